Source: an optimization exercise on an open RTL-to-GDS flow (aim: small area). Production flows keep margins and buffers that such runs may drop.
RTL that was checked went through simulation tests only; none was proved equivalent to the original.
Order is by start time. A run may have started before the one above it ended, and the first run may already hold edits.
Some runs may be left out. An edit can pass the tests and still lose a function that they never use.
Function not checked in runs 1, 6, 8, 9 and 12: the RTL went through the layout flow alone.
No driver is modelled on the clock port, so clocking that relies on it looks cheaper here than on a real chip.
Power and IR drop assume default switching activity.

File: flow/config.mk
export PLATFORM = sky130hd
export DESIGN_NAME = codec_fsm
export DESIGN_NICKNAME = codec_fsm
export VERILOG_FILES = /design/flow/design.v
export SDC_FILE = /design/flow/constraint.sdc
export NUM_CORES = 4
export LEC_CHECK = 0
export CAP_MARGIN = 20
export CORE_MARGIN = 2
export CORE_UTILIZATION = 40
export SLEW_MARGIN = 20
File: flow/design.v
module codec_fsm #(
	parameter OVERSAMPLE 	= 250,
	parameter DATA_WIDTH 	= 32,
	parameter CHANNELS		= 2
)(
	input	wire 						xclk_i,
	input	wire						reset_n,
	input	wire	signed	[ 31:0 ] 	right_i,
	input	wire	signed	[ 31:0 ] 	left_i,
	output	wire	signed	[ 31:0 ]	right_o,
	output	wire	signed	[ 31:0 ]	left_o,
	output	wire						ready_o,
	output 	wire						bclk_o,
	output 	wire						daclrck_o,
	output	wire						dacdat_o,
	output	wire						adclrck_o,
	input	wire						adcdat_i
);
	reg			half;
	reg [ 6:0 ]	cnt;
	reg			adc_d;				 
	reg [ 31:0 ]	sh_left, sh_right;		 
	reg [ 31:0 ]	adc_left_reg, adc_right_reg;
	wire rst		= ~reset_n;
	wire end_half	= ( cnt == 7'd124 );
	wire in_reset	= ( cnt == 7'd127 );
	wire start		= ( half & end_half ) | in_reset;	 
	wire first64	= ~cnt[6];
	wire shift_l	= ~half & first64 & cnt[0];
	wire shift_r	= half & ~cnt[0] & ( first64 | ( cnt == 7'd64 ) );
	always @( posedge xclk_i ) begin
		adc_d <= adcdat_i;
		if( rst ) begin
			half	<= 1'b0;
			cnt		<= 7'd127;
		end
		else if( end_half ) begin
			half	<= ~half;
			cnt		<= 7'd0;
		end
		else begin
			cnt		<= cnt + 1'b1;
		end
	end
	always @( posedge xclk_i ) begin
		if( rst ) begin
			sh_left		<= 32'd0;
			sh_right	<= 32'd0;
		end
		else if( start ) begin
			sh_left		<= left_i;
			sh_right	<= right_i;
		end
		else begin
			if( shift_l ) sh_left	<= { sh_left[30:0], adc_d };
			if( shift_r ) sh_right	<= { sh_right[30:0], adc_d };
		end
	end
	always @( posedge xclk_i ) begin
		if( ~rst & start ) begin
			adc_left_reg	<= sh_left;
			adc_right_reg	<= sh_right;
		end
	end
	assign bclk_o		= cnt[0] ^ half;
	assign daclrck_o	= ~half;
	assign adclrck_o	= ~half;
	assign ready_o		= ~half & ( cnt == 7'd0 );
	assign dacdat_o		= half ? ( sh_right[31] & ( cnt < 7'd63 ) ) : ( sh_left[31] & first64 );
	assign left_o		= adc_left_reg;
	assign right_o		= adc_right_reg;
endmodule
File: flow/run.sh
#!/bin/bash
# synth_recipe.tcl (not shown) runs the flow's synth.tcl, then flattens the netlist and writes it again
# the make line also repeats each setting of config.mk as NAME=value (left out here)
make -C /OpenROAD-flow-scripts/flow DESIGN_CONFIG=/design/flow/config.mk WORK_HOME=/design/flow/orfs CLKGATE_MAP_FILE= SYNTH_SCRIPT=/design/flow/synth_recipe.tcl finish
File: flow/constraint.sdc
create_clock -name core_clock -period 5.0 [get_ports {xclk_i}]
set_input_delay 1.0000 -clock core_clock [delete_from_list [all_inputs] [get_ports {xclk_i}]]
set_output_delay 1.0000 -clock core_clock [all_outputs]
set_load 0.01 [all_outputs]
==> results of run 1 <==
-- power breakdown --
part / total [W] / switching [W] / internal (W)
Combinational: 0.000946 / 0.000469 / 0.000477
Sequential: 0.00164 / 0.000163 / 0.00147
Clock: 0.00120 / 0.000446 / 0.000752
-- layer usage --
metal  up-vias  GRT usage [%]
met2       110           22.1
met3        13           5.76
met4         0           5.82
met1      1616           20.3
met5         -              0
li1       1779              -
-- worst paths after layout --
kind	from	cells past startpoint	endpoint	slack, ns
worst max-delay path	cnt[0]	6	ready_o	1.78
worst min-delay path	sh_left[16]	0	adc_left_reg[16]	0.45
worst max register to register	cnt[0]	5	adc_right_reg[9]	2.29
worst min register to register	sh_left[16]	0	adc_left_reg[16]	0.45
-- cell usage in the layout, fill, tap and decap left out, types with 2 or more instances in the layout --
cell type,netlist,final
buf_4,9,2
nor3b_2,1,2
dfxtp_1,73,73
clkinvlp_4,0,6
a22oi_2,29,29
o21ai_1,6,6
o211a_1,31,31
inv_1,3,3
a21oi_1,2,2
xor2_1,2,2
nand3b_1,2,2
a22oi_1,5,5
bufinv_16,0,2
mux2i_1,30,30
xnor2_1,3,3
nor3_1,2,2
nand2_1,32,32
clkbuf_8,0,2
clkdlybuf4s50_1,0,134
a21boi_1,5,5
ha_1,3,3
a21boi_2,29,29
edfxtp_1,64,64
nand3_1,37,37
clkinv_1,0,2
clkinv_2,0,3
clkbuf_16,0,17
-- per-stage QoR --
stage | cells | total power, W | hold slack, ns | worst slack [ns] | util [%]
after floorplan | 408 | 0.00235 | 0.429 | 1.52 | -
after global placement | 690 | 0.00258 | 0.444 | 2.08 | 50.5
after detailed placement | 690 | 0.00260 | 0.441 | 2.07 | 50.5
final | 724 | 0.00378 | 0.454 | 1.78 | 54.9
after global routing | 723 | 0.00398 | 0.458 | 1.64 | 54.9
after CTS | 722 | 0.00381 | 0.455 | 1.75 | 54.7
-- kinds of logic after synthesis --
kind of cell,Yosys count
AO/OA/AOI/OAI,110
multiplexers,30
flip-flops,137
AND/OR/NAND/NOR,84
adder cells (fa/ha/maj),3
buffers and inverters,39
XOR/XNOR,5
-- worst max-delay path: stages (launching register included) --
cell	delay, ns
dfxtp_1	0.34
inv_1	0.12
ha_1	0.21
nor3b_2	0.33
nand2_1	0.10
nor3_1	0.16
clkdlybuf4s50_1	0.56
-- cell type report --
| type | count | area [µm²] | area share (%) |
|---|---|---|---|
| inverter | 4 | 15.0 | 0.199 |
| clock inverter | 13 | 128 | 1.69 |
| tap | 180 | 225 | 2.98 |
| antenna | 1 | 2.50 | 0.0331 |
| clock buffer | 19 | 453 | 5.99 |
| timing repair buffer | 138 | 1390 | 18.4 |
| sequential | 137 | 3380 | 44.7 |
| multi-input combinational | 232 | 1970 | 26.0 |
==> reports/metrics.cfg, run 1 <==
[worst_setup_path]
crit_path_end_kind=output pin
worst_ep_required_time_ns=4.00
path_max_fanout=6
arrival_ns=2.22
crit_path_start_kind=register
path_class=reg -> out

[logic_synthesis]
synth_seq_area_share_pct=60.4
syn_area_per_cell_um2=13.7
synth_area_mm2=0.00560
syn_inst=408
synth.distinct_cells=37
synth_fa_ha_area_share_pct=0.670
async_flop_share_pct=0
synth_mux_area_share_pct=5.36
yosysTopAreaCellShare_pct=34.3
synthXorXnorAreaFrac_pct=0.782
synth_compound_area_share_pct=20.4
ys.flop_type=dfxtp_1
yosys.area.top_type=edfxtp_1
synth_common_cells=dfxtp_1, edfxtp_1, nand3_1
synthSimpleGateAreaFrac_pct=7.46
synth_top_family_by_area=compound AO/OA/AOI/OAI gates
yosys-top-cells-area=edfxtp_1, dfxtp_1, a22oi_2
synth-seq-cells=137
synth_edf_count=64
syn_nets=478
synth.most_common_cell=dfxtp_1
synth_warnings=1

[die]
io_pins=136
die_h_um=122
fp-row-count=43
core_area_mm2=0.0138
die_w_um=122
initial_core_util_pct=40.7
die-area_mm2=0.0150

[status]
status=complete, no violations

[route]
vias_per_cell=4.86
routed_wl_um=11200
wl_met2_um=4920
vias=3518
antenna_left=0
drtIter0Drc=177
drt-met1-wl_um=5180
wl_met3_um=933
topRoutingLayerUsed=met4
dr.pass1.iters=4
drcViolationCount=0
wl_per_cell_um=15.5

[clock_tree]
clockBufferDepth=2
cts_sinks=137
cts-root-buf=clkbuf_16
hold_buffers=0
post_cts_buffers=0
path_clk_slew_ns=0.06
cts_buffers=17
cts_resized=0
htree_levels=4
clock_latency_ns=0.40
cts_tree=yes

[placed_design]
place_congestion=0.756
placed_area_mm2=0.00695
detailed_place_hpwl_um=6980
port_buffers=135

[global_route]
antenna_found_initial=0
grt_util_all_layers_pct=15.1
grt_pass1_vias=3334
grt_start_max_net_pins=95
grt.overflow.total=0
grt_pass1_wl_um=17100

[hold_path]
hp-class=reg -> reg

[sta]
report.final.slew_viol_count=0
rsz0062_at_grt=no
setup_viol=0
worst_slew_pin_slew_ns=0.990
hold_violations=0
relSlewSlack_pct=34.0
post-route-period-util_pct=64.5
skew_ns=0.00522
period_minus_slack_ns=3.22
finalSetupTns_ns=0
max_freq_mhz=310

[power_and_ir_drop]
power_density_mw_per_mm2=500
ir_drop_v=0.000185
p_leak_nw=2.83

[layout]
fin_area_mm2=0.00756
layout-drive-gt1-share_pct=18.6
nFillCells=1193
fin_nets=600
area_delta_synth_final_pct=35.0

[flow_run]
drv_cap=0

==> inputs of run 2 (changes only) <==
--- a/flow/design.v
+++ b/flow/design.v
@@ -42,22 +42,17 @@
 			cnt		<= cnt + 1'b1;
 		end
 	end
+	wire load		= reset_n & start;
+	wire sl			= reset_n & shift_l;
+	wire sr			= reset_n & shift_r;
 	always @( posedge xclk_i ) begin
-		if( rst ) begin
-			sh_left		<= 32'd0;
-			sh_right	<= 32'd0;
-		end
-		else if( start ) begin
-			sh_left		<= left_i;
-			sh_right	<= right_i;
-		end
-		else begin
-			if( shift_l ) sh_left	<= { sh_left[30:0], adc_d };
-			if( shift_r ) sh_right	<= { sh_right[30:0], adc_d };
-		end
+		if( rst | load | sl )
+			sh_left		<= ( {32{load}} & left_i ) | ( {32{sl}} & { sh_left[30:0], adc_d } );
+		if( rst | load | sr )
+			sh_right	<= ( {32{load}} & right_i ) | ( {32{sr}} & { sh_right[30:0], adc_d } );
 	end
 	always @( posedge xclk_i ) begin
-		if( ~rst & start ) begin
+		if( load ) begin
 			adc_left_reg	<= sh_left;
 			adc_right_reg	<= sh_right;
 		end
==> run 2 against run 1 <==
Non-clock buffer count increased by 2. Global-route usage about the same. Setup slack improved by 0.084 ns. Wire length decreased by 8.8%. Critical endpoint unchanged. Highest routed layer unchanged. Synthesized cell count decreased by 34%. Clock power increased by 19%. Still clean. Design area decreased by 4.7%.
==> reports/metrics.cfg, run 2 <==
[status]
status=complete, no violations

[die]
fp-row-count=41  ; -4.7%
die_w_um=116  ; -4.9%
io_pins=136  ; unchanged
die_h_um=116  ; -4.9%
die-area_mm2=0.0135  ; -9.6%
core_area_mm2=0.0125  ; -9.5%
initial_core_util_pct=40.5  ; -0.17 points

[logic_synthesis]
synth_area_mm2=0.00505  ; -9.9%
synth-seq-cells=137  ; unchanged
synth.most_common_cell=edfxtp_1
syn_inst=269  ; -34%
syn_area_per_cell_um2=18.8  ; +37%
synth_warnings=1  ; unchanged
yosys.area.top_type=edfxtp_1
synth.distinct_cells=30  ; -19%
yosysTopAreaCellShare_pct=76.2  ; +42 points
ys.flop_type=edfxtp_1
synth_common_cells=edfxtp_1, a22o_1, buf_6, dfxtp_1
synth_edf_count=128  ; +100%
yosys-top-cells-area=edfxtp_1, a22o_1, dfxtp_1
syn_nets=339  ; -29%
async_flop_share_pct=0  ; unchanged
synth_seq_area_share_pct=79.7  ; +19 points

[sta]
relSlewSlack_pct=55.6  ; +22 points
hold_violations=0  ; unchanged
skew_ns=0.0151  ; +0.00990 ns
finalSetupTns_ns=0  ; unchanged
period_minus_slack_ns=3.14  ; -0.0837 ns
worst_slew_pin_slew_ns=0.666  ; -0.324 ns
post-route-period-util_pct=62.8  ; -1.7 points
report.final.slew_viol_count=0  ; unchanged
max_freq_mhz=319  ; +2.7%
setup_viol=0  ; unchanged
rsz0062_at_grt=no

[hold_path]
hold_path_end=adc_left_reg[9]
hp-start=sh_left[9]
hold_depth=0  ; unchanged
hp-class=reg -> reg

[worst_setup_path]
crit_path_start_kind=register
rrSetupSlack_ns=2.68  ; +0.39 ns
reg2reg_depth=5  ; unchanged
path_class=reg -> out
worst_ep_required_time_ns=4.00  ; about the same
crit_chain=inv_1, ha_1, nor3b_1, and3_1, clkdlybuf4s50_1
cp_top_family=buffers and inverters
r2r_start=cnt[0]
crit_buf_inv=2  ; unchanged
path_max_fanout=6  ; unchanged
cp_slowest_cell=clkdlybuf4s50_1
arrival_ns=2.14  ; -0.08 ns
crit_path_end_kind=output pin
r2r_end=sh_left[26]
crit_path_max_incr_delay_ns=0.54  ; -0.02 ns

[clock_tree]
cts_sinks=137  ; unchanged
clockBufferDepth=2  ; unchanged
hold_buffers=0  ; unchanged
post_cts_buffers=0  ; unchanged
htree_levels=4  ; unchanged
clock_latency_ns=0.41  ; about the same
cts_resized=0  ; unchanged
path_clk_slew_ns=0.06  ; about the same
cts-root-buf=clkbuf_16
cts_tree=yes
cts_buffers=17  ; unchanged

[power_and_ir_drop]
totalPowerFinal_w=0.00361  ; -4.7%
seqPwrFrac_pct=46.7  ; +3.4 points
clock_power_share_pct=39.7  ; +8.0 points
combPwrFrac_pct=13.6  ; -11 points
p_sw_w=0.000811  ; -25%
power_density_mw_per_mm2=501  ; about the same
p_int_w=0.00279  ; +3.4%
p_leak_nw=2.59  ; -8.5%
ir_drop_v=0.000224  ; +21%
sw_frac_of_total_pct=22.5  ; -6.0 points

[route]
drcViolationCount=0  ; unchanged
wl_per_cell_um=17.2  ; +11%
vias=2987  ; -15%
drtIter0Drc=299  ; +69%
antenna_left=0  ; unchanged
dr.pass1.iters=4  ; unchanged
vias_per_cell=5.02  ; +3.3%
routed_wl_um=10200  ; -8.8%

[flow_run]
drv_cap=0  ; unchanged

[global_route]
antenna_found_initial=0  ; unchanged
grt_pass1_wl_um=14900  ; -13%
grt_start_max_net_pins=73  ; -23%
grt_util_all_layers_pct=15.2  ; +0.029 points
grt_pass1_vias=2819  ; -15%
grt.overflow.total=0  ; unchanged

[placed_design]
port_buffers=135  ; unchanged
detailed_place_hpwl_um=6600  ; -5.4%
place_congestion=0.761  ; +0.75%

[layout]
antenna_cells=0  ; -1
fin_nets=480  ; -20%
layout-drive-gt1-share_pct=8.75  ; -9.9 points
final_cell_mix=clkdlybuf4s50_1, edfxtp_1, a22o_1
area_delta_synth_final_pct=42.7
layout_commonest_cell=clkdlybuf4s50_1

run 2: how the worst max path moves through the flow:
stage | start | to | slack (ns) | cells past startpoint
5_1_grt | cnt[0] | ready_o | 1.71 | 5
6_report | cnt[0] | ready_o | 1.86 | 5
2_1_floorplan | cnt[0] | sh_right[0] | 2.03 | 5
3_5_place_dp | reset_n | adc_right_reg[5] | 1.66 | 3
3_3_place_gp | reset_n | adc_right_reg[2] | 1.69 | 3
4_1_cts | cnt[0] | ready_o | 1.84 | 5
run 2: cell families after synthesis:
group,count (synthesis),share of synthesized area [%]
flops,137,79.7
compound gates,79,13.0
fa+ha+maj,3,0.744
buf+inv,24,3.27
mux,1,0.198
xor+xnor,3,0.521
simple gates,22,2.58
run 2: power groups by stage:
stage	Clock, W	Combinational [W]	Sequential, W
2_1_floorplan	0	0.000235	0.00170
3_3_place_gp	0	0.000486	0.00170
3_5_place_dp	0	0.000496	0.00170
4_1_cts	0.00145	0.000497	0.00168
5_1_grt	0.00149	0.000530	0.00171
6_report	0.00143	0.000490	0.00168
run 2: cell type report:
type,instances,area [µm²]
inverters,6,22.5
repair buffers,140,1400
fillers,970,5260
flip-flops and latches,137,4020
well taps,172,215
multi-input cells,108,858
clock inverters,13,249
clock buffers,19,433
run 2: stage by stage:
step	instances	util [%]	setup slack [ns]	hold slack, ns	area, µm²
floorplan	269	-	2.03	0.427	5050
global placement	563	52.3	1.69	0.431	6520
detailed placement	563	52.3	1.66	0.436	6520
CTS	595	57.8	1.84	0.448	7200
global route	595	57.8	1.71	0.456	7200
finish	595	57.8	1.86	0.447	7200
run 2: per-layer routing:
layer,track usage (%),vias up,wire length (µm)
li1,-,1388,-
met1,19.2,1498,4390
met2,24.3,95,5270
met3,3.63,6,450
met4,8.17,0,97
met5,0,-,0
==> inputs of run 3 (changes only) <==
==> flow/flow/run.sh (new file) <==
#!/bin/bash
# Standard ORFS layout with small port buffers and a clock tree built from
# small clock buffers without dummy balancing loads.
set -euo pipefail
export BUFFER_PORTS_ARGS="-buffer_cell sky130_fd_sc_hd__buf_1"
export CTS_ARGS="-sink_clustering_enable -repair_clock_nets -buf_list {sky130_fd_sc_hd__clkbuf_4 sky130_fd_sc_hd__clkbuf_8} -dont_use_dummy_load"
bash standard.sh > standard.log 2>&1
==> flow/standard.sh (new file) <==
#!/bin/bash
# synth_recipe.tcl (not shown) runs the flow's synth.tcl, then flattens the netlist and writes it again
# the make line also repeats each setting of config.mk as NAME=value (left out here)
make -C /OpenROAD-flow-scripts/flow DESIGN_CONFIG=/design/flow/config.mk WORK_HOME=/design/flow/orfs CLKGATE_MAP_FILE= SYNTH_SCRIPT=/design/flow/synth_recipe.tcl "${@:-finish}"
removed: flow/run.sh
==> run 3 against run 2 <==
Still clean on timing, DRC and antenna. Clock power down 55%. Register-to-register slack improved by 0.10 ns. Wire length is 5.9% lower. Hold slack worse by 0.0099 ns. First-iteration DRC count fell by 37%. Sequential power hardly changed. Clock-buffer cell count is 2 lower. Maximum frequency up 14%. Total power is 25% lower. Flip-flop and latch count unchanged. Largest power group unchanged.
==> reports/metrics.cfg, run 3 <==
[worst_setup_path]
cp_top_family=simple AND/OR/NAND/NOR gates
crit_path_start=cnt[0]
crit_path_start_kind=register
r2r_end=adc_right_reg[6]
arrival_ns=1.75  ; -0.39 ns
reg2reg_depth=4  ; -1
rrSetupSlack_ns=2.78  ; +0.10 ns
worst_ep_required_time_ns=4.00  ; about the same
cp_slowest_cell=dfxtp_1
path_class=reg -> out
crit_path_end_kind=output pin
path_max_fanout=6  ; unchanged
crit_buf_inv=2  ; unchanged
crit_path_max_incr_delay_ns=0.35  ; -0.19 ns
crit_chain=inv_1, ha_1, nor3b_1, and3_1, buf_1
r2r_start=cnt[0]

[logic_synthesis]
syn_area_per_cell_um2=18.8  ; unchanged
syn_nets=339  ; unchanged
synth.most_common_cell=edfxtp_1
synth_warnings=1  ; unchanged
synth-seq-cells=137  ; unchanged
async_flop_share_pct=0  ; unchanged
synth.distinct_cells=30  ; unchanged
synth_area_mm2=0.00505  ; unchanged
yosys.area.top_type=edfxtp_1
yosys-top-cells-area=edfxtp_1, a22o_1, dfxtp_1
synth_edf_count=128  ; unchanged
synth_common_cells=edfxtp_1, a22o_1, buf_6, dfxtp_1
ys.flop_type=edfxtp_1
yosysTopAreaCellShare_pct=76.2  ; unchanged
syn_inst=269  ; unchanged
synth_seq_area_share_pct=79.7  ; unchanged

[clock_tree]
path_clk_slew_ns=0.08  ; +0.02 ns
htree_levels=4  ; unchanged
cts_sinks=137  ; unchanged
post_cts_buffers=0  ; unchanged
cts_buffers=17  ; unchanged
cts_tree=yes
cts-root-buf=clkbuf_8
clockBufferDepth=2  ; unchanged
hold_buffers=0  ; unchanged
cts_resized=0  ; unchanged
clock_latency_ns=0.42  ; about the same

[sta]
skew_ns=0.0221  ; +0.00699 ns
setup_viol=0  ; unchanged
period_minus_slack_ns=2.75  ; -0.390 ns
max_freq_mhz=364  ; +14%
hold_violations=0  ; unchanged
rsz0062_at_grt=no
report.final.slew_viol_count=0  ; unchanged
relSlewSlack_pct=59.6  ; +4.0 points
post-route-period-util_pct=55.0  ; -7.8 points
finalSetupTns_ns=0  ; unchanged
worst_slew_pin_slew_ns=0.606  ; -0.0604 ns

[power_and_ir_drop]
p_int_w=0.00200  ; -29%
power_density_mw_per_mm2=456  ; -8.9%
combPwrFrac_pct=13.9  ; +0.3 points
p_sw_w=0.000699  ; -14%
sw_frac_of_total_pct=25.9  ; +3.4 points
totalPowerFinal_w=0.00270  ; -25%
p_leak_nw=2.02  ; -22%
seqPwrFrac_pct=62.5  ; +16 points
ir_drop_v=0.000120  ; -46%
clock_power_share_pct=23.7  ; -16 points

[flow_run]
drv_cap=0  ; unchanged

[global_route]
grt_pass1_wl_um=14000  ; -5.9%
grt_util_all_layers_pct=13.9  ; -1.2 points
top_usage_layer=met2
use_met2_pct=21.9  ; -2.4 points
grt_util_met3_pct=4.41  ; +0.78 points
grt.overflow.total=0  ; unchanged
use_met1_pct=17.8  ; -1.3 points
antenna_found_initial=0  ; unchanged
grt_start_max_net_pins=87  ; +19%
grt_pass1_vias=2714  ; -3.7%

[route]
routed_wl_um=9610  ; -5.9%
drcViolationCount=0  ; unchanged
wl_per_cell_um=16.6  ; -3.4%
vias=2892  ; -3.2%
vias_per_cell=4.99  ; -0.68%
drtIter0Drc=187  ; -37%
dr.pass1.iters=4  ; unchanged
antenna_left=0  ; unchanged

[die]
initial_core_util_pct=40.5  ; unchanged
io_pins=136  ; unchanged
die-area_mm2=0.0135  ; unchanged
core_area_mm2=0.0125  ; unchanged
fp-row-count=41  ; unchanged
die_w_um=116  ; unchanged
die_h_um=116  ; unchanged

[layout]
area_delta_synth_final_pct=17.1
layout-drive-gt1-share_pct=5.88  ; -2.9 points
instances_no_fill=580  ; -2.5%
seq_area_mm2=0.00402  ; unchanged
fin_nets=480  ; unchanged
multi_input_area_um2=858  ; unchanged
layout_commonest_cell=buf_1
nFillCells=1112  ; +15%
final_cell_mix=buf_1, edfxtp_1, a22o_1
antenna_cells=0  ; unchanged

[hold_path]
hold_path_end=adc_left_reg[4]
hp-start=sh_left[4]
hp-class=reg -> reg
hold_depth=0  ; unchanged

[placed_design]
port_buffers=135  ; unchanged
detailed_place_hpwl_um=6160  ; -6.7%
dp.cells=563  ; unchanged
place_congestion=0.776  ; +2.0%

[status]
status=complete, no violations

-- run 3: cell counts after synthesis --
Identical to the previous run, type by type.
-- run 3: kinds of logic after synthesis --
logic type | after synthesis | share of synthesized area, %
and+or+nand+nor | 22 | 2.58
muxes | 1 | 0.198
buffers and inverters | 24 | 3.27
xor gates and xnor gates | 3 | 0.521
AOI/OAI and AO/OA | 79 | 13.0
DFF | 137 | 79.7
adders and majority gates | 3 | 0.744
-- run 3: stage by stage --
stage | utilization [%] | instance area, µm² | hold slack (ns) | worst slack [ns]
2_1_floorplan | - | 5050 | 0.427 | 2.03
3_3_place_gp | 45.5 | 5680 | 0.430 | 2.06
3_5_place_dp | 45.5 | 5680 | 0.435 | 2.01
4_1_cts | 47.4 | 5910 | 0.435 | 2.22
5_1_grt | 47.4 | 5910 | 0.448 | 2.09
6_report | 47.4 | 5910 | 0.437 | 2.25
-- run 3: final cells by class --
cell class                 count  share of cell area [%]
tap                          172                    3.64
sequential                   137                    68.1
inverter                       6                   0.381
timing repair buffer         140                    9.42
multi-input combinational    108                    14.5
clock buffer                  17                    3.96
-- run 3: power groups by stage --
stage                     clock network, W  registers (W)  logic, W
final                             0.000638        0.00168  0.000374
after global routing              0.000702        0.00171  0.000417
after CTS                         0.000663        0.00168  0.000382
after detailed placement                 0        0.00170  0.000379
after global placement                   0        0.00170  0.000372
after floorplan                          0        0.00170  0.000235
-- run 3: worst reg2reg max path, stage by stage, from the launching register on --
cell     delay (ns)
dfxtp_1        0.40
ha_1           0.29
a21o_1         0.13
and4_4         0.59
buf_12         0.42
-- run 3: worst max path at each step --
stage / slack (ns) / to / cells after the start
after floorplan: 2.03 / sh_right[0] / 5
after global placement: 2.06 / sh_left[27] / 5
after detailed placement: 2.01 / sh_left[28] / 5
after CTS: 2.22 / ready_o / 5
after global routing: 2.09 / ready_o / 5
final: 2.25 / ready_o / 5
-- run 3: per-layer routing --
layer	vias up	routed length, µm
li1	1367	-
met1	1425	4260
met2	88	4740
met3	12	459
met4	0	148
met5	-	0
==> inputs of run 4 (changes only) <==
==> flow/flow/run.sh (replaced) <==
#!/bin/bash
# Standard ORFS layout with small port buffers and a clock tree built from
# small clock buffers without dummy balancing loads.
set -euo pipefail
export BUFFER_PORTS_ARGS="-buffer_cell sky130_fd_sc_hd__buf_1"
export CTS_ARGS="-sink_clustering_enable -repair_clock_nets -buf_list {sky130_fd_sc_hd__clkbuf_8} -sink_clustering_size 30 -dont_use_dummy_load"
bash standard.sh > standard.log 2>&1
==> run 4 against run 3 <==
Final cell count stayed put. Clock skew stayed put. Combinational power hardly changed. Flip-flop and latch count stayed put. Critical path depth stayed put. Hold slack stayed put. Critical path type unchanged. Largest cell class unchanged.
==> reports/metrics.cfg, run 4 <==
[power_and_ir_drop]
clock_power_share_pct=23.7  ; about the same
p_leak_nw=2.02  ; unchanged
p_sw_w=0.000699  ; unchanged
seqPwrFrac_pct=62.5  ; about the same
p_int_w=0.00200  ; unchanged
power_density_mw_per_mm2=456  ; unchanged
ir_drop_v=0.000120  ; unchanged
sw_frac_of_total_pct=25.9  ; unchanged
combPwrFrac_pct=13.9  ; about the same
totalPowerFinal_w=0.00270  ; unchanged

[clock_tree]
cts_resized=0  ; unchanged
cts_sinks=137  ; unchanged
path_clk_slew_ns=0.08  ; about the same
hold_buffers=0  ; unchanged
cts-root-buf=clkbuf_8
htree_levels=4  ; unchanged
cts_buffers=17  ; unchanged
clockBufferDepth=2  ; unchanged
post_cts_buffers=0  ; unchanged
clock_latency_ns=0.42  ; about the same
cts_tree=yes

[placed_design]
port_buffers=135  ; unchanged
place_congestion=0.776  ; unchanged
detailed_place_hpwl_um=6160  ; unchanged

[status]
status=complete, no violations

[logic_synthesis]
synth.most_common_cell=edfxtp_1
syn_inst=269  ; unchanged
async_flop_share_pct=0  ; unchanged
synth_warnings=1  ; unchanged
synth_edf_count=128  ; unchanged
ys.flop_type=edfxtp_1
yosys.area.top_type=edfxtp_1
synth_seq_area_share_pct=79.7  ; unchanged
synth_area_mm2=0.00505  ; unchanged
syn_nets=339  ; unchanged
syn_area_per_cell_um2=18.8  ; unchanged
yosysTopAreaCellShare_pct=76.2  ; unchanged
synth-seq-cells=137  ; unchanged
synth_common_cells=edfxtp_1, a22o_1, buf_6, dfxtp_1
yosys-top-cells-area=edfxtp_1, a22o_1, dfxtp_1
synth.distinct_cells=30  ; unchanged

[sta]
max_freq_mhz=364  ; unchanged
hold_violations=0  ; unchanged
worst_slew_pin_slew_ns=0.606  ; unchanged
period_minus_slack_ns=2.75  ; unchanged
finalSetupTns_ns=0  ; unchanged
report.final.slew_viol_count=0  ; unchanged
hold_slack_ns=0.437  ; unchanged
skew_ns=0.0221  ; unchanged
relSlewSlack_pct=59.6  ; unchanged
setup_viol=0  ; unchanged
post-route-period-util_pct=55.0  ; unchanged
rsz0062_at_grt=no

[layout]
layout-drive-gt1-share_pct=5.88  ; unchanged
area_delta_synth_final_pct=17.1  ; unchanged
layout_commonest_cell=buf_1
fin_nets=480  ; unchanged
antenna_cells=0  ; unchanged
final_cell_mix=buf_1, edfxtp_1, a22o_1

[route]
antenna_left=0  ; unchanged
dr.pass1.iters=4  ; unchanged
wl_per_cell_um=16.6  ; unchanged
vias_per_cell=4.99  ; unchanged
vias=2892  ; unchanged
drcViolationCount=0  ; unchanged
routed_wl_um=9610  ; unchanged
drtIter0Drc=187  ; unchanged

[global_route]
grt_util_all_layers_pct=13.9  ; unchanged
grt_pass1_wl_um=14000  ; unchanged
grt_start_max_net_pins=87  ; unchanged
grt_pass1_vias=2714  ; unchanged
antenna_found_initial=0  ; unchanged
grt.overflow.total=0  ; unchanged

[die]
initial_core_util_pct=40.5  ; unchanged
io_pins=136  ; unchanged
core_area_mm2=0.0125  ; unchanged
die_w_um=116  ; unchanged
die_h_um=116  ; unchanged
die-area_mm2=0.0135  ; unchanged
fp-row-count=41  ; unchanged

[worst_setup_path]
rrSetupSlack_ns=2.78  ; about the same
arrival_ns=1.75  ; about the same
crit_path_start=cnt[0]
crit_path_start_kind=register
path_class=reg -> out
path_max_fanout=6  ; unchanged
reg2reg_depth=4  ; unchanged
worst_ep_required_time_ns=4.00  ; about the same
r2r_start=cnt[0]
setup.worst_path.end=ready_o
r2r_end=adc_right_reg[6]
crit_path_end_kind=output pin

[hold_path]
hp-class=reg -> reg

[flow_run]
drv_cap=0  ; unchanged

[run 4: cell counts after synthesis]
Identical to the previous run, type by type.
[run 4: worst min-delay path by stage]
stage                       from           endpoint  depth (start not counted)
floorplan           sh_right[31]  adc_right_reg[31]                          0
global placement     sh_right[4]   adc_right_reg[4]                          0
detailed placement  sh_right[19]  adc_right_reg[19]                          0
CTS                 sh_right[26]  adc_right_reg[26]                          0
global route          sh_left[4]    adc_left_reg[4]                          0
finish                sh_left[4]    adc_left_reg[4]                          0
[run 4: final cells by class]
type	instances	area, µm²
fillers	1112	6560
well taps	172	215
flip-flops and latches	137	4020
clock buffers	17	234
repair buffers	140	557
multi-input cells	108	858
inverters	6	22.5
[run 4: cells by family after synthesis]
| kind of cell | count (synthesis) | share of synthesized area [%] |
|---|---|---|
| flip-flops | 137 | 79.7 |
| AO/OA/AOI/OAI | 79 | 13.0 |
| buffers and inverters | 24 | 3.27 |
| AND/OR/NAND/NOR | 22 | 2.58 |
| XOR/XNOR | 3 | 0.521 |
| adder cells (fa/ha/maj) | 3 | 0.744 |
| multiplexers | 1 | 0.198 |
[run 4: per-layer routing]
| metal | global-route usage, % | vias to the layer above | wire [µm] |
|---|---|---|---|
| met5 | 0 | - | 0 |
| met4 | 6.27 | 0 | 148 |
| met3 | 4.41 | 12 | 459 |
| met2 | 21.9 | 88 | 4740 |
| met1 | 17.8 | 1425 | 4260 |
| li1 | - | 1367 | - |
[run 4: per-stage QoR]
step                setup WS (ns)  instance area [µm²]  utilization, %  instances
detailed placement           2.01                 5680            45.5        563
global placement             2.06                 5680            45.5        563
finish                       2.25                 5910            47.4        580
CTS                          2.22                 5910            47.4        580
global route                 2.09                 5910            47.4        580
floorplan                    2.03                 5050               -        269
[run 4: power groups by stage]
| stage | Clock [W] | Combinational, W | Sequential (W) |
|---|---|---|---|
| final | 0.000638 | 0.000374 | 0.00168 |
| after global routing | 0.000702 | 0.000417 | 0.00171 |
| after CTS | 0.000663 | 0.000382 | 0.00168 |
| after detailed placement | 0 | 0.000379 | 0.00170 |
| after global placement | 0 | 0.000372 | 0.00170 |
| after floorplan | 0 | 0.000235 | 0.00170 |
[run 4: critical path, stage by stage (launching register included)]
cell     delay (ns)
dfxtp_1        0.35
inv_1          0.09
ha_1           0.21
nor3b_1        0.32
and3_1         0.23
buf_1          0.15
==> inputs of run 5 (changes only) <==
==> flow/flow/run.sh (replaced) <==
#!/bin/bash
# Standard ORFS layout with small port buffers and a clock tree built from
# small clock buffers without dummy balancing loads.
set -euo pipefail
export BUFFER_PORTS_ARGS="-buffer_cell sky130_fd_sc_hd__buf_1"
export CTS_ARGS="-sink_clustering_enable -repair_clock_nets -buf_list {sky130_fd_sc_hd__clkbuf_2 sky130_fd_sc_hd__clkbuf_4} -dont_use_dummy_load"
bash standard.sh > standard.log 2>&1
==> run 5 against run 4 <==
Still clean. Maximum frequency decreased by 2.5%. Die area unchanged. Non-clock buffer count unchanged. Via count increased by 0.80%. Largest power group unchanged.
==> reports/metrics.cfg, run 5 <==
[status]
status=complete, no violations

[placed_design]
dp.cells=563  ; unchanged
port_buffers=135  ; unchanged
placed_area_mm2=0.00568  ; unchanged
detailed_place_hpwl_um=6160  ; unchanged
place_congestion=0.776  ; unchanged

[global_route]
grt_util_met3_pct=5.03  ; +0.62 points
antenna_found_initial=0  ; unchanged
use_met2_pct=21.8  ; -0.078 points
top_usage_layer=met2
grt_start_max_net_pins=87  ; unchanged
grt.overflow.total=0  ; unchanged
grt_pass1_vias=2715  ; +0.037%
use_met1_pct=17.8  ; -0.028 points
grt_pass1_wl_um=14000  ; -0.15%
grt_util_all_layers_pct=14.0  ; +0.035 points

[layout]
area_delta_synth_final_pct=15.0
final_cell_mix=buf_1, edfxtp_1, a22o_1
seq_area_mm2=0.00402  ; unchanged
instances_no_fill=581  ; +0.17%
fin_nets=480  ; unchanged
fin_area_mm2=0.00581  ; -1.8%
layout-drive-gt1-share_pct=5.88  ; unchanged
multi_input_area_um2=858  ; unchanged
nFillCells=1128  ; +1.4%
layout_commonest_cell=buf_1

[sta]
period_minus_slack_ns=2.82  ; +0.0711 ns
rsz0062_at_grt=no
max_freq_mhz=355  ; -2.5%
hold_violations=0  ; unchanged
finalSetupTns_ns=0  ; unchanged
setup_viol=0  ; unchanged
post-route-period-util_pct=56.4  ; +1.4 points
skew_ns=0.0356  ; +0.0135 ns
relSlewSlack_pct=59.7  ; +0.085 points
report.final.slew_viol_count=0  ; unchanged
worst_slew_pin_slew_ns=0.604  ; -0.00128 ns

[worst_setup_path]
reg2reg_depth=4  ; unchanged
crit_path_end_kind=output pin
path_class=reg -> out
crit_path_start_kind=register
worst_ep_required_time_ns=4.00  ; about the same
crit_path_start=cnt[0]
r2r_start=cnt[0]
rrSetupSlack_ns=2.77  ; about the same
path_max_fanout=6  ; unchanged
r2r_end=adc_right_reg[29]
arrival_ns=1.82  ; +0.07 ns

[clock_tree]
cts-root-buf=clkbuf_4
hold_buffers=0  ; unchanged
clock_latency_ns=0.50  ; +0.08 ns
cts_tree=yes
clockBufferDepth=2  ; unchanged
path_clk_slew_ns=0.12  ; +0.04 ns
post_cts_buffers=0  ; unchanged
cts_sinks=137  ; unchanged
cts_buffers=17  ; unchanged
cts_resized=0  ; unchanged
htree_levels=4  ; unchanged

[die]
die-area_mm2=0.0135  ; unchanged
die_h_um=116  ; unchanged
core_area_mm2=0.0125  ; unchanged
fp-row-count=41  ; unchanged
initial_core_util_pct=40.5  ; unchanged
die_w_um=116  ; unchanged
io_pins=136  ; unchanged

[route]
routed_wl_um=9560  ; -0.56%
vias=2915  ; +0.80%
vias_per_cell=5.02  ; +0.62%
dr.pass1.iters=4  ; unchanged
wl_per_cell_um=16.4  ; -0.73%
antenna_left=0  ; unchanged
drcViolationCount=0  ; unchanged
drtIter0Drc=206  ; +10%

[hold_path]
hold_path_end=adc_right_reg[26]
hold_depth=0  ; unchanged
hp-start=sh_right[26]
hp-class=reg -> reg

[logic_synthesis]
synth_common_cells=edfxtp_1, a22o_1, buf_6, dfxtp_1
synth_seq_area_share_pct=79.7  ; unchanged
synth_warnings=1  ; unchanged
syn_area_per_cell_um2=18.8  ; unchanged
synth.most_common_cell=edfxtp_1
syn_inst=269  ; unchanged
yosysTopAreaCellShare_pct=76.2  ; unchanged
synth_edf_count=128  ; unchanged
yosys.area.top_type=edfxtp_1
synth-seq-cells=137  ; unchanged
async_flop_share_pct=0  ; unchanged
synth_area_mm2=0.00505  ; unchanged
syn_nets=339  ; unchanged
synth.distinct_cells=30  ; unchanged
ys.flop_type=edfxtp_1
yosys-top-cells-area=edfxtp_1, a22o_1, dfxtp_1

[power_and_ir_drop]
totalPowerFinal_w=0.00253  ; -6.2%
p_leak_nw=1.98  ; -2.2%
power_density_mw_per_mm2=435  ; -4.6%
ir_drop_v=0.000120  ; -0.51%

[flow_run]
drv_cap=0  ; unchanged

==> run 5: kinds of logic after synthesis <==
logic type | after synthesis | synth area share [%]
adders and majority gates | 3 | 0.744
and+or+nand+nor | 22 | 2.58
DFF | 137 | 79.7
buffers and inverters | 24 | 3.27
xor gates and xnor gates | 3 | 0.521
muxes | 1 | 0.198
AOI/OAI and AO/OA | 79 | 13.0
==> run 5: how the worst max path moves through the flow <==
stage / endpoint / cells after the start
after CTS: ready_o / 5
final: ready_o / 5
after detailed placement: sh_left[28] / 5
after global placement: sh_left[27] / 5
after floorplan: sh_right[0] / 5
after global routing: ready_o / 5
==> run 5: metrics by stage <==
step | util (%) | hold slack, ns | setup slack [ns]
final | 46.6 | 0.428 | 2.18
after CTS | 46.6 | 0.428 | 2.12
after floorplan | - | 0.427 | 2.03
after detailed placement | 45.5 | 0.435 | 2.01
after global routing | 46.6 | 0.436 | 1.97
after global placement | 45.5 | 0.430 | 2.06
==> run 5: metal layers <==
metal | vias up | part of all wire [%]
met4 | 0 | 1.4
met2 | 97 | 49
met3 | 10 | 5.7
met1 | 1438 | 44
met5 | - | 0
li1 | 1370 | -
==> run 5: worst max-delay path: stages, from the launching register on <==
cell	delay [ns]
dfxtp_1	0.36
inv_1	0.09
ha_1	0.21
nor3b_1	0.32
and3_1	0.23
buf_1	0.15
==> run 5: cell type report <==
cell class,instances,area share [%]
tap,172,3.71
antenna,1,0.0431
timing repair buffer,140,9.59
sequential,137,69.3
inverter,6,0.388
multi-input combinational,108,14.8
clock buffer,17,2.20
==> run 5: where the power goes <==
part           internal [W]  total, W  switching [W]
sequential          0.00156   0.00168       0.000116
combinational      0.000131  0.000373       0.000242
clock              0.000156  0.000475       0.000319
==> inputs of run 6 (changes only) <==
==> flow/design.v (replaced) <==
module codec_fsm #(
	parameter OVERSAMPLE 	= 250,
	parameter DATA_WIDTH 	= 32,
	parameter CHANNELS		= 2
)(
	input	wire 						xclk_i,
	input	wire						reset_n,
	input	wire	signed	[ 31:0 ] 	right_i,
	input	wire	signed	[ 31:0 ] 	left_i,
	output	wire	signed	[ 31:0 ]	right_o,
	output	wire	signed	[ 31:0 ]	left_o,
	output	wire						ready_o,
	output 	wire						bclk_o,
	output 	wire						daclrck_o,
	output	wire						dacdat_o,
	output	wire						adclrck_o,
	input	wire						adcdat_i
);
	reg			seg;
	reg [ 6:0 ]	cnt;
	reg			in_rst;
	reg			adc_d;					 
	reg [ 31:0 ]	sh_left, sh_right;		 
	reg [ 31:0 ]	adc_left_reg, adc_right_reg;
	wire rst		= ~reset_n;
	wire seg_end	= &cnt;
	wire window		= cnt[6];
	wire start		= ~seg & ( cnt == 7'd63 );		 
	wire shift		= window & cnt[0];
	wire load		= reset_n & start;
	wire sl			= reset_n & ~seg & shift;
	wire sr			= reset_n & seg & shift;
	always @( posedge xclk_i ) begin
		adc_d	<= adcdat_i;
		in_rst	<= rst;
		if( rst ) begin
			seg		<= 1'b0;
			cnt		<= 7'd63;
		end
		else if( seg_end ) begin
			seg		<= ~seg;
			cnt		<= 7'd3;
		end
		else begin
			cnt		<= cnt + 1'b1;
		end
	end
	always @( posedge xclk_i ) begin
		if( rst | load | sl )
			sh_left		<= ( {32{load}} & left_i ) | ( {32{sl}} & { sh_left[30:0], adc_d } );
		if( rst | load | sr )
			sh_right	<= ( {32{load}} & right_i ) | ( {32{sr}} & { sh_right[30:0], adcdat_i } );
	end
	always @( posedge xclk_i ) begin
		if( load ) begin
			adc_left_reg	<= sh_left;
			adc_right_reg	<= sh_right;
		end
	end
	wire lrck = ( seg ^ cnt[6] ) | in_rst;
	assign bclk_o		= cnt[0] ^ seg;
	assign daclrck_o	= lrck;
	assign adclrck_o	= lrck;
	assign ready_o		= ~seg & ( cnt == 7'd64 );
	assign dacdat_o		= window & ( seg ? ( ~seg_end & ( cnt[0] ? sh_right[30] : sh_right[31] ) ) : sh_left[31] );
	assign left_o		= adc_left_reg;
	assign right_o		= adc_right_reg;
endmodule
==> run 6 against run 5 <==
Total power increased by 16%. Largest cell class unchanged. Maximum frequency about the same. Final cell count decreased by 0.34%. Synthesized area decreased by 0.15%. Combinational power increased by 47%. Design area increased by 0.24%. Via count decreased by 1.2%. Critical endpoint is now dacdat_o. Utilization increased by 0.11 points. Clock power increased by 1%. Critical path type unchanged. Wire length increased by 3.5%.
==> reports/metrics.cfg, run 6 <==
[status]
status=complete, no violations

[sta]
finalSetupTns_ns=0  ; unchanged
rsz0062_at_grt=no
setup_viol=0  ; unchanged
post-route-period-util_pct=56.4  ; about the same
report.final.slew_viol_count=0  ; unchanged
period_minus_slack_ns=2.82  ; +0.000810 ns
max_freq_mhz=355  ; about the same
hold_violations=0  ; unchanged
relSlewSlack_pct=53.1  ; -6.6 points
worst_slew_pin_slew_ns=0.703  ; +0.0987 ns
skew_ns=0.0277  ; -0.00791 ns

[placed_design]
detailed_place_hpwl_um=6410  ; +4.1%
placed_area_mm2=0.00569  ; +0.29%
place_congestion=0.805  ; +3.7%
port_buffers=135  ; unchanged

[global_route]
antenna_found_initial=0  ; unchanged
grt.overflow.total=0  ; unchanged
grt_pass1_wl_um=14900  ; +6.2%
grt_start_max_net_pins=59  ; -32%
grt_pass1_vias=2804  ; +3.3%
grt_util_all_layers_pct=15.0  ; +1.1 points

[logic_synthesis]
synth.most_common_cell=edfxtp_1
synth.distinct_cells=32  ; +6.7%
synth_area_mm2=0.00504  ; -0.15%
yosys.area.top_type=edfxtp_1
synth_warnings=1  ; unchanged
synth-seq-cells=138  ; +0.73%
yosys-top-cells-area=edfxtp_1, a22o_1, dfxtp_1
synth_edf_count=128  ; unchanged
syn_nets=336  ; -0.88%
syn_area_per_cell_um2=18.9  ; +0.98%
yosysTopAreaCellShare_pct=76.3  ; +0.11 points
synth_seq_area_share_pct=80.2  ; +0.52 points
ys.flop_type=edfxtp_1
synth_common_cells=edfxtp_1, a22o_1, dfxtp_1
syn_inst=266  ; -1.1%
async_flop_share_pct=0  ; unchanged

[die]
fp-row-count=41  ; unchanged
die-area_mm2=0.0135  ; -0.15%
initial_core_util_pct=40.4  ; -0.060 points
die_h_um=116  ; about the same
io_pins=136  ; unchanged
die_w_um=116  ; about the same
core_area_mm2=0.0125  ; unchanged

[worst_setup_path]
crit_path_max_incr_delay_ns=0.55  ; +0.19 ns
r2r_end=adc_right_reg[12]
path_class=reg -> out
reg2reg_depth=3  ; -1
r2r_start=cnt[0]
crit_chain=ha_1, a211oi_1, a21o_1, buf_1
crit_path_start=cnt[0]
crit_buf_inv=1  ; -1
crit_path_start_kind=register
cp_top_family=flip-flops
worst_ep_required_time_ns=4.00  ; about the same
cp_slowest_cell=dfxtp_1
arrival_ns=1.82  ; about the same
crit_path_end_kind=output pin
path_max_fanout=9  ; +3
rrSetupSlack_ns=2.46  ; -0.31 ns

[layout]
fin_area_mm2=0.00582  ; +0.24%
antenna_cells=0  ; -1
layout-drive-gt1-share_pct=6.88  ; +1.0 points
final_cell_mix=buf_1, edfxtp_1, a22o_1
fin_nets=479  ; -0.21%
layout_commonest_cell=buf_1
area_delta_synth_final_pct=15.5

[clock_tree]
hold_buffers=0  ; unchanged
cts_buffers=17  ; unchanged
clock_latency_ns=0.52  ; +0.02 ns
post_cts_buffers=0  ; unchanged
cts_resized=0  ; unchanged
clockBufferDepth=2  ; unchanged
cts_sinks=138  ; +0.73%
cts-root-buf=clkbuf_4
path_clk_slew_ns=0.11  ; about the same
htree_levels=4  ; unchanged
cts_tree=yes

[route]
wl_per_cell_um=17.1  ; +3.8%
antenna_left=0  ; unchanged
vias_per_cell=4.98  ; -0.82%
vias=2881  ; -1.2%
dr.pass1.iters=6  ; +2
drtIter0Drc=299  ; +45%
routed_wl_um=9890  ; +3.5%
drcViolationCount=0  ; unchanged

[power_and_ir_drop]
ir_drop_v=0.000201  ; +68%
p_leak_nw=1.99  ; +0.52%
power_density_mw_per_mm2=505  ; +16%

[hold_path]
hold_depth=0  ; unchanged
hp-class=reg -> reg
hp-start=sh_right[11]
hold_path_end=adc_right_reg[11]

[flow_run]
drv_cap=0  ; unchanged

==> run 6: changes by cell type after synthesis, moves of 2 or more <==
| cell | previous run | this run |
|---|---|---|
| nor2b_1 | 0 | 3 |
| a21oi_1 | 3 | 1 |
| buf_2 | 3 | 7 |
| o21ai_0 | 6 | 3 |
| clkbuf_1 | 5 | 3 |
| or3_1 | 0 | 2 |
| inv_1 | 6 | 3 |
| buf_6 | 9 | 6 |
==> run 6: cells by family after synthesis <==
| family | count (synthesis) | synth area share, % |
|---|---|---|
| AOI/OAI and AO/OA | 73 | 12.3 |
| xor gates and xnor gates | 4 | 0.695 |
| adders and majority gates | 3 | 0.745 |
| buffers and inverters | 20 | 2.63 |
| DFF | 138 | 80.2 |
| muxes | 2 | 0.397 |
| and+or+nand+nor | 26 | 3.00 |
==> run 6: layer usage <==
| metal | vias up | wire length, µm | track usage, % |
|---|---|---|---|
| met5 | - | 0 | 0 |
| met4 | 0 | 181 | 6.90 |
| met3 | 18 | 1220 | 8.77 |
| met2 | 139 | 4130 | 19.9 |
| met1 | 1369 | 4360 | 19.8 |
| li1 | 1355 | - | - |
==> run 6: how the worst max path moves through the flow <==
stage | to | slack [ns] | cells after the start
finish | dacdat_o | 2.18 | 4
global route | dacdat_o | 1.99 | 4
CTS | dacdat_o | 2.11 | 4
detailed placement | adc_right_reg[11] | 1.96 | 3
global placement | adc_right_reg[24] | 2.02 | 3
floorplan | sh_left[0] | 2.21 | 5
==> run 6: per-stage QoR <==
stage,setup WS [ns],utilization (%),power [W],hold WS [ns],cells
2_1_floorplan,2.21,-,0.00227,0.426,266
3_3_place_gp,2.02,45.7,0.00248,0.432,562
3_5_place_dp,1.96,45.7,0.00249,0.434,562
4_1_cts,2.11,46.7,0.00298,0.426,579
5_1_grt,1.99,46.7,0.00312,0.429,579
6_report,2.18,46.7,0.00294,0.425,579
==> run 6: power breakdown <==
group          internal (W)  leakage [nW]  switching (W)  total [W]
Sequential          0.00174          1.35       0.000176    0.00191
Combinational      0.000191         0.557       0.000356   0.000547
Clock              0.000155        0.0782       0.000325   0.000480
==> run 6: cell type report <==
type / instances / area (µm²)
inverter: 3 / 11.3
sequential: 138 / 4040
fill: 1135 / 6650
timing repair buffer: 141 / 552
multi-input combinational: 108 / 871
tap: 172 / 215
clock buffer: 17 / 128
==> run 6: worst reg2reg max path, stage by stage (launching register included) <==
cell and delay [ns]:
dfxtp_1 0.55, ha_1 0.35, and4_4 0.73, buf_4 0.53
==> inputs of run 7 (changes only) <==
==> flow/design.v (replaced) <==
module codec_fsm #(
	parameter OVERSAMPLE 	= 250,
	parameter DATA_WIDTH 	= 32,
	parameter CHANNELS		= 2
)(
	input	wire 						xclk_i,
	input	wire						reset_n,
	input	wire	signed	[ 31:0 ] 	right_i,
	input	wire	signed	[ 31:0 ] 	left_i,
	output	wire	signed	[ 31:0 ]	right_o,
	output	wire	signed	[ 31:0 ]	left_o,
	output	wire						ready_o,
	output 	wire						bclk_o,
	output 	wire						daclrck_o,
	output	wire						dacdat_o,
	output	wire						adclrck_o,
	input	wire						adcdat_i
);
	reg			half;
	reg [ 6:0 ]	cnt;
	reg			adc_d;				 
	reg [ 31:0 ]	sh_left, sh_right;		 
	reg [ 31:0 ]	adc_left_reg, adc_right_reg;
	wire rst		= ~reset_n;
	wire end_half	= ( cnt == 7'd124 );
	wire in_reset	= ( cnt == 7'd127 );
	wire start		= ( half & end_half ) | in_reset;	 
	wire first64	= ~cnt[6];
	wire shift_l	= ~half & first64 & cnt[0];
	wire shift_r	= half & ~cnt[0] & ( first64 | ( cnt == 7'd64 ) );
	always @( posedge xclk_i ) begin
		adc_d <= adcdat_i;
		if( rst ) begin
			half	<= 1'b0;
			cnt		<= 7'd127;
		end
		else if( end_half ) begin
			half	<= ~half;
			cnt		<= 7'd0;
		end
		else begin
			cnt		<= cnt + 1'b1;
		end
	end
	wire load		= reset_n & start;
	wire sl			= reset_n & shift_l;
	wire sr			= reset_n & shift_r;
	always @( posedge xclk_i ) begin
		if( rst | load | sl )
			sh_left		<= ( {32{load}} & left_i ) | ( {32{sl}} & { sh_left[30:0], adc_d } );
		if( rst | load | sr )
			sh_right	<= ( {32{load}} & right_i ) | ( {32{sr}} & { sh_right[30:0], adc_d } );
	end
	always @( posedge xclk_i ) begin
		if( load ) begin
			adc_left_reg	<= sh_left;
			adc_right_reg	<= sh_right;
		end
	end
	assign bclk_o		= cnt[0] ^ half;
	assign daclrck_o	= ~half;
	assign adclrck_o	= ~half;
	assign ready_o		= ~half & ( cnt == 7'd0 );
	assign dacdat_o		= half ? ( sh_right[31] & ( cnt < 7'd63 ) ) : ( sh_left[31] & first64 );
	assign left_o		= adc_left_reg;
	assign right_o		= adc_right_reg;
endmodule
--- a/flow/config.mk
+++ b/flow/config.mk
@@ -5,7 +5,7 @@
 export SDC_FILE = /design/flow/constraint.sdc
 export NUM_CORES = 4
 export LEC_CHECK = 0
-export CAP_MARGIN = 20
+export CAP_MARGIN = 0
 export CORE_MARGIN = 2
 export CORE_UTILIZATION = 40
-export SLEW_MARGIN = 20
+export SLEW_MARGIN = 0
==> run 7 against run 6 <==
Largest power group unchanged. Register-to-register slack better by 0.31 ns. Hold slack better by 0.0028 ns. Sequential share of layout area shrank 0.18 points. Final cell count increased by 0.35%. Clock skew up 0.0079 ns.
==> reports/metrics.cfg, run 7 <==
[status]
status=complete, no violations

[placed_design]
place_congestion=0.776  ; -3.6%
port_buffers=135  ; unchanged
pre_cts_slack_ns=2.01  ; +0.0570 ns
dp.cells=563  ; +0.18%
detailed_place_hpwl_um=6160  ; -3.9%

[global_route]
grt_util_all_layers_pct=14.0  ; -1.1 points
grt_pass1_vias=2715  ; -3.2%
antenna_found_initial=0  ; unchanged
grt.overflow.total=0  ; unchanged
grt_pass1_wl_um=14000  ; -5.8%
grt_start_max_net_pins=87  ; +47%

[power_and_ir_drop]
power_density_mw_per_mm2=435  ; -14%
p_leak_nw=1.98  ; -0.52%
totalPowerFinal_w=0.00253  ; -14%
ir_drop_v=0.000120  ; -40%

[worst_setup_path]
crit_path_start_kind=register
crit_path_max_incr_delay_ns=0.36  ; -0.19 ns
crit_chain=inv_1, ha_1, nor3b_1, and3_1, buf_1
r2r_start=cnt[0]
worst_ep_required_time_ns=4.00  ; about the same
path_class=reg -> out
rrSetupSlack_ns=2.77  ; +0.31 ns
cp_slowest_cell=dfxtp_1
reg2reg_depth=4  ; +1
path_max_fanout=6  ; -3
arrival_ns=1.82  ; about the same
r2r_end=adc_right_reg[29]
crit_path_start=cnt[0]
crit_path_end_kind=output pin
setup.worst_path.end=ready_o

[layout]
area_delta_synth_final_pct=15.0
final_cell_mix=buf_1, edfxtp_1, a22o_1
nFillCells=1128  ; -0.62%
utilization_pct=46.6  ; -0.11 points
layout-drive-gt1-share_pct=5.88  ; -1.0 points
layout_commonest_cell=buf_1
multi_input_area_um2=858  ; -1.4%
fin_nets=480  ; +0.21%
seq_area_mm2=0.00402  ; -0.50%
instances_no_fill=581  ; +0.35%

[sta]
rsz0062_at_grt=no
max_freq_mhz=355  ; about the same
finalWorstSetupSlack_ns=2.18  ; +0.000810 ns
setup_viol=0  ; unchanged
finalSetupTns_ns=0  ; unchanged
hold_violations=0  ; unchanged
worst_slew_pin_slew_ns=0.604  ; -0.0987 ns
skew_ns=0.0356  ; +0.00791 ns
period_minus_slack_ns=2.82  ; -0.000810 ns
post-route-period-util_pct=56.4  ; about the same
relSlewSlack_pct=59.7  ; +6.6 points
report.final.slew_viol_count=0  ; unchanged

[route]
wl_per_cell_um=16.4  ; -3.7%
dr.pass1.iters=4  ; -2
drtIter0Drc=206  ; -31%
vias=2915  ; +1.2%
antenna_left=0  ; unchanged
vias_per_cell=5.02  ; +0.83%
drcViolationCount=0  ; unchanged
routed_wl_um=9560  ; -3.3%

[die]
fp-row-count=41  ; unchanged
initial_core_util_pct=40.5  ; +0.060 points
die-area_mm2=0.0135  ; +0.15%
die_w_um=116  ; about the same
core_area_mm2=0.0125  ; unchanged
io_pins=136  ; unchanged
die_h_um=116  ; about the same

[clock_tree]
clockBufferDepth=2  ; unchanged
hold_buffers=0  ; unchanged
path_clk_slew_ns=0.12  ; about the same
post_cts_buffers=0  ; unchanged
htree_levels=4  ; unchanged
cts_resized=0  ; unchanged
clock_latency_ns=0.50  ; -0.02 ns
cts-root-buf=clkbuf_4
cts_sinks=137  ; -0.72%
cts_buffers=17  ; unchanged
cts_tree=yes

[logic_synthesis]
syn_area_per_cell_um2=18.8  ; -0.97%
yosys.area.top_type=edfxtp_1
synth_seq_area_share_pct=79.7  ; -0.52 points
syn_inst=269  ; +1.1%
synth_warnings=1  ; unchanged
synth_area_mm2=0.00505  ; +0.15%
yosysTopAreaCellShare_pct=76.2  ; -0.11 points
synth.distinct_cells=30  ; -6.3%
yosys-top-cells-area=edfxtp_1, a22o_1, dfxtp_1
synth-seq-cells=137  ; -0.72%
async_flop_share_pct=0  ; unchanged
syn_nets=339  ; +0.89%
synth.most_common_cell=edfxtp_1
synth_edf_count=128  ; unchanged
synth_common_cells=edfxtp_1, a22o_1, buf_6, dfxtp_1
ys.flop_type=edfxtp_1

[flow_run]
drv_cap=0  ; unchanged

[hold_path]
hp-class=reg -> reg

## run 7: worst min-delay path by stage
stage / end / start / depth (start not counted) / slack (ns)
2_1_floorplan: adc_right_reg[31] / sh_right[31] / 0 / 0.43
3_3_place_gp: adc_right_reg[4] / sh_right[4] / 0 / 0.43
3_5_place_dp: adc_right_reg[19] / sh_right[19] / 0 / 0.43
4_1_cts: adc_right_reg[26] / sh_right[26] / 0 / 0.43
5_1_grt: adc_left_reg[4] / sh_left[4] / 0 / 0.44
6_report: adc_right_reg[26] / sh_right[26] / 0 / 0.43
## run 7: where the power goes
part / switching (W) / internal, W / total (W) / leakage [nW]
clock: 0.000319 / 0.000156 / 0.000475 / 0.0782
combinational: 0.000242 / 0.000131 / 0.000373 / 0.555
sequential: 0.000116 / 0.00156 / 0.00168 / 1.34
total: 0.000677 / 0.00185 / 0.00253 / 1.98
## run 7: cell families after synthesis
kind of cell	count (synthesis)	share of synthesized area (%)
flops	137	79.7
compound gates	79	13.0
buf+inv	24	3.27
simple gates	22	2.58
xor+xnor	3	0.521
fa+ha+maj	3	0.744
mux	1	0.198
## run 7: worst max-delay path: cells and delay by family (launching register included)
family                     cells  cell delay, ns
DFF                            1            0.36
and+or+nand+nor                2            0.55
buffers and inverters          2            0.24
adders and majority gates      1            0.21
## run 7: area by class of cell
class	instances	area share (%)
tap	172	3.71
antenna	1	0.0431
multi-input combinational	108	14.8
sequential	137	69.3
inverter	6	0.388
timing repair buffer	140	9.59
clock buffer	17	2.20
## run 7: through the flow
step	cell area, µm²	hold slack (ns)
after floorplan	5050	0.427
after CTS	5800	0.428
final	5810	0.428
after detailed placement	5680	0.435
after global placement	5680	0.430
after global routing	5800	0.436
## run 7: layer usage
| metal | share of wire (%) | global-route usage (%) |
|---|---|---|
| met1 | 44 | 17.8 |
| met4 | 1.4 | 5.79 |
| met2 | 49 | 21.8 |
| met3 | 5.7 | 5.03 |
| met5 | 0 | 0 |
==> inputs of run 8 (changes only) <==
--- a/flow/design.v
+++ b/flow/design.v
@@ -27,7 +27,7 @@
 	wire start		= ( half & end_half ) | in_reset;	 
 	wire first64	= ~cnt[6];
 	wire shift_l	= ~half & first64 & cnt[0];
-	wire shift_r	= half & ~cnt[0] & ( first64 | ( cnt == 7'd64 ) );
+	wire shift_r	= half & first64 & cnt[0];
 	always @( posedge xclk_i ) begin
 		adc_d <= adcdat_i;
 		if( rst ) begin
@@ -49,7 +49,7 @@
 		if( rst | load | sl )
 			sh_left		<= ( {32{load}} & left_i ) | ( {32{sl}} & { sh_left[30:0], adc_d } );
 		if( rst | load | sr )
-			sh_right	<= ( {32{load}} & right_i ) | ( {32{sr}} & { sh_right[30:0], adc_d } );
+			sh_right	<= ( {32{load}} & right_i ) | ( {32{sr}} & { sh_right[30:0], adcdat_i } );
 	end
 	always @( posedge xclk_i ) begin
 		if( load ) begin
@@ -61,7 +61,7 @@
 	assign daclrck_o	= ~half;
 	assign adclrck_o	= ~half;
 	assign ready_o		= ~half & ( cnt == 7'd0 );
-	assign dacdat_o		= half ? ( sh_right[31] & ( cnt < 7'd63 ) ) : ( sh_left[31] & first64 );
+	assign dacdat_o		= half ? ( ( cnt[0] ? sh_right[30] : sh_right[31] ) & ( cnt < 7'd63 ) ) : ( sh_left[31] & first64 );
 	assign left_o		= adc_left_reg;
 	assign right_o		= adc_right_reg;
 endmodule
--- a/flow/config.mk
+++ b/flow/config.mk
@@ -5,7 +5,7 @@
 export SDC_FILE = /design/flow/constraint.sdc
 export NUM_CORES = 4
 export LEC_CHECK = 0
-export CAP_MARGIN = 0
+export CAP_MARGIN = 20
 export CORE_MARGIN = 2
 export CORE_UTILIZATION = 40
-export SLEW_MARGIN = 0
+export SLEW_MARGIN = 20
==> run 8 against run 7 <==
Critical path depth decreased by 1. Clock power about the same. Clock skew decreased by 0.0056 ns. Combinational power increased by about 20%. Still clean. Largest power group unchanged. Non-clock buffer count increased by 1. Setup slack got worse by 0.12 ns. Global-route usage increased by 1.3 points. Maximum frequency decreased by 4.2%. Synthesized area decreased by 0.50%.
==> reports/metrics.cfg, run 8 <==
[worst_setup_path]
path_class=reg -> out
worst_ep_required_time_ns=4.00  ; about the same
crit_path_max_incr_delay_ns=0.48  ; +0.12 ns
arrival_ns=1.94  ; +0.12 ns
crit_buf_inv=1  ; -1
cp_slowest_cell=dfxtp_1
cp_top_family=compound AO/OA/AOI/OAI gates
crit_path_start_kind=register
crit_path_end_kind=output pin
path_max_fanout=7  ; +1
crit_chain=nand4_2, o311ai_0, a21oi_1, buf_1

[route]
antenna_left=0  ; unchanged
drcViolationCount=0  ; unchanged
dr.pass1.iters=4  ; unchanged
wl_per_cell_um=17.2  ; +4.5%
routed_wl_um=9930  ; +3.9%
vias_per_cell=5.08  ; +1.3%
vias=2939  ; +0.82%
drtIter0Drc=236  ; +15%

[logic_synthesis]
yosys.area.top_type=edfxtp_1
synth.most_common_cell=edfxtp_1
synthXorXnorAreaFrac_pct=0.698  ; +0.18 points
yosysTopAreaCellShare_pct=76.5  ; +0.38 points
synth_compound_area_share_pct=12.9  ; -0.035 points
yosys-top-cells-area=edfxtp_1, a22o_1, dfxtp_1
synth_area_mm2=0.00502  ; -0.50%
synth_edf_count=128  ; unchanged
synth_top_family_by_area=compound AO/OA/AOI/OAI gates
async_flop_share_pct=0  ; unchanged
ys.flop_type=edfxtp_1
syn_inst=268  ; -0.37%
synth_warnings=1  ; unchanged
synth_mux_area_share_pct=0.424  ; +0.23 points
synth_seq_area_share_pct=80.1  ; +0.40 points
synth-seq-cells=137  ; unchanged
synthSimpleGateAreaFrac_pct=2.82  ; +0.24 points
syn_area_per_cell_um2=18.7  ; -0.12%
synth_fa_ha_area_share_pct=0.498  ; -0.25 points
syn_nets=337  ; -0.59%
synth.distinct_cells=32  ; +6.7%
synth_common_cells=edfxtp_1, a22o_1, dfxtp_1

[power_and_ir_drop]
power_density_mw_per_mm2=454  ; +4.3%
totalPowerFinal_w=0.00266  ; +5.3%
ir_drop_v=0.000210  ; +75%
p_leak_nw=1.97  ; -0.37%

[die]
core_area_mm2=0.0121  ; -2.8%
die-area_mm2=0.0135  ; -0.48%
die_h_um=116  ; -0.24%
die_w_um=116  ; -0.24%
initial_core_util_pct=41.5  ; +0.98 points
io_pins=136  ; unchanged
fp-row-count=40  ; -2.4%

[layout]
area_delta_synth_final_pct=16.7
utilization_pct=48.4  ; +1.8 points
fin_nets=481  ; +0.21%
final_cell_mix=buf_1, edfxtp_1, a22o_1
layout_commonest_cell=buf_1
layout-drive-gt1-share_pct=7.07  ; +1.2 points
antenna_cells=0  ; -1

[clock_tree]
path_clk_slew_ns=0.11  ; about the same
cts_tree=yes
cts-root-buf=clkbuf_4
cts_sinks=137  ; unchanged
cts_resized=0  ; unchanged
cts_buffers=17  ; unchanged
clock_latency_ns=0.52  ; +0.02 ns
post_cts_buffers=0  ; unchanged
hold_buffers=0  ; unchanged
htree_levels=4  ; unchanged
clockBufferDepth=2  ; unchanged

[flow_run]
drv_cap=0  ; unchanged

[global_route]
grt.overflow.total=0  ; unchanged
antenna_found_initial=0  ; unchanged
grt_pass1_vias=2894  ; +6.6%
grt_start_max_net_pins=79  ; -9.2%
grt_util_all_layers_pct=15.2  ; +1.3 points
grt_pass1_wl_um=14900  ; +6.3%

[placed_design]
port_buffers=135  ; unchanged
detailed_place_hpwl_um=6300  ; +2.3%
place_congestion=0.803  ; +3.4%

[sta]
period_minus_slack_ns=2.94  ; +0.124 ns
max_freq_mhz=340  ; -4.2%
relSlewSlack_pct=41.9  ; -18 points
rsz0062_at_grt=no
report.final.slew_viol_count=0  ; unchanged
setup_viol=0  ; unchanged
hold_violations=0  ; unchanged
skew_ns=0.0300  ; -0.00557 ns
finalSetupTns_ns=0  ; unchanged
worst_slew_pin_slew_ns=0.872  ; +0.267 ns
post-route-period-util_pct=58.9  ; +2.5 points
hold_slack_ns=0.431  ; +0.00293 ns

[status]
status=complete, no violations

[hold_path]
hp-class=reg -> reg

[run 8: cell types whose count changed in the layout (fill, tap and decap cells not counted), moves of 2 or more]
cell / delta
and4_1: +2
and4_4: -2
o211ai_1: -2
and3_1: -2
[run 8: path summary, 6_finish.rpt]
path | slack [ns] | startpoint | to | cells past startpoint
worst max-delay path | 2.06 | cnt[2] | dacdat_o | 4
worst min register to register | 0.43 | sh_right[2] | adc_right_reg[2] | 0
worst min-delay path | 0.43 | sh_right[2] | adc_right_reg[2] | 0
worst max register to register | 2.63 | cnt[0] | sh_right[15] | 5
[run 8: routing by layer]
| layer | up-vias | GRT usage [%] | routed length (µm) |
|---|---|---|---|
| met5 | - | 0 | 0 |
| li1 | 1367 | - | - |
| met4 | 0 | 6.27 | 107 |
| met3 | 11 | 8.32 | 1030 |
| met1 | 1430 | 19.7 | 4540 |
| met2 | 131 | 21.4 | 4250 |
[run 8: kinds of logic (layout without fill, tap and decap cells)]
logic type      count (synthesis)  after routing
mux                             2              2
flops                         137            137
buf+inv                        21            163
compound gates                 78             78
fa+ha+maj                       2              2
simple gates                   24             24
xor+xnor                        4              4
[run 8: worst register-to-register path: stages (launching register included)]
cell and delay (ns):
dfxtp_1 0.51, ha_1 0.35, a21oi_1 0.15, nor4_4 0.20, buf_4 0.72, a22o_1 0.30
[run 8: through the flow]
step / instances / cell area (µm²) / worst slack [ns]
after detailed placement: 560 / 5700 / 1.86
after global placement: 560 / 5700 / 1.96
final: 578 / 5860 / 2.06
after floorplan: 268 / 5020 / 2.09
after CTS: 577 / 5830 / 2.00
after global routing: 578 / 5860 / 1.90
[run 8: power by group]
group	leakage, nW	switching (W)	internal, W	total, W
clock network	0.0782	0.000320	0.000155	0.000475
logic	0.545	0.000291	0.000155	0.000446
registers	1.35	0.000133	0.00161	0.00174
[run 8: layout make-up]
cell class | instances | area [µm²]
multi-input cells | 110 | 907
repair buffers | 141 | 572
clock buffers | 17 | 128
fillers | 1088 | 6250
inverters | 5 | 18.8
flip-flops and latches | 137 | 4020
well taps | 168 | 210
==> inputs of run 9 (changes only) <==
--- a/flow/design.v
+++ b/flow/design.v
@@ -27,7 +27,7 @@
 	wire start		= ( half & end_half ) | in_reset;	 
 	wire first64	= ~cnt[6];
 	wire shift_l	= ~half & first64 & cnt[0];
-	wire shift_r	= half & first64 & cnt[0];
+	wire shift_r	= half & ~cnt[0] & ( first64 | ( cnt == 7'd64 ) );
 	always @( posedge xclk_i ) begin
 		adc_d <= adcdat_i;
 		if( rst ) begin
@@ -49,10 +49,10 @@
 		if( rst | load | sl )
 			sh_left		<= ( {32{load}} & left_i ) | ( {32{sl}} & { sh_left[30:0], adc_d } );
 		if( rst | load | sr )
-			sh_right	<= ( {32{load}} & right_i ) | ( {32{sr}} & { sh_right[30:0], adcdat_i } );
+			sh_right	<= ( {32{load}} & right_i ) | ( {32{sr}} & { sh_right[30:0], adc_d } );
 	end
 	always @( posedge xclk_i ) begin
-		if( load ) begin
+		if( start ) begin
 			adc_left_reg	<= sh_left;
 			adc_right_reg	<= sh_right;
 		end
@@ -61,7 +61,7 @@
 	assign daclrck_o	= ~half;
 	assign adclrck_o	= ~half;
 	assign ready_o		= ~half & ( cnt == 7'd0 );
-	assign dacdat_o		= half ? ( ( cnt[0] ? sh_right[30] : sh_right[31] ) & ( cnt < 7'd63 ) ) : ( sh_left[31] & first64 );
+	assign dacdat_o		= half ? ( sh_right[31] & ( cnt < 7'd63 ) ) : ( sh_left[31] & first64 );
 	assign left_o		= adc_left_reg;
 	assign right_o		= adc_right_reg;
 endmodule
==> run 9 against run 8 <==
Final cell count increased by 0.35%. Sequential power grew 2%. First-iteration DRC count fell by 33%. Design area is 0.23% lower. Total power is 4.0% higher. Via count down 2.1%. Setup slack gained 0.25 ns. Die area is 0.87% higher. Flip-flop and latch count stayed put. Maximum frequency rose by 9.3%. Sequential share of layout area rose by 0.16 points.
==> reports/metrics.cfg, run 9 <==
[power_and_ir_drop]
p_int_w=0.00197  ; +2.7%
combPwrFrac_pct=18.4  ; +1.6 points
clock_power_share_pct=17.3  ; -0.6 points
ir_drop_v=0.000229  ; +9.1%
power_density_mw_per_mm2=473  ; +4.3%
p_sw_w=0.000799  ; +7.3%
seqPwrFrac_pct=64.3  ; -1.1 points
p_leak_nw=2.00  ; +1.4%
sw_frac_of_total_pct=28.9  ; +0.89 points

[route]
vias=2876  ; -2.1%
wl_per_cell_um=16.7  ; -2.9%
antenna_left=0  ; unchanged
dr.pass1.iters=4  ; unchanged
routed_wl_um=9680  ; -2.6%
drcViolationCount=0  ; unchanged
drtIter0Drc=158  ; -33%
vias_per_cell=4.96  ; -2.5%

[worst_setup_path]
arrival_ns=1.69  ; -0.25 ns
worst_ep_required_time_ns=4.00  ; about the same
crit_path_end_kind=output pin
path_class=reg -> out
path_max_fanout=7  ; unchanged
crit_path_start_kind=register
reg2reg_depth=4  ; -1

[clock_tree]
cts_sinks=137  ; unchanged
path_clk_slew_ns=0.09  ; -0.02 ns
post_cts_buffers=0  ; unchanged
cts-root-buf=clkbuf_4
cts_resized=0  ; unchanged
htree_levels=4  ; unchanged
hold_buffers=0  ; unchanged
cts_buffers=17  ; unchanged
clockBufferDepth=2  ; unchanged
cts_tree=yes
clock_latency_ns=0.53  ; about the same

[global_route]
grt_pass1_wl_um=14200  ; -4.5%
grt_util_all_layers_pct=14.3  ; -0.92 points
grt.overflow.total=0  ; unchanged
antenna_found_initial=0  ; unchanged
grt_pass1_vias=2728  ; -5.7%
grt_start_max_net_pins=50  ; -37%

[sta]
report.final.slew_viol_count=0  ; unchanged
finalSetupTns_ns=0  ; unchanged
max_freq_mhz=371  ; +9.3%
rsz0062_at_grt=no
setup_viol=0  ; unchanged
hold_violations=0  ; unchanged
worst_slew_pin_slew_ns=1.08  ; +0.206 ns
period_minus_slack_ns=2.69  ; -0.251 ns
hold_slack_ns=0.452  ; +0.0212 ns
relSlewSlack_pct=28.0  ; -14 points
skew_ns=0.0290  ; -0.00102 ns
post-route-period-util_pct=53.8  ; -5.0 points

[logic_synthesis]
synth-seq-cells=137  ; unchanged
synth_edf_count=128  ; unchanged
ys.flop_type=edfxtp_1
yosys-top-cells-area=edfxtp_1, a22o_1, dfxtp_1
synth_seq_area_share_pct=79.4  ; -0.71 points
syn_area_per_cell_um2=18.8  ; +0.52%
synth.most_common_cell=edfxtp_1
yosys.area.top_type=edfxtp_1
syn_inst=269  ; +0.37%
async_flop_share_pct=0  ; unchanged
synth.distinct_cells=33  ; +3.1%
syn_nets=339  ; +0.59%
yosysTopAreaCellShare_pct=75.9  ; -0.68 points
synth_warnings=1  ; unchanged
synth_common_cells=edfxtp_1, a22o_1, buf_6
synth_area_mm2=0.00507  ; +0.90%

[placed_design]
dp.cells=561  ; +0.18%
port_buffers=135  ; unchanged
placed_area_mm2=0.00569  ; -0.31%
detailed_place_hpwl_um=6340  ; +0.57%
place_congestion=0.801  ; -0.22%

[die]
die_w_um=117  ; +0.44%
io_pins=136  ; unchanged
die-area_mm2=0.0136  ; +0.87%
die_h_um=117  ; +0.44%
initial_core_util_pct=40.5  ; -0.98 points
fp-row-count=41  ; +2.5%
core_area_mm2=0.0125  ; +3.3%

[layout]
layout-drive-gt1-share_pct=6.88  ; -0.19 points
nFillCells=1156  ; +6.3%
instances_no_fill=580  ; +0.35%
final_cell_mix=buf_1, edfxtp_1, a22o_1
fin_area_mm2=0.00585  ; -0.23%
utilization_pct=46.7  ; -1.7 points
fin_nets=479  ; -0.42%
area_delta_synth_final_pct=15.4
layout_commonest_cell=buf_1

[flow_run]
drv_cap=0  ; unchanged

[hold_path]
hp-class=reg -> reg
hold_depth=0  ; unchanged

[status]
status=complete, no violations

==> run 9: logic make-up (layout without fill, tap and decap cells) <==
| family | count (synthesis) | in the layout | share of synthesized area [%] |
|---|---|---|---|
| fa+ha+maj | 3 | 3 | 0.741 |
| buf+inv | 23 | 161 | 3.36 |
| other cells | 0 | 1 | 0 |
| mux | 1 | 1 | 0.198 |
| xor+xnor | 3 | 3 | 0.519 |
| compound gates | 81 | 81 | 13.4 |
| simple gates | 21 | 21 | 2.40 |
| flops | 137 | 137 | 79.4 |
==> run 9: path summary, 6_finish.rpt <==
| kind | from | to | slack [ns] |
|---|---|---|---|
| max | cnt[3] | ready_o | 2.31 |
| min | sh_right[28] | adc_right_reg[28] | 0.45 |
| max reg2reg | cnt[3] | adc_left_reg[30] | 2.32 |
| min reg2reg | sh_right[28] | adc_right_reg[28] | 0.45 |
==> run 9: per-layer routing <==
layer,up-vias,part of all wire (%),global-route usage (%)
met5,-,0,0
met4,0,1.9,7.84
met3,14,5.1,4.15
met2,87,49,22.2
met1,1401,44,18.2
li1,1374,-,-
==> run 9: power groups by stage <==
stage | logic (W) | clock network (W) | registers, W
6_report | 0.000509 | 0.000479 | 0.00178
5_1_grt | 0.000564 | 0.000538 | 0.00181
4_1_cts | 0.000512 | 0.000495 | 0.00178
3_5_place_dp | 0.000511 | 0 | 0.00181
3_3_place_gp | 0.000499 | 0 | 0.00180
2_1_floorplan | 0.000265 | 0 | 0.00185
==> run 9: final cells by class <==
class                      count  area, µm²  area share [%]
antenna                        1       2.50          0.0428
clock buffer                  17        128            2.18
inverter                       5       18.8           0.321
multi-input combinational    109        901            15.4
sequential                   137       4020            68.8
tap                          172        215            3.68
timing repair buffer         139        557            9.52
==> run 9: worst max-delay path: stages (launching register included) <==
cell	delay, ns
dfxtp_1	0.39
nor4_1	0.40
and3_1	0.22
buf_1	0.17
==> run 9: per-stage QoR <==
stage | power, W | setup WS, ns
2_1_floorplan | 0.00211 | 1.08
3_3_place_gp | 0.00230 | 1.84
3_5_place_dp | 0.00232 | 1.77
4_1_cts | 0.00279 | 2.25
5_1_grt | 0.00291 | 2.17
6_report | 0.00277 | 2.31
==> inputs of run 10 (changes only) <==
--- a/flow/design.v
+++ b/flow/design.v
@@ -52,7 +52,7 @@
 			sh_right	<= ( {32{load}} & right_i ) | ( {32{sr}} & { sh_right[30:0], adc_d } );
 	end
 	always @( posedge xclk_i ) begin
-		if( start ) begin
+		if( load ) begin
 			adc_left_reg	<= sh_left;
 			adc_right_reg	<= sh_right;
 		end
--- a/flow/flow/run.sh
+++ b/flow/flow/run.sh
@@ -4,4 +4,5 @@
 set -euo pipefail
 export BUFFER_PORTS_ARGS="-buffer_cell sky130_fd_sc_hd__buf_1"
 export CTS_ARGS="-sink_clustering_enable -repair_clock_nets -buf_list {sky130_fd_sc_hd__clkbuf_2 sky130_fd_sc_hd__clkbuf_4} -dont_use_dummy_load"
+export RECOVER_POWER=100
 bash standard.sh > standard.log 2>&1
==> run 10 against run 9 <==
Sequential share of layout area rose by 0.61 points. Combinational power fell by 28%. Critical path type is now in -> reg. Die area fell by 0.39%. Highest routed layer unchanged. Largest power group unchanged. Clock-buffer cell count did not move. Sequential power fell by 6%. Hold slack got worse by 0.025 ns. The layout now fails its checks (max-capacitance violations, max-slew violations). Synthesized cell count did not move. Global-route usage fell by 0.33 points. Critical endpoint is now sh_left[25]. Largest cell class unchanged.
==> reports/metrics.cfg, run 10 <==
[status]
status=failed layout checks
failed_checks=max-capacitance violations, max-slew violations

[logic_synthesis]
synthSimpleGateAreaFrac_pct=2.58  ; +0.18 points
synth_edf_count=128  ; unchanged
synth.distinct_cells=30  ; -9.1%
synth_area_mm2=0.00505  ; -0.40%
syn_area_per_cell_um2=18.8  ; -0.40%
synth_mux_area_share_pct=0.198  ; +0.00078 points
async_flop_share_pct=0  ; unchanged
synth_compound_area_share_pct=13.0  ; -0.42 points
syn_nets=339  ; unchanged
synthXorXnorAreaFrac_pct=0.521  ; +0.0021 points
ys.flop_type=edfxtp_1
synth_common_cells=edfxtp_1, a22o_1, buf_6, dfxtp_1
synth_top_family_by_area=compound AO/OA/AOI/OAI gates
synth.most_common_cell=edfxtp_1
synth_fa_ha_area_share_pct=0.744  ; +0.0029 points
synth-seq-cells=137  ; unchanged
synth_seq_area_share_pct=79.7  ; +0.31 points
synth_warnings=1  ; unchanged
syn_inst=269  ; unchanged
yosys-top-cells-area=edfxtp_1, a22o_1, dfxtp_1
yosysTopAreaCellShare_pct=76.2  ; +0.30 points
yosys.area.top_type=edfxtp_1

[global_route]
grt_pass1_vias=2715  ; -0.48%
grt_util_all_layers_pct=14.0  ; -0.33 points
grt.overflow.total=0  ; unchanged
grt_start_max_net_pins=87  ; +74%
antenna_found_initial=0  ; unchanged
grt_pass1_wl_um=14000  ; -1.5%

[placed_design]
pre_cts_slack_ns=2.01  ; +0.248 ns
place_congestion=0.776  ; -3.1%
detailed_place_hpwl_um=6160  ; -2.9%
port_buffers=135  ; unchanged
dp.cells=563  ; +0.36%

[worst_setup_path]
arrival_ns=3.53  ; +1.84 ns
crit_chain=clkbuf_1, and3_1, buf_4, nand3b_1, clkbuf_1
cp_slowest_cell=clkbuf_1
path_class=in -> reg
crit_path_start_kind=primary input
cp_common_cell=clkbuf_1
rrSetupSlack_ns=1.97  ; -0.35 ns
worst_ep_required_time_ns=5.08  ; +1.08 ns
crit_path_max_incr_delay_ns=1.29  ; +0.89 ns
crit_path_end_kind=register
reg2reg_depth=4  ; unchanged
path_max_fanout=33  ; +26

[power_and_ir_drop]
seqPwrFrac_pct=66.7  ; +2.4 points
p_sw_w=0.000679  ; -15%
combPwrFrac_pct=14.4  ; -4.0 points
power_density_mw_per_mm2=436  ; -7.9%
clock_power_share_pct=18.9  ; +1.6 points
p_leak_nw=1.97  ; -1.5%
ir_drop_v=0.000118  ; -48%
p_int_w=0.00185  ; -6.1%
sw_frac_of_total_pct=26.9  ; -2.0 points

[route]
drtIter0Drc=190  ; +20%
wl_per_cell_um=16.5  ; -1.0%
vias=2940  ; +2.2%
drcViolationCount=0  ; unchanged
vias_per_cell=5.06  ; +2.0%
dr.pass1.iters=4  ; unchanged
antenna_left=0  ; unchanged
routed_wl_um=9590  ; -0.87%

[sta]
max_freq_mhz=290  ; -22%
skew_ns=0.0346  ; +0.00561 ns
finalSetupTns_ns=0  ; unchanged
rsz0062_at_grt=no
post-route-period-util_pct=69.1  ; +15 points
worst_slew_pin_slew_ns=1.81  ; +0.733 ns
period_minus_slack_ns=3.45  ; +0.761 ns
report.final.slew_viol_count=109  ; +109
relSlewSlack_pct=-20.7  ; -49 points
hold_violations=0  ; unchanged
finalWorstSetupSlack_ns=1.55  ; -0.761 ns
setup_viol=0  ; unchanged

[layout]
layout-drive-gt1-share_pct=4.90  ; -2.0 points
utilization_pct=46.5  ; -0.22 points
final_cell_mix=buf_1, edfxtp_1, a22o_1
instances_no_fill=581  ; +0.17%
area_delta_synth_final_pct=14.8
layout_commonest_cell=buf_1
fin_nets=480  ; +0.21%

[die]
die_h_um=116  ; -0.19%
die-area_mm2=0.0135  ; -0.39%
fp-row-count=41  ; unchanged
io_pins=136  ; unchanged
core_area_mm2=0.0125  ; -0.41%
initial_core_util_pct=40.5  ; about the same
die_w_um=116  ; -0.19%

[clock_tree]
clockBufferDepth=2  ; unchanged
hold_buffers=0  ; unchanged
cts-root-buf=clkbuf_4
post_cts_buffers=0  ; unchanged
htree_levels=4  ; unchanged
cts_tree=yes
clock_latency_ns=0.50  ; -0.03 ns
cts_buffers=17  ; unchanged
cts_sinks=137  ; unchanged
path_clk_slew_ns=0.12  ; +0.03 ns
cts_resized=0  ; unchanged

[flow_run]
drv_cap=3  ; +3

[hold_path]
hold_depth=0  ; unchanged
hp-class=reg -> reg

==> run 10: final cells by class <==
cell class	count	area, µm²
timing repair buffer	140	549
antenna	1	2.50
fill	1130	6670
tap	172	215
inverter	6	22.5
multi-input combinational	108	853
sequential	137	4020
clock buffer	17	128
==> run 10: kinds of logic (layout without fill, tap and decap cells) <==
group	count (synthesis)	count (layout)
adder cells (fa/ha/maj)	3	3
multiplexers	1	1
AO/OA/AOI/OAI	79	79
buffers and inverters	24	163
AND/OR/NAND/NOR	22	22
XOR/XNOR	3	3
flip-flops	137	137
other	0	1
==> run 10: path summary, 6_finish.rpt <==
| check | startpoint | endpoint |
|---|---|---|
| min | sh_left[4] | adc_left_reg[4] |
| max reg2reg | cnt[0] | adc_right_reg[5] |
| min reg2reg | sh_left[4] | adc_left_reg[4] |
| max | reset_n | sh_left[25] |
==> run 10: stage by stage <==
stage	total power, W	hold slack, ns	instance area, µm²
after floorplan	0.00194	0.427	5050
after global placement	0.00207	0.430	5680
after CTS	0.00256	0.428	5800
final	0.00253	0.428	5790
after detailed placement	0.00208	0.435	5680
after global routing	0.00266	0.436	5790
==> run 10: power groups by stage <==
stage | clock network [W] | logic [W] | registers, W
floorplan | 0 | 0.000235 | 0.00170
global placement | 0 | 0.000372 | 0.00170
detailed placement | 0 | 0.000379 | 0.00170
CTS | 0.000497 | 0.000382 | 0.00168
global route | 0.000540 | 0.000407 | 0.00171
finish | 0.000478 | 0.000365 | 0.00168
==> run 10: critical path: cells and delay by family <==
kind / cells / cell delay, ns
buffers and inverters: 3 / 2.08
AND/OR/NAND/NOR: 2 / 0.41
==> run 10: routing by layer <==
layer | part of all wire (%) | global-route usage [%]
met1 | 44 | 17.8
met2 | 49 | 21.8
met3 | 5.3 | 5.03
met4 | 1.5 | 5.79
met5 | 0 | 0
==> inputs of run 11 (changes only) <==
==> flow/design.v (replaced) <==
module codec_fsm #(
	parameter OVERSAMPLE 	= 250,
	parameter DATA_WIDTH 	= 32,
	parameter CHANNELS		= 2
)(
	input	wire 						xclk_i,
	input	wire						reset_n,
	input	wire	signed	[ 31:0 ] 	right_i,
	input	wire	signed	[ 31:0 ] 	left_i,
	output	wire	signed	[ 31:0 ]	right_o,
	output	wire	signed	[ 31:0 ]	left_o,
	output	wire						ready_o,
	output 	wire						bclk_o,
	output 	wire						daclrck_o,
	output	wire						dacdat_o,
	output	wire						adclrck_o,
	input	wire						adcdat_i
);
	reg			half;
	reg [ 6:0 ]	cnt;
	reg			adc_d;				 
	reg [ 31:0 ]	sh_left, sh_right;		 
	reg [ 31:0 ]	adc_left_reg, adc_right_reg;
	reg			load_q, sl_q, sr_q, hl_q, hr_q;
	wire rst		= ~reset_n;
	wire		end_half	= ( cnt == 7'd124 );
	wire		half_n		= ~rst & ( half ^ end_half );
	wire [ 6:0 ]	cnt_n		= rst ? 7'd127 : end_half ? 7'd0 : cnt + 1'b1;
	wire start_n	= ( half_n & ( cnt_n == 7'd124 ) ) | ( cnt_n == 7'd127 );
	wire sl_n		= ~half_n & ~cnt_n[6] & cnt_n[0];
	wire sr_n		= half_n & ~cnt_n[0] & ( ~cnt_n[6] | ( cnt_n == 7'd64 ) );
	always @( posedge xclk_i ) begin
		adc_d	<= adcdat_i;
		half	<= half_n;
		cnt		<= cnt_n;
		load_q	<= start_n;
		sl_q	<= sl_n;
		sr_q	<= sr_n;
		hl_q	<= ~start_n & ~sl_n;
		hr_q	<= ~start_n & ~sr_n;
	end
	always @( posedge xclk_i ) begin
		sh_left		<= {32{reset_n}} & ( ( {32{load_q}} & left_i ) | ( {32{sl_q}} & { sh_left[30:0], adc_d } ) | ( {32{hl_q}} & sh_left ) );
		sh_right	<= {32{reset_n}} & ( ( {32{load_q}} & right_i ) | ( {32{sr_q}} & { sh_right[30:0], adc_d } ) | ( {32{hr_q}} & sh_right ) );
	end
	always @( posedge xclk_i ) begin
		if( reset_n & load_q ) begin
			adc_left_reg	<= sh_left;
			adc_right_reg	<= sh_right;
		end
	end
	assign bclk_o		= cnt[0] ^ half;
	assign daclrck_o	= ~half;
	assign adclrck_o	= ~half;
	assign ready_o		= ~half & ( cnt == 7'd0 );
	assign dacdat_o		= half ? ( sh_right[31] & ( cnt < 7'd63 ) ) : ( sh_left[31] & ~cnt[6] );
	assign left_o		= adc_left_reg;
	assign right_o		= adc_right_reg;
endmodule
--- a/flow/flow/run.sh
+++ b/flow/flow/run.sh
@@ -4,5 +4,4 @@
 set -euo pipefail
 export BUFFER_PORTS_ARGS="-buffer_cell sky130_fd_sc_hd__buf_1"
 export CTS_ARGS="-sink_clustering_enable -repair_clock_nets -buf_list {sky130_fd_sc_hd__clkbuf_2 sky130_fd_sc_hd__clkbuf_4} -dont_use_dummy_load"
-export RECOVER_POWER=100
 bash standard.sh > standard.log 2>&1
==> run 11 against run 10 <==
Now clean on timing, DRC and antenna. Maximum frequency grew 18%. Setup slack better by 0.53 ns. Combinational power up 39%. Sequential power is 2% lower. Die area shrank 2.8%. Global-route usage rose by 2.2 points. Via count grew 18%. Flip-flop and latch count increased by 5. Utilization rose by 0.43 points. Largest power group unchanged.
==> reports/metrics.cfg, run 11 <==
[sta]
max_freq_mhz=342  ; +18%
rsz0062_at_grt=no
report.final.slew_viol_count=0  ; -100%
setup_viol=0  ; unchanged
post-route-period-util_pct=58.5  ; -11 points
hold_violations=0  ; unchanged
worst_slew_pin_slew_ns=1.08  ; -0.732 ns
hold_slack_ns=0.453  ; +0.0251 ns
period_minus_slack_ns=2.92  ; -0.529 ns
skew_ns=0.0216  ; -0.0130 ns
finalSetupTns_ns=0  ; unchanged
relSlewSlack_pct=28.0  ; +49 points

[logic_synthesis]
yosys-top-cells-area=edfxtp_1, dfxtp_1, a222oi_1
synth.distinct_cells=35  ; +17%
synth_area_mm2=0.00490  ; -2.9%
ys.flop_type=dfxtp_1
synth-seq-cells=142  ; +3.6%
synth_common_cells=dfxtp_1, nor2_1, a222oi_1, edfxtp_1, clkbuf_1
yosys.area.top_type=edfxtp_1
synth_seq_area_share_pct=71.1  ; -8.6 points
synth_edf_count=64  ; -50%
yosysTopAreaCellShare_pct=39.2  ; -37 points
async_flop_share_pct=0  ; unchanged
syn_area_per_cell_um2=13.8  ; -26%
synth_warnings=1  ; unchanged
synth.most_common_cell=dfxtp_1
syn_nets=424  ; +25%
syn_inst=355  ; +32%

[layout]
area_delta_synth_final_pct=14.5
layout_commonest_cell=buf_1
antenna_cells=0  ; -1
seq_area_mm2=0.00349  ; -13%
fin_nets=549  ; +14%
final_cell_mix=buf_1, dfxtp_1, nor2_1
multi_input_area_mm2=0.00127  ; +48%
nFillCells=1094  ; -3.2%
layout-drive-gt1-share_pct=7.53  ; +2.6 points

[clock_tree]
cts_sinks=142  ; +3.6%
hold_buffers=0  ; unchanged
path_clk_slew_ns=0.11  ; about the same
cts_buffers=17  ; unchanged
clockBufferDepth=2  ; unchanged
htree_levels=4  ; unchanged
cts_tree=yes
post_cts_buffers=0  ; unchanged
cts-root-buf=clkbuf_4
clock_latency_ns=0.49  ; about the same
cts_resized=0  ; unchanged

[worst_setup_path]
crit_path_max_incr_delay_ns=0.88  ; -0.41 ns
path_class=in -> reg
path_max_fanout=67  ; +100%
cp_common_cell=nor2_1
crit_path_end_kind=register
crit_path_start_kind=primary input
crit_buf_inv=2  ; -1
cp_slowest_cell=clkinv_2
crit_chain=buf_1, clkinv_2, nor2_1, nand4_1, a311oi_2, nor2_1
worst_ep_required_time_ns=5.36  ; +0.28 ns
cp_top_family=buffers and inverters
arrival_ns=3.28  ; -0.25 ns

[die]
fp-row-count=40  ; -2.4%
core_area_mm2=0.0120  ; -4.0%
die_h_um=115  ; -1.4%
die-area_mm2=0.0132  ; -2.8%
io_pins=136  ; unchanged
die_w_um=115  ; -1.4%
initial_core_util_pct=41.0  ; +0.48 points

[route]
wl_per_cell_um=17.0  ; +3.1%
drtIter0Drc=402  ; +110%
dr.pass1.iters=9  ; +5
drcViolationCount=0  ; unchanged
antenna_left=0  ; unchanged
vias_per_cell=5.56  ; +9.9%
routed_wl_um=10600  ; +11%
vias=3477  ; +18%

[global_route]
grt.overflow.total=0  ; unchanged
grt_pass1_wl_um=16300  ; +16%
antenna_found_initial=0  ; unchanged
grt_start_max_net_pins=68  ; -22%
grt_pass1_vias=3261  ; +20%
grt_util_all_layers_pct=16.2  ; +2.2 points

[flow_run]
drv_cap=0  ; -3

[placed_design]
place_congestion=0.820  ; +5.6%
port_buffers=135  ; unchanged
detailed_place_hpwl_um=7030  ; +14%

[power_and_ir_drop]
ir_drop_v=0.000218  ; +85%
p_leak_nw=1.90  ; -3.5%
power_density_mw_per_mm2=467  ; +7.2%
totalPowerFinal_w=0.00262  ; +3.8%

[status]
status=complete, no violations

[hold_path]
hp-class=reg -> reg

## run 11: changes by cell type in the layout (fill, tap and decap cells not counted), sizes merged, moves of 2 or more
cell / previous run / this run
clkbuf: 20 / 17
o311ai: 0 / 2
nor2: 3 / 71
a22o: 64 / 0
edfxtp: 128 / 64
dfxtp: 9 / 78
mux2: 0 / 2
a222oi: 0 / 64
## run 11: layout make-up
type                       count  area share (%)
tap                          147            3.28
timing repair buffer         137            9.30
sequential                   142            62.2
inverter                       6           0.424
multi-input combinational    176            22.6
clock buffer                  17            2.27
## run 11: path summary, 6_finish.rpt
path,start,end,slack (ns),cells after the start
max,reset_n,hr_q,2.08,6
min,sh_left[5],adc_left_reg[5],0.45,0
max reg2reg,load_q,adc_right_reg[27],2.54,3
min reg2reg,sh_left[5],adc_left_reg[5],0.45,0
## run 11: cell families (layout without fill, tap and decap cells)
kind of cell / Yosys count / in the layout / share of synthesized area (%)
fa+ha+maj: 2 / 2 / 0.511
flops: 142 / 142 / 71.1
xor+xnor: 5 / 5 / 0.894
simple gates: 87 / 87 / 7.84
compound gates: 80 / 80 / 16.1
buf+inv: 37 / 160 / 3.11
mux: 2 / 2 / 0.460
## run 11: power by group
group	internal (W)	total, W	switching [W]	leakage, nW
registers	0.00145	0.00164	0.000192	1.25
clock network	0.000156	0.000474	0.000318	0.0782
logic	0.000213	0.000508	0.000295	0.565
total	0.00182	0.00262	0.000806	1.90
## run 11: worst reg2reg max path, stage by stage, from the launching register on
cell,delay [ns]
dfxtp_2,0.32
buf_4,0.53
and2_2,0.66
buf_4,0.56
## run 11: layer usage
metal | vias up | global-route usage [%] | wire (µm)
li1 | 1658 | - | -
met5 | - | 0 | 0
met3 | 10 | 5.13 | 656
met4 | 0 | 5.46 | 127
met1 | 1670 | 20.9 | 4570
met2 | 139 | 25.8 | 5280
## run 11: metrics by stage
stage	utilization [%]	instance area, µm²	setup WS (ns)	instances
after floorplan	-	4900	1.89	355
after global placement	45.8	5480	2.04	608
after detailed placement	45.8	5480	1.97	608
after CTS	46.9	5610	2.24	625
after global routing	46.9	5610	1.91	625
final	46.9	5610	2.08	625
==> inputs of run 12 (changes only) <==
--- a/flow/design.v
+++ b/flow/design.v
@@ -21,7 +21,7 @@
 	reg			adc_d;				 
 	reg [ 31:0 ]	sh_left, sh_right;		 
 	reg [ 31:0 ]	adc_left_reg, adc_right_reg;
-	reg			load_q, sl_q, sr_q, hl_q, hr_q;
+	reg			load_q, hold_q, sl_q, sr_q, hl_q, hr_q;
 	wire rst		= ~reset_n;
 	wire		end_half	= ( cnt == 7'd124 );
 	wire		half_n		= ~rst & ( half ^ end_half );
@@ -34,6 +34,7 @@
 		half	<= half_n;
 		cnt		<= cnt_n;
 		load_q	<= start_n;
+		hold_q	<= ~start_n;
 		sl_q	<= sl_n;
 		sr_q	<= sr_n;
 		hl_q	<= ~start_n & ~sl_n;
@@ -43,11 +44,11 @@
 		sh_left		<= {32{reset_n}} & ( ( {32{load_q}} & left_i ) | ( {32{sl_q}} & { sh_left[30:0], adc_d } ) | ( {32{hl_q}} & sh_left ) );
 		sh_right	<= {32{reset_n}} & ( ( {32{load_q}} & right_i ) | ( {32{sr_q}} & { sh_right[30:0], adc_d } ) | ( {32{hr_q}} & sh_right ) );
 	end
+	wire out_load	= reset_n & load_q;
+	wire out_hold	= rst | hold_q;
 	always @( posedge xclk_i ) begin
-		if( reset_n & load_q ) begin
-			adc_left_reg	<= sh_left;
-			adc_right_reg	<= sh_right;
-		end
+		adc_left_reg	<= ( {32{out_load}} & sh_left ) | ( {32{out_hold}} & adc_left_reg );
+		adc_right_reg	<= ( {32{out_load}} & sh_right ) | ( {32{out_hold}} & adc_right_reg );
 	end
 	assign bclk_o		= cnt[0] ^ half;
 	assign daclrck_o	= ~half;
==> run 12 against run 11 <==
Sequential share of layout area is 11 points lower. Critical endpoint is now ready_o. Still clean on timing, DRC and antenna. Synthesized area hardly changed. Die area hardly changed. Utilization is 0.42 points lower. Global-route usage is 2.3 points higher.
==> reports/metrics.cfg, run 12 <==
[worst_setup_path]
worst_ep_required_time_ns=4.00  ; -1.36 ns
crit_path_end_kind=output pin
path_max_fanout=10  ; -85%
path_class=reg -> out
arrival_ns=1.71  ; -1.57 ns
crit_path_start_kind=register

[logic_synthesis]
synth_area_mm2=0.00490  ; about the same
ys.flop_type=dfxtp_1
async_flop_share_pct=0  ; unchanged
synth_common_cells=dfxtp_1, nor2_1, a222oi_1, a22o_1, clkbuf_1
yosys-top-cells-area=dfxtp_1, a222oi_1, a22o_1
synth_edf_count=0  ; -100%
synth.distinct_cells=42  ; +20%
synth_seq_area_share_pct=58.4  ; -13 points
synth.most_common_cell=dfxtp_1
syn_inst=435  ; +23%
yosysTopAreaCellShare_pct=58.4  ; +19 points
syn_nets=504  ; +19%
syn_area_per_cell_um2=11.3  ; -18%
yosys.area.top_type=dfxtp_1
synth-seq-cells=143  ; +0.70%
synth_warnings=1  ; unchanged

[clock_tree]
cts_resized=0  ; unchanged
cts_tree=yes
hold_buffers=0  ; unchanged
htree_levels=4  ; unchanged
cts_buffers=17  ; unchanged
post_cts_buffers=0  ; unchanged
cts-root-buf=clkbuf_4
clockBufferDepth=2  ; unchanged
clock_latency_ns=0.53  ; +0.04 ns
cts_sinks=143  ; +0.70%
path_clk_slew_ns=0.09  ; -0.02 ns

[sta]
setup_viol=0  ; unchanged
relSlewSlack_pct=53.4  ; +25 points
skew_ns=0.0413  ; +0.0197 ns
finalSetupTns_ns=0  ; unchanged
hold_violations=0  ; unchanged
worst_slew_pin_slew_ns=0.699  ; -0.381 ns
rsz0062_at_grt=no
period_minus_slack_ns=2.71  ; -0.213 ns
post-route-period-util_pct=54.2  ; -4.3 points
max_freq_mhz=369  ; +7.9%
report.final.slew_viol_count=0  ; unchanged

[layout]
area_delta_synth_final_pct=13.5
final_cell_mix=dfxtp_1, buf_1, nor2_1
antenna_cells=0  ; unchanged
layout-drive-gt1-share_pct=7.14  ; -0.39 points
layout_commonest_cell=dfxtp_1
instances_no_fill=693  ; +11%
fin_nets=617  ; +12%

[flow_run]
drv_cap=0  ; unchanged

[status]
status=complete, no violations

[global_route]
grt_pass1_vias=3699  ; +13%
use_met2_pct=29.6  ; +3.8 points
grt_pass1_wl_um=18800  ; +16%
use_met1_pct=23.1  ; +2.2 points
top_usage_layer=met2
grt.overflow.total=0  ; unchanged
antenna_found_initial=0  ; unchanged
grt_util_all_layers_pct=18.5  ; +2.3 points
grt_util_met3_pct=5.88  ; +0.74 points
grt_start_max_net_pins=65  ; -4.4%

[placed_design]
detailed_place_hpwl_um=7670  ; +9.2%
place_congestion=0.859  ; +4.7%
port_buffers=135  ; unchanged
dp.cells=676  ; +11%

[route]
drtIter0Drc=435  ; +8.2%
wl_per_cell_um=17.4  ; +2.5%
routed_wl_um=12100  ; +14%
drcViolationCount=0  ; unchanged
dr.pass1.iters=8  ; -1
vias_per_cell=5.82  ; +4.7%
antenna_left=0  ; unchanged
vias=4036  ; +16%

[die]
initial_core_util_pct=41.0  ; about the same
die_h_um=115  ; about the same
core_area_mm2=0.0120  ; unchanged
io_pins=136  ; unchanged
fp-row-count=40  ; unchanged
die-area_mm2=0.0132  ; about the same
die_w_um=115  ; about the same

[power_and_ir_drop]
totalPowerFinal_w=0.00302  ; +15%
power_density_mw_per_mm2=544  ; +16%
ir_drop_v=0.000259  ; +19%
p_leak_nw=2.07  ; +9.0%

[hold_path]
hp-class=reg -> reg

[run 12: cell types whose count changed after synthesis, moves of 2 or more]
cell,before,now
dfxtp_1,78,143
a22o_1,0,64
edfxtp_1,64,0
clkbuf_1,23,34
buf_2,2,7
buf_1,3,1
buf_4,3,1
buf_6,0,2
[run 12: kinds of logic after synthesis]
kind of cell | Yosys count | share of synthesized area [%]
adders and majority gates | 2 | 0.511
muxes | 2 | 0.460
AOI/OAI and AO/OA | 144 | 27.1
DFF | 143 | 58.4
buffers and inverters | 51 | 4.47
xor gates and xnor gates | 5 | 0.894
and+or+nand+nor | 88 | 8.12
[run 12: power breakdown]
part	leakage, nW	total, W	internal [W]	switching, W
clock network	0.0782	0.000493	0.000155	0.000338
logic	0.813	0.000809	0.000371	0.000437
registers	1.18	0.00172	0.00144	0.000277
total	2.07	0.00302	0.00197	0.00105
[run 12: area by class of cell]
class / count / area [µm²]
well taps: 147 / 184
repair buffers: 139 / 537
clock buffers: 17 / 128
multi-input cells: 241 / 1820
flip-flops and latches: 143 / 2870
fillers: 1153 / 6400
inverters: 6 / 22.5
[run 12: final timing paths]
check             cells past startpoint          endpoint  slack [ns]              from
setup / recovery                      4           ready_o        2.29            cnt[0]
hold / removal                        1  adc_right_reg[6]        0.48  adc_right_reg[6]
setup reg to reg                      6              hr_q        2.81            cnt[0]
hold reg to reg                       1  adc_right_reg[6]        0.48  adc_right_reg[6]
[run 12: critical path, cell delays in order, from the launching register on]
cell and delay, ns:
dfxtp_1 0.56, inv_1 0.11, ha_1 0.24, and4_1 0.16, buf_1 0.12
[run 12: metrics by stage]
stage                     setup WS [ns]  instance area (µm²)  util (%)  hold WS (ns)
after detailed placement           2.21                 5430      45.4         0.464
final                              2.29                 5560      46.5         0.478
after CTS                          2.24                 5560      46.5         0.482
after global routing               2.14                 5560      46.5         0.495
after global placement             2.28                 5430      45.4         0.462
after floorplan                    2.84                 4900         -         0.462
[run 12: layer usage]
layer | part of all wire [%] | wire, µm | up-vias
met5 | 0 | 0 | -
met3 | 7.2 | 866 | 18
met1 | 44 | 5320 | 1936
met4 | 1.8 | 217 | 0
met2 | 47 | 5680 | 140
li1 | - | - | 1942
==> inputs of run 13 (changes only) <==
--- a/flow/design.v
+++ b/flow/design.v
@@ -26,19 +26,21 @@
 	wire		end_half	= ( cnt == 7'd124 );
 	wire		half_n		= ~rst & ( half ^ end_half );
 	wire [ 6:0 ]	cnt_n		= rst ? 7'd127 : end_half ? 7'd0 : cnt + 1'b1;
-	wire start_n	= ( half_n & ( cnt_n == 7'd124 ) ) | ( cnt_n == 7'd127 );
-	wire sl_n		= ~half_n & ~cnt_n[6] & cnt_n[0];
-	wire sr_n		= half_n & ~cnt_n[0] & ( ~cnt_n[6] | ( cnt_n == 7'd64 ) );
 	always @( posedge xclk_i ) begin
 		adc_d	<= adcdat_i;
 		half	<= half_n;
 		cnt		<= cnt_n;
-		load_q	<= start_n;
-		hold_q	<= ~start_n;
+	end
+	wire load_n		= rst | ( half & ( cnt == 7'd123 ) );
+	wire sl_n		= reset_n & ~half & ~cnt[6] & ~cnt[0];
+	wire sr_n		= reset_n & ( half ? ( ~cnt[6] & cnt[0] ) : end_half );
+	always @( posedge xclk_i ) begin
+		load_q	<= load_n;
+		hold_q	<= ~load_n;
 		sl_q	<= sl_n;
 		sr_q	<= sr_n;
-		hl_q	<= ~start_n & ~sl_n;
-		hr_q	<= ~start_n & ~sr_n;
+		hl_q	<= ~load_n & ~sl_n;
+		hr_q	<= ~load_n & ~sr_n;
 	end
 	always @( posedge xclk_i ) begin
 		sh_left		<= {32{reset_n}} & ( ( {32{load_q}} & left_i ) | ( {32{sl_q}} & { sh_left[30:0], adc_d } ) | ( {32{hl_q}} & sh_left ) );
==> run 13 against run 12 <==
Total power is 30% lower. Final cell count shrank 1.0%. Synthesized area is 1.6% lower. Clock power is 1% lower. Utilization shrank 0.51 points. Clock-buffer cell count stayed put. Still clean on timing, DRC and antenna. Via count decreased by 0.45%. Clock skew fell by 0.012 ns. First-iteration DRC count rose by 24%.
==> reports/metrics.cfg, run 13 <==
[logic_synthesis]
yosysTopAreaCellShare_pct=59.4  ; +0.94 points
synth_compound_area_share_pct=27.2  ; +0.073 points
synth_top_family_by_area=compound AO/OA/AOI/OAI gates
synth_common_cells=dfxtp_1, nor2_1, a222oi_1, a22o_1, clkbuf_1
synth_area_mm2=0.00482  ; -1.6%
synthSimpleGateAreaFrac_pct=7.65  ; -0.47 points
synth_fa_ha_area_share_pct=0.519  ; +0.0082 points
synth.most_common_cell=dfxtp_1
synthXorXnorAreaFrac_pct=0.727  ; -0.17 points
synth_mux_area_share_pct=0  ; -0.46 points
synth-seq-cells=143  ; unchanged
syn_nets=498  ; -1.2%
async_flop_share_pct=0  ; unchanged
syn_area_per_cell_um2=11.2  ; -0.21%
synth_warnings=1  ; unchanged
synth.distinct_cells=32  ; -24%
ys.flop_type=dfxtp_1
syn_inst=429  ; -1.4%
synth_seq_area_share_pct=59.4  ; +0.94 points
synth_edf_count=0  ; unchanged
yosys-top-cells-area=dfxtp_1, a222oi_1, a22o_1
yosys.area.top_type=dfxtp_1

[global_route]
grt_pass1_wl_um=18400  ; -2.4%
grt_start_max_net_pins=67  ; +3.1%
grt.overflow.total=0  ; unchanged
grt_pass1_vias=3705  ; +0.16%
antenna_found_initial=0  ; unchanged
grt_util_all_layers_pct=18.0  ; -0.46 points

[sta]
post-route-period-util_pct=55.0  ; +0.81 points
hold_slack_ns=0.484  ; +0.00523 ns
report.final.slew_viol_count=0  ; unchanged
relSlewSlack_pct=35.7  ; -18 points
setup_viol=0  ; unchanged
worst_slew_pin_slew_ns=0.963  ; +0.265 ns
hold_violations=0  ; unchanged
finalWorstSetupSlack_ns=2.25  ; -0.0405 ns
rsz0062_at_grt=no
period_minus_slack_ns=2.75  ; +0.0405 ns
max_freq_mhz=363  ; -1.5%
skew_ns=0.0297  ; -0.0116 ns
finalSetupTns_ns=0  ; unchanged

[hold_path]
hold_depth=1  ; unchanged
hp-start=adc_right_reg[12]
hold_path_end=adc_right_reg[12]
hp-class=reg -> reg

[placed_design]
detailed_place_hpwl_um=7470  ; -2.6%
place_congestion=0.807  ; -6.1%
port_buffers=135  ; unchanged
pre_cts_slack_ns=2.10  ; -0.112 ns
placed_area_mm2=0.00534  ; -1.6%
dp.cells=669  ; -1.0%

[route]
wl_per_cell_um=17.2  ; -1.6%
antenna_left=0  ; unchanged
dr.pass1.iters=10  ; +2
vias=4018  ; -0.45%
drcViolationCount=0  ; unchanged
routed_wl_um=11800  ; -2.6%
vias_per_cell=5.86  ; +0.57%
drtIter0Drc=540  ; +24%

[worst_setup_path]
rrSetupSlack_ns=3.29  ; +0.48 ns
crit_path_end_kind=output pin
cp_slowest_cell=dfxtp_1
worst_ep_required_time_ns=4.00  ; about the same
reg2reg_depth=4  ; -2
crit_path_start_kind=register
path_class=reg -> out
path_max_fanout=7  ; -3
crit_path_max_incr_delay_ns=0.57  ; about the same
r2r_end=hr_q
arrival_ns=1.75  ; +0.04 ns
crit_chain=nand4_1, o211ai_1, a21oi_1, buf_1
r2r_start=cnt[0]

[power_and_ir_drop]
clock_power_share_pct=22.9  ; +6.6 points
power_density_mw_per_mm2=389  ; -28%
sw_frac_of_total_pct=28.2  ; -6.6 points
ir_drop_v=0.000174  ; -33%
p_leak_nw=2.10  ; +1.5%
combPwrFrac_pct=13.6  ; -13 points
p_sw_w=0.000601  ; -43%
seqPwrFrac_pct=63.5  ; +6.6 points
p_int_w=0.00153  ; -22%

[clock_tree]
hold_buffers=0  ; unchanged
clock_latency_ns=0.55  ; +0.02 ns
path_clk_slew_ns=0.11  ; +0.02 ns
post_cts_buffers=0  ; unchanged
cts_buffers=17  ; unchanged
cts-root-buf=clkbuf_4
htree_levels=4  ; unchanged
clockBufferDepth=2  ; unchanged
cts_tree=yes
cts_sinks=143  ; unchanged
cts_resized=0  ; unchanged

[flow_run]
drv_cap=0  ; unchanged

[status]
status=complete, no violations

[die]
fp-row-count=40  ; unchanged
core_area_mm2=0.0119  ; -0.42%
die_h_um=114  ; -0.77%
io_pins=136  ; unchanged
die-area_mm2=0.0129  ; -1.5%
initial_core_util_pct=40.5  ; -0.48 points
die_w_um=114  ; -0.77%

[layout]
fin_nets=610  ; -1.1%
layout_commonest_cell=dfxtp_1
antenna_cells=0  ; unchanged
fin_area_mm2=0.00548  ; -1.5%
nFillCells=1171  ; +1.6%
instances_no_fill=686  ; -1.0%
layout-drive-gt1-share_pct=5.94  ; -1.2 points
final_cell_mix=dfxtp_1, buf_1, nor2_1
area_delta_synth_final_pct=13.6  ; about the same

[run 13: cell families (layout without fill, tap and decap cells)]
logic type               count (synthesis)  after routing
buffers and inverters                   51            161
adder cells (fa/ha/maj)                  2              2
XOR/XNOR                                 4              4
AND/OR/NAND/NOR                         86             86
flip-flops                             143            143
AO/OA/AOI/OAI                          143            143
[run 13: critical path: cells and delay by family, from the launching register on]
family          cells  cell delay (ns)
simple gates        1             0.19
compound gates      2             0.30
buf+inv             1             0.15
flops               1             0.57
[run 13: how the worst max path moves through the flow]
stage / start / end / slack, ns / cells past startpoint
after global routing: cnt[2] / dacdat_o / 2.10 / 4
after detailed placement: reset_n / adc_left_reg[24] / 2.10 / 4
final: cnt[2] / dacdat_o / 2.25 / 4
after global placement: reset_n / adc_right_reg[15] / 2.21 / 4
after floorplan: cnt[0] / ready_o / 3.08 / 4
after CTS: cnt[2] / dacdat_o / 2.21 / 4
[run 13: power by group through the flow]
| stage | registers, W | clock network, W | logic [W] |
|---|---|---|---|
| finish | 0.00135 | 0.000488 | 0.000289 |
| global route | 0.00137 | 0.000554 | 0.000324 |
| CTS | 0.00135 | 0.000510 | 0.000291 |
| detailed placement | 0.00137 | 0 | 0.000291 |
| global placement | 0.00137 | 0 | 0.000281 |
| floorplan | 0.00135 | 0 | 0.000205 |
[run 13: final cells by class]
class	count	area, µm²	share of cell area (%)
flip-flops and latches	143	2870	52.4
clock buffers	17	128	2.33
well taps	147	184	3.36
repair buffers	138	529	9.66
inverters	6	23.8	0.434
multi-input cells	235	1740	31.8
[run 13: routing by layer]
metal	up-vias	share of wire, %	track usage [%]
met5	-	0	0
met4	0	1.5	6.67
met3	15	10	7.60
met2	196	45	27.5
met1	1905	44	22.9
li1	1902	-	-
[run 13: through the flow]
step,utilization [%],total power [W]
floorplan,-,0.00156
global placement,44.9,0.00165
detailed placement,44.9,0.00167
CTS,45.9,0.00215
global route,46.0,0.00224
finish,46.0,0.00213
==> inputs of run 14 (changes only) <==
==> flow/design.v (replaced) <==
module codec_fsm #(
	parameter OVERSAMPLE 	= 250,
	parameter DATA_WIDTH 	= 32,
	parameter CHANNELS		= 2
)(
	input	wire 						xclk_i,
	input	wire						reset_n,
	input	wire	signed	[ 31:0 ] 	right_i,
	input	wire	signed	[ 31:0 ] 	left_i,
	output	wire	signed	[ 31:0 ]	right_o,
	output	wire	signed	[ 31:0 ]	left_o,
	output	wire						ready_o,
	output 	wire						bclk_o,
	output 	wire						daclrck_o,
	output	wire						dacdat_o,
	output	wire						adclrck_o,
	input	wire						adcdat_i
);
	reg			half;
	reg [ 6:0 ]	cnt;
	reg			adc_d;				 
	reg [ 63:0 ]	sh;					 
	reg [ 31:0 ]	adc_left_reg, adc_right_reg;
	reg			load_q, hold_q, sh_q, hd_q;
	reg			in_rst;				 
	wire rst		= ~reset_n;
	wire		end_half	= ( cnt == 7'd124 );
	wire		half_n		= ~rst & ( half ^ end_half );
	wire [ 6:0 ]	cnt_n		= rst ? 7'd127 : end_half ? 7'd0 : cnt + 1'b1;
	always @( posedge xclk_i ) begin
		adc_d	<= adcdat_i;
		half	<= half_n;
		cnt		<= cnt_n;
	end
	wire load_n		= rst | ( half & ( cnt == 7'd123 ) );
	wire sh_n		= reset_n & ~cnt[6] & ~cnt[0];
	always @( posedge xclk_i ) begin
		in_rst	<= rst;
		load_q	<= load_n;
		hold_q	<= ~load_n;
		sh_q	<= sh_n;
		hd_q	<= ~load_n & ~sh_n;
	end
	wire adc_in = half ? adcdat_i : adc_d;
	always @( posedge xclk_i ) begin
		sh <= ( {64{load_q}} & { left_i, right_i } ) | ( {64{sh_q}} & { sh[62:0], adc_in } ) | ( {64{hd_q}} & sh );
	end
	wire out_load	= reset_n & load_q & ~in_rst;
	wire out_hold	= rst | hold_q;
	always @( posedge xclk_i ) begin
		adc_left_reg	<= ( {32{out_load}} & sh[63:32] ) | ( {32{out_hold}} & adc_left_reg );
		adc_right_reg	<= ( {32{out_load}} & sh[31:0] ) | ( {32{out_hold}} & adc_right_reg );
	end
	assign dacdat_o		= ~cnt[6] & ( ( half & cnt[0] ) ? ( sh[62] & ~( cnt == 7'd63 ) ) : sh[63] );
	assign bclk_o		= cnt[0] ^ half;
	assign daclrck_o	= ~half;
	assign adclrck_o	= ~half;
	assign ready_o		= ~half & ( cnt == 7'd0 );
	assign left_o		= adc_left_reg;
	assign right_o		= adc_right_reg;
endmodule
==> run 14 against run 13 <==
Wire length fell by 5.6%. Clock power fell by 1%. Clock skew barely moved. Utilization rose by 1.4 points. Critical path depth rose by 1. Non-clock buffer count rose by 2. First-iteration DRC count fell by 11%. Sequential share of layout area fell by 0.26 points. Sequential power rose by 7%. Clock-buffer cell count did not move. Largest cell class unchanged.
==> reports/metrics.cfg, run 14 <==
[power_and_ir_drop]
p_sw_w=0.000665  ; +11%
sw_frac_of_total_pct=28.9  ; +0.73 points
clock_power_share_pct=21.0  ; -1.9 points
p_leak_nw=2.38  ; +13%
combPwrFrac_pct=16.1  ; +2.5 points
seqPwrFrac_pct=62.9  ; -0.6 points
ir_drop_v=0.000160  ; -8.2%
power_density_mw_per_mm2=421  ; +8.2%
p_int_w=0.00163  ; +6.8%

[sta]
period_minus_slack_ns=2.97  ; +0.220 ns
rsz0062_at_grt=no
report.final.slew_viol_count=0  ; unchanged
finalSetupTns_ns=0  ; unchanged
skew_ns=0.0294  ; -0.000329 ns
post-route-period-util_pct=59.4  ; +4.4 points
max_freq_mhz=337  ; -7.4%
setup_viol=0  ; unchanged
worst_slew_pin_slew_ns=1.02  ; +0.0543 ns
hold_violations=0  ; unchanged
relSlewSlack_pct=32.0  ; -3.7 points

[hold_path]
hold_depth=1  ; unchanged
hp-class=reg -> reg
hold_path_end=adc_right_reg[7]
hp-start=sh[7]

[worst_setup_path]
rrSetupSlack_ns=3.12  ; -0.17 ns
worst_ep_required_time_ns=4.00  ; about the same
arrival_ns=1.97  ; +0.22 ns
path_max_fanout=7  ; unchanged
r2r_end=adc_right_reg[21]
reg2reg_depth=4  ; unchanged
crit_path_start_kind=register
r2r_start=load_q
path_class=reg -> out
crit_path_end_kind=output pin

[logic_synthesis]
synth_edf_count=0  ; unchanged
syn_area_per_cell_um2=11.4  ; +1.4%
yosys-top-cells-area=dfxtp_1, a222oi_1, a22o_1
synth_warnings=1  ; unchanged
syn_inst=419  ; -2.3%
syn_nets=489  ; -1.8%
synth_seq_area_share_pct=59.5  ; +0.14 points
synth-seq-cells=142  ; -0.70%
yosys.area.top_type=dfxtp_1
synth.distinct_cells=30  ; -6.3%
async_flop_share_pct=0  ; unchanged
synth_common_cells=dfxtp_1, inv_1, a222oi_1, a22o_1, buf_2
yosysTopAreaCellShare_pct=59.5  ; +0.14 points
synth_area_mm2=0.00478  ; -0.93%
synth.most_common_cell=dfxtp_1
ys.flop_type=dfxtp_1

[global_route]
grt_pass1_vias=3532  ; -4.7%
grt_start_max_net_pins=65  ; -3.0%
grt_util_all_layers_pct=17.6  ; -0.47 points
antenna_found_initial=1  ; +1
grt.overflow.total=0  ; unchanged
grt_pass1_wl_um=17700  ; -3.7%

[route]
antenna_left=0  ; unchanged
drcViolationCount=0  ; unchanged
vias_per_cell=5.62  ; -4.0%
routed_wl_um=11100  ; -5.6%
vias=3834  ; -4.6%
drtIter0Drc=479  ; -11%
wl_per_cell_um=16.3  ; -5.0%
dr.pass1.iters=13  ; +3

[die]
die_w_um=113  ; -0.45%
fp-row-count=39  ; -2.5%
die_h_um=113  ; -0.45%
die-area_mm2=0.0128  ; -0.90%
io_pins=136  ; unchanged
core_area_mm2=0.0115  ; -3.3%
initial_core_util_pct=41.5  ; +1.0 points

[placed_design]
detailed_place_hpwl_um=7140  ; -4.5%
port_buffers=135  ; unchanged
place_congestion=0.811  ; +0.51%

[clock_tree]
cts-root-buf=clkbuf_4
post_cts_buffers=0  ; unchanged
hold_buffers=0  ; unchanged
cts_resized=0  ; unchanged
htree_levels=4  ; unchanged
clockBufferDepth=2  ; unchanged
cts_sinks=142  ; -0.70%
cts_buffers=17  ; unchanged
cts_tree=yes
clock_latency_ns=0.52  ; -0.03 ns
path_clk_slew_ns=0.10  ; about the same

[layout]
area_delta_synth_final_pct=14.3
fin_nets=610  ; unchanged
final_cell_mix=dfxtp_1, buf_1, inv_1
layout_commonest_cell=dfxtp_1
utilization_pct=47.4  ; +1.4 points
largest_register_ff_count=64
layout-drive-gt1-share_pct=5.76  ; -0.17 points

[status]
status=complete, no violations

[flow_run]
drv_cap=0  ; unchanged

run 14: worst max path at each step:
stage / from / to / cells after the start
final: cnt[0] / ready_o / 5
after global routing: cnt[0] / ready_o / 5
after CTS: cnt[0] / ready_o / 5
after detailed placement: reset_n / adc_right_reg[21] / 5
after global placement: reset_n / adc_right_reg[22] / 5
after floorplan: cnt[0] / ready_o / 4
run 14: critical path, cell delays in order, from the launching register on:
cell and delay [ns]:
dfxtp_1 0.39, inv_1 0.09, ha_1 0.19, or4b_1 0.45
nor4_2 0.16, buf_1 0.18
run 14: power groups by stage:
| stage | Clock (W) | Sequential (W) | Combinational, W |
|---|---|---|---|
| final | 0.000482 | 0.00145 | 0.000371 |
| after global routing | 0.000557 | 0.00147 | 0.000416 |
| after CTS | 0.000510 | 0.00144 | 0.000375 |
| after detailed placement | 0 | 0.00147 | 0.000374 |
| after global placement | 0 | 0.00146 | 0.000364 |
| after floorplan | 0 | 0.00145 | 0.000252 |
run 14: area by class of cell:
| class | count | area (µm²) |
|---|---|---|
| inverters | 70 | 263 |
| flip-flops and latches | 142 | 2850 |
| clock buffers | 17 | 128 |
| diodes | 1 | 2.50 |
| multi-input cells | 169 | 1500 |
| fillers | 1118 | 6050 |
| repair buffers | 140 | 544 |
| well taps | 143 | 179 |
run 14: metrics by stage:
step | instance area [µm²] | hold WS (ns) | worst slack (ns) | total power, W | std cells
global route | 5460 | 0.500 | 1.84 | 0.00244 | 682
finish | 5460 | 0.472 | 2.03 | 0.00230 | 682
floorplan | 4780 | 0.462 | 2.75 | 0.00170 | 419
CTS | 5460 | 0.473 | 1.93 | 0.00233 | 681
global placement | 5330 | 0.460 | 1.89 | 0.00183 | 664
detailed placement | 5330 | 0.463 | 1.81 | 0.00184 | 664
run 14: logic make-up (layout without fill, tap and decap cells):
family / Yosys count / in the layout / share of synthesized area (%)
multiplexers: 3 / 3 / 0.655
AO/OA/AOI/OAI: 139 / 139 / 26.7
flip-flops: 142 / 142 / 59.5
AND/OR/NAND/NOR: 21 / 21 / 2.62
XOR/XNOR: 3 / 3 / 0.550
other: 0 / 1 / 0
buffers and inverters: 108 / 227 / 9.17
adder cells (fa/ha/maj): 3 / 3 / 0.786
run 14: per-layer routing:
| metal | wire length [µm] | track usage [%] | vias to the layer above |
|---|---|---|---|
| met5 | 0 | 0 | - |
| met4 | 244 | 8.54 | 0 |
| met3 | 766 | 5.30 | 16 |
| met2 | 5020 | 25.4 | 152 |
| met1 | 5090 | 23.9 | 1839 |
| li1 | - | - | 1827 |
==> inputs of run 15 (changes only) <==
--- a/flow/design.v
+++ b/flow/design.v
@@ -22,7 +22,6 @@
 	reg [ 63:0 ]	sh;					 
 	reg [ 31:0 ]	adc_left_reg, adc_right_reg;
 	reg			load_q, hold_q, sh_q, hd_q;
-	reg			in_rst;				 
 	wire rst		= ~reset_n;
 	wire		end_half	= ( cnt == 7'd124 );
 	wire		half_n		= ~rst & ( half ^ end_half );
@@ -35,7 +34,6 @@
 	wire load_n		= rst | ( half & ( cnt == 7'd123 ) );
 	wire sh_n		= reset_n & ~cnt[6] & ~cnt[0];
 	always @( posedge xclk_i ) begin
-		in_rst	<= rst;
 		load_q	<= load_n;
 		hold_q	<= ~load_n;
 		sh_q	<= sh_n;
@@ -45,7 +43,7 @@
 	always @( posedge xclk_i ) begin
 		sh <= ( {64{load_q}} & { left_i, right_i } ) | ( {64{sh_q}} & { sh[62:0], adc_in } ) | ( {64{hd_q}} & sh );
 	end
-	wire out_load	= reset_n & load_q & ~in_rst;
+	wire out_load	= reset_n & load_q & half;
 	wire out_hold	= rst | hold_q;
 	always @( posedge xclk_i ) begin
 		adc_left_reg	<= ( {32{out_load}} & sh[63:32] ) | ( {32{out_hold}} & adc_left_reg );
==> run 15 against run 14 <==
Critical endpoint unchanged. Clock-buffer cell count did not move. Total power is 8.4% lower. Still clean on timing, DRC and antenna. Die area shrank 0.53%. Non-clock buffer count stayed put. Combinational power down 28%. Hold slack improved by 0.012 ns. Design area is 0.53% lower. Critical path type unchanged. Maximum frequency rose by 1.1%.
==> reports/metrics.cfg, run 15 <==
[layout]
fin_nets=607  ; -0.49%
instances_no_fill=679  ; -0.44%
nFillCells=1123  ; +0.45%
layout_commonest_cell=dfxtp_1
area_delta_synth_final_pct=14.4  ; about the same
final_cell_mix=dfxtp_1, buf_1, inv_1
layout-drive-gt1-share_pct=5.79  ; +0.032 points
largest_register_ff_count=64  ; unchanged
seq_area_mm2=0.00283  ; -0.70%
multi_input_area_mm2=0.00149  ; -0.33%

[sta]
finalSetupTns_ns=0  ; unchanged
post-route-period-util_pct=58.8  ; -0.64 points
hold_slack_ns=0.484  ; +0.0121 ns
setup_viol=0  ; unchanged
rsz0062_at_grt=no
worst_slew_pin_slew_ns=1.07  ; +0.0511 ns
period_minus_slack_ns=2.94  ; -0.0322 ns
skew_ns=0.0383  ; +0.00896 ns
relSlewSlack_pct=28.7  ; -3.2 points
hold_violations=0  ; unchanged
max_freq_mhz=340  ; +1.1%
report.final.slew_viol_count=0  ; unchanged

[global_route]
grt.overflow.total=0  ; unchanged
grt_util_all_layers_pct=17.8  ; +0.30 points
antenna_found_initial=1  ; unchanged
grt_start_max_net_pins=65  ; unchanged
grt_pass1_vias=3637  ; +3.0%
grt_pass1_wl_um=18200  ; +3.2%

[worst_setup_path]
crit_path_end_kind=output pin
rrSetupSlack_ns=3.06  ; -0.06 ns
worst_ep_required_time_ns=4.00  ; about the same
reg2reg_depth=3  ; -1
r2r_start=half
path_max_fanout=6  ; -1
arrival_ns=1.94  ; -0.03 ns
path_class=reg -> out
crit_path_start_kind=register
r2r_end=adc_right_reg[24]
crit_chain=inv_1, ha_1, or4b_4, nor4_2, buf_1
cp_slowest_cell=or4b_4
crit_path_max_incr_delay_ns=0.47  ; +0.02 ns

[clock_tree]
hold_buffers=0  ; unchanged
clock_latency_ns=0.51  ; about the same
post_cts_buffers=0  ; unchanged
cts_sinks=141  ; -0.70%
path_clk_slew_ns=0.11  ; about the same
htree_levels=4  ; unchanged
cts-root-buf=clkbuf_4
cts_tree=yes
cts_resized=0  ; unchanged
clockBufferDepth=2  ; unchanged
cts_buffers=17  ; unchanged

[route]
antenna_left=0  ; unchanged
dr.pass1.iters=23  ; +10
drtIter0Drc=623  ; +30%
vias_per_cell=5.63  ; +0.21%
routed_wl_um=11100  ; about the same
vias=3825  ; -0.23%
wl_per_cell_um=16.4  ; +0.36%
drcViolationCount=0  ; unchanged

[logic_synthesis]
synth-seq-cells=141  ; -0.70%
synth.distinct_cells=29  ; -3.3%
synth_edf_count=0  ; unchanged
synth_area_mm2=0.00475  ; -0.55%
ys.flop_type=dfxtp_1
yosys.area.top_type=dfxtp_1
synth_seq_area_share_pct=59.4  ; -0.092 points
synth_common_cells=dfxtp_1, inv_1, a222oi_1, a22o_1, buf_2
synth_warnings=1  ; unchanged
async_flop_share_pct=0  ; unchanged
syn_nets=487  ; -0.41%
syn_inst=417  ; -0.48%
synth.most_common_cell=dfxtp_1
yosysTopAreaCellShare_pct=59.4  ; -0.092 points
yosys-top-cells-area=dfxtp_1, a222oi_1, a22o_1
syn_area_per_cell_um2=11.4  ; about the same

[die]
die_h_um=113  ; -0.26%
die_w_um=113  ; -0.26%
io_pins=136  ; unchanged
initial_core_util_pct=41.3  ; -0.23 points
fp-row-count=39  ; unchanged
die-area_mm2=0.0128  ; -0.53%
core_area_mm2=0.0115  ; unchanged

[power_and_ir_drop]
p_leak_nw=2.33  ; -2.3%
power_density_mw_per_mm2=387  ; -7.9%
ir_drop_v=0.000135  ; -16%

[hold_path]
hold_depth=1  ; unchanged
hp-start=adc_right_reg[0]
hp-class=reg -> reg
hold_path_end=adc_right_reg[0]

[status]
status=complete, no violations

[placed_design]
dp.cells=661  ; -0.45%
place_congestion=0.746  ; -8.1%
port_buffers=135  ; unchanged
detailed_place_hpwl_um=7250  ; +1.5%

[flow_run]
drv_cap=0  ; unchanged

[run 15: report_power, final]
| part | switching (W) | internal (W) | total [W] |
|---|---|---|---|
| Combinational | 0.000144 | 0.000124 | 0.000268 |
| Clock | 0.000321 | 0.000156 | 0.000476 |
| Sequential | 0.000114 | 0.00125 | 0.00136 |
| Total | 0.000579 | 0.00153 | 0.00211 |
[run 15: routing by layer]
layer / routed length [µm] / GRT usage, %
met1: 5040 / 23.0
met3: 816 / 5.95
met5: 0 / 0
met2: 5070 / 27.9
met4: 180 / 6.75
[run 15: area by class of cell]
cell class / instances / share of cell area [%]
diodes: 1 / 0.0461
clock buffers: 17 / 2.35
inverters: 69 / 4.77
multi-input cells: 168 / 27.5
flip-flops and latches: 141 / 52.0
well taps: 143 / 3.29
repair buffers: 140 / 10.0
[run 15: cell families after synthesis]
| kind of cell | Yosys count | share of synthesized area, % |
|---|---|---|
| AOI/OAI and AO/OA | 139 | 26.9 |
| xor gates and xnor gates | 3 | 0.553 |
| adders and majority gates | 3 | 0.790 |
| buffers and inverters | 108 | 9.22 |
| DFF | 141 | 59.4 |
| muxes | 3 | 0.658 |
| and+or+nand+nor | 20 | 2.50 |
[run 15: stage by stage]
stage	setup slack (ns)	instance area (µm²)	util, %	power (W)
2_1_floorplan	2.75	4750	-	0.00156
3_3_place_gp	2.02	5300	46.0	0.00164
3_5_place_dp	1.95	5300	46.0	0.00165
4_1_cts	1.97	5430	47.2	0.00213
5_1_grt	1.87	5430	47.2	0.00223
6_report	2.06	5430	47.2	0.00211
[run 15: worst max path at each step]
stage             from                end  slack [ns]  cells past startpoint
2_1_floorplan   cnt[0]            ready_o        2.75                      4
3_3_place_gp   reset_n  adc_right_reg[25]        2.02                      4
3_5_place_dp   reset_n  adc_right_reg[16]        1.95                      4
4_1_cts         cnt[0]            ready_o        1.97                      5
5_1_grt         cnt[0]            ready_o        1.87                      5
6_report        cnt[0]            ready_o        2.06                      5
[run 15: worst max-delay path, delay by kind of cell, from the launching register on]
kind	cells	cell delay (ns)
fa+ha+maj	1	0.18
buf+inv	2	0.26
flops	1	0.38
simple gates	2	0.62
==> inputs of run 16 (changes only) <==
==> flow/design.v (replaced) <==
module codec_fsm #(
	parameter OVERSAMPLE 	= 250,
	parameter DATA_WIDTH 	= 32,
	parameter CHANNELS		= 2
)(
	input	wire 						xclk_i,
	input	wire						reset_n,
	input	wire	signed	[ 31:0 ] 	right_i,
	input	wire	signed	[ 31:0 ] 	left_i,
	output	wire	signed	[ 31:0 ]	right_o,
	output	wire	signed	[ 31:0 ]	left_o,
	output	wire						ready_o,
	output 	wire						bclk_o,
	output 	wire						daclrck_o,
	output	wire						dacdat_o,
	output	wire						adclrck_o,
	input	wire						adcdat_i
);
	reg			half;
	reg [ 6:0 ]	cnt;
	reg			adc_d;				 
	reg [ 63:0 ]	ring;
	reg [ 31:0 ]	adc_left_reg, adc_right_reg;
	reg			load_q, move_q;
	wire rst		= ~reset_n;
	wire		end_half	= ( cnt == 7'd124 );
	wire		half_n		= ~rst & ( half ^ end_half );
	wire [ 6:0 ]	cnt_n		= rst ? 7'd127 : end_half ? 7'd0 : cnt + 1'b1;
	always @( posedge xclk_i ) begin
		adc_d	<= adcdat_i;
		half	<= half_n;
		cnt		<= cnt_n;
	end
	wire load_n		= rst | ( half & ( cnt == 7'd123 ) );
	always @( posedge xclk_i ) begin
		load_q	<= load_n;
		move_q	<= ~load_n;
	end
	wire [ 63:0 ] load_word;
	genvar gb;
	generate for( gb = 0; gb < 32; gb = gb + 1 ) begin : g_load
		assign load_word[ 2*gb+1 ]						= left_i[ gb ];
		assign load_word[ ( 2 - 2*( 31 - gb ) + 64 ) % 64 ]	= right_i[ gb ];
	end endgenerate
	wire ins		= ~load_q & ~cnt[6] & cnt[0];
	wire adc_in		= half ? ~adcdat_i : adc_d;
	always @( posedge xclk_i ) begin
		ring[ 0 ]		<= ~( ( load_q & load_word[ 0 ] ) | ( move_q & ring[ 63 ] ) );
		ring[ 1 ]		<= ~( ( load_q & load_word[ 1 ] ) | ( ~load_q & ( ins ? adc_in : ring[ 0 ] ) ) );
		ring[ 63:2 ]	<= ~( ( {62{load_q}} & load_word[ 63:2 ] ) | ( {62{move_q}} & ring[ 62:1 ] ) );
	end
	wire [ 31:0 ] ring_left, ring_right;
	generate for( gb = 0; gb < 32; gb = gb + 1 ) begin : g_adc
		assign ring_left[ gb ]	= ring[ ( 56 - 2*( 31 - gb ) + 64 ) % 64 ];
		assign ring_right[ gb ]	= ring[ ( 123 - 2*( 31 - gb ) + 64 ) % 64 ];
	end endgenerate
	wire out_load	= reset_n & load_q & half;
	wire out_hold	= rst | move_q;
	always @( posedge xclk_i ) begin
		adc_left_reg	<= ( {32{out_load}} & ring_left ) | ( {32{out_hold}} & adc_left_reg );
		adc_right_reg	<= ( {32{out_load}} & ring_right ) | ( {32{out_hold}} & adc_right_reg );
	end
	wire dac_l		= cnt[0] ? ring[ 0 ] : ~ring[ 63 ];
	wire dac_r		= cnt[0] ? ( ~ring[ 62 ] & ~( cnt == 7'd63 ) ) : ring[ 63 ];
	assign dacdat_o		= ~cnt[6] & ( half ? dac_r : dac_l );
	assign bclk_o		= cnt[0] ^ half;
	assign daclrck_o	= ~half;
	assign adclrck_o	= ~half;
	assign ready_o		= ~half & ( cnt == 7'd0 );
	assign left_o		= adc_left_reg;
	assign right_o		= adc_right_reg;
endmodule
==> run 16 against run 15 <==
Synthesized cell count down 17%. Final cell count down 10%. Clock power grew 0.8%. Register-to-register slack worse by 0.10 ns. Critical endpoint unchanged. Via count shrank 17%. Setup slack worse by 0.098 ns. Flip-flop and latch count is 2 lower. Critical path depth did not move.
==> reports/metrics.cfg, run 16 <==
[status]
status=complete, no violations

[logic_synthesis]
synth_top_family_by_area=compound AO/OA/AOI/OAI gates
yosys-top-cells-area=dfxtp_1, a22o_1, a22oi_1
synth.distinct_cells=34  ; +17%
synth_mux_area_share_pct=0  ; -0.66 points
yosys.area.top_type=dfxtp_1
synth.most_common_cell=dfxtp_1
synthSimpleGateAreaFrac_pct=2.58  ; +0.081 points
syn_nets=416  ; -15%
async_flop_share_pct=0  ; unchanged
synth_edf_count=0  ; unchanged
syn_area_per_cell_um2=12.6  ; +10%
syn_inst=347  ; -17%
synth_seq_area_share_pct=63.8  ; +4.4 points
synth_area_mm2=0.00436  ; -8.2%
synth_fa_ha_area_share_pct=0.574  ; -0.22 points
synth_common_cells=dfxtp_1, a22o_1, a22oi_1
synthXorXnorAreaFrac_pct=0.804  ; +0.25 points
ys.flop_type=dfxtp_1
synth_warnings=1  ; unchanged
synth-seq-cells=139  ; -1.4%
yosysTopAreaCellShare_pct=63.8  ; +4.4 points
synth_compound_area_share_pct=26.7  ; -0.14 points

[worst_setup_path]
path_max_fanout=8  ; +2
cp_top_family=simple AND/OR/NAND/NOR gates
worst_ep_required_time_ns=4.00  ; about the same
crit_buf_inv=2  ; unchanged
crit_path_end_kind=output pin
rrSetupSlack_ns=2.96  ; -0.10 ns
crit_path_start_kind=register
cp_slowest_cell=or4b_1
crit_chain=inv_1, ha_1, or4b_1, nor4_2, buf_1
crit_path_max_incr_delay_ns=0.45  ; -0.02 ns
path_class=reg -> out
arrival_ns=2.04  ; +0.10 ns

[clock_tree]
htree_levels=4  ; unchanged
hold_buffers=0  ; unchanged
cts_tree=yes
clock_latency_ns=0.52  ; about the same
cts_resized=0  ; unchanged
cts-root-buf=clkbuf_4
clockBufferDepth=2  ; unchanged
cts_sinks=139  ; -1.4%
post_cts_buffers=0  ; unchanged
cts_buffers=17  ; unchanged
path_clk_slew_ns=0.12  ; about the same

[route]
antenna_left=0  ; unchanged
vias=3182  ; -17%
vias_per_cell=5.22  ; -7.4%
dr.pass1.iters=4  ; -83%
wl_per_cell_um=15.9  ; -2.7%
drcViolationCount=0  ; unchanged
drtIter0Drc=159  ; -74%
routed_wl_um=9710  ; -13%

[power_and_ir_drop]
power_density_mw_per_mm2=395  ; +1.9%
ir_drop_v=0.000184  ; +37%
p_leak_nw=1.91  ; -18%

[die]
die-area_mm2=0.0117  ; -8.0%
io_pins=136  ; unchanged
initial_core_util_pct=40.6  ; -0.69 points
die_h_um=108  ; -4.1%
core_area_mm2=0.0107  ; -6.7%
fp-row-count=38  ; -2.6%
die_w_um=108  ; -4.1%

[sta]
setup_viol=0  ; unchanged
hold_violations=0  ; unchanged
skew_ns=0.0371  ; -0.00118 ns
max_freq_mhz=329  ; -3.2%
rsz0062_at_grt=no
worst_slew_pin_slew_ns=0.725  ; -0.343 ns
relSlewSlack_pct=51.6  ; +23 points
report.final.slew_viol_count=0  ; unchanged
hold_slack_ns=0.432  ; -0.0528 ns
post-route-period-util_pct=60.7  ; +2.0 points
finalSetupTns_ns=0  ; unchanged
period_minus_slack_ns=3.04  ; +0.0977 ns

[hold_path]
hp-class=reg -> reg

[global_route]
grt_util_all_layers_pct=17.1  ; -0.70 points
grt.overflow.total=0  ; unchanged
grt_pass1_wl_um=15100  ; -17%
grt_start_max_net_pins=66  ; +1.5%
antenna_found_initial=0  ; -1
grt_pass1_vias=3037  ; -16%

[layout]
layout-drive-gt1-share_pct=5.96  ; +0.16 points
nFillCells=1065  ; -5.2%
largest_register_ff_count=64  ; unchanged
layout_commonest_cell=dfxtp_1
instances_no_fill=610  ; -10%
fin_nets=541  ; -11%
final_cell_mix=dfxtp_1, buf_1, a22o_1
utilization_pct=46.4  ; -0.82 points
antenna_cells=0  ; -1
area_delta_synth_final_pct=14.3  ; about the same

[placed_design]
detailed_place_hpwl_um=6050  ; -16%
dp.cells=593  ; -10%
port_buffers=135  ; unchanged
place_congestion=0.803  ; +7.7%

[flow_run]
drv_cap=0  ; unchanged

-- run 16: cell types whose count changed after synthesis, moves of 8 or more --
cell | previous run | this run
inv_1 | 69 | 4
a222oi_1 | 64 | 0
a22oi_1 | 0 | 63
buf_2 | 17 | 4
clkbuf_1 | 14 | 5
buf_6 | 1 | 9
-- run 16: routing by layer --
| layer | GRT usage [%] | up-vias | part of all wire (%) |
|---|---|---|---|
| met4 | 6.04 | 0 | 0.66 |
| met5 | 0 | - | 0 |
| met1 | 20.4 | 1514 | 45 |
| met3 | 8.02 | 6 | 7.3 |
| li1 | - | 1562 | - |
| met2 | 27.2 | 100 | 47 |
-- run 16: layout make-up --
cell class                 instances  area, µm²  area share (%)
sequential                       139       2790            55.9
timing repair buffer             139        537            10.8
multi-input combinational        171       1340            26.9
inverter                           4       15.0           0.301
clock buffer                      17        128            2.56
tap                              140        175            3.52
-- run 16: final timing paths --
check / end / cells past startpoint / from
worst min register to register: ring[36] / 1 / ring[35]
worst max register to register: adc_right_reg[13] / 4 / move_q
worst max-delay path: ready_o / 5 / cnt[0]
worst min-delay path: ring[36] / 1 / ring[35]
-- run 16: through the flow --
stage          total power, W  setup WS [ns]  area (µm²)
6_report              0.00197           1.96        4980
3_3_place_gp          0.00151           2.29        4850
2_1_floorplan         0.00144           2.61        4360
3_5_place_dp          0.00151           2.24        4850
5_1_grt               0.00208           1.72        4980
4_1_cts               0.00200           1.90        4980
-- run 16: cells by family (layout without fill, tap and decap cells) --
group | count (synthesis) | in the layout
compound gates | 146 | 146
xor+xnor | 4 | 4
fa+ha+maj | 2 | 2
buf+inv | 37 | 160
flops | 139 | 139
simple gates | 19 | 19
-- run 16: worst register-to-register path, cell delays in order, from the launching register on --
cell	delay [ns]
dfxtp_2	0.32
buf_4	0.55
nand2b_2	0.24
buf_4	0.58
a22o_1	0.29
-- run 16: power by group --
| group | internal [W] | total (W) | switching [W] | leakage [nW] |
|---|---|---|---|---|
| registers | 0.00121 | 0.00128 | 0.0000730 | 1.15 |
| logic | 0.0000960 | 0.000209 | 0.000113 | 0.682 |
| clock network | 0.000155 | 0.000480 | 0.000324 | 0.0782 |
| total | 0.00146 | 0.00197 | 0.000510 | 1.91 |
==> inputs of run 17 (changes only) <==
--- a/flow/design.v
+++ b/flow/design.v
@@ -45,9 +45,9 @@
 	wire ins		= ~load_q & ~cnt[6] & cnt[0];
 	wire adc_in		= half ? ~adcdat_i : adc_d;
 	always @( posedge xclk_i ) begin
-		ring[ 0 ]		<= ~( ( load_q & load_word[ 0 ] ) | ( move_q & ring[ 63 ] ) );
+		ring[ 0 ]		<= ~( ( move_q | load_word[ 0 ] ) & ( load_q | ring[ 63 ] ) );
 		ring[ 1 ]		<= ~( ( load_q & load_word[ 1 ] ) | ( ~load_q & ( ins ? adc_in : ring[ 0 ] ) ) );
-		ring[ 63:2 ]	<= ~( ( {62{load_q}} & load_word[ 63:2 ] ) | ( {62{move_q}} & ring[ 62:1 ] ) );
+		ring[ 63:2 ]	<= ~( ( {62{move_q}} | load_word[ 63:2 ] ) & ( {62{load_q}} | ring[ 62:1 ] ) );
 	end
 	wire [ 31:0 ] ring_left, ring_right;
 	generate for( gb = 0; gb < 32; gb = gb + 1 ) begin : g_adc
==> run 17 against run 16 <==
Still clean. Clock skew is 0.016 ns higher. Critical path depth stayed put. First-iteration DRC count shrank 33%. Setup slack better by 0.073 ns. Total power is 1.2% lower. Synthesized cell count unchanged. Die area is 1.7% lower. Critical path type unchanged. Highest routed layer unchanged.
==> reports/metrics.cfg, run 17 <==
[die]
die-area_mm2=0.0115  ; -1.7%
fp-row-count=37  ; -2.6%
initial_core_util_pct=41.3  ; +0.71 points
core_area_mm2=0.0104  ; -3.5%
io_pins=136  ; unchanged
die_w_um=107  ; -0.88%
die_h_um=107  ; -0.88%

[layout]
nFillCells=1039  ; -2.4%
area_delta_synth_final_pct=14.4
largest_register_ff_count=64  ; unchanged
fin_area_mm2=0.00490  ; -1.7%
layout_commonest_cell=dfxtp_1
final_cell_mix=dfxtp_1, buf_1, a22o_1
fin_nets=541  ; unchanged
antenna_cells=0  ; unchanged
layout-drive-gt1-share_pct=5.96  ; unchanged

[sta]
relSlewSlack_pct=53.0  ; +1.4 points
worst_slew_pin_slew_ns=0.704  ; -0.0210 ns
report.final.slew_viol_count=0  ; unchanged
finalSetupTns_ns=0  ; unchanged
max_freq_mhz=337  ; +2.5%
hold_violations=0  ; unchanged
skew_ns=0.0536  ; +0.0164 ns
setup_viol=0  ; unchanged
post-route-period-util_pct=59.3  ; -1.5 points
period_minus_slack_ns=2.96  ; -0.0728 ns
rsz0062_at_grt=no

[placed_design]
detailed_place_hpwl_um=6120  ; +1.0%
port_buffers=135  ; unchanged
placed_area_mm2=0.00477  ; -1.7%
place_congestion=0.773  ; -3.7%

[clock_tree]
cts_tree=yes
cts-root-buf=clkbuf_4
hold_buffers=0  ; unchanged
clock_latency_ns=0.49  ; -0.03 ns
cts_buffers=17  ; unchanged
clockBufferDepth=2  ; unchanged
cts_resized=0  ; unchanged
post_cts_buffers=0  ; unchanged
cts_sinks=139  ; unchanged
htree_levels=4  ; unchanged
path_clk_slew_ns=0.10  ; -0.02 ns

[worst_setup_path]
path_max_fanout=8  ; unchanged
arrival_ns=1.96  ; -0.08 ns
crit_chain=inv_1, ha_1, or4b_1, nor4_2, buf_1
worst_ep_required_time_ns=4.00  ; about the same
rrSetupSlack_ns=3.06  ; +0.10 ns
path_class=reg -> out
cp_slowest_cell=or4b_1
crit_path_start_kind=register
crit_path_end_kind=output pin
crit_path_max_incr_delay_ns=0.46  ; about the same

[power_and_ir_drop]
p_int_w=0.00145  ; -0.63%
sw_frac_of_total_pct=25.5  ; -0.42 points
combPwrFrac_pct=10.3  ; -0.3 points
clock_power_share_pct=24.3  ; about the same
ir_drop_v=0.000193  ; +4.7%
p_leak_nw=1.82  ; -4.4%
p_sw_w=0.000496  ; -2.8%
power_density_mw_per_mm2=397  ; +0.50%
seqPwrFrac_pct=65.4  ; +0.4 points

[logic_synthesis]
synth_warnings=1  ; unchanged
async_flop_share_pct=0  ; unchanged
yosys-top-cells-area=dfxtp_1, a22o_1, o22ai_1
yosys.area.top_type=dfxtp_1
synth.most_common_cell=dfxtp_1
synth_area_mm2=0.00428  ; -1.8%
synth_seq_area_share_pct=65.0  ; +1.2 points
ys.flop_type=dfxtp_1
yosysTopAreaCellShare_pct=65.0  ; +1.2 points
synth_common_cells=dfxtp_1, a22o_1, o22ai_1
syn_inst=347  ; unchanged
synth_edf_count=0  ; unchanged
syn_nets=416  ; unchanged
syn_area_per_cell_um2=12.3  ; -1.8%
synth.distinct_cells=34  ; unchanged
synth-seq-cells=139  ; unchanged

[global_route]
grt_util_all_layers_pct=16.6  ; -0.51 points
antenna_found_initial=0  ; unchanged
grt_pass1_wl_um=14800  ; -1.5%
grt_pass1_vias=3048  ; +0.36%
grt_start_max_net_pins=66  ; unchanged
grt.overflow.total=0  ; unchanged

[flow_run]
drv_cap=0  ; unchanged

[route]
vias_per_cell=5.19  ; -0.45%
antenna_left=0  ; unchanged
routed_wl_um=9340  ; -3.8%
wl_per_cell_um=15.4  ; -3.2%
vias=3147  ; -1.1%
drcViolationCount=0  ; unchanged
drtIter0Drc=107  ; -33%
dr.pass1.iters=7  ; +3

[status]
status=complete, no violations

[hold_path]
hp-class=reg -> reg

run 17: worst paths after layout:
| path | depth (start not counted) | from | endpoint |
|---|---|---|---|
| worst min register to register | 1 | ring[57] | adc_right_reg[30] |
| worst min-delay path | 1 | ring[57] | adc_right_reg[30] |
| worst max register to register | 3 | half | adc_right_reg[1] |
| worst max-delay path | 5 | cnt[0] | ready_o |
run 17: area by class of cell:
type,instances,area [µm²],area share [%]
sequential,139,2790,56.9
multi-input combinational,171,1260,25.8
timing repair buffer,139,537,11.0
tap,136,170,3.47
clock buffer,17,128,2.61
inverter,4,15.0,0.307
run 17: worst max-delay path, delay by kind of cell (launching register included):
kind / cells / cell delay, ns
buffers and inverters: 2 / 0.33
adder cells (fa/ha/maj): 1 / 0.19
AND/OR/NAND/NOR: 2 / 0.60
flip-flops: 1 / 0.39
run 17: power groups by stage:
stage	Combinational (W)	Clock [W]	Sequential, W
2_1_floorplan	0.000142	0	0.00129
3_3_place_gp	0.000196	0	0.00129
3_5_place_dp	0.000202	0	0.00130
4_1_cts	0.000202	0.000497	0.00127
5_1_grt	0.000226	0.000543	0.00129
6_report	0.000199	0.000473	0.00127
run 17: kinds of logic after synthesis:
kind of cell    synth area share [%]
compound gates                  25.4
flops                           65.0
buf+inv                         5.58
simple gates                    2.63
xor+xnor                       0.819
fa+ha+maj                      0.585
run 17: metrics by stage:
step                      worst slack, ns  power (W)  utilization (%)  hold slack, ns  instances
final                                2.04    0.00194             47.2           0.424        606
after global routing                 1.84    0.00206             47.2           0.449        606
after CTS                            1.98    0.00197             47.2           0.430        606
after detailed placement             2.31    0.00150             46.0           0.446        589
after global placement               2.33    0.00149             46.0           0.441        589
after floorplan                      2.61    0.00143                -           0.412        347
run 17: metal layers:
metal  wire [µm]  GRT usage [%]
met1        4410           21.8
met2        4190           25.0
met3         647           6.23
met4          96           6.04
met5           0              0
==> inputs of run 18 (changes only) <==
==> flow/flow/run.sh (replaced) <==
#!/bin/bash
# Standard ORFS layout with small port buffers and a clock tree built from
# small clock buffers without dummy balancing loads; clock buffers that
# drive a slow clock slew are up-sized after CTS (flow/fixclk.tcl).
set -euo pipefail
export BUFFER_PORTS_ARGS="-buffer_cell sky130_fd_sc_hd__buf_1"
export CTS_ARGS="-sink_clustering_enable -repair_clock_nets -buf_list {sky130_fd_sc_hd__clkbuf_2 sky130_fd_sc_hd__clkbuf_4} -dont_use_dummy_load"
export POST_CTS_TCL="$(pwd)/flow/fixclk.tcl"
bash standard.sh > standard.log 2>&1
==> flow/flow/fixclk.tcl (new file) <==
# POST_CTS hook: up-size to clkbuf_8 the clock buffers whose flip-flop clock
# pins see a slew over 115 ps (placement estimate), then legalise again.
set_propagated_clock [all_clocks]
estimate_parasitics -placement
set fixclk_n 0
foreach inst [get_cells *] {
  if {[get_property $inst ref_name] != "sky130_fd_sc_hd__clkbuf_4"} { continue }
  set out [get_pins -of_objects $inst -filter "direction == output"]
  set worst 0
  foreach p [get_pins -of_objects [get_nets -of_objects $out] -filter "direction == input"] {
    set s [get_property $p slew_max]
    if {$s > $worst} { set worst $s }
  }
  if {$worst > 0.115} {
    replace_cell $inst [get_lib_cells */sky130_fd_sc_hd__clkbuf_8]
    incr fixclk_n
  }
}
puts "fixclk: up-sized $fixclk_n clock buffers"
detailed_placement
check_placement -verbose
estimate_parasitics -placement
==> run 18 against run 17 <==
Non-clock buffer count did not move. Synthesized area stayed put. Total power grew 1.4%. Via count is 0.22% higher. Largest cell class unchanged. Synthesized cell count did not move. Final cell count unchanged. Clock-buffer cell count stayed put. Still clean. Maximum frequency is 2.9% higher. Critical path depth unchanged. Clock skew fell by 0.021 ns. Combinational power is essentially flat. Largest power group unchanged. Flip-flop and latch count stayed put.
==> reports/metrics.cfg, run 18 <==
[status]
status=complete, no violations

[logic_synthesis]
synth_area_mm2=0.00428  ; unchanged
synth_warnings=1  ; unchanged
syn_nets=416  ; unchanged
yosysTopAreaCellShare_pct=65.0  ; unchanged
yosys.area.top_type=dfxtp_1
ys.flop_type=dfxtp_1
synth-seq-cells=139  ; unchanged
syn_inst=347  ; unchanged
yosys-top-cells-area=dfxtp_1, a22o_1, o22ai_1
synth_fa_ha_area_share_pct=0.585  ; unchanged
synth_mux_area_share_pct=0  ; unchanged
synth.most_common_cell=dfxtp_1
synth_compound_area_share_pct=25.4  ; unchanged
synthSimpleGateAreaFrac_pct=2.63  ; unchanged
syn_area_per_cell_um2=12.3  ; unchanged
synth_seq_area_share_pct=65.0  ; unchanged
synthXorXnorAreaFrac_pct=0.818  ; unchanged
synth_top_family_by_area=compound AO/OA/AOI/OAI gates
synth_common_cells=dfxtp_1, a22o_1, o22ai_1
synth.distinct_cells=34  ; unchanged
async_flop_share_pct=0  ; unchanged
synth_edf_count=0  ; unchanged

[layout]
layout_commonest_cell=dfxtp_1
layout-drive-gt1-share_pct=5.96  ; unchanged
fin_nets=541  ; unchanged
antenna_cells=0  ; unchanged
area_delta_synth_final_pct=14.8
seq_area_mm2=0.00279  ; unchanged
largest_register_ff_count=64  ; unchanged
multi_input_area_mm2=0.00126  ; unchanged
final_cell_mix=dfxtp_1, buf_1, a22o_1
nFillCells=1036  ; -0.29%

[clock_tree]
clock_latency_ns=0.39  ; -0.10 ns
cts_tree=yes
path_clk_slew_ns=0.10  ; about the same
cts_sinks=139  ; unchanged

[worst_setup_path]
cp_top_family=simple AND/OR/NAND/NOR gates
crit_path_max_incr_delay_ns=0.46  ; about the same
crit_chain=inv_1, ha_1, or4b_1, nor4_2, buf_1
cp_slowest_cell=or4b_1
rrSetupSlack_ns=3.06  ; about the same
path_max_fanout=8  ; unchanged
path_class=reg -> out
cp.depth=5  ; unchanged
crit_path_start_kind=register
crit_buf_inv=2  ; unchanged
arrival_ns=1.88  ; -0.08 ns
worst_ep_required_time_ns=4.00  ; about the same
reg2reg_depth=3  ; unchanged
crit_path_end_kind=output pin

[power_and_ir_drop]
p_sw_w=0.000496  ; -0.13%
ir_drop_v=0.000193  ; about the same
seqPwrFrac_pct=64.5  ; -0.9 points
combPwrFrac_pct=10.1  ; -0.2 points
p_int_w=0.00148  ; +1.9%
p_leak_nw=1.83  ; +0.43%
power_density_mw_per_mm2=401  ; +1.0%
sw_frac_of_total_pct=25.1  ; -0.39 points
clock_power_share_pct=25.4  ; +1.1 points

[sta]
report.final.slew_viol_count=0  ; unchanged
max_freq_mhz=347  ; +2.9%
finalSetupTns_ns=0  ; unchanged
worst_slew_pin_slew_ns=0.708  ; +0.00420 ns
skew_ns=0.0325  ; -0.0211 ns
post-route-period-util_pct=57.6  ; -1.6 points
rsz0062_at_grt=no
relSlewSlack_pct=52.8  ; -0.28 points
hold_violations=0  ; unchanged
setup_viol=0  ; unchanged
hold_slack_ns=0.429  ; +0.00479 ns
period_minus_slack_ns=2.88  ; -0.0825 ns

[global_route]
grt_start_max_net_pins=66  ; unchanged
antenna_found_initial=0  ; unchanged
grt.overflow.total=0  ; unchanged
grt_pass1_wl_um=14900  ; about the same
grt_pass1_vias=3052  ; +0.13%
grt_util_all_layers_pct=16.6  ; unchanged

[route]
antenna_left=0  ; unchanged
wl_per_cell_um=15.3  ; -0.43%
routed_wl_um=9300  ; -0.43%
vias_per_cell=5.20  ; +0.22%
drcViolationCount=0  ; unchanged
vias=3154  ; +0.22%
dr.pass1.iters=5  ; -2
drtIter0Drc=114  ; +6.5%

[placed_design]
detailed_place_hpwl_um=6120  ; unchanged
port_buffers=135  ; unchanged
place_congestion=0.773  ; unchanged

[hold_path]
hold_depth=1  ; unchanged
hp-class=reg -> reg

[die]
initial_core_util_pct=41.3  ; unchanged
core_area_mm2=0.0104  ; unchanged
die_h_um=107  ; unchanged
die-area_mm2=0.0115  ; unchanged
die_w_um=107  ; unchanged
fp-row-count=37  ; unchanged
io_pins=136  ; unchanged

[flow_run]
drv_cap=0  ; unchanged

[run 18: metrics by stage]
step	worst slack, ns	power, W	area [µm²]	instances	utilization (%)
final	2.12	0.00197	4920	606	47.4
after global routing	1.95	0.00209	4920	606	47.4
after detailed placement	2.31	0.00150	4770	589	46.0
after global placement	2.33	0.00149	4770	589	46.0
after floorplan	2.61	0.00143	4280	347	-
[run 18: worst register-to-register path, stage by stage, from the launching register on]
cell and delay [ns]:
dfxtp_1 0.58, and3_2 0.61, buf_4 0.49, a22o_1 0.19
[run 18: final timing paths]
kind	endpoint	from
hold / removal	adc_right_reg[30]	ring[57]
setup / recovery	ready_o	cnt[0]
hold reg to reg	adc_right_reg[30]	ring[57]
setup reg to reg	adc_right_reg[1]	half
[run 18: routing by layer]
metal	GRT usage [%]	wire, µm	up-vias
met5	0	0	-
met4	6.59	94	0
met3	5.87	686	9
met2	25.0	4180	106
met1	21.8	4340	1475
li1	-	-	1564
[run 18: power by group through the flow]
stage | Clock [W] | Sequential (W) | Combinational [W]
floorplan | 0 | 0.00129 | 0.000142
global placement | 0 | 0.00129 | 0.000196
detailed placement | 0 | 0.00130 | 0.000202
global route | 0.000575 | 0.00129 | 0.000226
finish | 0.000500 | 0.00127 | 0.000199
[run 18: kinds of logic after synthesis]
| logic type | after synthesis |
|---|---|
| flip-flops | 139 |
| AND/OR/NAND/NOR | 19 |
| adder cells (fa/ha/maj) | 2 |
| XOR/XNOR | 4 |
| buffers and inverters | 37 |
| AO/OA/AOI/OAI | 146 |
[run 18: final cells by class]
| cell class | instances | share of cell area (%) |
|---|---|---|
| inverter | 4 | 0.305 |
| clock buffer | 17 | 2.98 |
| timing repair buffer | 139 | 10.9 |
| multi-input combinational | 171 | 25.7 |
| sequential | 139 | 56.7 |
| tap | 136 | 3.46 |
==> inputs of run 19 (changes only) <==
--- a/flow/config.mk
+++ b/flow/config.mk
@@ -7,5 +7,5 @@
 export LEC_CHECK = 0
 export CAP_MARGIN = 20
 export CORE_MARGIN = 2
-export CORE_UTILIZATION = 40
+export CORE_UTILIZATION = 60
 export SLEW_MARGIN = 20
==> run 19 against run 18 <==
Non-clock buffer count decreased by 1. Wire length is 4.2% lower. Final cell count decreased by 6.8%. Utilization is 24 points higher. Sequential share of layout area rose by 0.39 points. Still clean. Synthesized cell count unchanged. Synthesized area unchanged. Maximum frequency shrank 1.8%. Clock skew fell by 0.0031 ns. Largest cell class unchanged. Flip-flop and latch count unchanged. Hold slack gained 0.0050 ns.
==> reports/metrics.cfg, run 19 <==
[clock_tree]
cts_tree=yes
cts_sinks=139  ; unchanged
clock_latency_ns=0.40  ; about the same
path_clk_slew_ns=0.11  ; about the same

[logic_synthesis]
synth_area_mm2=0.00428  ; unchanged
syn_area_per_cell_um2=12.3  ; unchanged
async_flop_share_pct=0  ; unchanged
yosys-top-cells-area=dfxtp_1, a22o_1, o22ai_1
synth_warnings=1  ; unchanged
ys.flop_type=dfxtp_1
synth.distinct_cells=34  ; unchanged
synth_edf_count=0  ; unchanged
synth_common_cells=dfxtp_1, a22o_1, o22ai_1
syn_nets=416  ; unchanged
synth.most_common_cell=dfxtp_1
yosys.area.top_type=dfxtp_1
synth_seq_area_share_pct=65.0  ; unchanged
syn_inst=347  ; unchanged
yosysTopAreaCellShare_pct=65.0  ; unchanged
synth-seq-cells=139  ; unchanged

[global_route]
grt_util_all_layers_pct=22.8  ; +6.2 points
grt_pass1_vias=2934  ; -3.9%
antenna_found_initial=0  ; unchanged
grt_util_met3_pct=8.21  ; +2.3 points
use_met2_pct=34.7  ; +9.6 points
grt_start_max_net_pins=66  ; unchanged
use_met1_pct=29.7  ; +7.8 points
top_usage_layer=met2
grt.overflow.total=0  ; unchanged
grt_pass1_wl_um=13600  ; -8.5%

[power_and_ir_drop]
p_leak_nw=1.83  ; about the same
power_density_mw_per_mm2=404  ; +0.85%
ir_drop_v=0.000191  ; -0.85%

[route]
drcViolationCount=0  ; unchanged
dr.pass1.iters=4  ; -1
vias_per_cell=5.65  ; +8.6%
wl_per_cell_um=15.8  ; +2.8%
vias=3194  ; +1.3%
drtIter0Drc=166  ; +46%
antenna_left=0  ; unchanged
routed_wl_um=8910  ; -4.2%

[status]
status=complete, no violations

[worst_setup_path]
crit_path_end_kind=output pin
worst_ep_required_time_ns=4.00  ; about the same
path_max_fanout=8  ; unchanged
crit_path_start_kind=register
arrival_ns=1.93  ; +0.05 ns
path_class=reg -> out

[layout]
final_cell_mix=dfxtp_1, buf_1, a22o_1
layout-drive-gt1-share_pct=5.76  ; -0.20 points
fin_nets=540  ; -0.18%
layout_commonest_cell=dfxtp_1
fin_area_mm2=0.00488  ; -0.69%
largest_register_ff_count=64  ; unchanged
antenna_cells=0  ; unchanged
area_delta_synth_final_pct=14.1

[sta]
worst_slew_pin_slew_ns=0.723  ; +0.0148 ns
setup_viol=0  ; unchanged
rsz0062_at_grt=no
relSlewSlack_pct=51.8  ; -0.99 points
finalWorstSetupSlack_ns=2.07  ; -0.0525 ns
max_freq_mhz=341  ; -1.8%
hold_violations=0  ; unchanged
report.final.slew_viol_count=0  ; unchanged
period_minus_slack_ns=2.93  ; +0.0525 ns
finalSetupTns_ns=0  ; unchanged
post-route-period-util_pct=58.7  ; +1.0 points
skew_ns=0.0294  ; -0.00306 ns

[die]
die-area_mm2=0.00783  ; -32%
initial_core_util_pct=62.7  ; +21 points
fp-row-count=30  ; -19%
io_pins=136  ; unchanged
core_area_mm2=0.00683  ; -34%
die_w_um=88.5  ; -18%
die_h_um=88.5  ; -18%

[flow_run]
drv_cap=0  ; unchanged

[placed_design]
port_buffers=135  ; unchanged
place_congestion=0.837  ; +8.3%
placed_area_mm2=0.00473  ; -0.79%
detailed_place_hpwl_um=5690  ; -7.0%
pre_cts_slack_ns=2.28  ; -0.0361 ns

[hold_path]
hp-class=reg -> reg

-- run 19: cell counts after synthesis --
No cell type changed its count.
-- run 19: metrics by stage --
stage                     power (W)  instances  hold WS, ns  utilization, %
after global placement      0.00148        547        0.433            68.9
after floorplan             0.00143        347        0.412               -
final                       0.00197        565        0.434            71.5
after global routing        0.00207        565        0.448            71.5
after detailed placement    0.00150        548        0.444            69.3
-- run 19: power by group --
part / internal [W] / total, W / switching (W)
Clock: 0.000184 / 0.000502 / 0.000318
Sequential: 0.00120 / 0.00128 / 0.0000742
Combinational: 0.0000921 / 0.000197 / 0.000104
Total: 0.00148 / 0.00197 / 0.000497
-- run 19: metal layers --
layer / vias to the layer above / share of wire (%)
met5: - / 0
met2: 103 / 46
li1: 1558 / -
met4: 0 / 1.6
met1: 1520 / 45
met3: 13 / 7.1
-- run 19: path summary, 6_finish.rpt --
kind	startpoint	endpoint	slack, ns	depth (start not counted)
max	cnt[0]	ready_o	2.07	5
min	ring[5]	ring[6]	0.43	1
max reg2reg	move_q	adc_right_reg[22]	3.08	3
min reg2reg	ring[5]	ring[6]	0.43	1
-- run 19: critical path, cell delays in order (launching register included) --
cell	delay, ns
dfxtp_1	0.40
inv_1	0.15
ha_1	0.20
or4b_1	0.47
nor4_2	0.14
buf_1	0.18
-- run 19: final cells by class --
type / instances / area (µm²)
inverter: 4 / 15.0
tap: 96 / 120
clock buffer: 17 / 146
sequential: 139 / 2790
fill: 595 / 1950
multi-input combinational: 171 / 1270
timing repair buffer: 138 / 549
-- run 19: logic make-up (layout without fill, tap and decap cells) --
logic type                 count (synthesis)  count (layout)  synth area share (%)
adders and majority gates                  2               2                 0.585
and+or+nand+nor                           19              19                  2.63
AOI/OAI and AO/OA                        146             146                  25.4
xor gates and xnor gates                   4               4                 0.819
DFF                                      139             139                  65.0
buffers and inverters                     37             159                  5.58
==> inputs of run 20 (changes only) <==
==> flow/flow/run.sh (replaced) <==
#!/bin/bash
# Standard ORFS layout with small port buffers and a clock tree built from
# small clock buffers without dummy balancing loads; after CTS the clock
# sinks are spread more evenly over the leaf buffers (flow/fixclk.tcl).
set -euo pipefail
export BUFFER_PORTS_ARGS="-buffer_cell sky130_fd_sc_hd__buf_1"
export CTS_ARGS="-sink_clustering_enable -repair_clock_nets -buf_list {sky130_fd_sc_hd__clkbuf_2 sky130_fd_sc_hd__clkbuf_4} -dont_use_dummy_load"
export POST_CTS_TCL="$(pwd)/flow/fixclk.tcl"
bash standard.sh > standard.log 2>&1
--- a/flow/flow/fixclk.tcl
+++ b/flow/flow/fixclk.tcl
@@ -1,5 +1,64 @@
-# POST_CTS hook: up-size to clkbuf_8 the clock buffers whose flip-flop clock
-# pins see a slew over 115 ps (placement estimate), then legalise again.
+# POST_CTS hook.  The H-tree leaves of the clock tree drive 5 to 13 flip-flops
+# each.  Move clock sinks from leaves that drive more than 10 to the nearest
+# leaf that drives fewer, farthest sink first; then up-size to clkbuf_8 any
+# clock buffer whose flip-flop clock pins still see a slew over 115 ps
+# (placement estimate), and legalise the placement again.
+proc fixclk_xy {inst} {
+  set bb [$inst getBBox]
+  return [list [expr {([$bb xMin]+[$bb xMax])/2.0}] [expr {([$bb yMin]+[$bb yMax])/2.0}]]
+}
+set fixclk_max 10
+set block [ord::get_db_block]
+set leaves {}
+foreach inst [$block getInsts] {
+  if {![string match "sky130_fd_sc_hd__clkbuf_*" [[$inst getMaster] getName]]} { continue }
+  set onet [[$inst findITerm X] getNet]
+  set sinks {}
+  foreach it [$onet getITerms] {
+    if {[$it isOutputSignal]} { continue }
+    if {[string match "*clkbuf*" [[[$it getInst] getMaster] getName]]} { set sinks {}; break }
+    lappend sinks $it
+  }
+  if {[llength $sinks] > 0} { lappend leaves [list $inst $onet $sinks] }
+}
+set moves 0
+set changed 1
+while {$changed} {
+  set changed 0
+  set cnt {}
+  foreach l $leaves { lappend cnt [llength [lindex $l 2]] }
+  for {set i 0} {$i < [llength $leaves]} {incr i} {
+    if {[lindex $cnt $i] <= $fixclk_max} { continue }
+    lassign [lindex $leaves $i] inst onet sinks
+    lassign [fixclk_xy $inst] bx by
+    set far ""; set fard -1
+    foreach it $sinks {
+      lassign [fixclk_xy [$it getInst]] x y
+      set d [expr {abs($x-$bx)+abs($y-$by)}]
+      if {$d > $fard} { set fard $d; set far $it }
+    }
+    lassign [fixclk_xy [$far getInst]] sx sy
+    set bj -1; set bd 1e18
+    for {set j 0} {$j < [llength $leaves]} {incr j} {
+      if {$j == $i || [lindex $cnt $j] >= $fixclk_max} { continue }
+      lassign [fixclk_xy [lindex [lindex $leaves $j] 0]] x y
+      set d [expr {abs($x-$sx)+abs($y-$sy)}]
+      if {$d < $bd} { set bd $d; set bj $j }
+    }
+    if {$bj < 0} { continue }
+    $far disconnect
+    $far connect [lindex [lindex $leaves $bj] 1]
+    set k [lsearch -exact $sinks $far]
+    lset leaves $i 2 [lreplace $sinks $k $k]
+    set lj [lindex $leaves $bj]
+    lset leaves $bj 2 [concat [lindex $lj 2] [list $far]]
+    incr moves
+    set changed 1
+    break
+  }
+}
+puts "fixclk: moved $moves clock sinks"
+
 set_propagated_clock [all_clocks]
 estimate_parasitics -placement
 set fixclk_n 0
--- a/flow/config.mk
+++ b/flow/config.mk
@@ -7,5 +7,5 @@
 export LEC_CHECK = 0
 export CAP_MARGIN = 20
 export CORE_MARGIN = 2
-export CORE_UTILIZATION = 60
+export CORE_UTILIZATION = 40
 export SLEW_MARGIN = 20
==> run 20 against run 19 <==
Die area is 48% higher. Synthesized area stayed put. Wire length is 5.9% higher. Sequential power hardly changed. Critical path depth stayed put. Utilization is 24 points lower. Setup slack better by 0.062 ns. Critical endpoint unchanged. Still clean. Non-clock buffer count is 1 higher. Register-to-register slack hardly changed. Clock skew is 0.0074 ns higher.
==> reports/metrics.cfg, run 20 <==
[status]
status=complete, no violations

[sta]
max_freq_mhz=348  ; +2.1%
skew_ns=0.0368  ; +0.00741 ns
finalSetupTns_ns=0  ; unchanged
finalWorstSetupSlack_ns=2.13  ; +0.0616 ns
post-route-period-util_pct=57.5  ; -1.2 points
period_minus_slack_ns=2.87  ; -0.0616 ns
setup_viol=0  ; unchanged
relSlewSlack_pct=52.2  ; +0.39 points
hold_violations=0  ; unchanged
report.final.slew_viol_count=0  ; unchanged
worst_slew_pin_slew_ns=0.717  ; -0.00592 ns
rsz0062_at_grt=no

[worst_setup_path]
r2r_end=adc_left_reg[3]
cp.depth=5  ; unchanged
crit_chain=inv_1, ha_1, or4b_1, nor4_2, buf_1
worst_ep_required_time_ns=4.00  ; about the same
reg2reg_depth=3  ; unchanged
setup.worst_path.end=ready_o
crit_buf_inv=2  ; unchanged
r2r_start=half
path_max_fanout=8  ; unchanged
crit_path_start_kind=register
arrival_ns=1.87  ; -0.06 ns
crit_path_end_kind=output pin
crit_path_start=cnt[0]
cp_top_family=simple AND/OR/NAND/NOR gates
rrSetupSlack_ns=3.07  ; about the same
path_class=reg -> out
cp_slowest_cell=or4b_1
crit_path_max_incr_delay_ns=0.46  ; about the same

[logic_synthesis]
synth.distinct_cells=34  ; unchanged
syn_nets=416  ; unchanged
synth_warnings=1  ; unchanged
yosysTopAreaCellShare_pct=65.0  ; unchanged
yosys.area.top_type=dfxtp_1
syn_area_per_cell_um2=12.3  ; unchanged
synth_seq_area_share_pct=65.0  ; unchanged
synth_area_mm2=0.00428  ; unchanged
async_flop_share_pct=0  ; unchanged
syn_inst=347  ; unchanged
synth_common_cells=dfxtp_1, a22o_1, o22ai_1
synth-seq-cells=139  ; unchanged
yosys-top-cells-area=dfxtp_1, a22o_1, o22ai_1
synth_edf_count=0  ; unchanged
synth.most_common_cell=dfxtp_1
ys.flop_type=dfxtp_1

[die]
die-area_mm2=0.0115  ; +48%
initial_core_util_pct=41.3  ; -21 points
io_pins=136  ; unchanged
die_w_um=107  ; +21%
die_h_um=107  ; +21%
core_area_mm2=0.0104  ; +52%
fp-row-count=37  ; +23%

[global_route]
grt_pass1_wl_um=15000  ; +10%
grt.overflow.total=0  ; unchanged
antenna_found_initial=0  ; unchanged
grt_util_all_layers_pct=16.9  ; -5.9 points
grt_start_max_net_pins=66  ; unchanged
grt_pass1_vias=3067  ; +4.5%

[route]
routed_wl_um=9440  ; +5.9%
vias=3150  ; -1.4%
antenna_left=0  ; unchanged
drtIter0Drc=108  ; -35%
drcViolationCount=0  ; unchanged
dr.pass1.iters=4  ; unchanged
wl_per_cell_um=15.6  ; -1.3%
vias_per_cell=5.20  ; -8.1%

[layout]
nFillCells=1038  ; +74%
antenna_cells=0  ; unchanged
final_cell_mix=dfxtp_1, buf_1, a22o_1
largest_register_ff_count=64  ; unchanged
instances_no_fill=606  ; +7.3%
fin_nets=541  ; +0.19%
area_delta_synth_final_pct=14.6
layout-drive-gt1-share_pct=5.96  ; +0.20 points
layout_commonest_cell=dfxtp_1

[power_and_ir_drop]
combPwrFrac_pct=10.1  ; about the same
totalPowerFinal_w=0.00197  ; -0.40%
power_density_mw_per_mm2=401  ; -0.83%
sw_frac_of_total_pct=25.8  ; +0.63 points
p_sw_w=0.000507  ; +2.1%
seqPwrFrac_pct=64.7  ; about the same
clock_power_share_pct=25.2  ; -0.2 points
ir_drop_v=0.000192  ; +0.83%
p_int_w=0.00146  ; -1.2%
p_leak_nw=1.83  ; -0.33%

[clock_tree]
clock_latency_ns=0.39  ; about the same
cts_tree=yes
path_clk_slew_ns=0.10  ; about the same
cts_sinks=139  ; unchanged

[placed_design]
pre_cts_slack_ns=2.31  ; +0.0361 ns
dp.cells=589  ; +7.5%
place_congestion=0.773  ; -7.7%
detailed_place_hpwl_um=6120  ; +7.5%
port_buffers=135  ; unchanged

[hold_path]
hold_depth=1  ; unchanged
hp-class=reg -> reg

[flow_run]
drv_cap=0  ; unchanged

==> run 20: worst min-delay path by stage <==
stage	start	endpoint
6_report	ring[57]	adc_right_reg[30]
5_1_grt	ring[59]	ring[60]
3_5_place_dp	ring[51]	ring[52]
3_3_place_gp	ring[56]	ring[57]
2_1_floorplan	ring[61]	ring[62]
==> run 20: kinds of logic (layout without fill, tap and decap cells) <==
group / count (synthesis) / in the layout / share of synthesized area [%]
xor gates and xnor gates: 4 / 4 / 0.819
buffers and inverters: 37 / 160 / 5.58
adders and majority gates: 2 / 2 / 0.585
DFF: 139 / 139 / 65.0
and+or+nand+nor: 19 / 19 / 2.63
AOI/OAI and AO/OA: 146 / 146 / 25.4
==> run 20: power groups by stage <==
stage / logic (W) / clock network, W / registers (W)
after floorplan: 0.000142 / 0 / 0.00129
after global placement: 0.000196 / 0 / 0.00129
after detailed placement: 0.000202 / 0 / 0.00130
after global routing: 0.000226 / 0.000567 / 0.00129
final: 0.000199 / 0.000495 / 0.00127
==> run 20: cell type report <==
cell class | instances | area (µm²) | area share, %
Clock buffer | 17 | 134 | 2.73
Inverter | 4 | 15.0 | 0.306
Multi-Input combinational cell | 171 | 1260 | 25.7
Sequential cell | 139 | 2790 | 56.8
Tap cell | 136 | 170 | 3.47
Timing Repair Buffer | 139 | 537 | 10.9
==> run 20: metal layers <==
metal  GRT usage, %  part of all wire [%]  vias up
met5              0                     0        -
met4           6.59                   1.0        0
met3           5.69                   7.0       10
met2           25.9                    45      103
met1           22.0                    47     1472
li1               -                     -     1565
==> run 20: metrics by stage <==
stage	instance area (µm²)	util [%]	hold WS, ns
after floorplan	4280	-	0.412
after global placement	4770	46.0	0.441
after detailed placement	4770	46.0	0.446
after global routing	4900	47.3	0.447
final	4900	47.3	0.429
==> inputs of run 21 (changes only) <==
--- a/flow/config.mk
+++ b/flow/config.mk
@@ -8,4 +8,5 @@
 export CAP_MARGIN = 20
 export CORE_MARGIN = 2
 export CORE_UTILIZATION = 40
+export PLACE_DENSITY = 0.7
 export SLEW_MARGIN = 20
==> run 21 against run 20 <==
Total power up 1.3%. Critical endpoint unchanged. Design area up 0.28%. Clock power up 5.5%. Utilization increased by 0.13 points. Non-clock buffer count decreased by 1. Synthesized cell count stayed put. Final cell count shrank 0.17%.
==> reports/metrics.cfg, run 21 <==
[layout]
fin_nets=540  ; -0.18%
nFillCells=1010  ; -2.7%
layout-drive-gt1-share_pct=5.76  ; -0.20 points
fin_area_mm2=0.00492  ; +0.28%
largest_register_ff_count=64  ; unchanged
final_cell_mix=dfxtp_1, buf_1, a22o_1
area_delta_synth_final_pct=14.9
antenna_cells=0  ; unchanged
layout_commonest_cell=dfxtp_1

[die]
die_h_um=107  ; unchanged
core_area_mm2=0.0104  ; unchanged
initial_core_util_pct=41.3  ; unchanged
io_pins=136  ; unchanged
die_w_um=107  ; unchanged
fp-row-count=37  ; unchanged
die-area_mm2=0.0115  ; unchanged

[sta]
post-route-period-util_pct=58.8  ; +1.3 points
hold_violations=0  ; unchanged
finalSetupTns_ns=0  ; unchanged
relSlewSlack_pct=53.4  ; +1.2 points
report.final.slew_viol_count=0  ; unchanged
max_freq_mhz=340  ; -2.3%
rsz0062_at_grt=no
setup_viol=0  ; unchanged
skew_ns=0.0321  ; -0.00474 ns
period_minus_slack_ns=2.94  ; +0.0667 ns
worst_slew_pin_slew_ns=0.699  ; -0.0180 ns

[placed_design]
port_buffers=135  ; unchanged
place_congestion=0.765  ; -1.0%
detailed_place_hpwl_um=6110  ; -0.17%
placed_area_mm2=0.00476  ; -0.10%

[route]
antenna_left=0  ; unchanged
drcViolationCount=0  ; unchanged
vias=3200  ; +1.6%
drtIter0Drc=128  ; +19%
dr.pass1.iters=4  ; unchanged
wl_per_cell_um=15.4  ; -1.3%
vias_per_cell=5.29  ; +1.8%
routed_wl_um=9300  ; -1.4%

[hold_path]
hp-class=reg -> reg

[logic_synthesis]
synth_edf_count=0  ; unchanged
yosys.area.top_type=dfxtp_1
syn_nets=416  ; unchanged
yosys-top-cells-area=dfxtp_1, a22o_1, o22ai_1
yosysTopAreaCellShare_pct=65.0  ; unchanged
synth.distinct_cells=34  ; unchanged
syn_inst=347  ; unchanged
synth_warnings=1  ; unchanged
synth_common_cells=dfxtp_1, a22o_1, o22ai_1
synth-seq-cells=139  ; unchanged
syn_area_per_cell_um2=12.3  ; unchanged
synth_seq_area_share_pct=65.0  ; unchanged
synth.most_common_cell=dfxtp_1
async_flop_share_pct=0  ; unchanged
ys.flop_type=dfxtp_1
synth_area_mm2=0.00428  ; unchanged

[global_route]
use_met1_pct=20.0  ; -2.0 points
antenna_found_initial=0  ; unchanged
grt_pass1_vias=3165  ; +3.2%
grt_start_max_net_pins=67  ; +1.5%
top_usage_layer=met2
use_met2_pct=26.8  ; +0.95 points
grt_util_met3_pct=4.96  ; -0.73 points
grt_pass1_wl_um=14900  ; -0.92%
grt_util_all_layers_pct=16.4  ; -0.51 points
grt.overflow.total=0  ; unchanged

[clock_tree]
cts_sinks=139  ; unchanged
path_clk_slew_ns=0.10  ; about the same
clock_latency_ns=0.39  ; about the same
cts_tree=yes

[power_and_ir_drop]
power_density_mw_per_mm2=405  ; +1.1%
totalPowerFinal_w=0.00199  ; +1.3%
ir_drop_v=0.000154  ; -20%
p_leak_nw=1.83  ; +0.18%

[worst_setup_path]
path_max_fanout=8  ; unchanged
crit_path_start_kind=register
arrival_ns=1.94  ; +0.07 ns
path_class=reg -> out
worst_ep_required_time_ns=4.00  ; about the same
crit_path_end_kind=output pin

[flow_run]
drv_cap=0  ; unchanged

[status]
status=complete, no violations

==> run 21: cell counts after synthesis <==
Identical to the previous run, type by type.
==> run 21: report_power, final <==
part	internal [W]	switching, W
Sequential	0.00120	0.0000791
Combinational	0.0000898	0.000101
Clock	0.000193	0.000330
==> run 21: logic make-up after synthesis <==
kind of cell | count (synthesis) | synth area share, %
compound gates | 146 | 25.4
flops | 139 | 65.0
buf+inv | 37 | 5.58
simple gates | 19 | 2.63
xor+xnor | 4 | 0.819
fa+ha+maj | 2 | 0.585
==> run 21: worst paths after layout <==
kind                                from         endpoint  slack (ns)  cells past startpoint
worst max-delay path              cnt[0]          ready_o        2.06                      5
worst min-delay path            ring[60]         ring[61]        0.43                      1
worst max register to register    load_q  adc_left_reg[2]        2.68                      4
worst min register to register  ring[60]         ring[61]        0.43                      1
==> run 21: through the flow <==
| stage | worst slack (ns) | hold slack (ns) | cells | utilization (%) |
|---|---|---|---|---|
| 2_1_floorplan | 2.61 | 0.412 | 347 | - |
| 3_3_place_gp | 2.35 | 0.439 | 588 | 45.9 |
| 3_5_place_dp | 2.33 | 0.442 | 588 | 45.9 |
| 5_1_grt | 1.90 | 0.446 | 605 | 47.4 |
| 6_report | 2.06 | 0.429 | 605 | 47.4 |
==> run 21: critical path, cell delays in order (launching register included) <==
cell and delay, ns:
dfxtp_1 0.39, inv_1 0.14, ha_1 0.19, or4b_1 0.46
nor4_2 0.18, buf_1 0.19
==> run 21: cell type report <==
| type | count | area, µm² | share of cell area, % |
|---|---|---|---|
| clock buffer | 17 | 153 | 3.10 |
| timing repair buffer | 138 | 529 | 10.8 |
| inverter | 4 | 15.0 | 0.305 |
| tap | 136 | 170 | 3.46 |
| sequential | 139 | 2790 | 56.7 |
| multi-input combinational | 171 | 1260 | 25.7 |
==> run 21: routing by layer <==
layer  wire (µm)  share of wire, %
met1        4150                45
met2        4490                48
met3         469               5.0
met4         193               2.1
met5           0                 0

[separate check: timing with driven ports]
How much do the figures lean on ideal ports? The routed layouts below were timed once more, with nothing changed but the port constraints.
Step 1 assumes that a clkbuf_16 drives the clock port and a buf_2 every other input.
Step 2 moves the port delays by t, midway between the first and last clock arrival at a register: inputs arrive t later, outputs are due t later. That takes back most of the time a late clock gives input paths.
Three values: ideal, step 1, step 2; two values: the first two.
run | t (ns) | setup WS [ns] | worst hold slack (ns) | worst setup path at the end
run 1 | 0.441 | 1.777 / 1.740 / 2.088 | 0.454 / 0.454 / 0.454 | input to register
run 2 | 0.443 | 1.861 / 1.824 / 1.647 | 0.447 / 0.447 / 0.447 | input to register
run 3 | 0.445 | 2.251 / 2.217 / 1.994 | 0.437 / 0.437 / 0.437 | input to register
run 4 | 0.445 | 2.251 / 2.217 / 1.994 | 0.437 / 0.437 / 0.437 | input to register
run 5 | 0.513 | 2.180 / 2.148 / 1.992 | 0.428 / 0.428 / 0.428 | input to register
run 6 | 0.536 | 2.179 / 2.149 / 1.989 | 0.425 / 0.425 / 0.425 | input to register
run 7 | 0.513 | 2.180 / 2.148 / 1.992 | 0.428 / 0.428 / 0.428 | input to register
run 8 | 0.531 | 2.056 / 2.028 / 1.855 | 0.431 / 0.431 / 0.431 | input to register
run 9 | 0.550 | 2.308 / 2.275 / 1.780 | 0.452 / 0.452 / 0.452 | input to register
run 10 | 0.516 | 1.547 / 1.553 / 1.037 | 0.428 / 0.428 / 0.428 | input to register
run 11 | 0.510 | 2.076 / 2.081 / 1.571 | 0.453 / 0.453 / 0.453 | input to register
run 12 | 0.548 | 2.289 / 2.254 / 2.192 | 0.478 / 0.478 / 0.478 | input to register
run 13 | 0.565 | 2.248 / 2.216 / 2.134 | 0.484 / 0.484 / 0.484 | input to register
run 14 | 0.542 | 2.029 / 1.999 / 1.828 | 0.472 / 0.472 / 0.472 | input to register
run 15 | 0.524 | 2.061 / 2.030 / 1.963 | 0.484 / 0.484 / 0.484 | input to register
run 16 | 0.532 | 1.963 / 1.932 / 2.216 | 0.432 / 0.432 / 0.432 | input to register
run 17 | 0.499 | 2.036 / 2.004 / 2.297 | 0.424 / 0.424 / 0.424 | input to register
run 18 | 0.407 | 2.118 / 2.085 / 2.302 | 0.429 / 0.429 / 0.429 | input to register
run 19 | 0.415 | 2.066 / 2.036 / 2.451 | 0.434 / 0.434 / 0.434 | register to output
run 20 | 0.401 | 2.127 / 2.094 / 2.314 | 0.429 / 0.429 / 0.429 | input to register
run 21 | 0.408 | 2.061 / 2.030 / 2.274 | 0.429 / 0.429 / 0.429 | input to register
The setup slack of run 9, which loses most, moves by -0.033 ns with the drivers and by -0.528 ns with both steps.
